This is an optimization exercise on Yosys and OpenROAD, whose aim is small area, a short achievable clock period and few clock cycles, not a production implementation.
Function was checked by simulation only, so behaviour that the tests miss may differ from the original.
Runs are listed by start time; runs that overlapped did not see each other's results, and the first one shown may already differ from the original design.
Not every run is shown, and edits may drop behaviour that the tests do not exercise.
The clock port is modelled as an ideal driver; clocking choices that lean on that would not hold on a real chip.
Power is estimated from default activity; no workload was simulated.

===== flow/design.v =====
module adder(
    input  logic [31:0] a, b,  
    output logic [31:0] y      
);
    assign y = a + b;
endmodule
module mux2 #(parameter WIDTH = 8)
(
    input  logic [WIDTH-1:0] d0, d1,   
    input  logic             s,        
    output logic [WIDTH-1:0] y         
);
    assign y = s ? d1 : d0;   
endmodule
module signext(
    input  logic [15:0] a,   
    output logic [31:0] y    
);
    assign y = {{16{a[15]}}, a};
endmodule
module sl2(
    input  logic [31:0] a,   
    output logic [31:0] y    
);
    assign y = {a[29:0], 2'b00};
endmodule
module flopr #(parameter WIDTH = 32)
(
    input  logic             clk, reset,    
    input  logic [WIDTH-1:0] d,            
    output logic [WIDTH-1:0] q             
);
    always_ff @(posedge clk, posedge reset) begin
        if (reset) q <= 0;                 
        else q <= d;                       
    end
endmodule
module regfile(
    input  logic        clk,       
    input  logic        we3,       
    input  logic [4:0]  ra1, ra2,  
    input  logic [4:0]  wa3,       
    input  logic [31:0] wd3,       
    output logic [31:0] rd1, rd2   
);
    logic [31:0] rf[31:0];
    always_ff @(posedge clk) begin
        if (we3) begin
            if (wa3 != 0) rf[wa3] <= wd3;
        end
    end
    assign rd1 = (ra1 != 0) ? rf[ra1] : 0;
    assign rd2 = (ra2 != 0) ? rf[ra2] : 0;
endmodule
module ula(
    input  logic [31:0] a, b,          
    input  logic [2:0]  ULAcontrol,    
    output logic [31:0] result,        
    output logic        zero           
);
    always_comb begin
        case (ULAcontrol)
            3'b000:  result = a & b;                       
            3'b001:  result = a | b;                       
            3'b010:  result = a + b;                       
            3'b110:  result = a - b;                       
            3'b111:  begin
                if (a[31] != b[31])
                    result = a[31] ? 32'd1 : 32'd0;
                else
                    result = (a < b) ? 32'd1 : 32'd0;
            end
            default: begin
                if (ULAcontrol[0] == 0)
                    result = a & b;   
                else
                    result = a | b;   
            end
        endcase
    end
    assign zero = (result == 32'b0);
endmodule
module ula_control(
    input  logic [1:0] ULAop,        
    input  logic [5:0] funct,        
    output logic [2:0] ULAcontrol    
);
    always_comb begin
        case(ULAop)
            2'b00: ULAcontrol = 3'b010;   
            2'b01: ULAcontrol = 3'b110;   
            2'b10: begin
                case(funct)
                    6'b100000: ULAcontrol = 3'b010;  
                    6'b100010: ULAcontrol = 3'b110;  
                    6'b100100: ULAcontrol = 3'b000;  
                    6'b100101: ULAcontrol = 3'b001;  
                    6'b101010: ULAcontrol = 3'b111;  
                    default:   ULAcontrol = 3'b010;  
                endcase
            end
            default: ULAcontrol = 3'b010;   
        endcase
    end
endmodule
module main_control(
    input  logic [5:0] op,     
    output logic regdst,       
    output logic ULAsrc,       
    output logic memtoreg,     
    output logic regwrite,     
    output logic memread,      
    output logic memwrite,     
    output logic branch,       
    output logic [1:0] ULAop   
);
    parameter R_FORMAT = 6'b000000;   
    parameter LW       = 6'b100011;   
    parameter SW       = 6'b101011;   
    parameter BEQ      = 6'b000100;   
    parameter ADDI     = 6'b001000;   
    parameter J        = 6'b000010;   
    always_comb begin
        case(op)
            R_FORMAT: begin
                regdst   = 1'b1;   
                ULAsrc   = 1'b0;   
                memtoreg = 1'b0;   
                regwrite = 1'b1;   
                memread  = 1'b0;   
                memwrite = 1'b0;   
                branch   = 1'b0;   
                ULAop    = 2'b10;  
            end
            LW: begin
                regdst   = 1'b0;   
                ULAsrc   = 1'b1;   
                memtoreg = 1'b1;   
                regwrite = 1'b1;   
                memread  = 1'b1;   
                memwrite = 1'b0;   
                branch   = 1'b0;   
                ULAop    = 2'b00;  
            end
            SW: begin
                regdst   = 1'b0;   
                ULAsrc   = 1'b1;   
                memtoreg = 1'b0;   
                regwrite = 1'b0;   
                memread  = 1'b0;   
                memwrite = 1'b1;   
                branch   = 1'b0;   
                ULAop    = 2'b00;  
            end
            BEQ: begin
                regdst   = 1'b0;   
                ULAsrc   = 1'b0;   
                memtoreg = 1'b0;   
                regwrite = 1'b0;   
                memread  = 1'b0;   
                memwrite = 1'b0;   
                branch   = 1'b1;   
                ULAop    = 2'b01;  
            end
            ADDI: begin
                regdst   = 1'b0;   
                ULAsrc   = 1'b1;   
                memtoreg = 1'b0;   
                regwrite = 1'b1;   
                memread  = 1'b0;   
                memwrite = 1'b0;   
                branch   = 1'b0;   
                ULAop    = 2'b00;  
            end
            J: begin
                regdst   = 1'b0;   
                ULAsrc   = 1'b0;   
                memtoreg = 1'b0;   
                regwrite = 1'b0;   
                memread  = 1'b0;   
                memwrite = 1'b0;   
                branch   = 1'b0;   
                ULAop    = 2'b00;  
            end
            default: begin
                regdst   = 1'b0;   
                ULAsrc   = 1'b0;   
                memtoreg = 1'b0;   
                regwrite = 1'b0;   
                memread  = 1'b0;   
                memwrite = 1'b0;   
                branch   = 1'b0;   
                ULAop    = 2'b00;  
            end
        endcase
    end
endmodule
module controller(
    input  logic [5:0] op,      
    input  logic [5:0] funct,   
    input  logic       zero,    
    output logic       memtoreg,   
    output logic       memwrite,   
    output logic       memread,    
    output logic       pcsrc,      
    output logic       ULAsrc,     
    output logic       regdst,     
    output logic       regwrite,   
    output logic [2:0] ULAcontrol,  
    output logic       jump        
);
    logic [1:0] ULAop;    
    logic       branch;    
    main_control mc(
        .op(op),
        .memread(memread),
        .memtoreg(memtoreg),
        .memwrite(memwrite),
        .branch(branch),
        .ULAsrc(ULAsrc),
        .regdst(regdst),
        .regwrite(regwrite),
        .ULAop(ULAop)
    );
    ula_control uc(
        .funct(funct),
        .ULAop(ULAop),
        .ULAcontrol(ULAcontrol)
    );
    assign pcsrc = branch & zero;
    assign jump = (op == 6'b000010);
endmodule
module datapath(
    input  logic        clk, reset,
    input  logic        memtoreg, pcsrc,      
    input  logic        ULAsrc, regdst,       
    input  logic        regwrite, memread,
    input  logic        jump,                 
    input  logic [2:0]  ULAcontrol,           
    output logic        zero,                 
    output logic [31:0] pc,                   
    input  logic [31:0] instr,                
    output logic [31:0] ULAout, writedata,    
    input  logic [31:0] readdata              
);
    logic [4:0]  writereg;                    
    logic [31:0] pcnext, pcnextbr, pcplus4, pcbranch;   
    logic [31:0] signimm, signimmsh;          
    logic [31:0] srca, srcb;                  
    logic [31:0] result;                      
    flopr #(32) pcreg(                        
        .clk(clk),
        .reset(reset),
        .d(pcnext),     
        .q(pc)
    );
    adder pcadd1(                             
        .a(pc),
        .b(32'b100),                          
        .y(pcplus4)
    );
    sl2 immshift(                             
        .a(signimm),
        .y(signimmsh)
    );
    adder pcadd2(                             
        .a(pcplus4),
        .b(signimmsh),
        .y(pcbranch)
    );
    mux2 #(32) pcbrmux(                       
        .d0(pcplus4),
        .d1(pcbranch),
        .s(pcsrc),
        .y(pcnextbr)      
    );
    mux2 #(32) pcmux(
        .d0(pcnextbr),
        .d1({pcplus4[31:28], instr[25:0], 2'b00}),
        .s(jump),
        .y(pcnext)
    );
    regfile rf(                               
        .clk(clk),
        .we3(regwrite),                       
        .ra1(instr[25:21]),                   
        .ra2(instr[20:16]),                   
        .wa3(writereg),                       
        .wd3(result),                         
        .rd1(srca),                           
        .rd2(writedata)                       
    );
    mux2 #(5) wrmux(                          
        .d0(instr[20:16]),                    
        .d1(instr[15:11]),                    
        .s(regdst),
        .y(writereg)
    );
    mux2 #(32) resmux(                        
        .d0(ULAout),                          
        .d1(readdata),                        
        .s(memtoreg),
        .y(result)
    );
    signext se(                               
        .a(instr[15:0]),                      
        .y(signimm)                           
    );
    mux2 #(32) srcbmux(                       
        .d0(writedata),                       
        .d1(signimm),                         
        .s(ULAsrc),       
        .y(srcb)
    );
    ula mainula(                              
        .a(srca),                             
        .b(srcb),                             
        .ULAcontrol(ULAcontrol),              
        .result(ULAout),                      
        .zero(zero)                           
    );
endmodule
module mips(
    input  logic        clk, reset,
    output logic [31:0] pc,          
    input  logic [31:0] instr,       
    output logic        memwrite,    
    output logic [31:0] dataadr,     
    output logic [31:0] writedata,   
    input  logic [31:0] readdata     
);
    logic        memtoreg, memread, regdst, regwrite, pcsrc, zero, ULAsrc, jump;
    logic [2:0]  ULAcontrol;
    controller c(
        .op(instr[31:26]),
        .funct(instr[5:0]),
        .zero(zero),
        .memtoreg(memtoreg),
        .memwrite(memwrite),
        .memread(memread),
        .pcsrc(pcsrc),
        .ULAsrc(ULAsrc),
        .regdst(regdst),
        .regwrite(regwrite),
        .ULAcontrol(ULAcontrol),
        .jump(jump)
    );
    datapath dp(
        .clk(clk),
        .reset(reset),
        .memtoreg(memtoreg),
        .pcsrc(pcsrc),
        .ULAsrc(ULAsrc),
        .regdst(regdst),
        .regwrite(regwrite),
        .memread(memread),
        .jump(jump),
        .ULAcontrol(ULAcontrol),
        .zero(zero),
        .pc(pc),
        .instr(instr),
        .ULAout(dataadr),
        .writedata(writedata),
        .readdata(readdata)
    );
endmodule

===== flow/run.sh =====
#!/bin/bash
# synth_recipe.tcl (not shown) runs the flow's synth.tcl, then flattens the netlist and writes it again
# the make line also repeats each setting of config.mk as NAME=value (left out here)
make -C /OpenROAD-flow-scripts/flow DESIGN_CONFIG=/design/flow/config.mk WORK_HOME=/design/flow/orfs CLKGATE_MAP_FILE= SYNTH_SCRIPT=/design/flow/synth_recipe.tcl finish

===== flow/config.mk =====
export PLATFORM = sky130hd
export DESIGN_NAME = mips
export DESIGN_NICKNAME = mips
export VERILOG_FILES = /design/flow/design.v
export SDC_FILE = /design/flow/constraint.sdc
export NUM_CORES = 4
export LEC_CHECK = 0
export CAP_MARGIN = 20
export CORE_MARGIN = 2
export CORE_UTILIZATION = 40
export SLEW_MARGIN = 20

===== flow/constraint.sdc =====
create_clock -name core_clock -period 11.0 [get_ports {clk}]
set_input_delay 2.2000 -clock core_clock [delete_from_list [all_inputs] [get_ports {clk}]]
set_output_delay 2.2000 -clock core_clock [all_outputs]
set_load 0.01 [all_outputs]

==> results of run 1 <==
Yosys cell counts, drive strengths merged, types with 12 or more instances:
cell type,number
edfxtp,1024
mux4,640
nor2,203
nand2,181
clkbuf,144
a21oi,139
ha,135
inv,122
buf,101
o21ai,66
nand2b,55
mux2i,52
xnor2,41
nor3,38
a21o,35
nand3,35
dfrtp,30
o41ai,30
a31o,27
xor2,25
and3,23
o211ai,22
a211oi,19
o31ai,18
a31oi,16
o21bai,15
nor2b,14
nand4,13
or3,12
final cells by class:
class	instances	area (um2)
sequential	1054	31500
clock inverter	65	681.9
multi-input combinational	2080	24400
timing repair buffer	380	3608
tap	1890	2365
inverter	122	457.9
clock buffer	134	2885
fill	12210	75340
metrics by stage:
stage	std cells	util	total power, mW	setup slack (ns)
3_5_place_dp	5526	0.4412	8.065	0.2096
6_report	5725	0.4666	11.75	0.2586
2_1_floorplan	3501	-	6.818	0.6255
5_1_grt	5725	0.4666	12.19	0.006520
4_1_cts	5725	0.4665	11.78	0.1658
3_3_place_gp	5526	0.4411	8.053	0.2707
critical path: stages:
cell                              delay [ns]
sky130_fd_sc_hd__buf_8                  0.48
sky130_fd_sc_hd__buf_12                 0.30
sky130_fd_sc_hd__buf_4                  0.24
sky130_fd_sc_hd__mux4_2                 0.33
sky130_fd_sc_hd__mux4_2                 0.47
sky130_fd_sc_hd__mux2i_1                0.14
sky130_fd_sc_hd__nor2_1                 0.07
sky130_fd_sc_hd__mux2i_1                0.42
sky130_fd_sc_hd__ha_1                   0.38
sky130_fd_sc_hd__buf_4                  0.20
sky130_fd_sc_hd__nand3_1                0.14
sky130_fd_sc_hd__o311ai_1               0.14
sky130_fd_sc_hd__buf_4                  0.17
sky130_fd_sc_hd__o21a_1                 0.19
sky130_fd_sc_hd__o211ai_1               0.40
sky130_fd_sc_hd__a211oi_1               0.18
sky130_fd_sc_hd__a2111oi_0              0.48
sky130_fd_sc_hd__buf_4                  0.20
sky130_fd_sc_hd__nand2_1                0.05
sky130_fd_sc_hd__and3_1                 0.20
sky130_fd_sc_hd__a211oi_4               0.41
sky130_fd_sc_hd__clkdlybuf4s50_1        0.64
how the worst max path moves through the flow:
stage / depth (start not counted) / to / slack [ns] / start
final: 22 / dataadr[28] / 0.26 / instr[17]
after global routing: 21 / dataadr[31] / 0.007 / instr[17]
after CTS: 17 / dataadr[22] / 0.17 / instr[16]
after detailed placement: 17 / dataadr[22] / 0.21 / instr[16]
after global placement: 17 / dataadr[22] / 0.27 / instr[16]
after floorplan: 22 / dataadr[28] / 0.63 / instr[21]
kinds of logic (layout without fill, tap and decap cells):
| logic type | count (synthesis) | in the layout | synth area share |
|---|---|---|---|
| AOI/OAI and AO/OA | 511 | 511 | 0.06285 |
| xor gates and xnor gates | 66 | 66 | 0.01017 |
| adders and majority gates | 138 | 138 | 0.03078 |
| buffers and inverters | 367 | 701 | 0.02518 |
| DFF | 1054 | 1054 | 0.5542 |
| muxes | 698 | 698 | 0.2640 |
| other | 1 | 34 | 0.00006598 |
| and+or+nand+nor | 633 | 633 | 0.05275 |
report_power, final:
| part | switching [mW] | internal (mW) |
|---|---|---|
| Combinational | 1.85 | 1.10 |
| Clock | 1.63 | 2.10 |
| Sequential | 0.0509 | 5.01 |
| Total | 3.53 | 8.22 |
layer usage:
metal  up-vias  track usage  routed length, um
li1      14880            -                  -
met1     19550       0.3772              79220
met2      2005       0.4052              87570
met3       310      0.05043              18310
met4         2      0.07561               5798
met5         -            0                 12
registers in the layout, indices dropped and copies added, names as in the netlist:
register and flops:
dp.pcreg.q 30, dp.rf.rf 1024
==> impl_summary.txt, run 1 <==
----------------------------------------------------
[Outcome]
  Run status ... timing/DRC/antenna clean

[Place]
  Cell Area, Placed ... 0.06231 mm2
  IO Port Bufs ... 160
  Routability congestion estimate from global placement ... 0.9865
  Post-detail-place hpwl ... 123.5 mm

[Cells and area]
  Leading cell type in the layout, fill and taps excluded ... sky130_fd_sc_hd__edfxtp_1
  Layout Nets ... 3952
  Diodes inserted ... 0
  Share of layout cells above drive strength 1 ... 0.2931
  Area grow syn2layout ... 15.95%
  Commonest non-fill, non-tap cells in the layout ... sky130_fd_sc_hd__edfxtp_1 (1024), sky130_fd_sc_hd__mux4_2 (640), sky130_fd_sc_hd__buf_4 (197)
  Design Area, Final ... 0.06590 mm2

[Route]
  DRC errors left ... 0
  Drt initial violations ... 4886
  Remaining number of nets flagged by the antenna check after routing ... 0
  Final routed wirelength across all metal layers ... 190.9 mm
  Vias post-DR ... 36750
  Drt via density ... 6.419
  Iteration count of the initial detailed-routing pass ... 6
  Average wire per cell in the routed design ... 33.35 um

[Clocking]
  Number of gates resized after CTS ... 0
  Number of buffers added by the clock tree synthesis step ... 110
  Skew-Pair Late Insertion Delay ... 0.77 ns
  Maximum count of clock buffers along a single path ... 3
  CTS sink count ... 1054
  Root Driver ... sky130_fd_sc_hd__clkbuf_16
  Post-CTS Hold Buffers ... 0
  Level count of the clock H-tree ... 3
  Post-CTS setup buffer count ... 0
  Clock slew at reported path FFs ... 0.06 ns
  Clock tree from TritonCTS ... yes

[Die]
  DIE HEIGHT ... 380.9 um
  Die Outline Area ... 0.1451 mm2
  Initial standard-cell utilization of the core ... 0.4024
  Standard cell core area ... 0.1412 mm2
  Die W ... 380.9 um
  Boundary pin count ... 163
  Number of rows created at floorplan ... 138

[STA]
  Worst slew margin ... 0.2334
  Shortest clock period the worst path allows after layout ... 10.74 ns
  Finish-stage setup viols ... 0
  Number of pins with negative max-slew slack in the final report ... 0
  Unrepaired setup endpoints after global routing ... no
  Tcrit/Tclk final ... 0.9765
  Achievable clock frequency ... 93.10 MHz
  Max Clock Skew ... 0.06363 ns
  Slew @ Worst Pin ... 1.146 ns
  TNS Setup ... 0 ns
  Worst hold slack ... 0.6172 ns
  Final hold viol count ... 0

[Yosys]
  Top FF cell, synth ... sky130_fd_sc_hd__edfxtp_1
  Proportion of register bits with asynchronous set or reset after synthesis ... 0.02846
  Number of flops mapped to enable cells by yosys ... 1024
  Leading post-synthesis cells by cell area ... sky130_fd_sc_hd__edfxtp_1 (54%), sky130_fd_sc_hd__mux4_2 (25%), sky130_fd_sc_hd__ha_1 (3.0%), sky130_fd_sc_hd__nor2_1 (1.3%), sky130_fd_sc_hd__dfrtp_1 (1.3%)
  Area fraction of the dominant cell type after synthesis ... 0.5410
  Number of distinct library cells after synthesis ... 89
  Synthesis-stage register bit count ... 1054
  Per-instance average area after synthesis ... 16.39 um2
  Fraction of the yosys area taken by sequential cells ... 0.5542
  Top cell type by total area after synthesis ... sky130_fd_sc_hd__edfxtp_1
  Count of warnings emitted by yosys ... 5
  Synthesized cell area ... 0.05683 mm2
  Number of instances in the synthesized netlist ... 3468

[Worst setup path]
  Critical path class ... in -> out
  FF-to-FF Start ... dp.rf.rf[26][1]
  Element type at the critical path start ... primary input
  Required time at the endpoint of the critical path ... 8.80 ns
  Critical Path End Type ... primary output
  R2r worst-path depth ... 22
  Reg-to-reg slack, setup ... 3.00 ns
  Crit path DAT ... 8.54 ns
  Crit path max fanout ... 63
  Reg2Reg Capture Point ... dp.pcreg.q[30]

[GRT]
  Global route overflow ... 0
  Antenna violations before repair ... 4
  Pin count of the biggest net entering global routing ... 72
  All-layer global routing usage ... 0.2617
  Number of global-route vias before repair ... 36090
  Global-route wire length before repair ... 270.9 mm

[Hold path]
  Worst min-delay path startpoint ... dp.pcreg.q[31]
  Hold worst-path end ... dp.pcreg.q[31]
  Number of stages on the worst hold path ... 2
  Class of the most critical hold timing path ... reg -> reg

[Flow run]
  Max Cap Viol ... 0

[Power]
  Peak ir drop on the vdd network ... 178.6 uV
  LEAKAGE ... 22.03 nW
  Pwr Density ... 178.3 mW/mm2

----------------------------------------------------
Testbench counts, summed over its fixed seeds: cycles 17,920.
==> run 2, diff against run 1 <==
--- a/flow/design.v
+++ b/flow/design.v
@@ -329,38 +329,141 @@
     output logic [31:0] writedata,   
     input  logic [31:0] readdata     
 );
-    logic        memtoreg, memread, regdst, regwrite, pcsrc, zero, ULAsrc, jump;
-    logic [2:0]  ULAcontrol;
-    controller c(
-        .op(instr[31:26]),
-        .funct(instr[5:0]),
-        .zero(zero),
-        .memtoreg(memtoreg),
-        .memwrite(memwrite),
-        .memread(memread),
-        .pcsrc(pcsrc),
-        .ULAsrc(ULAsrc),
-        .regdst(regdst),
-        .regwrite(regwrite),
-        .ULAcontrol(ULAcontrol),
-        .jump(jump)
-    );
-    datapath dp(
+    localparam logic [5:0] OP_R = 6'h00, OP_J = 6'h02, OP_BEQ = 6'h04,
+                           OP_ADDI = 6'h08, OP_LW = 6'h23, OP_SW = 6'h2B;
+    logic        d_valid;
+    logic [31:0] d_instr;
+    logic [31:0] d_pc4;
+    logic        e_wr, e_load, e_store, e_beq;    
+    logic [4:0]  e_dest;
+    logic [31:0] e_a, e_b;
+    logic [15:0] e_imm;
+    logic        e_useimm, e_fwda, e_fwdb;
+    logic        e_sub, e_and, e_or, e_slt;
+    logic [31:0] e_btarget;
+    logic        m_wr, m_load;
+    logic [4:0]  m_dest;
+    logic [31:0] m_res, m_wd;
+    logic [31:0] pc4, pcnext;
+    logic        redirect_e, redirect_d, stall_d, jump_f;
+    logic [31:0] btarget_d;
+    assign pc4    = pc + 32'd4;
+    assign jump_f = (instr[31:26] == OP_J);
+    always_comb begin
+        if (redirect_e)      pcnext = e_btarget;
+        else if (redirect_d) pcnext = btarget_d;
+        else if (stall_d)    pcnext = pc;
+        else if (jump_f)     pcnext = {pc4[31:28], instr[25:0], 2'b00};
+        else                 pcnext = pc4;
+    end
+    always_ff @(posedge clk, posedge reset)
+        if (reset) pc <= 32'd0;
+        else       pc <= pcnext;
+    always_ff @(posedge clk, posedge reset)
+        if (reset) d_valid <= 1'b0;
+        else if (redirect_e | redirect_d) d_valid <= 1'b0;
+        else if (!stall_d) d_valid <= !jump_f;
+    always_ff @(posedge clk)
+        if (!stall_d) begin
+            d_instr <= instr;
+            d_pc4   <= pc4;
+        end
+    logic [5:0]  d_op, d_funct;
+    logic [4:0]  d_rs, d_rt, d_rd;
+    logic [31:0] d_simm;
+    logic        d_isr, d_isaddi, d_islw, d_issw, d_isbeq;
+    logic        d_use_rs, d_use_rt, d_wr;
+    logic [4:0]  d_dest;
+    logic [31:0] rf_a, rf_b, d_a, d_b, wb_data;
+    assign d_op    = d_instr[31:26];
+    assign d_rs    = d_instr[25:21];
+    assign d_rt    = d_instr[20:16];
+    assign d_rd    = d_instr[15:11];
+    assign d_funct = d_instr[5:0];
+    assign d_simm  = {{16{d_instr[15]}}, d_instr[15:0]};
+    assign d_isr    = (d_op == OP_R);
+    assign d_isaddi = (d_op == OP_ADDI);
+    assign d_islw   = (d_op == OP_LW);
+    assign d_issw   = (d_op == OP_SW);
+    assign d_isbeq  = (d_op == OP_BEQ);
+    assign d_dest   = d_isr ? d_rd : d_rt;
+    assign d_wr     = (d_isr | d_isaddi | d_islw) & (d_dest != 5'd0);
+    assign d_use_rs = d_isr | d_isaddi | d_islw | d_issw | (d_isbeq & (d_rs != d_rt));
+    assign d_use_rt = d_isr | d_issw | (d_isbeq & (d_rs != d_rt));
+    assign btarget_d = d_pc4 + {d_simm[29:0], 2'b00};
+    assign stall_d = d_valid & e_load &
+                     ((d_use_rs & (d_rs == e_dest)) | (d_use_rt & (d_rt == e_dest)));
+    assign redirect_d = d_valid & d_isbeq & (d_rs == d_rt) & !redirect_e;
+    assign wb_data = m_load ? readdata : m_res;
+    regfile rf(
         .clk(clk),
-        .reset(reset),
-        .memtoreg(memtoreg),
-        .pcsrc(pcsrc),
-        .ULAsrc(ULAsrc),
-        .regdst(regdst),
-        .regwrite(regwrite),
-        .memread(memread),
-        .jump(jump),
-        .ULAcontrol(ULAcontrol),
-        .zero(zero),
-        .pc(pc),
-        .instr(instr),
-        .ULAout(dataadr),
-        .writedata(writedata),
-        .readdata(readdata)
+        .we3(m_wr),
+        .ra1(d_rs),
+        .ra2(d_rt),
+        .wa3(m_dest),
+        .wd3(wb_data),
+        .rd1(rf_a),
+        .rd2(rf_b)
     );
+    assign d_a = (m_wr & (m_dest == d_rs)) ? wb_data : rf_a;
+    assign d_b = (m_wr & (m_dest == d_rt)) ? wb_data : rf_b;
+    logic d_go;
+    assign d_go = d_valid & !stall_d & !redirect_e;
+    always_ff @(posedge clk, posedge reset)
+        if (reset) begin
+            e_wr    <= 1'b0;
+            e_load  <= 1'b0;
+            e_store <= 1'b0;
+            e_beq   <= 1'b0;
+        end else begin
+            e_wr    <= d_go & d_wr;
+            e_load  <= d_go & d_islw & (d_dest != 5'd0);
+            e_store <= d_go & d_issw;
+            e_beq   <= d_go & d_isbeq & (d_rs != d_rt);
+        end
+    always_ff @(posedge clk) begin
+        e_dest    <= d_dest;
+        e_a       <= d_a;
+        e_b       <= d_b;
+        e_imm     <= d_instr[15:0];
+        e_useimm  <= !d_isr;
+        e_fwda    <= e_wr & !e_load & (e_dest == d_rs);
+        e_fwdb    <= e_wr & !e_load & (e_dest == d_rt);
+        e_sub     <= d_isr & (d_funct == 6'h22);
+        e_and     <= d_isr & (d_funct == 6'h24);
+        e_or      <= d_isr & (d_funct == 6'h25);
+        e_slt     <= d_isr & (d_funct == 6'h2A);
+        e_btarget <= btarget_d;
+    end
+    logic [31:0] a, b, srcb, sum, res;
+    logic        lt;
+    assign a    = e_fwda ? m_res : e_a;
+    assign b    = e_fwdb ? m_res : e_b;
+    assign srcb = e_useimm ? {{16{e_imm[15]}}, e_imm} : b;
+    assign sum  = a + ((e_sub | e_slt) ? ~srcb : srcb) + {31'd0, e_sub | e_slt};
+    assign lt   = (a[31] != srcb[31]) ? a[31] : sum[31];
+    always_comb begin
+        if (e_and)      res = a & srcb;
+        else if (e_or)  res = a | srcb;
+        else if (e_slt) res = {31'd0, lt};
+        else            res = sum;
+    end
+    assign redirect_e = e_beq & (a == b);
+    always_ff @(posedge clk, posedge reset)
+        if (reset) begin
+            memwrite <= 1'b0;
+            m_wr     <= 1'b0;
+            m_load   <= 1'b0;
+        end else begin
+            memwrite <= e_store;
+            m_wr     <= e_wr;
+            m_load   <= e_load;
+        end
+    always_ff @(posedge clk) begin
+        m_dest <= e_dest;
+        m_res  <= res;
+        m_wd   <= b;
+    end
+    assign dataadr   = m_res;
+    assign writedata = m_wd;
 endmodule
==> run 2 against run 1 <==
Sequential cell count is 277 higher. Count of clock-buffer cells in the layout is 40 higher. Routed wire length is 1.5% lower. Via count is 1.6% higher. Area after synthesis is 12% higher. Worst hold slack worse by 0.27 ns. Largest cell class unchanged. Largest power group unchanged.
==> impl_summary.txt, run 2 <==
----------------------------------------------------
[Outcome]
  Run status ... timing/DRC/antenna clean

[Place]
  Number of placed instances, taps included ... 5777 (+4.5%)
  IO Port Bufs ... 162 (+1.3%)
  Post-detail-place hpwl ... 110.0 mm (-11%)
  Routability congestion estimate from global placement ... 0.9374 (-5.0%)

[Worst setup path]
  Largest stage delay on the critical path ... 0.55 ns (-0.09 ns)
  Critical Path End Type ... flip-flop
  Critical path, cell by cell ... buf_4 > mux2i_1 > inv_1 > o21ai_0 > xor2_1 > ha_1 > a21o_1 > a211o_1 > o221a_1 > o21ai_1 > a31oi_2 > a31o_1 > a41oi_1 > mux2i_1 > o211ai_1
  Crit path DAT ... 5.16 ns (-3.38 ns)
  Critical path class ... reg -> reg
  Crit path max fanout ... 52 (-17%)
  Element type at the critical path start ... flip-flop
  Crit path max-delay cell type ... sky130_fd_sc_hd__buf_4
  CP most frequent cell ... sky130_fd_sc_hd__mux2i_1
  Cell class contributing the biggest share of worst-path delay ... compound AO/OA/AOI/OAI gates
  Required time at the endpoint of the critical path ... 11.65 ns (+2.85 ns)
  Crit path buffers/inverters ... 2 (-5)

[Power]
  Flop pwr share ... 0.474 (+0.043)
  Net Switching ... 3.867 mW (+9.5%)
  Pwr Density ... 191.4 mW/mm2 (+7.4%)
  LEAKAGE ... 24.01 nW (+9.0%)
  Design internal power ... 10.01 mW (+22%)
  Switching power share of the total ... 0.2787 (-0.02184)
  Portion of total power attributed to the clock network ... 0.353 (+0.035)
  Combinational group share of total power ... 0.173 (-0.078)
  Peak ir drop on the vdd network ... 111.2 uV (-38%)

[Cells and area]
  Leading cell type in the layout, fill and taps excluded ... sky130_fd_sc_hd__edfxtp_1
  Share of layout cells above drive strength 1 ... 0.2713 (-0.02176)
  Count of placed standard cells in the final layout, fillers left out ... 6035 (+5.4%)
  Layout Nets ... 3976 (+0.61%)
  Area grow syn2layout ... 14.09%
  Largest register FFs ... 1024 (unchanged)
  Number of fillers in the final layout ... 13400 (+9.7%)
  Register with the highest flop count ... rf.rf
  Commonest non-fill, non-tap cells in the layout ... sky130_fd_sc_hd__edfxtp_1 (1088), sky130_fd_sc_hd__mux4_2 (640), sky130_fd_sc_hd__dfxtp_1 (191)

[Route]
  DRC errors left ... 0 (unchanged)
  Average wire per cell in the routed design ... 31.14 um (-6.6%)
  Drt initial violations ... 4261 (-13%)
  Vias post-DR ... 37340 (+1.6%)
  Final routed wirelength across all metal layers ... 188.0 mm (-1.5%)
  Drt via density ... 6.187 (-3.6%)
  Remaining number of nets flagged by the antenna check after routing ... 0 (unchanged)
  Iteration count of the initial detailed-routing pass ... 6 (unchanged)

[Yosys]
  Synthesis-stage register bit count ... 1331 (+26%)
  Per-instance average area after synthesis ... 17.30 um2 (+5.6%)
  Top cell type by total area after synthesis ... sky130_fd_sc_hd__edfxtp_1
  Number of flops mapped to enable cells by yosys ... 1088 (+6.3%)
  Count of warnings emitted by yosys ... 2 (-3)
  Fraction of the yosys area taken by sequential cells ... 0.5941 (+0.03983)
  Area fraction of the dominant cell type after synthesis ... 0.5143 (-0.02670)
  Synthesized cell area ... 0.06352 mm2 (+12%)
  Top FF cell, synth ... sky130_fd_sc_hd__edfxtp_1
  Leading post-synthesis cells by cell area ... sky130_fd_sc_hd__edfxtp_1 (51%), sky130_fd_sc_hd__mux4_2 (23%), sky130_fd_sc_hd__dfxtp_1 (6.4%), sky130_fd_sc_hd__mux2i_1 (2.4%), sky130_fd_sc_hd__dfrtp_1 (1.6%)
  Top cells by instance count after synthesis ... sky130_fd_sc_hd__edfxtp_1 (1088), sky130_fd_sc_hd__mux4_2 (640), sky130_fd_sc_hd__dfxtp_1 (203)
  Number of instances in the synthesized netlist ... 3672 (+5.9%)
  Dominant cell by count in the synthesized netlist ... sky130_fd_sc_hd__edfxtp_1
  Number of distinct library cells after synthesis ... 98 (+10%)
  Proportion of register bits with asynchronous set or reset after synthesis ... 0.03005 (+0.001590)

[Clocking]
  Clock slew at reported path FFs ... 0.06 ns (about the same)
  CTS sink count ... 1331 (+26%)
  Number of buffers added by the clock tree synthesis step ... 139 (+26%)
  Maximum count of clock buffers along a single path ... 3 (unchanged)
  Skew-Pair Late Insertion Delay ... 0.79 ns (+0.02 ns)
  Clock tree from TritonCTS ... yes
  Number of gates resized after CTS ... 0 (unchanged)
  Level count of the clock H-tree ... 4 (+1)
  Post-CTS setup buffer count ... 0 (unchanged)
  Root Driver ... sky130_fd_sc_hd__clkbuf_16
  Post-CTS Hold Buffers ... 0 (unchanged)

[GRT]
  Global route overflow ... 0 (unchanged)
  All-layer global routing usage ... 0.2311 (-0.03065)
  Global-route wire length before repair ... 270.1 mm (-0.27%)
  Met1 usage ... 0.3196 (-0.05758)
  Met2 demand-to-capacity share in global routing ... 0.3727 (-0.03240)
  Antenna violations before repair ... 2 (-2)
  Met3 Resource Use GR ... 0.04017 (-0.01026)
  Grt peak-use layer ... met2
  Number of global-route vias before repair ... 37160 (+3.0%)
  Pin count of the biggest net entering global routing ... 122 (+69%)

[Die]
  Die W ... 402.5 um (+5.7%)
  Initial standard-cell utilization of the core ... 0.4020 (about the same)
  Die Outline Area ... 0.1620 mm2 (+12%)
  Standard cell core area ... 0.1580 mm2 (+12%)
  Boundary pin count ... 163 (unchanged)
  DIE HEIGHT ... 402.5 um (+5.7%)
  Number of rows created at floorplan ... 146 (+5.8%)

[STA]
  Finish-stage setup viols ... 0 (unchanged)
  Unrepaired setup endpoints after global routing ... no
  Number of pins with negative max-slew slack in the final report ... 0 (unchanged)
  TNS Setup ... 0 ns (unchanged)
  Max Clock Skew ... 0.02848 ns (-0.03515 ns)
  Tcrit/Tclk final ... 0.4103 (-0.5662)
  Worst hold slack ... 0.3505 ns (-0.2666 ns)
  Shortest clock period the worst path allows after layout ... 4.513 ns (-6.229 ns)
  Worst slew margin ... 0.2130 (-0.02039)
  Final hold viol count ... 0 (unchanged)
  Achievable clock frequency ... 221.6 MHz (+140%)
  Slew @ Worst Pin ... 1.148 ns (+0.001384 ns)

[Hold path]
  Class of the most critical hold timing path ... reg -> reg

[Flow run]
  Max Cap Viol ... 0 (unchanged)

----------------------------------------------------
[run 2: cell types whose count changed in the layout (fill, tap and decap cells not counted), moves of 57 or more]
| cell | before | now |
|---|---|---|
| sky130_fd_sc_hd__a21oi_1 | 136 | 72 |
| sky130_fd_sc_hd__buf_4 | 197 | 73 |
| sky130_fd_sc_hd__dfxtp_1 | 0 | 191 |
| sky130_fd_sc_hd__edfxtp_1 | 1024 | 1088 |
| sky130_fd_sc_hd__ha_1 | 135 | 62 |
| sky130_fd_sc_hd__mux2i_1 | 52 | 153 |
| sky130_fd_sc_hd__nand2_1 | 180 | 74 |
| sky130_fd_sc_hd__nor2_1 | 167 | 92 |
| sky130_fd_sc_hd__o22ai_1 | 5 | 79 |
| sky130_fd_sc_hd__xnor2_1 | 41 | 101 |
| sky130_fd_sc_hd__xor2_1 | 25 | 82 |
[run 2: cell type report]
| class | instances | area [um2] | share of cell area |
|---|---|---|---|
| Timing Repair Buffer | 240 | 2277 | 0.03142 |
| Inverter | 125 | 469.2 | 0.006474 |
| Antenna cell | 1 | 2.502 | 0.00003453 |
| Clock buffer | 174 | 3749 | 0.05172 |
| Tap cell | 2072 | 2592 | 0.03577 |
| Sequential cell | 1331 | 37780 | 0.5213 |
| Clock inverter | 83 | 962.2 | 0.01328 |
| Multi-Input combinational cell | 2009 | 24640 | 0.3400 |
[run 2: path summary, 6_finish.rpt]
kind	start	to	slack [ns]	cells after the start
worst max-delay path	e_fwdb	m_res[28]	6.49	15
worst min-delay path	e_store	memwrite	0.35	0
worst max register to register	e_fwdb	m_res[28]	6.49	15
worst min register to register	e_store	memwrite	0.35	0
max in group asynchronous	reset	m_load	8.61	3
min in group asynchronous	reset	pc[0]	1.93	3
[run 2: power by group through the flow]
stage               Clock (mW)  Combinational [mW]  Sequential [mW]
floorplan                    0                1.52             6.50
global placement             0                2.35             6.67
detailed placement           0                2.38             6.67
CTS                       4.96                2.39             6.57
global route              5.15                2.59             6.60
finish                    4.89                2.40             6.58
[run 2: metal layers]
layer / vias up / share of wire
li1: 15410 / -
met1: 19780 / 0.41
met2: 1827 / 0.48
met3: 326 / 0.081
met4: 0 / 0.030
met5: - / 0
[run 2: cell families (layout without fill, tap and decap cells)]
logic type,after synthesis,count (layout),synth area share
AO/OA/AOI/OAI,457,457,0.04765
XOR/XNOR,184,184,0.02549
adder cells (fa/ha/maj),64,64,0.01284
buffers and inverters,363,622,0.02411
flip-flops,1331,1331,0.5941
multiplexers,854,854,0.2628
other,1,33,0.00005904
AND/OR/NAND/NOR,418,418,0.03297
[run 2: per-stage QoR]
step | instance area (um2) | setup slack, ns | utilization | power, mW
2_1_floorplan | 63640 | 7.227 | - | 8.017
3_3_place_gp | 67730 | 6.421 | 0.4286 | 9.026
3_5_place_dp | 67760 | 6.403 | 0.4288 | 9.052
4_1_cts | 72470 | 6.578 | 0.4586 | 13.92
5_1_grt | 72470 | 6.285 | 0.4586 | 14.35
6_report | 72470 | 6.487 | 0.4586 | 13.87
Testbench counts for the RTL of run 2, summed over its fixed seeds: cycles 20,218.
==> run 3, diff against run 2 <==
--- a/flow/design.v
+++ b/flow/design.v
@@ -1,8 +1,29 @@
 module adder(
-    input  logic [31:0] a, b,  
-    output logic [31:0] y      
-);
-    assign y = a + b;
+    input  logic [31:0] a, b,
+    input  logic        cin,
+    output logic [31:0] y
+);
+    logic [31:0] g [0:5];
+    logic [31:0] p [0:5];
+    logic [31:0] c;
+    always_comb begin
+        g[0] = a & b;
+        p[0] = a ^ b;
+        g[0][0] = (a[0] & b[0]) | (cin & (a[0] ^ b[0]));
+        for (int l = 0; l < 5; l++) begin
+            for (int i = 0; i < 32; i++) begin
+                if ((i >> l) & 1) begin
+                    g[l+1][i] = g[l][i] | (p[l][i] & g[l][((i >> l) << l) - 1]);
+                    p[l+1][i] = p[l][i] & p[l][((i >> l) << l) - 1];
+                end else begin
+                    g[l+1][i] = g[l][i];
+                    p[l+1][i] = p[l][i];
+                end
+            end
+        end
+        c = {g[5][30:0], cin};
+        y = p[0] ^ c;
+    end
 endmodule
 module mux2 #(parameter WIDTH = 8)
 (
@@ -43,14 +64,20 @@
     input  logic [31:0] wd3,       
     output logic [31:0] rd1, rd2   
 );
-    logic [31:0] rf[31:0];
-    always_ff @(posedge clk) begin
-        if (we3) begin
-            if (wa3 != 0) rf[wa3] <= wd3;
+    logic [31:0] rf [1:31];
+    logic [31:1] sel1, sel2;
+    always_ff @(posedge clk)
+        if (we3 && wa3 != 5'd0) rf[wa3] <= wd3;
+    always_comb begin
+        rd1 = 32'd0;
+        rd2 = 32'd0;
+        for (int i = 1; i < 32; i++) begin
+            sel1[i] = (ra1 == 5'(i));
+            sel2[i] = (ra2 == 5'(i));
+            rd1 = rd1 | ({32{sel1[i]}} & rf[i]);
+            rd2 = rd2 | ({32{sel2[i]}} & rf[i]);
         end
     end
-    assign rd1 = (ra1 != 0) ? rf[ra1] : 0;
-    assign rd2 = (ra2 != 0) ? rf[ra2] : 0;
 endmodule
 module ula(
     input  logic [31:0] a, b,          
@@ -333,7 +360,6 @@
                            OP_ADDI = 6'h08, OP_LW = 6'h23, OP_SW = 6'h2B;
     logic        d_valid;
     logic [31:0] d_instr;
-    logic [31:0] d_pc4;
     logic        e_wr, e_load, e_store, e_beq;    
     logic [4:0]  e_dest;
     logic [31:0] e_a, e_b;
@@ -364,10 +390,7 @@
         else if (redirect_e | redirect_d) d_valid <= 1'b0;
         else if (!stall_d) d_valid <= !jump_f;
     always_ff @(posedge clk)
-        if (!stall_d) begin
-            d_instr <= instr;
-            d_pc4   <= pc4;
-        end
+        if (!stall_d) d_instr <= instr;
     logic [5:0]  d_op, d_funct;
     logic [4:0]  d_rs, d_rt, d_rd;
     logic [31:0] d_simm;
@@ -390,7 +413,7 @@
     assign d_wr     = (d_isr | d_isaddi | d_islw) & (d_dest != 5'd0);
     assign d_use_rs = d_isr | d_isaddi | d_islw | d_issw | (d_isbeq & (d_rs != d_rt));
     assign d_use_rt = d_isr | d_issw | (d_isbeq & (d_rs != d_rt));
-    assign btarget_d = d_pc4 + {d_simm[29:0], 2'b00};
+    assign btarget_d = pc + {d_simm[29:0], 2'b00};
     assign stall_d = d_valid & e_load &
                      ((d_use_rs & (d_rs == e_dest)) | (d_use_rt & (d_rt == e_dest)));
     assign redirect_d = d_valid & d_isbeq & (d_rs == d_rt) & !redirect_e;
@@ -440,7 +463,12 @@
     assign a    = e_fwda ? m_res : e_a;
     assign b    = e_fwdb ? m_res : e_b;
     assign srcb = e_useimm ? {{16{e_imm[15]}}, e_imm} : b;
-    assign sum  = a + ((e_sub | e_slt) ? ~srcb : srcb) + {31'd0, e_sub | e_slt};
+    adder alu_add(
+        .a(a),
+        .b((e_sub | e_slt) ? ~srcb : srcb),
+        .cin(e_sub | e_slt),
+        .y(sum)
+    );
     assign lt   = (a[31] != srcb[31]) ? a[31] : sum[31];
     always_comb begin
         if (e_and)      res = a & srcb;
==> run 3 against run 2 <==
Still clean. Final cell count increased by 1.8%. Critical path depth is the same. Global-route usage rose by 12 points. First-iteration DRC count increased to 2.8 times the previous value. Clock power fell by 9.4%. Routed wire length up 36%. Register-to-register slack got worse by 0.14 ns. Sequential share of layout area is 3.3 points higher. Synthesized cell count is 11% higher. Die area fell by 12%. Count of clock-buffer cells in the layout rose by 14. Non-clock buffer count up 62. Critical path type unchanged. Critical endpoint is now m_res[31]. Largest cell class unchanged. Largest power group unchanged.
==> impl_summary.txt, run 3 <==
----------------------------------------------------
[Outcome]
  Run status ... timing/DRC/antenna clean

[Route]
  Drt initial violations ... 11900 (+180%)
  Drt via density ... 7.494 (+21%)
  Average wire per cell in the routed design ... 41.75 um (+34%)
  Vias post-DR ... 46030 (+23%)
  Final routed wirelength across all metal layers ... 256.4 mm (+36%)
  Iteration count of the initial detailed-routing pass ... 14 (+8)
  Remaining number of nets flagged by the antenna check after routing ... 0 (unchanged)
  DRC errors left ... 0 (unchanged)

[Die]
  Standard cell core area ... 0.1377 mm2 (-13%)
  DIE HEIGHT ... 376.5 um (-6.5%)
  Number of rows created at floorplan ... 136 (-6.8%)
  Boundary pin count ... 163 (unchanged)
  Initial standard-cell utilization of the core ... 0.4032 (+0.001198)
  Die Outline Area ... 0.1418 mm2 (-12%)
  Die W ... 376.5 um (-6.5%)

[STA]
  Worst hold slack ... 0.3400 ns (-0.01049 ns)
  Tcrit/Tclk final ... 0.4227 (+0.01249)
  Slew @ Worst Pin ... 1.362 ns (+0.2143 ns)
  Max Clock Skew ... 0.04236 ns (+0.01388 ns)
  TNS Setup ... 0 ns (unchanged)
  Worst slew margin ... 0.08986 (-0.1231)
  Achievable clock frequency ... 215.0 MHz (-3.0%)
  Number of pins with negative max-slew slack in the final report ... 0 (unchanged)
  Shortest clock period the worst path allows after layout ... 4.650 ns (+0.1374 ns)
  Finish-stage setup viols ... 0 (unchanged)
  Final hold viol count ... 0 (unchanged)
  Unrepaired setup endpoints after global routing ... no

[Cells and area]
  Leading cell type in the layout, fill and taps excluded ... sky130_fd_sc_hd__edfxtp_1
  Area grow syn2layout ... 15.80%
  Sequential cell area ... 0.03562 mm2 (-5.7%)
  Share of layout cells above drive strength 1 ... 0.1149 (-0.1564)
  Register with the highest flop count ... rf.rf
  Commonest non-fill, non-tap cells in the layout ... sky130_fd_sc_hd__edfxtp_1 (1024), sky130_fd_sc_hd__a221oi_1 (453), sky130_fd_sc_hd__a22o_1 (448)
  Layout Nets ... 4369 (+9.9%)
  Post-Route Utilization ... 0.4669 (+0.008255)
  Footprint of the multi-input gates ... 0.01917 mm2 (-22%)
  Number of fillers in the final layout ... 12010 (-10%)
  Largest register FFs ... 992 (-3.1%)

[Hold path]
  Hold worst-path end ... memwrite
  Worst min-delay path startpoint ... e_store
  Number of stages on the worst hold path ... 0 (unchanged)
  Class of the most critical hold timing path ... reg -> reg

[Worst setup path]
  Critical path class ... reg -> reg
  Reg2Reg Capture Point ... m_res[31]
  R2r worst-path depth ... 15 (unchanged)
  Crit path max-delay cell type ... sky130_fd_sc_hd__a211oi_1
  Element type at the critical path start ... flip-flop
  Critical Path End Type ... flip-flop
  Crit path DAT ... 5.32 ns (+0.16 ns)
  FF-to-FF Start ... e_fwdb
  Reg-to-reg slack, setup ... 6.35 ns (-0.14 ns)
  Largest stage delay on the critical path ... 0.57 ns (+0.02 ns)
  Critical path, cell by cell ... buf_4 > mux2_2 > mux2i_1 > mux2i_1 > fa_1 > a211oi_1 > o21ai_0 > nand3_1 > a21boi_0 > buf_4 > a41o_1 > a21o_1 > a211oi_1 > or4_1 > o211ai_1
  Crit path max fanout ... 41 (-21%)
  Required time at the endpoint of the critical path ... 11.67 ns (+0.02 ns)
  Critical Path Source ... e_fwdb

[Yosys]
  Count of warnings emitted by yosys ... 5 (+3)
  Synthesis-stage register bit count ... 1257 (-5.6%)
  Top cell type by total area after synthesis ... sky130_fd_sc_hd__edfxtp_1
  Top cells by instance count after synthesis ... sky130_fd_sc_hd__edfxtp_1 (1024), sky130_fd_sc_hd__a221oi_1 (453), sky130_fd_sc_hd__a22o_1 (448)
  Number of distinct library cells after synthesis ... 78 (-20%)
  Synthesized cell area ... 0.05550 mm2 (-13%)
  Leading post-synthesis cells by cell area ... sky130_fd_sc_hd__edfxtp_1 (55%), sky130_fd_sc_hd__a221oi_1 (7.1%), sky130_fd_sc_hd__a22o_1 (7.1%), sky130_fd_sc_hd__dfxtp_1 (7.0%), sky130_fd_sc_hd__dfrtp_1 (1.8%)
  Top FF cell, synth ... sky130_fd_sc_hd__edfxtp_1
  Number of flops mapped to enable cells by yosys ... 1024 (-5.9%)
  Per-instance average area after synthesis ... 13.59 um2 (-21%)
  Fraction of the yosys area taken by sequential cells ... 0.6416 (+0.04757)
  Area fraction of the dominant cell type after synthesis ... 0.5540 (+0.03966)
  Proportion of register bits with asynchronous set or reset after synthesis ... 0.03182 (+0.001769)
  Dominant cell by count in the synthesized netlist ... sky130_fd_sc_hd__edfxtp_1
  Number of instances in the synthesized netlist ... 4085 (+11%)

[Clocking]
  Root Driver ... sky130_fd_sc_hd__clkbuf_16
  Number of buffers added by the clock tree synthesis step ... 133 (-4.3%)
  Clock tree from TritonCTS ... yes
  Maximum count of clock buffers along a single path ... 3 (unchanged)
  Post-CTS Hold Buffers ... 0 (unchanged)
  Post-CTS setup buffer count ... 0 (unchanged)
  Clock slew at reported path FFs ... 0.06 ns (about the same)
  CTS sink count ... 1257 (-5.6%)
  Skew-Pair Late Insertion Delay ... 0.80 ns (about the same)
  Number of gates resized after CTS ... 0 (unchanged)
  Level count of the clock H-tree ... 4 (unchanged)

[Flow run]
  Max Cap Viol ... 0 (unchanged)

[GRT]
  Global-route wire length before repair ... 346.2 mm (+28%)
  Antenna violations before repair ... 6 (+4)
  Number of global-route vias before repair ... 43320 (+17%)
  Pin count of the biggest net entering global routing ... 67 (-45%)
  Global route overflow ... 0 (unchanged)
  All-layer global routing usage ... 0.3519 (+0.1208)

[Place]
  IO Port Bufs ... 162 (unchanged)
  Routability congestion estimate from global placement ... 0.9448 (+0.79%)
  Post-detail-place hpwl ... 138.5 mm (+26%)

[Power]
  LEAKAGE ... 21.22 nW (-12%)
  Peak ir drop on the vdd network ... 155.0 uV (+39%)
  Pwr Density ... 197.3 mW/mm2 (+3.0%)

----------------------------------------------------
[run 3: cell families (layout without fill, tap and decap cells)]
kind of cell,count (synthesis),in the layout,synth area share
compound gates,1389,1389,0.2002
xor+xnor,173,173,0.02730
fa+ha+maj,67,67,0.01591
buf+inv,379,636,0.02673
flops,1257,1257,0.6416
mux,119,119,0.02335
other cells,0,6,0
simple gates,701,701,0.06485
[run 3: worst max-delay path by stage]
stage,endpoint,depth (start not counted)
after floorplan,m_res[23],17
after global placement,pc[21],7
after detailed placement,pc[21],7
after CTS,m_res[31],15
after global routing,m_res[31],15
final,m_res[31],15
[run 3: cell type report]
| cell class | instances | share of cell area |
|---|---|---|
| diodes | 6 | 0.0002336 |
| clock buffers | 188 | 0.05791 |
| clock inverters | 53 | 0.007300 |
| inverters | 93 | 0.005431 |
| multi-input cells | 2449 | 0.2983 |
| flip-flops and latches | 1257 | 0.5542 |
| well taps | 1794 | 0.03492 |
| repair buffers | 302 | 0.04174 |
[run 3: critical path, delay by kind of cell (launching register included)]
kind	cells	cell delay [ns]
compound gates	7	1.74
fa+ha+maj	1	0.53
buf+inv	2	0.67
flops	1	0.31
mux	3	0.91
simple gates	2	0.33
[run 3: through the flow]
step                      std cells  cell area (um2)  total power [mW]  setup WS (ns)
after floorplan                4085            55500             7.251          6.728
after global placement         5893            60000             8.222          6.083
after detailed placement       5893            60000             8.244          6.234
after CTS                      6134            64190             12.57          6.463
after global routing           6137            64260             12.99          6.053
final                          6142            64270             12.68          6.350
[run 3: routing by layer]
metal | vias to the layer above | GRT usage | wire, um
li1 | 17270 | - | -
met5 | - | 0.004117 | 100
met2 | 5058 | 0.4773 | 100100
met1 | 22340 | 0.4484 | 88480
met3 | 1358 | 0.1647 | 45970
met4 | 6 | 0.2228 | 21760
[run 3: where the power goes]
| part | switching, mW | total, mW | internal (mW) |
|---|---|---|---|
| Combinational | 1.45 | 2.17 | 0.719 |
| Clock | 1.94 | 4.43 | 2.49 |
| Sequential | 0.257 | 6.08 | 5.82 |
| Total | 3.65 | 12.7 | 9.03 |
Testbench counts for the RTL of run 3, summed over its fixed seeds: cycles 20,218.
==> run 4, diff against run 3 <==
--- a/flow/design.v
+++ b/flow/design.v
@@ -1,29 +1,8 @@
 module adder(
-    input  logic [31:0] a, b,
-    input  logic        cin,
-    output logic [31:0] y
-);
-    logic [31:0] g [0:5];
-    logic [31:0] p [0:5];
-    logic [31:0] c;
-    always_comb begin
-        g[0] = a & b;
-        p[0] = a ^ b;
-        g[0][0] = (a[0] & b[0]) | (cin & (a[0] ^ b[0]));
-        for (int l = 0; l < 5; l++) begin
-            for (int i = 0; i < 32; i++) begin
-                if ((i >> l) & 1) begin
-                    g[l+1][i] = g[l][i] | (p[l][i] & g[l][((i >> l) << l) - 1]);
-                    p[l+1][i] = p[l][i] & p[l][((i >> l) << l) - 1];
-                end else begin
-                    g[l+1][i] = g[l][i];
-                    p[l+1][i] = p[l][i];
-                end
-            end
-        end
-        c = {g[5][30:0], cin};
-        y = p[0] ^ c;
-    end
+    input  logic [31:0] a, b,  
+    output logic [31:0] y      
+);
+    assign y = a + b;
 endmodule
 module mux2 #(parameter WIDTH = 8)
 (
@@ -463,12 +442,7 @@
     assign a    = e_fwda ? m_res : e_a;
     assign b    = e_fwdb ? m_res : e_b;
     assign srcb = e_useimm ? {{16{e_imm[15]}}, e_imm} : b;
-    adder alu_add(
-        .a(a),
-        .b((e_sub | e_slt) ? ~srcb : srcb),
-        .cin(e_sub | e_slt),
-        .y(sum)
-    );
+    assign sum  = a + ((e_sub | e_slt) ? ~srcb : srcb) + {31'd0, e_sub | e_slt};
     assign lt   = (a[31] != srcb[31]) ? a[31] : sum[31];
     always_comb begin
         if (e_and)      res = a & srcb;
==> run 4 against run 3 <==
Critical path depth decreased by 2. Combinational power grew 2%. Sequential share of layout area fell by 0.45 points. Global-route usage grew 0.46 points. Routed wire length is 1.8% higher. Sequential power is 0.8% higher. Count of clock-buffer cells in the layout is 27 lower. Fmax decreased by 21%. Non-clock buffer count did not move. Die area rose by 0.47%. Worst hold slack improved by 0.021 ns. Critical path type unchanged. Critical endpoint is now m_res[30]. Highest routed layer unchanged.
==> impl_summary.txt, run 4 <==
----------------------------------------------------
[Die]
  Initial standard-cell utilization of the core ... 0.4012 (-0.002040)
  Number of rows created at floorplan ... 137 (+0.74%)
  Standard cell core area ... 0.1390 mm2 (+0.98%)
  Die Outline Area ... 0.1424 mm2 (+0.47%)
  Die W ... 377.4 um (+0.23%)
  DIE HEIGHT ... 377.4 um (+0.23%)
  Boundary pin count ... 163 (unchanged)

[Yosys]
  Number of flops mapped to enable cells by yosys ... 1024 (unchanged)
  Dominant cell by count in the synthesized netlist ... sky130_fd_sc_hd__edfxtp_1
  Top FF cell, synth ... sky130_fd_sc_hd__edfxtp_1
  Synthesized cell area ... 0.05577 mm2 (+0.47%)
  Per-instance average area after synthesis ... 13.45 um2 (-1.0%)
  Number of instances in the synthesized netlist ... 4147 (+1.5%)
  Top cells by instance count after synthesis ... sky130_fd_sc_hd__edfxtp_1 (1024), sky130_fd_sc_hd__a221oi_1 (454), sky130_fd_sc_hd__a22o_1 (453)
  Leading post-synthesis cells by cell area ... sky130_fd_sc_hd__edfxtp_1 (55%), sky130_fd_sc_hd__a221oi_1 (7.1%), sky130_fd_sc_hd__a22o_1 (7.1%), sky130_fd_sc_hd__dfxtp_1 (6.9%), sky130_fd_sc_hd__dfrtp_1 (1.8%)
  Fraction of the yosys area taken by sequential cells ... 0.6386 (-0.003023)
  Count of warnings emitted by yosys ... 2 (-3)
  Top cell type by total area after synthesis ... sky130_fd_sc_hd__edfxtp_1
  Proportion of register bits with asynchronous set or reset after synthesis ... 0.03182 (unchanged)
  Area fraction of the dominant cell type after synthesis ... 0.5514 (-0.002610)
  Synthesis-stage register bit count ... 1257 (unchanged)
  Number of distinct library cells after synthesis ... 79 (+1.3%)

[Clocking]
  Level count of the clock H-tree ... 4 (unchanged)
  Post-CTS setup buffer count ... 0 (unchanged)
  Number of buffers added by the clock tree synthesis step ... 134 (+0.75%)
  Clock slew at reported path FFs ... 0.06 ns (about the same)
  Maximum count of clock buffers along a single path ... 3 (unchanged)
  Post-CTS Hold Buffers ... 0 (unchanged)
  Number of gates resized after CTS ... 0 (unchanged)
  Root Driver ... sky130_fd_sc_hd__clkbuf_16
  Skew-Pair Late Insertion Delay ... 0.80 ns (about the same)
  Clock tree from TritonCTS ... yes
  CTS sink count ... 1257 (unchanged)

[STA]
  Max Clock Skew ... 0.03000 ns (-0.01236 ns)
  TNS Setup ... 0 ns (unchanged)
  Number of pins with negative max-slew slack in the final report ... 0 (unchanged)
  Worst slew margin ... 0.08476 (-0.005103)
  Final hold viol count ... 0 (unchanged)
  Unrepaired setup endpoints after global routing ... no
  Tcrit/Tclk final ... 0.5374 (+0.1146)
  Shortest clock period the worst path allows after layout ... 5.911 ns (+1.261 ns)
  Slew @ Worst Pin ... 1.362 ns (+0.0004037 ns)
  Finish-stage setup viols ... 0 (unchanged)
  Achievable clock frequency ... 169.2 MHz (-21%)

[Cells and area]
  Area grow syn2layout ... 16.19%
  Sequential cell area ... 0.03562 mm2 (unchanged)
  Commonest non-fill, non-tap cells in the layout ... sky130_fd_sc_hd__edfxtp_1 (1024), sky130_fd_sc_hd__a221oi_1 (454), sky130_fd_sc_hd__a22o_1 (453)
  Share of layout cells above drive strength 1 ... 0.1136 (-0.001319)
  Footprint of the multi-input gates ... 0.01941 mm2 (+1.3%)
  Post-Route Utilization ... 0.4661 (-0.0007890)
  Layout Nets ... 4430 (+1.4%)
  Register with the highest flop count ... rf.rf
  Leading cell type in the layout, fill and taps excluded ... sky130_fd_sc_hd__edfxtp_1
  Largest register FFs ... 992 (unchanged)
  Count of placed standard cells in the final layout, fillers left out ... 6291 (+2.4%)
  Number of fillers in the final layout ... 12210 (+1.6%)

[Power]
  Pwr Density ... 199.3 mW/mm2 (+1.0%)
  Design internal power ... 9.114 mW (+0.92%)
  LEAKAGE ... 21.48 nW (+1.2%)
  Portion of total power attributed to the clock network ... 0.353 (+0.004)
  Net Switching ... 3.800 mW (+4.2%)
  Flop pwr share ... 0.475 (-0.005)
  Peak ir drop on the vdd network ... 118.8 uV (-23%)
  Overall power consumption ... 12.91 mW (+1.9%)
  Switching power share of the total ... 0.2943 (+0.006598)
  Combinational group share of total power ... 0.172 (about the same)

[Flow run]
  Max Cap Viol ... 0 (unchanged)

[Route]
  Iteration count of the initial detailed-routing pass ... 10 (-4)
  Drt initial violations ... 11530 (-3.0%)
  DRC errors left ... 0 (unchanged)
  Remaining number of nets flagged by the antenna check after routing ... 0 (unchanged)
  Final routed wirelength across all metal layers ... 261.0 mm (+1.8%)
  Drt via density ... 7.439 (-0.73%)
  Average wire per cell in the routed design ... 41.50 um (-0.61%)
  Vias post-DR ... 46800 (+1.7%)

[GRT]
  Number of global-route vias before repair ... 43640 (+0.74%)
  All-layer global routing usage ... 0.3564 (+0.004563)
  Pin count of the biggest net entering global routing ... 51 (-24%)
  Global-route wire length before repair ... 351.1 mm (+1.4%)
  Global route overflow ... 0 (unchanged)
  Antenna violations before repair ... 7 (+1)

[Place]
  Post-detail-place hpwl ... 141.8 mm (+2.4%)
  Number of placed instances, taps included ... 6037 (+2.4%)
  Routability congestion estimate from global placement ... 0.9451 (about the same)
  IO Port Bufs ... 162 (unchanged)

[Worst setup path]
  Crit path DAT ... 6.56 ns (+1.24 ns)
  Critical path, cell by cell ... clkinv_1 > mux2i_1 > xor2_1 > ha_1 > and3_1 > and3_1 > a221oi_1 > a21oi_1 > a221oi_1 > o21ai_0 > a31oi_1 > mux2i_1 > o21ai_0
  Required time at the endpoint of the critical path ... 11.65 ns (-0.02 ns)
  Crit path max-delay cell type ... sky130_fd_sc_hd__clkinv_1
  Crit path max fanout ... 22 (-46%)
  Critical path class ... reg -> reg
  Largest stage delay on the critical path ... 1.00 ns (+0.43 ns)
  Critical Path End Type ... flip-flop
  Element type at the critical path start ... flip-flop

[Hold path]
  Class of the most critical hold timing path ... reg -> reg

[Outcome]
  Run status ... timing/DRC/antenna clean

----------------------------------------------------
[run 4: cell types whose count changed after synthesis, sizes merged, moves of 7 or more]
cell / before / now
o21a: 4 / 13
xor2: 84 / 110
a31oi: 12 / 19
a21o: 27 / 37
xnor2: 89 / 66
nor2: 167 / 177
inv: 93 / 102
[run 4: path summary, 6_finish.rpt]
kind / from / to / depth (start not counted) / slack, ns
worst max-delay path: e_useimm / m_res[30] / 13 / 5.09
worst min-delay path: e_store / memwrite / 0 / 0.36
worst max register to register: e_useimm / m_res[30] / 13 / 5.09
worst min register to register: e_store / memwrite / 0 / 0.36
max in group asynchronous: reset / m_load / 2 / 8.55
min in group asynchronous: reset / pc[1] / 2 / 1.88
[run 4: layer usage]
metal	track usage	vias up	routed length, um
met1	0.4576	22660	91180
li1	-	17510	-
met5	0.01132	-	241
met3	0.1641	1362	46520
met4	0.2291	16	22240
met2	0.4789	5261	100900
[run 4: power by group through the flow]
| stage | clock, mW | sequential, mW | combinational [mW] |
|---|---|---|---|
| floorplan | 0 | 6.12 | 1.19 |
| global placement | 0 | 6.22 | 2.09 |
| detailed placement | 0 | 6.22 | 2.12 |
| CTS | 4.54 | 6.12 | 2.12 |
| global route | 4.73 | 6.15 | 2.35 |
| finish | 4.56 | 6.13 | 2.22 |
[run 4: area by class of cell]
cell class,instances,area share
Sequential cell,1257,0.5497
Multi-Input combinational cell,2502,0.2996
Clock buffer,161,0.05411
Timing Repair Buffer,302,0.04130
Tap cell,1876,0.03622
Clock inverter,85,0.01288
Inverter,103,0.005986
Antenna cell,5,0.0001931
[run 4: through the flow]
step / area [um2] / hold WS (ns) / setup slack [ns]
global route: 64780 / 0.3676 / 4.869
global placement: 60390 / 0.3350 / 5.216
detailed placement: 60390 / 0.3464 / 5.243
finish: 64800 / 0.3613 / 5.089
CTS: 64730 / 0.3599 / 5.225
floorplan: 55770 / 0.3312 / 6.695
[run 4: critical path, delay by kind of cell, from the launching register on]
family | cells | cell delay (ns)
simple gates | 2 | 0.45
mux | 2 | 0.75
flops | 1 | 0.96
buf+inv | 1 | 1.00
compound gates | 6 | 2.09
fa+ha+maj | 1 | 0.40
xor+xnor | 1 | 0.12
[run 4: kinds of logic (layout without fill, tap and decap cells)]
kind of cell	count (synthesis)	in the layout	synth area share
compound gates	1421	1421	0.2035
xor+xnor	176	176	0.02764
fa+ha+maj	64	64	0.01463
buf+inv	388	651	0.02686
flops	1257	1257	0.6386
mux	125	125	0.02354
other cells	0	5	0
simple gates	716	716	0.06524
Testbench counts for the RTL of run 4, summed over its fixed seeds: cycles 20,218.
==> run 5, diff against run 4 <==
--- a/flow/design.v
+++ b/flow/design.v
@@ -1,8 +1,33 @@
-module adder(
-    input  logic [31:0] a, b,  
-    output logic [31:0] y      
-);
-    assign y = a + b;
+module adder #(parameter W = 32)
+(
+    input  logic [W-1:0] a, b,
+    input  logic         cin,
+    output logic [W-1:0] y,
+    output logic         cout
+);
+    localparam L = (W > 32) ? 6 : (W > 16) ? 5 : (W > 8) ? 4 : (W > 4) ? 3 : (W > 2) ? 2 : 1;
+    logic [W-1:0] g [0:L];
+    logic [W-1:0] p [0:L];
+    logic [W:0]   c;
+    always_comb begin
+        g[0] = a & b;
+        p[0] = a ^ b;
+        for (int l = 0; l < L; l++) begin
+            for (int i = 0; i < W; i++) begin
+                if ((i >> l) & 1) begin
+                    g[l+1][i] = g[l][i] | (p[l][i] & g[l][((i >> l) << l) - 1]);
+                    p[l+1][i] = p[l][i] & p[l][((i >> l) << l) - 1];
+                end else begin
+                    g[l+1][i] = g[l][i];
+                    p[l+1][i] = p[l][i];
+                end
+            end
+        end
+        c[0] = cin;
+        for (int i = 0; i < W; i++) c[i+1] = g[L][i] | (p[L][i] & cin);
+        y    = p[0] ^ c[W-1:0];
+        cout = c[W];
+    end
 endmodule
 module mux2 #(parameter WIDTH = 8)
 (
@@ -44,47 +69,33 @@
     output logic [31:0] rd1, rd2   
 );
     logic [31:0] rf [1:31];
-    logic [31:1] sel1, sel2;
     always_ff @(posedge clk)
         if (we3 && wa3 != 5'd0) rf[wa3] <= wd3;
-    always_comb begin
-        rd1 = 32'd0;
-        rd2 = 32'd0;
-        for (int i = 1; i < 32; i++) begin
-            sel1[i] = (ra1 == 5'(i));
-            sel2[i] = (ra2 == 5'(i));
-            rd1 = rd1 | ({32{sel1[i]}} & rf[i]);
-            rd2 = rd2 | ({32{sel2[i]}} & rf[i]);
-        end
-    end
+    assign rd1 = (ra1 != 5'd0) ? rf[ra1] : 32'd0;
+    assign rd2 = (ra2 != 5'd0) ? rf[ra2] : 32'd0;
 endmodule
 module ula(
-    input  logic [31:0] a, b,          
-    input  logic [2:0]  ULAcontrol,    
-    output logic [31:0] result,        
-    output logic        zero           
+    input  logic [31:0] a, bx,
+    input  logic        inv,
+    input  logic        op_and, op_or, op_slt,    
+    output logic [31:0] result
 );
+    logic [31:0] sum;
+    logic        lt;
+    adder add(
+        .a(a),
+        .b(bx),
+        .cin(inv),
+        .y(sum),
+        .cout()
+    );
+    assign lt = (a[31] == bx[31]) ? a[31] : sum[31];
     always_comb begin
-        case (ULAcontrol)
-            3'b000:  result = a & b;                       
-            3'b001:  result = a | b;                       
-            3'b010:  result = a + b;                       
-            3'b110:  result = a - b;                       
-            3'b111:  begin
-                if (a[31] != b[31])
-                    result = a[31] ? 32'd1 : 32'd0;
-                else
-                    result = (a < b) ? 32'd1 : 32'd0;
-            end
-            default: begin
-                if (ULAcontrol[0] == 0)
-                    result = a & b;   
-                else
-                    result = a | b;   
-            end
-        endcase
+        if (op_and)      result = a & bx;
+        else if (op_or)  result = a | bx;
+        else if (op_slt) result = {31'd0, lt};
+        else             result = sum;
     end
-    assign zero = (result == 32'b0);
 endmodule
 module ula_control(
     input  logic [1:0] ULAop,        
@@ -341,26 +352,27 @@
     logic [31:0] d_instr;
     logic        e_wr, e_load, e_store, e_beq;    
     logic [4:0]  e_dest;
-    logic [31:0] e_a, e_b;
-    logic [15:0] e_imm;
-    logic        e_useimm, e_fwda, e_fwdb;
-    logic        e_sub, e_and, e_or, e_slt;
+    logic [31:0] e_a, e_b;                        
+    logic [31:0] e_bi;                            
+    logic        e_inv;
+    logic        e_fwda, e_fwdb, e_fwdbi;         
+    logic        e_fwda_l, e_fwdb_l;              
+    logic        e_and, e_or, e_slt;
     logic [31:0] e_btarget;
     logic        m_wr, m_load;
     logic [4:0]  m_dest;
     logic [31:0] m_res, m_wd;
-    logic [31:0] pc4, pcnext;
+    logic [31:0] pc4, pcnext, btarget_d;
     logic        redirect_e, redirect_d, stall_d, jump_f;
-    logic [31:0] btarget_d;
     assign pc4    = pc + 32'd4;
     assign jump_f = (instr[31:26] == OP_J);
-    always_comb begin
-        if (redirect_e)      pcnext = e_btarget;
-        else if (redirect_d) pcnext = btarget_d;
-        else if (stall_d)    pcnext = pc;
-        else if (jump_f)     pcnext = {pc4[31:28], instr[25:0], 2'b00};
-        else                 pcnext = pc4;
-    end
+    logic [31:0] pcnext_e;
+    logic        sel_f;
+    assign pcnext_e = redirect_e ? e_btarget :
+                      redirect_d ? btarget_d :
+                      stall_d    ? pc : pc4;
+    assign sel_f    = jump_f & !redirect_e & !redirect_d & !stall_d;
+    assign pcnext   = sel_f ? {pc4[31:28], instr[25:0], 2'b00} : pcnext_e;
     always_ff @(posedge clk, posedge reset)
         if (reset) pc <= 32'd0;
         else       pc <= pcnext;
@@ -374,9 +386,9 @@
     logic [4:0]  d_rs, d_rt, d_rd;
     logic [31:0] d_simm;
     logic        d_isr, d_isaddi, d_islw, d_issw, d_isbeq;
-    logic        d_use_rs, d_use_rt, d_wr;
+    logic        d_alu_rs, d_alu_rt, d_wr, d_inv;
     logic [4:0]  d_dest;
-    logic [31:0] rf_a, rf_b, d_a, d_b, wb_data;
+    logic [31:0] rf_a, rf_b, d_a, d_b, d_bi, wb_data;
     assign d_op    = d_instr[31:26];
     assign d_rs    = d_instr[25:21];
     assign d_rt    = d_instr[20:16];
@@ -390,12 +402,18 @@
     assign d_isbeq  = (d_op == OP_BEQ);
     assign d_dest   = d_isr ? d_rd : d_rt;
     assign d_wr     = (d_isr | d_isaddi | d_islw) & (d_dest != 5'd0);
-    assign d_use_rs = d_isr | d_isaddi | d_islw | d_issw | (d_isbeq & (d_rs != d_rt));
-    assign d_use_rt = d_isr | d_issw | (d_isbeq & (d_rs != d_rt));
-    assign btarget_d = pc + {d_simm[29:0], 2'b00};
-    assign stall_d = d_valid & e_load &
-                     ((d_use_rs & (d_rs == e_dest)) | (d_use_rt & (d_rt == e_dest)));
+    assign d_alu_rs = d_isr | d_isaddi | d_islw | d_issw;
+    assign d_alu_rt = d_isr;
+    adder d_badd(
+        .a(pc),
+        .b({d_simm[29:0], 2'b00}),
+        .cin(1'b0),
+        .y(btarget_d),
+        .cout()
+    );
     assign redirect_d = d_valid & d_isbeq & (d_rs == d_rt) & !redirect_e;
+    assign stall_d = d_valid & e_load &
+                     ((d_alu_rs & (d_rs == e_dest)) | (d_alu_rt & (d_rt == e_dest)));
     assign wb_data = m_load ? readdata : m_res;
     regfile rf(
         .clk(clk),
@@ -409,6 +427,8 @@
     );
     assign d_a = (m_wr & (m_dest == d_rs)) ? wb_data : rf_a;
     assign d_b = (m_wr & (m_dest == d_rt)) ? wb_data : rf_b;
+    assign d_inv = d_isr & ((d_funct == 6'h22) | (d_funct == 6'h2A));
+    assign d_bi  = (d_isr ? d_b : d_simm) ^ {32{d_inv}};
     logic d_go;
     assign d_go = d_valid & !stall_d & !redirect_e;
     always_ff @(posedge clk, posedge reset)
@@ -427,30 +447,34 @@
         e_dest    <= d_dest;
         e_a       <= d_a;
         e_b       <= d_b;
-        e_imm     <= d_instr[15:0];
-        e_useimm  <= !d_isr;
+        e_bi      <= d_bi;
+        e_inv     <= d_inv;
         e_fwda    <= e_wr & !e_load & (e_dest == d_rs);
         e_fwdb    <= e_wr & !e_load & (e_dest == d_rt);
-        e_sub     <= d_isr & (d_funct == 6'h22);
+        e_fwdbi   <= e_wr & !e_load & (e_dest == d_rt) & d_isr;
+        e_fwda_l  <= e_load & (e_dest == d_rs);
+        e_fwdb_l  <= e_load & (e_dest == d_rt);
         e_and     <= d_isr & (d_funct == 6'h24);
         e_or      <= d_isr & (d_funct == 6'h25);
         e_slt     <= d_isr & (d_funct == 6'h2A);
         e_btarget <= btarget_d;
     end
-    logic [31:0] a, b, srcb, sum, res;
-    logic        lt;
-    assign a    = e_fwda ? m_res : e_a;
-    assign b    = e_fwdb ? m_res : e_b;
-    assign srcb = e_useimm ? {{16{e_imm[15]}}, e_imm} : b;
-    assign sum  = a + ((e_sub | e_slt) ? ~srcb : srcb) + {31'd0, e_sub | e_slt};
-    assign lt   = (a[31] != srcb[31]) ? a[31] : sum[31];
-    always_comb begin
-        if (e_and)      res = a & srcb;
-        else if (e_or)  res = a | srcb;
-        else if (e_slt) res = {31'd0, lt};
-        else            res = sum;
-    end
-    assign redirect_e = e_beq & (a == b);
+    logic [31:0] a, b, a_cmp, b_full, bx, res;
+    assign a      = e_fwda ? m_res : e_a;
+    assign b      = e_fwdb ? m_res : e_b;
+    assign a_cmp  = e_fwda_l ? readdata : a;
+    assign b_full = e_fwdb_l ? readdata : b;
+    assign bx     = e_fwdbi ? (m_res ^ {32{e_inv}}) : e_bi;
+    ula alu(
+        .a(a),
+        .bx(bx),
+        .inv(e_inv),
+        .op_and(e_and),
+        .op_or(e_or),
+        .op_slt(e_slt),
+        .result(res)
+    );
+    assign redirect_e = e_beq & (a_cmp == b_full);
     always_ff @(posedge clk, posedge reset)
         if (reset) begin
             memwrite <= 1'b0;
@@ -464,7 +488,7 @@
     always_ff @(posedge clk) begin
         m_dest <= e_dest;
         m_res  <= res;
-        m_wd   <= b;
+        m_wd   <= b_full;
     end
     assign dataadr   = m_res;
     assign writedata = m_wd;
==> flow/flow/run.sh (new file) <==
#!/bin/bash
# Standard ORFS layout with: a stronger setup repair target, plain port buffers,
# and no dummy loads in the clock tree.
set -euo pipefail
bash standard.sh \
  SETUP_SLACK_MARGIN=7.5 \
  "BUFFER_PORTS_ARGS=-buffer_cell sky130_fd_sc_hd__buf_2" \
  "CTS_ARGS=-sink_clustering_enable -repair_clock_nets -dont_use_dummy_load" \
  finish > standard.log 2>&1
==> flow/standard.sh (new file) <==
#!/bin/bash
# synth_recipe.tcl (not shown) runs the flow's synth.tcl, then flattens the netlist and writes it again
# the make line also repeats each setting of config.mk as NAME=value (left out here)
make -C /OpenROAD-flow-scripts/flow DESIGN_CONFIG=/design/flow/config.mk WORK_HOME=/design/flow/orfs CLKGATE_MAP_FILE= SYNTH_SCRIPT=/design/flow/synth_recipe.tcl "${@:-finish}"
removed: flow/run.sh
==> run 5 against run 4 <==
Final cell count fell by 0.73%. Synthesized cell count fell by 4.5%. Power fell by 3.4%. Clock skew rose by 0.016 ns. Critical path type is now in -> reg. Area after synthesis rose by 12%. Fmax rose by 58%. Final area rose by 11%. Still clean.
==> impl_summary.txt, run 5 <==
----------------------------------------------------
[STA]
  Worst slew margin ... 0.2488 (+0.1640)
  Achievable clock frequency ... 266.5 MHz (+58%)
  Unrepaired setup endpoints after global routing ... yes
  Number of pins with negative max-slew slack in the final report ... 0 (unchanged)
  Tcrit/Tclk final ... 0.3411 (-0.1962)
  Final hold viol count ... 0 (unchanged)
  Max Clock Skew ... 0.04615 ns (+0.01615 ns)
  TNS Setup ... 0 ns (unchanged)
  Shortest clock period the worst path allows after layout ... 3.752 ns (-2.159 ns)
  Slew @ Worst Pin ... 1.121 ns (-0.2416 ns)
  Finish-stage setup viols ... 0 (unchanged)

[GRT]
  Global-route wire length before repair ... 278.0 mm (-21%)
  Global route overflow ... 0 (unchanged)
  Pin count of the biggest net entering global routing ... 87 (+71%)
  Number of global-route vias before repair ... 38340 (-12%)
  All-layer global routing usage ... 0.2433 (-0.1132)
  Antenna violations before repair ... 4 (-3)

[Worst setup path]
  R2r worst-path depth ... 8 (-5)
  Required time at the endpoint of the critical path ... 11.63 ns (-0.02 ns)
  Element type at the critical path start ... primary input
  Crit path buffers/inverters ... 2 (+1)
  Critical path class ... in -> reg
  Largest stage delay on the critical path ... 0.49 ns (-0.51 ns)
  Number of cells on the critical path ... 9 (-4)
  Crit path DAT ... 4.39 ns (-2.17 ns)
  Critical Path End Type ... flip-flop
  FF-to-FF Start ... e_fwdb
  Cell class contributing the biggest share of worst-path delay ... simple AND/OR/NAND/NOR gates
  Critical path endpoint ... pc[3]
  Crit path max-delay cell type ... sky130_fd_sc_hd__nor4_4
  Reg-to-reg slack, setup ... 7.43 ns (+2.34 ns)
  Critical path, cell by cell ... buf_8 > nand2_4 > o21ai_4 > xnor2_4 > nor4_4 > nand4_1 > buf_6 > or3_4 > mux2_4
  Crit path max fanout ... 8 (-64%)
  Reg2Reg Capture Point ... pc[3]
  Critical Path Source ... readdata[9]

[Place]
  IO Port Bufs ... 162 (unchanged)
  Routability congestion estimate from global placement ... 0.8560 (-9.4%)
  Post-detail-place hpwl ... 112.7 mm (-21%)
  Cell Area, Placed ... 0.06565 mm2 (+8.7%)

[Yosys]
  Synthesized cell area ... 0.06244 mm2 (+12%)
  Leading post-synthesis cells by cell area ... sky130_fd_sc_hd__edfxtp_1 (49%), sky130_fd_sc_hd__mux4_2 (20%), sky130_fd_sc_hd__dfxtp_1 (7.1%), sky130_fd_sc_hd__mux2i_1 (4.1%), sky130_fd_sc_hd__ha_1 (1.9%)
  Top cells by instance count after synthesis ... sky130_fd_sc_hd__edfxtp_1 (1024), sky130_fd_sc_hd__mux4_2 (554), sky130_fd_sc_hd__mux2i_1 (257)
  Per-instance average area after synthesis ... 15.76 um2 (+17%)
  Proportion of register bits with asynchronous set or reset after synthesis ... 0.03113 (-0.0006934)
  Count of warnings emitted by yosys ... 6 (+4)
  Top FF cell, synth ... sky130_fd_sc_hd__edfxtp_1
  Top cell type by total area after synthesis ... sky130_fd_sc_hd__edfxtp_1
  Dominant cell by count in the synthesized netlist ... sky130_fd_sc_hd__edfxtp_1
  Area fraction of the dominant cell type after synthesis ... 0.4925 (-0.05893)
  Number of distinct library cells after synthesis ... 85 (+7.6%)
  Fraction of the yosys area taken by sequential cells ... 0.5793 (-0.05928)
  Number of flops mapped to enable cells by yosys ... 1024 (unchanged)
  Synthesis-stage register bit count ... 1285 (+2.2%)
  Number of instances in the synthesized netlist ... 3962 (-4.5%)

[Cells and area]
  Commonest non-fill, non-tap cells in the layout ... sky130_fd_sc_hd__edfxtp_1 (1024), sky130_fd_sc_hd__mux4_2 (554), sky130_fd_sc_hd__mux2i_1 (228)
  Number of fillers in the final layout ... 13140 (+7.6%)
  Area grow syn2layout ... 15.58%
  Share of layout cells above drive strength 1 ... 0.3348 (+0.2212)
  Largest register FFs ... 992 (unchanged)
  Layout Nets ... 4366 (-1.4%)
  Design Area, Final ... 0.07217 mm2 (+11%)
  Leading cell type in the layout, fill and taps excluded ... sky130_fd_sc_hd__edfxtp_1
  Register with the highest flop count ... rf.rf

[Route]
  Drt initial violations ... 4703 (-59%)
  Remaining number of nets flagged by the antenna check after routing ... 0 (unchanged)
  DRC errors left ... 0 (unchanged)
  Iteration count of the initial detailed-routing pass ... 5 (-5)
  Vias post-DR ... 39060 (-17%)
  Drt via density ... 6.254 (-16%)
  Average wire per cell in the routed design ... 31.43 um (-24%)
  Final routed wirelength across all metal layers ... 196.3 mm (-25%)

[Power]
  Peak ir drop on the vdd network ... 122.2 uV (+2.9%)
  LEAKAGE ... 24.39 nW (+14%)
  Portion of total power attributed to the clock network ... 0.319 (-0.034)
  Combinational group share of total power ... 0.199 (+0.027)
  Flop pwr share ... 0.483 (+0.008)
  Pwr Density ... 172.9 mW/mm2 (-13%)
  Design internal power ... 9.024 mW (-0.99%)
  Switching power share of the total ... 0.2769 (-0.01735)
  Net Switching ... 3.456 mW (-9.1%)

[Clocking]
  Clock tree from TritonCTS ... yes
  Clock slew at reported path FFs ... 0.05 ns (about the same)
  Level count of the clock H-tree ... 4 (unchanged)
  CTS sink count ... 1285 (+2.2%)
  Root Driver ... sky130_fd_sc_hd__clkbuf_16
  Maximum count of clock buffers along a single path ... 3 (unchanged)
  Skew-Pair Late Insertion Delay ... 0.79 ns (about the same)
  Post-CTS Hold Buffers ... 0 (unchanged)
  Number of buffers added by the clock tree synthesis step ... 139 (+3.7%)

[Die]
  Initial standard-cell utilization of the core ... 0.4039 (+0.002765)
  Die W ... 399.1 um (+5.8%)
  Boundary pin count ... 163 (unchanged)
  Standard cell core area ... 0.1546 mm2 (+11%)
  Number of rows created at floorplan ... 144 (+5.1%)
  DIE HEIGHT ... 399.1 um (+5.8%)
  Die Outline Area ... 0.1593 mm2 (+12%)

[Hold path]
  Class of the most critical hold timing path ... reg -> reg

[Outcome]
  Run status ... timing/DRC/antenna clean

[Flow run]
  Max Cap Viol ... 0 (unchanged)

----------------------------------------------------
==> run 5: cell types whose count changed in the layout (fill, tap and decap cells not counted), moves of 61 or more <==
cell and change:
sky130_fd_sc_hd__mux2i_1 +144, sky130_fd_sc_hd__xor2_1 -61, sky130_fd_sc_hd__mux4_2 +554, sky130_fd_sc_hd__clkdlybuf4s50_1 -162, sky130_fd_sc_hd__nor2_4 -71, sky130_fd_sc_hd__a221oi_1 -448, sky130_fd_sc_hd__buf_2 +108, sky130_fd_sc_hd__nor2_1 +87
sky130_fd_sc_hd__nand4_1 -130, sky130_fd_sc_hd__a222oi_1 -63, sky130_fd_sc_hd__a22o_1 -451
==> run 5: cell families after synthesis <==
kind of cell / count (synthesis) / synth area share
buffers and inverters: 419 / 0.02809
DFF: 1285 / 0.5793
muxes: 869 / 0.2525
AOI/OAI and AO/OA: 554 / 0.05679
adders and majority gates: 98 / 0.02024
and+or+nand+nor: 594 / 0.04298
xor gates and xnor gates: 143 / 0.02006
==> run 5: area by class of cell <==
type,count,area [um2],area share
well taps,2044,2557,0.03544
repair buffers,376,3458,0.04792
flip-flops and latches,1285,36390,0.5043
multi-input cells,2260,25720,0.3564
repair inverters,4,27.53,0.0003814
inverters,136,529.3,0.007334
clock buffers,139,3478,0.04820
diodes,1,2.502,0.00003468
==> run 5: through the flow <==
stage / utilization / power, mW / setup slack, ns / instances / hold WS (ns)
floorplan: - / 7.390 / 7.119 / 3962 / 0.3312
global placement: 0.4247 / 8.171 / 5.324 / 5972 / 0.3735
detailed placement: 0.4247 / 8.202 / 5.511 / 5972 / 0.3857
CTS: 0.4608 / 12.42 / 7.344 / 6206 / 0.4104
global route: 0.4668 / 12.90 / 7.285 / 6244 / 0.4055
finish: 0.4668 / 12.48 / 7.248 / 6245 / 0.4021
==> run 5: worst min-delay path by stage <==
stage                     startpoint           end  slack (ns)  cells after the start
after floorplan              e_store      memwrite        0.33                      0
after global routing       e_dest[4]     m_dest[4]        0.41                      0
final                      e_dest[4]     m_dest[4]        0.40                      0
after CTS                  e_dest[3]     m_dest[3]        0.41                      0
after global placement         pc[0]  e_btarget[0]        0.37                      0
after detailed placement       pc[0]  e_btarget[0]        0.39                      0
==> run 5: worst reg2reg max path, cell delays in order, from the launching register on <==
cell	delay, ns
sky130_fd_sc_hd__dfxtp_2	0.32
sky130_fd_sc_hd__buf_4	0.52
sky130_fd_sc_hd__mux2i_1	0.66
sky130_fd_sc_hd__o21ai_2	0.15
sky130_fd_sc_hd__xnor2_2	0.18
sky130_fd_sc_hd__nor4_4	0.51
sky130_fd_sc_hd__nand3_4	0.25
sky130_fd_sc_hd__or3_4	0.51
sky130_fd_sc_hd__mux2_4	0.35
==> run 5: per-layer routing <==
metal / GRT usage / part of all wire / vias to the layer above
met3: 0.05245 / 0.093 / 339
met1: 0.3338 / 0.40 / 20490
li1: - / - / 16250
met5: 0 / 0 / -
met2: 0.3805 / 0.47 / 1980
met4: 0.09217 / 0.038 / 0
==> run 5: power by group through the flow <==
stage | clock network (mW) | registers, mW | logic [mW]
detailed placement | 0 | 6.18 | 2.02
finish | 3.98 | 6.02 | 2.48
CTS | 4.03 | 6.02 | 2.37
floorplan | 0 | 6.08 | 1.31
global placement | 0 | 6.18 | 1.99
global route | 4.19 | 6.04 | 2.67
==> run 5: repair_timing <==
| action | CTS | global route |
|---|---|---|
| pin swaps | 25 | 35 |
| cloned | 9 | 10 |
| resized for setup | 315 | 111 |
| endpoints found under the setup margin | 253 | 306 |
| buffers inserted | 86 | 28 |
Testbench counts for the RTL of run 5, summed over its fixed seeds: cycles 20,178.
==> run 6, diff against run 5 <==
--- a/flow/design.v
+++ b/flow/design.v
@@ -356,7 +356,7 @@
     logic [31:0] e_bi;                            
     logic        e_inv;
     logic        e_fwda, e_fwdb, e_fwdbi;         
-    logic        e_fwda_l, e_fwdb_l;              
+    logic        e_fwdb_l;                        
     logic        e_and, e_or, e_slt;
     logic [31:0] e_btarget;
     logic        m_wr, m_load;
@@ -375,7 +375,7 @@
     assign pcnext   = sel_f ? {pc4[31:28], instr[25:0], 2'b00} : pcnext_e;
     always_ff @(posedge clk, posedge reset)
         if (reset) pc <= 32'd0;
-        else       pc <= pcnext;
+        else       pc <= {pcnext[31:2], 2'b00};    
     always_ff @(posedge clk, posedge reset)
         if (reset) d_valid <= 1'b0;
         else if (redirect_e | redirect_d) d_valid <= 1'b0;
@@ -402,8 +402,8 @@
     assign d_isbeq  = (d_op == OP_BEQ);
     assign d_dest   = d_isr ? d_rd : d_rt;
     assign d_wr     = (d_isr | d_isaddi | d_islw) & (d_dest != 5'd0);
-    assign d_alu_rs = d_isr | d_isaddi | d_islw | d_issw;
-    assign d_alu_rt = d_isr;
+    assign d_alu_rs = d_isr | d_isaddi | d_islw | d_issw | d_isbeq;
+    assign d_alu_rt = d_isr | d_isbeq;
     adder d_badd(
         .a(pc),
         .b({d_simm[29:0], 2'b00}),
@@ -452,17 +452,15 @@
         e_fwda    <= e_wr & !e_load & (e_dest == d_rs);
         e_fwdb    <= e_wr & !e_load & (e_dest == d_rt);
         e_fwdbi   <= e_wr & !e_load & (e_dest == d_rt) & d_isr;
-        e_fwda_l  <= e_load & (e_dest == d_rs);
         e_fwdb_l  <= e_load & (e_dest == d_rt);
         e_and     <= d_isr & (d_funct == 6'h24);
         e_or      <= d_isr & (d_funct == 6'h25);
         e_slt     <= d_isr & (d_funct == 6'h2A);
         e_btarget <= btarget_d;
     end
-    logic [31:0] a, b, a_cmp, b_full, bx, res;
+    logic [31:0] a, b, b_full, bx, res;
     assign a      = e_fwda ? m_res : e_a;
     assign b      = e_fwdb ? m_res : e_b;
-    assign a_cmp  = e_fwda_l ? readdata : a;
     assign b_full = e_fwdb_l ? readdata : b;
     assign bx     = e_fwdbi ? (m_res ^ {32{e_inv}}) : e_bi;
     ula alu(
@@ -474,7 +472,7 @@
         .op_slt(e_slt),
         .result(res)
     );
-    assign redirect_e = e_beq & (a_cmp == b_full);
+    assign redirect_e = e_beq & (a == b);
     always_ff @(posedge clk, posedge reset)
         if (reset) begin
             memwrite <= 1'b0;
==> run 6 against run 5 <==
Final cell count down 0.21%. Combinational power hardly changed. Non-clock buffer count is 11 lower. Routed wire length rose by 3.9%. First-iteration DRC count is 22% higher. Via count grew 1.3%. Area after synthesis is 0.42% lower. Sequential power rose by 1%. Clock skew rose by 0.0091 ns. Synthesized cell count rose by 0.30%. Register-to-register slack better by 0.09 ns. Critical path type is now reg -> out. Largest power group unchanged.
==> impl_summary.txt, run 6 <==
----------------------------------------------------
[Clocking]
  CTS sink count ... 1280 (-0.39%)
  Level count of the clock H-tree ... 4 (unchanged)
  Clock slew at reported path FFs ... 0.06 ns (about the same)
  Post-CTS Hold Buffers ... 0 (unchanged)
  Number of buffers added by the clock tree synthesis step ... 139 (unchanged)
  Skew-Pair Late Insertion Delay ... 0.77 ns (-0.02 ns)
  Maximum count of clock buffers along a single path ... 3 (unchanged)
  Root Driver ... sky130_fd_sc_hd__clkbuf_16
  Clock tree from TritonCTS ... yes

[Route]
  Average wire per cell in the routed design ... 32.73 um (+4.1%)
  Met1 Routed Length ... 81.40 mm (+2.8%)
  DRC errors left ... 0 (unchanged)
  Final routed wirelength across all metal layers ... 204.0 mm (+3.9%)
  Highest routed layer ... met5
  Metal2 WL ... 93.53 mm (+2.5%)
  Vias post-DR ... 39570 (+1.3%)
  Drt initial violations ... 5736 (+22%)
  Iteration count of the initial detailed-routing pass ... 7 (+2)
  Remaining number of nets flagged by the antenna check after routing ... 0 (unchanged)
  Drt via density ... 6.349 (+1.5%)
  Met3 routed WL ... 21.06 mm (+15%)

[Worst setup path]
  Crit path buffers/inverters ... 1 (-1)
  Critical path, cell by cell ... buf_6
  Crit path max-delay cell type ... sky130_fd_sc_hd__dfrtp_2
  Crit path max fanout ... 2 (-6)
  Largest stage delay on the critical path ... 0.43 ns (-0.06 ns)
  Element type at the critical path start ... flip-flop
  Critical Path End Type ... primary output
  Cell class contributing the biggest share of worst-path delay ... flip-flops
  Crit path DAT ... 1.31 ns (-3.08 ns)
  Required time at the endpoint of the critical path ... 8.80 ns (-2.83 ns)
  Critical path class ... reg -> out

[STA]
  Final hold viol count ... 0 (unchanged)
  Worst slew margin ... 0.2135 (-0.03525)
  Tcrit/Tclk final ... 0.3191 (-0.02204)
  Achievable clock frequency ... 284.9 MHz (+6.9%)
  TNS Setup ... 0 ns (unchanged)
  Number of pins with negative max-slew slack in the final report ... 0 (unchanged)
  Slew @ Worst Pin ... 1.180 ns (+0.05898 ns)
  Finish-stage setup viols ... 0 (unchanged)
  Shortest clock period the worst path allows after layout ... 3.510 ns (-0.2424 ns)
  Max Clock Skew ... 0.05522 ns (+0.009071 ns)
  Unrepaired setup endpoints after global routing ... yes

[Yosys]
  Dominant cell by count in the synthesized netlist ... sky130_fd_sc_hd__edfxtp_1
  Synthesis-stage register bit count ... 1280 (-0.39%)
  Fraction of the yosys area taken by sequential cells ... 0.5800 (+0.0006540)
  Top cells by instance count after synthesis ... sky130_fd_sc_hd__edfxtp_1 (1024), sky130_fd_sc_hd__mux4_2 (546), sky130_fd_sc_hd__mux2i_1 (236)
  Synthesized-area fraction occupied by adder cells ... 0.02032 (+0.00008471)
  Per-instance average area after synthesis ... 15.65 um2 (-0.72%)
  Leading post-synthesis cells by cell area ... sky130_fd_sc_hd__edfxtp_1 (49%), sky130_fd_sc_hd__mux4_2 (20%), sky130_fd_sc_hd__dfxtp_1 (7.0%), sky130_fd_sc_hd__mux2i_1 (3.8%), sky130_fd_sc_hd__ha_1 (1.9%)
  Area fraction of the dominant cell type after synthesis ... 0.4945 (+0.002061)
  Number of instances in the synthesized netlist ... 3974 (+0.30%)
  Compound-Gate Fraction of Synth Area ... 0.05803 (+0.001244)
  Top cell type by total area after synthesis ... sky130_fd_sc_hd__edfxtp_1
  Number of distinct library cells after synthesis ... 78 (-8.2%)
  Main combinational cell family by area after synthesis ... multiplexers
  Synth Area in XOR/XNOR ... 0.03071 (+0.01065)
  Synthesized cell area ... 0.06218 mm2 (-0.42%)
  Proportion of register bits with asynchronous set or reset after synthesis ... 0.02969 (-0.001441)
  Number of flops mapped to enable cells by yosys ... 1024 (unchanged)
  Top FF cell, synth ... sky130_fd_sc_hd__edfxtp_1
  Area fraction in and, or, nand and nor cells after synthesis ... 0.04113 (-0.001852)
  Multiplexer area fraction after synthesis ... 0.2397 (-0.01277)
  Count of warnings emitted by yosys ... 6 (unchanged)

[Die]
  Die W ... 398.3 um (-0.21%)
  Number of rows created at floorplan ... 144 (unchanged)
  Boundary pin count ... 163 (unchanged)
  Standard cell core area ... 0.1542 mm2 (-0.23%)
  Die Outline Area ... 0.1586 mm2 (-0.41%)
  DIE HEIGHT ... 398.3 um (-0.21%)
  Initial standard-cell utilization of the core ... 0.4032 (-0.0007437)

[Hold path]
  Class of the most critical hold timing path ... reg -> reg

[Power]
  Net Switching ... 3.549 mW (+2.7%)
  Peak ir drop on the vdd network ... 90.77 uV (-26%)
  Combinational group share of total power ... 0.200 (about the same)
  Flop pwr share ... 0.485 (+0.002)
  Portion of total power attributed to the clock network ... 0.316 (-0.003)
  Overall power consumption ... 12.57 mW (+0.71%)
  Pwr Density ... 176.5 mW/mm2 (+2.1%)
  Switching power share of the total ... 0.2824 (+0.005458)
  Design internal power ... 9.019 mW (about the same)
  LEAKAGE ... 24.15 nW (-0.98%)

[Flow run]
  Max Cap Viol ... 0 (unchanged)

[Place]
  IO Port Bufs ... 160 (-1.2%)
  Routability congestion estimate from global placement ... 0.9090 (+6.2%)
  Post-detail-place hpwl ... 119.6 mm (+6.1%)

[Cells and area]
  Area grow syn2layout ... 14.50%
  Leading cell type in the layout, fill and taps excluded ... sky130_fd_sc_hd__edfxtp_1
  Layout Nets ... 4352 (-0.32%)
  Share of layout cells above drive strength 1 ... 0.3060 (-0.02874)
  Commonest non-fill, non-tap cells in the layout ... sky130_fd_sc_hd__edfxtp_1 (1024), sky130_fd_sc_hd__mux4_2 (546), sky130_fd_sc_hd__mux2i_1 (211)
  Register with the highest flop count ... rf.rf
  Largest register FFs ... 992 (unchanged)

[GRT]
  Antenna violations before repair ... 10 (+6)
  Global-route wire length before repair ... 284.1 mm (+2.2%)
  Global route overflow ... 0 (unchanged)
  Number of global-route vias before repair ... 38230 (-0.29%)
  Pin count of the biggest net entering global routing ... 154 (+77%)
  All-layer global routing usage ... 0.2532 (+0.009953)

[Outcome]
  Run status ... timing/DRC/antenna clean

----------------------------------------------------
[run 6: repair_timing]
| action | 4_1_cts | 5_1_grt |
|---|---|---|
| hold endpoints to repair | 0 | 0 |
| resized for setup | 214 | 84 |
| endpoints found under the setup margin | 205 | 169 |
| setup buffers | 79 | 32 |
| pin swaps | 6 | 21 |
| gates cloned | 7 | 5 |
[run 6: power groups by stage]
stage / logic [mW] / clock network [mW] / registers (mW)
global placement: 1.99 / 0 / 6.32
finish: 2.51 / 3.97 / 6.09
detailed placement: 2.03 / 0 / 6.32
CTS: 2.40 / 4.02 / 6.08
global route: 2.69 / 4.19 / 6.11
floorplan: 1.36 / 0 / 6.11
[run 6: final timing paths]
path,from,endpoint,slack (ns),depth (start not counted)
setup / recovery,pc[4],pc[4],7.49,1
hold / removal,e_wr,m_wr,0.39,0
setup reg to reg,e_b[13],pc[17],7.52,11
hold reg to reg,e_wr,m_wr,0.39,0
max in group asynchronous,reset,pc[12],8.98,3
min in group asynchronous,reset,pc[31],1.58,3
[run 6: stage by stage]
stage | cells | util | setup WS, ns | hold slack [ns] | area (um2)
after floorplan | 3975 | - | 7.442 | 0.3312 | 62310
after global placement | 5968 | 0.4239 | 6.406 | 0.3763 | 65370
after detailed placement | 5968 | 0.4239 | 6.389 | 0.3765 | 65370
after CTS | 6193 | 0.4567 | 7.444 | 0.3901 | 70430
after global routing | 6230 | 0.4616 | 7.332 | 0.4089 | 71190
final | 6232 | 0.4616 | 7.490 | 0.3916 | 71200
[run 6: cells by family after synthesis]
family / Yosys count
AO/OA/AOI/OAI: 571
XOR/XNOR: 218
adder cells (fa/ha/maj): 98
buffers and inverters: 462
flip-flops: 1280
multiplexers: 804
other: 1
AND/OR/NAND/NOR: 540
[run 6: routing by layer]
| metal | vias to the layer above | track usage |
|---|---|---|
| li1 | 16110 | - |
| met1 | 20620 | 0.3495 |
| met2 | 2385 | 0.3918 |
| met3 | 440 | 0.05736 |
| met4 | 8 | 0.09501 |
| met5 | - | 0 |
[run 6: final cells by class]
cell class / count / area (um2)
timing repair inverter: 2 / 15.01
clock buffer: 139 / 3478
tap: 2044 / 2557
inverter: 167 / 650.6
fill: 13210 / 83030
timing repair buffer: 365 / 3162
multi-input combinational: 2233 / 25050
sequential: 1280 / 36280
antenna: 2 / 5.005
Testbench counts for the RTL of run 6, summed over its fixed seeds: cycles 20,184.
==> run 7, diff against run 6 <==
==> flow/flow/run.sh (replaced) <==
#!/bin/bash
# Standard ORFS layout with: a stronger setup repair target, plain port buffers,
# and a clock tree of larger sink clusters without dummy loads.
set -euo pipefail
bash standard.sh \
  SETUP_SLACK_MARGIN=7.5 \
  "BUFFER_PORTS_ARGS=-buffer_cell sky130_fd_sc_hd__buf_2" \
  "CTS_ARGS=-sink_clustering_enable -repair_clock_nets -dont_use_dummy_load -sink_clustering_size 24 -sink_clustering_max_diameter 100 -buf_list sky130_fd_sc_hd__clkbuf_16" \
  finish > standard.log 2>&1
--- a/flow/config.mk
+++ b/flow/config.mk
@@ -7,5 +7,5 @@
 export LEC_CHECK = 0
 export CAP_MARGIN = 20
 export CORE_MARGIN = 2
-export CORE_UTILIZATION = 40
+export CORE_UTILIZATION = 50
 export SLEW_MARGIN = 20
==> run 7 against run 6 <==
Sequential power is essentially flat. Synthesized cell count unchanged. Sequential share of layout area rose by 1.8 points. Routed wire length decreased by 3.5%. Still clean. First-iteration DRC count decreased by 8.9%. Largest cell class unchanged. Final cell count is 7.8% lower. Clock power decreased by 38%. Setup slack worse by 0.022 ns. Area after synthesis did not move.
==> impl_summary.txt, run 7 <==
----------------------------------------------------
[Cells and area]
  Leading cell type in the layout, fill and taps excluded ... sky130_fd_sc_hd__edfxtp_1
  Share of layout cells above drive strength 1 ... 0.2920 (-0.01401)
  Number of fillers in the final layout ... 9650 (-27%)
  Sequential cell area ... 0.03627 mm2 (about the same)
  Layout Nets ... 4272 (-1.8%)
  Commonest non-fill, non-tap cells in the layout ... sky130_fd_sc_hd__edfxtp_1 (1024), sky130_fd_sc_hd__mux4_2 (546), sky130_fd_sc_hd__mux2i_1 (213)
  Footprint of the multi-input gates ... 0.02506 mm2 (about the same)
  Largest register FFs ... 992 (unchanged)
  Area grow syn2layout ... 10.52%
  Register with the highest flop count ... rf.rf

[STA]
  Worst-case setup margin in the final layout ... 7.468 ns (-0.02193 ns)
  Finish-stage setup viols ... 0 (unchanged)
  Slew @ Worst Pin ... 1.052 ns (-0.1274 ns)
  Achievable clock frequency ... 283.1 MHz (-0.62%)
  Shortest clock period the worst path allows after layout ... 3.532 ns (+0.02193 ns)
  Worst slew margin ... 0.2977 (+0.08414)
  Tcrit/Tclk final ... 0.3211 (+0.001994)
  Max Clock Skew ... 0.04891 ns (-0.006307 ns)
  Worst hold slack ... 0.3985 ns (+0.006909 ns)
  Final hold viol count ... 0 (unchanged)
  Number of pins with negative max-slew slack in the final report ... 0 (unchanged)
  TNS Setup ... 0 ns (unchanged)
  Unrepaired setup endpoints after global routing ... yes

[GRT]
  Global-route wire length before repair ... 276.3 mm (-2.8%)
  Pin count of the biggest net entering global routing ... 73 (-53%)
  Global route overflow ... 0 (unchanged)
  Number of global-route vias before repair ... 37550 (-1.8%)
  Met2 demand-to-capacity share in global routing ... 0.4908 (+0.09894)
  Met1 usage ... 0.4208 (+0.07124)
  Antenna violations before repair ... 4 (-6)
  Met3 Resource Use GR ... 0.06384 (+0.006481)
  All-layer global routing usage ... 0.3068 (+0.05360)
  Grt peak-use layer ... met2

[Worst setup path]
  Required time at the endpoint of the critical path ... 11.27 ns (+2.47 ns)
  Critical path class ... in -> reg
  Critical Path Source ... readdata[22]
  Critical Path End Type ... flip-flop
  R2r worst-path depth ... 8 (-3)
  Crit path DAT ... 3.81 ns (+2.50 ns)
  Reg-to-reg slack, setup ... 7.49 ns (-0.03 ns)
  Reg2Reg Capture Point ... e_bi[25]
  Element type at the critical path start ... primary input
  Crit path max fanout ... 31 (+29)

[Power]
  Overall power consumption ... 11.04 mW (-12%)
  Combinational group share of total power ... 0.223 (+0.023)
  Pwr Density ... 160.6 mW/mm2 (-9.0%)
  Peak ir drop on the vdd network ... 209.8 uV (+130%)
  Portion of total power attributed to the clock network ... 0.225 (-0.091)
  LEAKAGE ... 23.17 nW (-4.0%)
  Flop pwr share ... 0.552 (+0.067)
  Design internal power ... 7.787 mW (-14%)
  Net Switching ... 3.249 mW (-8.4%)
  Switching power share of the total ... 0.2944 (+0.01205)

[Place]
  Post-detail-place hpwl ... 114.7 mm (-4.1%)
  Routability congestion estimate from global placement ... 0.8807 (-3.1%)
  Dpl ws ... 6.037 ns (-0.3519 ns)
  IO Port Bufs ... 160 (unchanged)

[Hold path]
  Hold worst-path end ... m_wr
  Class of the most critical hold timing path ... reg -> reg
  Number of stages on the worst hold path ... 0 (unchanged)
  Worst min-delay path startpoint ... e_wr

[Yosys]
  Top FF cell, synth ... sky130_fd_sc_hd__edfxtp_1
  Count of warnings emitted by yosys ... 6 (unchanged)
  Top cell type by total area after synthesis ... sky130_fd_sc_hd__edfxtp_1
  Leading post-synthesis cells by cell area ... sky130_fd_sc_hd__edfxtp_1 (49%), sky130_fd_sc_hd__mux4_2 (20%), sky130_fd_sc_hd__dfxtp_1 (7.0%), sky130_fd_sc_hd__mux2i_1 (3.8%), sky130_fd_sc_hd__ha_1 (1.9%)
  Number of instances in the synthesized netlist ... 3974 (unchanged)
  Number of distinct library cells after synthesis ... 78 (unchanged)
  Area fraction of the dominant cell type after synthesis ... 0.4945 (unchanged)
  Per-instance average area after synthesis ... 15.65 um2 (unchanged)
  Number of flops mapped to enable cells by yosys ... 1024 (unchanged)
  Dominant cell by count in the synthesized netlist ... sky130_fd_sc_hd__edfxtp_1
  Synthesis-stage register bit count ... 1280 (unchanged)
  Fraction of the yosys area taken by sequential cells ... 0.5800 (unchanged)
  Top cells by instance count after synthesis ... sky130_fd_sc_hd__edfxtp_1 (1024), sky130_fd_sc_hd__mux4_2 (546), sky130_fd_sc_hd__mux2i_1 (236)
  Proportion of register bits with asynchronous set or reset after synthesis ... 0.02969 (unchanged)
  Synthesized cell area ... 0.06218 mm2 (unchanged)

[Clocking]
  Skew-Pair Late Insertion Delay ... 0.73 ns (-0.04 ns)
  CTS sink count ... 1280 (unchanged)
  Root Driver ... sky130_fd_sc_hd__clkbuf_16
  Clock tree from TritonCTS ... yes
  Level count of the clock H-tree ... 2 (-2)
  Number of buffers added by the clock tree synthesis step ... 61 (-56%)
  Post-CTS Hold Buffers ... 0 (unchanged)
  Maximum count of clock buffers along a single path ... 3 (unchanged)
  Clock slew at reported path FFs ... 0.09 ns (+0.03 ns)

[Route]
  DRC errors left ... 0 (unchanged)
  Iteration count of the initial detailed-routing pass ... 6 (-1)
  Drt via density ... 6.635 (+4.5%)
  Final routed wirelength across all metal layers ... 196.8 mm (-3.5%)
  Drt initial violations ... 5223 (-8.9%)
  Average wire per cell in the routed design ... 34.26 um (+4.7%)
  Vias post-DR ... 38110 (-3.7%)
  Remaining number of nets flagged by the antenna check after routing ... 0 (unchanged)

[Die]
  Number of rows created at floorplan ... 129 (-10%)
  Standard cell core area ... 0.1235 mm2 (-20%)
  DIE HEIGHT ... 356.7 um (-10%)
  Die W ... 356.7 um (-10%)
  Die Outline Area ... 0.1272 mm2 (-20%)
  Initial standard-cell utilization of the core ... 0.5036 (+0.1004)
  Boundary pin count ... 163 (unchanged)

[Flow run]
  Max Cap Viol ... 0 (unchanged)

[Outcome]
  Run status ... timing/DRC/antenna clean

----------------------------------------------------
## run 7: worst max-delay path: stages
cell and delay (ns):
sky130_fd_sc_hd__buf_2 0.12, sky130_fd_sc_hd__mux2i_1 0.79, sky130_fd_sc_hd__inv_1 0.68
## run 7: kinds of logic (layout without fill, tap and decap cells)
family          after synthesis  count (layout)  synth area share
other cells                   1               3        0.00006031
simple gates                540             540           0.04113
fa+ha+maj                    98              98           0.02032
buf+inv                     462             593           0.03002
compound gates              571             571           0.05803
xor+xnor                    218             218           0.03071
mux                         804             804            0.2397
flops                      1280            1280            0.5800
## run 7: cell type report
cell class | instances | area share
Inverter | 167 | 0.009413
Sequential cell | 1280 | 0.5278
Antenna cell | 1 | 0.00003641
Tap cell | 1637 | 0.02980
Clock buffer | 61 | 0.02221
Multi-Input combinational cell | 2233 | 0.3646
Timing Repair Buffer | 365 | 0.04608
## run 7: per-stage QoR
stage,utilization,cells,instance area [um2]
finish,0.5566,5744,68720
global route,0.5566,5744,68720
CTS,0.5501,5706,67920
detailed placement,0.5261,5566,64960
global placement,0.5256,5564,64900
floorplan,-,3975,62310
## run 7: how the worst max path moves through the flow
stage                               end  cells after the start  slack, ns
after CTS                      e_bi[30]                      9       7.34
after floorplan                  pc[14]                      8       7.44
final                     rf.rf[15][22]                      3       7.47
after global routing           e_bi[25]                      9       7.31
after global placement         e_bi[30]                      9       6.08
after detailed placement       e_bi[30]                      9       6.04
## run 7: timing repair
action	in CTS	in global routing
pin swaps	6	24
cloned	7	4
setup endpoints to repair	207	133
setup buffers	72	32
gates resized for setup	184	95
## run 7: routing by layer
metal / vias up / routed length [um]
li1: 15930 / -
met1: 20000 / 78240
met2: 1834 / 92790
met3: 340 / 17960
met4: 2 / 7812
met5: - / 11
## run 7: power by group through the flow
stage          sequential, mW  clock, mW  combinational (mW)
6_report                 6.09       2.48                2.47
5_1_grt                  6.11       2.67                2.65
4_1_cts                  6.08       2.52                2.36
3_5_place_dp             6.30          0                2.03
3_3_place_gp             6.29          0                2.01
2_1_floorplan            6.11          0                1.36
==> run 8, diff against run 7 <==
==> flow/flow/run.sh (replaced) <==
#!/bin/bash
# Standard ORFS layout with: a stronger setup repair target (plus a second repair
# pass after CTS), plain port buffers, and a clock tree of larger sink clusters
# without dummy loads.
set -euo pipefail
bash standard.sh \
  SETUP_SLACK_MARGIN=7.5 \
  "BUFFER_PORTS_ARGS=-buffer_cell sky130_fd_sc_hd__buf_2" \
  "CTS_ARGS=-sink_clustering_enable -repair_clock_nets -dont_use_dummy_load -sink_clustering_size 24 -sink_clustering_max_diameter 100 -buf_list sky130_fd_sc_hd__clkbuf_16" \
  "POST_CTS_TCL=$PWD/flow/post_cts.tcl" \
  finish > standard.log 2>&1
==> flow/flow/post_cts.tcl (new file) <==
# Extra setup repair after clock tree synthesis: a second repair_timing pass
# that may change cell footprints, then legalise the placement again.
estimate_parasitics -placement
repair_timing -setup -setup_margin 7.5 -repair_tns 100 -verbose
detailed_placement
check_placement -verbose
estimate_parasitics -placement
report_worst_slack
==> run 8 against run 7 <==
Still clean. Setup slack worse by 0.035 ns. Core utilization about the same. First-iteration DRC count down 2.9%. Sequential cell count unchanged. Power about the same. Routed wire length about the same. Final cell count about the same. Fmax down 0.97%. Largest cell class unchanged. Highest routed layer unchanged.
==> impl_summary.txt, run 8 <==
----------------------------------------------------
[GRT]
  Number of global-route vias before repair ... 37540 (-0.027%)
  All-layer global routing usage ... 0.3076 (+0.0007962)
  Global route overflow ... 0 (unchanged)
  Antenna violations before repair ... 4 (unchanged)
  Global-route wire length before repair ... 276.9 mm (+0.21%)
  Pin count of the biggest net entering global routing ... 73 (unchanged)

[Route]
  Drt initial violations ... 5069 (-2.9%)
  Average wire per cell in the routed design ... 34.24 um (about the same)
  Iteration count of the initial detailed-routing pass ... 6 (unchanged)
  Drt via density ... 6.640 (about the same)
  Final routed wirelength across all metal layers ... 196.8 mm (about the same)
  Vias post-DR ... 38170 (+0.17%)
  Remaining number of nets flagged by the antenna check after routing ... 0 (unchanged)
  DRC errors left ... 0 (unchanged)

[Cells and area]
  Register with the highest flop count ... rf.rf
  Area grow syn2layout ... 10.44% (about the same)
  Share of layout cells above drive strength 1 ... 0.2905 (-0.001501)
  Leading cell type in the layout, fill and taps excluded ... sky130_fd_sc_hd__edfxtp_1
  Largest register FFs ... 992 (unchanged)
  Commonest non-fill, non-tap cells in the layout ... sky130_fd_sc_hd__edfxtp_1 (1024), sky130_fd_sc_hd__mux4_2 (546), sky130_fd_sc_hd__mux2i_1 (213)
  Layout Nets ... 4276 (+0.094%)

[Worst setup path]
  Crit path DAT ... 1.37 ns (-2.44 ns)
  Element type at the critical path start ... flip-flop
  Reg2Reg Capture Point ... pc[17]
  Critical path class ... reg -> out
  Required time at the endpoint of the critical path ... 8.80 ns (-2.47 ns)
  Crit path max fanout ... 2 (-94%)
  FF-to-FF Start ... e_fwda
  Critical Path End Type ... primary output
  R2r worst-path depth ... 13 (+5)
  Reg-to-reg slack, setup ... 7.46 ns (-0.03 ns)

[STA]
  Worst hold slack ... 0.4016 ns (+0.003056 ns)
  Worst-case setup margin in the final layout ... 7.434 ns (-0.03459 ns)
  Number of pins with negative max-slew slack in the final report ... 0 (unchanged)
  Final hold viol count ... 0 (unchanged)
  Achievable clock frequency ... 280.4 MHz (-0.97%)
  Shortest clock period the worst path allows after layout ... 3.566 ns (+0.03459 ns)
  Tcrit/Tclk final ... 0.3242 (+0.003145)
  Worst slew margin ... 0.3073 (+0.009628)
  Finish-stage setup viols ... 0 (unchanged)
  Max Clock Skew ... 0.05194 ns (+0.003031 ns)
  TNS Setup ... 0 ns (unchanged)
  Unrepaired setup endpoints after global routing ... yes
  Slew @ Worst Pin ... 1.038 ns (-0.01443 ns)

[Place]
  Post-detail-place hpwl ... 114.7 mm (unchanged)
  Dpl ws ... 6.037 ns (unchanged)
  Routability congestion estimate from global placement ... 0.8807 (unchanged)
  IO Port Bufs ... 160 (unchanged)

[Die]
  Standard cell core area ... 0.1235 mm2 (unchanged)
  Number of rows created at floorplan ... 129 (unchanged)
  Boundary pin count ... 163 (unchanged)
  Die Outline Area ... 0.1272 mm2 (unchanged)
  Initial standard-cell utilization of the core ... 0.5036 (unchanged)
  DIE HEIGHT ... 356.7 um (unchanged)
  Die W ... 356.7 um (unchanged)

[Flow run]
  Max Cap Viol ... 0 (unchanged)

[Clocking]
  CTS sink count ... 1280 (unchanged)
  Clock tree from TritonCTS ... yes
  Clock slew at reported path FFs ... 0.11 ns (+0.02 ns)
  Skew-Pair Late Insertion Delay ... 0.73 ns (about the same)

[Yosys]
  Number of flops mapped to enable cells by yosys ... 1024 (unchanged)
  Dominant cell by count in the synthesized netlist ... sky130_fd_sc_hd__edfxtp_1
  Fraction of the yosys area taken by sequential cells ... 0.5800 (unchanged)
  Top cells by instance count after synthesis ... sky130_fd_sc_hd__edfxtp_1 (1024), sky130_fd_sc_hd__mux4_2 (546), sky130_fd_sc_hd__mux2i_1 (236)
  Per-instance average area after synthesis ... 15.65 um2 (unchanged)
  Proportion of register bits with asynchronous set or reset after synthesis ... 0.02969 (unchanged)
  Number of instances in the synthesized netlist ... 3974 (unchanged)
  Number of distinct library cells after synthesis ... 78 (unchanged)
  Synthesis-stage register bit count ... 1280 (unchanged)
  Area fraction of the dominant cell type after synthesis ... 0.4945 (unchanged)
  Top FF cell, synth ... sky130_fd_sc_hd__edfxtp_1
  Synthesized cell area ... 0.06218 mm2 (unchanged)
  Count of warnings emitted by yosys ... 6 (unchanged)
  Top cell type by total area after synthesis ... sky130_fd_sc_hd__edfxtp_1
  Leading post-synthesis cells by cell area ... sky130_fd_sc_hd__edfxtp_1 (49%), sky130_fd_sc_hd__mux4_2 (20%), sky130_fd_sc_hd__dfxtp_1 (7.0%), sky130_fd_sc_hd__mux2i_1 (3.8%), sky130_fd_sc_hd__ha_1 (1.9%)

[Outcome]
  Run status ... timing/DRC/antenna clean

[Hold path]
  Worst min-delay path startpoint ... e_wr
  Hold worst-path end ... m_wr
  Number of stages on the worst hold path ... 0 (unchanged)
  Class of the most critical hold timing path ... reg -> reg

[Power]
  LEAKAGE ... 23.19 nW (about the same)
  Pwr Density ... 160.7 mW/mm2 (about the same)
  Peak ir drop on the vdd network ... 210.2 uV (+0.22%)

----------------------------------------------------
## run 8: cell counts after synthesis
No cell type changed its count.
## run 8: layout make-up
cell class	instances	area, um2
tap	1637	2048
timing repair buffer	369	3218
fill	9659	54800
antenna	2	5.005
inverter	167	643.1
clock buffer	61	1526
sequential	1280	36270
multi-input combinational	2233	24960
## run 8: logic make-up after synthesis
| group | after synthesis | synth area share |
|---|---|---|
| muxes | 804 | 0.2397 |
| other | 1 | 0.00006031 |
| buffers and inverters | 462 | 0.03002 |
| DFF | 1280 | 0.5800 |
| adders and majority gates | 98 | 0.02032 |
| and+or+nand+nor | 540 | 0.04113 |
| AOI/OAI and AO/OA | 571 | 0.05803 |
| xor gates and xnor gates | 218 | 0.03071 |
## run 8: how the worst max path moves through the flow
stage	start	slack, ns	to
floorplan	instr[30]	7.44	pc[14]
global placement	flip-flop	6.08	e_bi[30]
detailed placement	flip-flop	6.04	e_bi[30]
global route	flip-flop	7.31	e_bi[25]
finish	pc[2]	7.43	pc[2]
## run 8: where the power goes
part	internal [mW]	switching (mW)
clock	0.985	1.50
combinational	0.943	1.52
sequential	5.86	0.226
## run 8: routing by layer
layer  global-route usage  vias to the layer above  wire, um
li1                     -                    15940         -
met1               0.4220                    19980     78080
met2               0.4911                     1894     92470
met3              0.06435                      364     18320
met4               0.1077                        2      7942
met5                    0                        -        11
## run 8: worst max-delay path: stages (launching register included)
cell and delay, ns:
sky130_fd_sc_hd__dfrtp_2 0.42, sky130_fd_sc_hd__buf_6 0.12, sky130_fd_sc_hd__buf_6 0.11
## run 8: metrics by stage
stage / utilization / instances / total power [mW] / area (um2)
floorplan: - / 3975 / 7.472 / 62310
global route: 0.5561 / 5748 / 11.43 / 68670
global placement: 0.5256 / 5564 / 8.303 / 64900
detailed placement: 0.5261 / 5566 / 8.329 / 64960
finish: 0.5562 / 5749 / 11.04 / 68670
==> run 9, diff against run 8 <==
--- a/flow/design.v
+++ b/flow/design.v
@@ -69,10 +69,19 @@
     output logic [31:0] rd1, rd2   
 );
     logic [31:0] rf [1:31];
+    logic [31:1] sel1, sel2;
     always_ff @(posedge clk)
         if (we3 && wa3 != 5'd0) rf[wa3] <= wd3;
-    assign rd1 = (ra1 != 5'd0) ? rf[ra1] : 32'd0;
-    assign rd2 = (ra2 != 5'd0) ? rf[ra2] : 32'd0;
+    always_comb begin
+        rd1 = 32'd0;
+        rd2 = 32'd0;
+        for (int i = 1; i < 32; i++) begin
+            sel1[i] = (ra1 == 5'(i));
+            sel2[i] = (ra2 == 5'(i));
+            rd1 = rd1 | ({32{sel1[i]}} & rf[i]);
+            rd2 = rd2 | ({32{sel2[i]}} & rf[i]);
+        end
+    end
 endmodule
 module ula(
     input  logic [31:0] a, bx,
--- a/flow/config.mk
+++ b/flow/config.mk
@@ -7,5 +7,6 @@
 export LEC_CHECK = 0
 export CAP_MARGIN = 20
 export CORE_MARGIN = 2
-export CORE_UTILIZATION = 50
+export CORE_UTILIZATION = 38
+export PLACE_DENSITY = 0.42
 export SLEW_MARGIN = 20
==> run 9 against run 8 <==
Sequential share of layout area grew 2.8 points. Register-to-register slack worse by 0.07 ns. Still clean. Worst hold slack better by 0.023 ns. Critical path type is now reg -> reg. Fmax is 1.1% lower. Final area shrank 5.6%. Count of clock-buffer cells in the layout up 5.
==> impl_summary.txt, run 9 <==
----------------------------------------------------
[Yosys]
  Count of warnings emitted by yosys ... 6 (unchanged)
  Area fraction of the dominant cell type after synthesis ... 0.5422 (+0.04764)
  Number of instances in the synthesized netlist ... 4244 (+6.8%)
  Top FF cell, synth ... sky130_fd_sc_hd__edfxtp_1
  Per-instance average area after synthesis ... 13.36 um2 (-15%)
  Synthesized cell area ... 0.05672 mm2 (-8.8%)
  Synthesized-area fraction occupied by adder cells ... 0.02228 (+0.001958)
  Number of flops mapped to enable cells by yosys ... 1024 (unchanged)
  Fraction of the yosys area taken by sequential cells ... 0.6323 (+0.05235)
  Proportion of register bits with asynchronous set or reset after synthesis ... 0.02992 (+0.0002338)
  Synthesis-stage register bit count ... 1270 (-0.78%)
  Main combinational cell family by area after synthesis ... compound AO/OA/AOI/OAI gates
  Top cell type by total area after synthesis ... sky130_fd_sc_hd__edfxtp_1
  Multiplexer area fraction after synthesis ... 0.02312 (-0.2166)
  Dominant cell by count in the synthesized netlist ... sky130_fd_sc_hd__edfxtp_1
  Synth Area in XOR/XNOR ... 0.03181 (+0.001105)
  Top cells by instance count after synthesis ... sky130_fd_sc_hd__edfxtp_1 (1024), sky130_fd_sc_hd__a221oi_1 (452), sky130_fd_sc_hd__a22o_1 (449)
  Leading post-synthesis cells by cell area ... sky130_fd_sc_hd__edfxtp_1 (54%), sky130_fd_sc_hd__dfxtp_1 (7.3%), sky130_fd_sc_hd__a221oi_1 (7.0%), sky130_fd_sc_hd__a22o_1 (6.9%), sky130_fd_sc_hd__xnor2_1 (2.2%)
  Area fraction in and, or, nand and nor cells after synthesis ... 0.06186 (+0.02073)
  Compound-Gate Fraction of Synth Area ... 0.1954 (+0.1374)
  Number of distinct library cells after synthesis ... 77 (-1.3%)

[Place]
  Post-detail-place hpwl ... 168.7 mm (+47%)
  Number of placed instances, taps included ... 6205 (+11%)
  Routability congestion estimate from global placement ... 0.8909 (+1.2%)
  Cell Area, Placed ... 0.06076 mm2 (-6.5%)
  IO Port Bufs ... 160 (unchanged)

[STA]
  Final hold viol count ... 0 (unchanged)
  Slew @ Worst Pin ... 1.213 ns (+0.1750 ns)
  Tcrit/Tclk final ... 0.3279 (+0.003671)
  Achievable clock frequency ... 277.3 MHz (-1.1%)
  Worst slew margin ... 0.1914 (-0.1159)
  Number of pins with negative max-slew slack in the final report ... 0 (unchanged)
  TNS Setup ... 0 ns (unchanged)
  Shortest clock period the worst path allows after layout ... 3.607 ns (+0.04038 ns)
  Unrepaired setup endpoints after global routing ... yes
  Max Clock Skew ... 0.07547 ns (+0.02352 ns)
  Worst hold slack ... 0.4248 ns (+0.02320 ns)
  Finish-stage setup viols ... 0 (unchanged)

[Route]
  Vias post-DR ... 46180 (+21%)
  Average wire per cell in the routed design ... 47.59 um (+39%)
  Final routed wirelength across all metal layers ... 305.5 mm (+55%)
  Drt via density ... 7.193 (+8.3%)
  Drt initial violations ... 9230 (+82%)
  DRC errors left ... 0 (unchanged)
  Remaining number of nets flagged by the antenna check after routing ... 0 (unchanged)
  Iteration count of the initial detailed-routing pass ... 10 (+4)

[Power]
  Switching power share of the total ... 0.3160 (+0.02169)
  Combinational group share of total power ... 0.229 (+0.006)
  Pwr Density ... 178.2 mW/mm2 (+11%)
  Net Switching ... 3.650 mW (+12%)
  Portion of total power attributed to the clock network ... 0.233 (+0.008)
  Design internal power ... 7.900 mW (+1.5%)
  Flop pwr share ... 0.538 (-0.014)
  Peak ir drop on the vdd network ... 111.0 uV (-47%)
  LEAKAGE ... 21.66 nW (-6.6%)

[Worst setup path]
  Crit path max-delay cell type ... sky130_fd_sc_hd__buf_4
  Crit path max fanout ... 22 (+20)
  Critical path, cell by cell ... or3b_2 > nor2_4 > buf_4 > a22o_1 > a221oi_1 > nand4_1 > nor3_1 > a21oi_1
  FF-to-FF Start ... d_instr[23]
  Reg-to-reg slack, setup ... 7.39 ns (-0.07 ns)
  Element type at the critical path start ... flip-flop
  Required time at the endpoint of the critical path ... 11.57 ns (+2.77 ns)
  Critical Path End Type ... flip-flop
  Reg2Reg Capture Point ... e_a[14]
  Critical path class ... reg -> reg
  Largest stage delay on the critical path ... 0.72 ns (+0.30 ns)
  R2r worst-path depth ... 8 (-5)
  Cell class contributing the biggest share of worst-path delay ... simple AND/OR/NAND/NOR gates
  Critical Path Source ... d_instr[23]
  Crit path DAT ... 4.18 ns (+2.81 ns)
  Crit path buffers/inverters ... 1 (-1)

[Cells and area]
  Register with the highest flop count ... rf.rf
  Largest register FFs ... 992 (unchanged)
  Commonest non-fill, non-tap cells in the layout ... sky130_fd_sc_hd__edfxtp_1 (1024), sky130_fd_sc_hd__a221oi_1 (451), sky130_fd_sc_hd__a22o_1 (449)
  Diodes inserted ... 0 (-2)
  Area grow syn2layout ... 14.26%
  Count of placed standard cells in the final layout, fillers left out ... 6420 (+12%)
  Leading cell type in the layout, fill and taps excluded ... sky130_fd_sc_hd__edfxtp_1
  Post-Route Utilization ... 0.4378 (-0.1183)
  Layout Nets ... 4656 (+8.9%)
  Design Area, Final ... 0.06481 mm2 (-5.6%)
  Share of layout cells above drive strength 1 ... 0.1906 (-0.09987)

[Clocking]
  CTS sink count ... 1270 (-0.78%)
  Clock tree from TritonCTS ... yes
  Skew-Pair Late Insertion Delay ... 0.72 ns (about the same)
  Clock slew at reported path FFs ... 0.10 ns (about the same)

[GRT]
  Global-route wire length before repair ... 401.6 mm (+45%)
  Pin count of the biggest net entering global routing ... 58 (-21%)
  Antenna violations before repair ... 4 (unchanged)
  All-layer global routing usage ... 0.3907 (+0.08306)
  Number of global-route vias before repair ... 44440 (+18%)
  Global route overflow ... 0 (unchanged)

[Hold path]
  Hold worst-path end ... m_dest[2]
  Class of the most critical hold timing path ... reg -> reg
  Worst min-delay path startpoint ... e_dest[2]
  Number of stages on the worst hold path ... 0 (unchanged)

[Die]
  Die W ... 390.3 um (+9.4%)
  Number of rows created at floorplan ... 141 (+9.3%)
  Standard cell core area ... 0.1480 mm2 (+20%)
  Die Outline Area ... 0.1524 mm2 (+20%)
  Boundary pin count ... 163 (unchanged)
  Initial standard-cell utilization of the core ... 0.3832 (-0.1204)
  DIE HEIGHT ... 390.3 um (+9.4%)

[Flow run]
  Max Cap Viol ... 0 (unchanged)

[Outcome]
  Run status ... timing/DRC/antenna clean

----------------------------------------------------
## run 9: logic make-up (layout without fill, tap and decap cells)
logic type,after synthesis,after routing
compound gates,1383,1383
flops,1270,1270
simple gates,698,700
buf+inv,460,703
xor+xnor,206,206
mux,128,128
fa+ha+maj,98,98
other cells,1,2
## run 9: cell type report
class / instances / area [um2]
clock buffer: 66 / 1652
fill: 13440 / 83210
inverter: 160 / 615.6
multi-input combinational: 2517 / 20400
sequential: 1270 / 36020
tap: 1930 / 2415
timing repair buffer: 474 / 3682
timing repair inverter: 3 / 20.02
## run 9: power groups by stage
stage               registers (mW)  logic, mW  clock network (mW)
floorplan                     6.23       1.26                   0
global route                  6.24       2.81                2.85
global placement              6.37       2.25                   0
finish                        6.22       2.65                2.69
detailed placement            6.36       2.23                   0
## run 9: worst max-delay path by stage
stage / endpoint / slack [ns] / cells past startpoint
final: e_a[14] / 7.39 / 8
after detailed placement: pc[15] / 6.16 / 12
after global routing: pc[16] / 7.34 / 18
after floorplan: pc[11] / 7.40 / 7
after global placement: pc[11] / 6.21 / 12
## run 9: routing by layer
metal | up-vias | part of all wire | GRT usage
li1 | 17700 | - | -
met1 | 23580 | 0.39 | 0.5241
met2 | 3967 | 0.42 | 0.5703
met3 | 931 | 0.12 | 0.1114
met4 | 2 | 0.069 | 0.2105
met5 | - | 0.000036 | 0
## run 9: through the flow
| stage | power [mW] | setup slack, ns |
|---|---|---|
| detailed placement | 8.595 | 6.163 |
| global route | 11.90 | 7.339 |
| finish | 11.55 | 7.393 |
| floorplan | 7.496 | 7.398 |
| global placement | 8.611 | 6.206 |
Testbench counts for the RTL of run 9, summed over its fixed seeds: cycles 20,184.
==> run 10, diff against run 9 <==
--- a/flow/design.v
+++ b/flow/design.v
@@ -69,17 +69,36 @@
     output logic [31:0] rd1, rd2   
 );
     logic [31:0] rf [1:31];
-    logic [31:1] sel1, sel2;
     always_ff @(posedge clk)
         if (we3 && wa3 != 5'd0) rf[wa3] <= wd3;
+    logic [7:0]  lo1, lo2;
+    logic [3:0]  hi1, hi2;
+    logic [31:0] g1 [0:3];
+    logic [31:0] g2 [0:3];
     always_comb begin
+        for (int k = 0; k < 8; k++) begin
+            lo1[k] = (ra1[2:0] == 3'(k));
+            lo2[k] = (ra2[2:0] == 3'(k));
+        end
+        for (int k = 0; k < 4; k++) begin
+            hi1[k] = (ra1[4:3] == 2'(k));
+            hi2[k] = (ra2[4:3] == 2'(k));
+        end
+        for (int k = 0; k < 4; k++) begin
+            g1[k] = 32'd0;
+            g2[k] = 32'd0;
+            for (int j = 0; j < 8; j++) begin
+                if (8 * k + j != 0) begin
+                    g1[k] = g1[k] | ({32{lo1[j]}} & rf[8 * k + j]);
+                    g2[k] = g2[k] | ({32{lo2[j]}} & rf[8 * k + j]);
+                end
+            end
+        end
         rd1 = 32'd0;
         rd2 = 32'd0;
-        for (int i = 1; i < 32; i++) begin
-            sel1[i] = (ra1 == 5'(i));
-            sel2[i] = (ra2 == 5'(i));
-            rd1 = rd1 | ({32{sel1[i]}} & rf[i]);
-            rd2 = rd2 | ({32{sel2[i]}} & rf[i]);
+        for (int k = 0; k < 4; k++) begin
+            rd1 = rd1 | ({32{hi1[k]}} & g1[k]);
+            rd2 = rd2 | ({32{hi2[k]}} & g2[k]);
         end
     end
 endmodule
--- a/flow/config.mk
+++ b/flow/config.mk
@@ -7,6 +7,5 @@
 export LEC_CHECK = 0
 export CAP_MARGIN = 20
 export CORE_MARGIN = 2
-export CORE_UTILIZATION = 38
-export PLACE_DENSITY = 0.42
+export CORE_UTILIZATION = 45
 export SLEW_MARGIN = 20
==> run 10 against run 9 <==
Still clean. Area after synthesis is 4.0% higher. Fmax decreased by 0.61%. Synthesized cell count increased by 9.5%. Sequential cell count stayed put. Global-route usage shrank 7.2 points. Final area rose by 0.93%. Core utilization is 6.6 points higher. Register-to-register slack better by 0.13 ns. Power is 5.6% lower. Highest routed layer unchanged.
==> impl_summary.txt, run 10 <==
----------------------------------------------------
[Cells and area]
  Share of layout cells above drive strength 1 ... 0.1632 (-0.02743)
  Register with the highest flop count ... rf.rf
  Leading cell type in the layout, fill and taps excluded ... sky130_fd_sc_hd__edfxtp_1
  Count of placed standard cells in the final layout, fillers left out ... 6474 (+0.84%)
  Largest register FFs ... 992 (unchanged)
  Layout Nets ... 4896 (+5.2%)
  Number of fillers in the final layout ... 11230 (-16%)
  Area grow syn2layout ... 10.87%
  Commonest non-fill, non-tap cells in the layout ... sky130_fd_sc_hd__edfxtp_1 (1024), sky130_fd_sc_hd__a22oi_1 (607), sky130_fd_sc_hd__a21oi_1 (208)

[Worst setup path]
  Reg-to-reg slack, setup ... 7.52 ns (+0.13 ns)
  R2r worst-path depth ... 12 (+4)
  Reg2Reg Capture Point ... e_bi[4]
  Critical Path Source ... readdata[9]
  Crit path DAT ... 3.89 ns (-0.29 ns)
  Required time at the endpoint of the critical path ... 11.26 ns (-0.31 ns)
  Critical Path End Type ... flip-flop
  FF-to-FF Start ... d_instr[16]
  Element type at the critical path start ... primary input
  Critical path class ... in -> reg
  Critical path endpoint ... rf.rf[30][9]
  Crit path max fanout ... 31 (+41%)

[Die]
  Initial standard-cell utilization of the core ... 0.4545 (+0.07131)
  DIE HEIGHT ... 366.1 um (-6.2%)
  Boundary pin count ... 163 (unchanged)
  Die Outline Area ... 0.1340 mm2 (-12%)
  Number of rows created at floorplan ... 132 (-6.4%)
  Standard cell core area ... 0.1298 mm2 (-12%)
  Die W ... 366.1 um (-6.2%)

[Hold path]
  Class of the most critical hold timing path ... reg -> reg
  Worst min-delay path startpoint ... e_store

[Clocking]
  Clock slew at reported path FFs ... 0.10 ns (about the same)
  Clock tree from TritonCTS ... yes
  CTS sink count ... 1270 (unchanged)
  Skew-Pair Late Insertion Delay ... 0.75 ns (+0.03 ns)

[Place]
  Post-detail-place hpwl ... 124.8 mm (-26%)
  Number of placed instances, taps included ... 6290 (+1.4%)
  IO Port Bufs ... 160 (unchanged)
  Routability congestion estimate from global placement ... 0.9142 (+2.6%)

[Yosys]
  Proportion of register bits with asynchronous set or reset after synthesis ... 0.02992 (unchanged)
  Leading post-synthesis cells by cell area ... sky130_fd_sc_hd__edfxtp_1 (52%), sky130_fd_sc_hd__a22oi_1 (7.7%), sky130_fd_sc_hd__dfxtp_1 (7.1%), sky130_fd_sc_hd__mux2i_1 (2.4%), sky130_fd_sc_hd__a221oi_1 (2.3%)
  Dominant cell by count in the synthesized netlist ... sky130_fd_sc_hd__edfxtp_1
  Fraction of the yosys area taken by sequential cells ... 0.6079 (-0.02446)
  Per-instance average area after synthesis ... 12.70 um2 (-5.0%)
  Synthesis-stage register bit count ... 1270 (unchanged)
  Number of distinct library cells after synthesis ... 89 (+16%)
  Count of warnings emitted by yosys ... 8 (+2)
  Synthesized cell area ... 0.05900 mm2 (+4.0%)
  Area fraction of the dominant cell type after synthesis ... 0.5212 (-0.02097)
  Top FF cell, synth ... sky130_fd_sc_hd__edfxtp_1
  Top cells by instance count after synthesis ... sky130_fd_sc_hd__edfxtp_1 (1024), sky130_fd_sc_hd__a22oi_1 (607), sky130_fd_sc_hd__a21oi_1 (221)
  Number of flops mapped to enable cells by yosys ... 1024 (unchanged)
  Top cell type by total area after synthesis ... sky130_fd_sc_hd__edfxtp_1
  Number of instances in the synthesized netlist ... 4647 (+9.5%)

[Route]
  Iteration count of the initial detailed-routing pass ... 9 (-1)
  Average wire per cell in the routed design ... 34.69 um (-27%)
  Drt initial violations ... 7491 (-19%)
  DRC errors left ... 0 (unchanged)
  Drt via density ... 6.931 (-3.6%)
  Vias post-DR ... 44870 (-2.8%)
  Final routed wirelength across all metal layers ... 224.6 mm (-26%)
  Remaining number of nets flagged by the antenna check after routing ... 0 (unchanged)

[STA]
  Worst slew margin ... 0.2651 (+0.07374)
  Worst hold slack ... 0.3714 ns (-0.05336 ns)
  Max Clock Skew ... 0.05572 ns (-0.01974 ns)
  Unrepaired setup endpoints after global routing ... yes
  Achievable clock frequency ... 275.6 MHz (-0.61%)
  Finish-stage setup viols ... 0 (unchanged)
  Number of pins with negative max-slew slack in the final report ... 0 (unchanged)
  TNS Setup ... 0 ns (unchanged)
  Shortest clock period the worst path allows after layout ... 3.629 ns (+0.02232 ns)
  Tcrit/Tclk final ... 0.3299 (+0.002029)
  Final hold viol count ... 0 (unchanged)
  Slew @ Worst Pin ... 1.072 ns (-0.1413 ns)

[Power]
  Pwr Density ... 166.7 mW/mm2 (-6.5%)
  LEAKAGE ... 21.67 nW (about the same)
  Overall power consumption ... 10.90 mW (-5.6%)
  Peak ir drop on the vdd network ... 142.2 uV (+28%)

[GRT]
  Number of global-route vias before repair ... 42840 (-3.6%)
  Global-route wire length before repair ... 311.8 mm (-22%)
  Global route overflow ... 0 (unchanged)
  Antenna violations before repair ... 7 (+3)
  Pin count of the biggest net entering global routing ... 97 (+67%)
  All-layer global routing usage ... 0.3186 (-0.07212)

[Flow run]
  Max Cap Viol ... 0 (unchanged)

[Outcome]
  Run status ... timing/DRC/antenna clean

----------------------------------------------------
## run 10: cell types whose count changed in the layout (fill, tap and decap cells not counted), sizes merged, moves of 33 or more
cell	previous run	this run
a211oi	9	46
buf	469	363
nand3	41	74
a311oi	0	35
a221oi	452	155
a22o	449	140
mux2	15	72
nor3	91	45
o21ai	85	140
a22oi	6	607
a222oi	65	3
## run 10: cell families after synthesis
group / count (synthesis) / share of synthesized area
compound gates: 1520 / 0.1869
fa+ha+maj: 98 / 0.02142
flops: 1270 / 0.6079
mux: 244 / 0.04929
other cells: 1 / 0.00006356
buf+inv: 543 / 0.03805
simple gates: 758 / 0.06481
xor+xnor: 213 / 0.03162
## run 10: how the worst min path moves through the flow
stage	end	cells after the start
after floorplan	memwrite	0
after global placement	memwrite	0
after detailed placement	memwrite	0
after global routing	memwrite	0
final	memwrite	0
## run 10: per-stage QoR
| stage | setup WS (ns) | area (um2) | utilization |
|---|---|---|---|
| 2_1_floorplan | 7.128 | 59090 | - |
| 5_1_grt | 7.435 | 65410 | 0.5039 |
| 3_3_place_gp | 6.370 | 61640 | 0.4748 |
| 3_5_place_dp | 6.353 | 61640 | 0.4749 |
| 6_report | 7.371 | 65410 | 0.5039 |
## run 10: layer usage
metal  track usage  share of wire  up-vias
met5             0        0.00018        -
met4        0.1497          0.052        6
met3       0.07783           0.12      667
met2        0.4984           0.45     3499
met1        0.4175           0.37    22180
li1              -              -    18520
## run 10: area by class of cell
type	count	area (um2)	area share
Tap cell	1742	2180	0.03332
Timing Repair inverter	4	25.02	0.0003826
Timing Repair Buffer	376	3216	0.04916
Inverter	173	664.4	0.01016
Clock buffer	59	1476	0.02257
Sequential cell	1270	36040	0.5509
Antenna cell	2	5.005	0.00007651
Multi-Input combinational cell	2848	21810	0.3334
## run 10: critical path, stage by stage
cell and delay (ns):
sky130_fd_sc_hd__buf_2 0.10, sky130_fd_sc_hd__mux2i_1 0.82, sky130_fd_sc_hd__inv_1 0.74
## run 10: power by group
group,switching (mW),internal [mW]
clock network,1.48,0.954
registers,0.161,5.81
logic,1.66,0.834
Testbench counts for the RTL of run 10, summed over its fixed seeds: cycles 20,184.
==> run 11, diff against run 10 <==
--- a/flow/design.v
+++ b/flow/design.v
@@ -69,36 +69,17 @@
     output logic [31:0] rd1, rd2   
 );
     logic [31:0] rf [1:31];
+    logic [31:1] sel1, sel2;
     always_ff @(posedge clk)
         if (we3 && wa3 != 5'd0) rf[wa3] <= wd3;
-    logic [7:0]  lo1, lo2;
-    logic [3:0]  hi1, hi2;
-    logic [31:0] g1 [0:3];
-    logic [31:0] g2 [0:3];
     always_comb begin
-        for (int k = 0; k < 8; k++) begin
-            lo1[k] = (ra1[2:0] == 3'(k));
-            lo2[k] = (ra2[2:0] == 3'(k));
-        end
-        for (int k = 0; k < 4; k++) begin
-            hi1[k] = (ra1[4:3] == 2'(k));
-            hi2[k] = (ra2[4:3] == 2'(k));
-        end
-        for (int k = 0; k < 4; k++) begin
-            g1[k] = 32'd0;
-            g2[k] = 32'd0;
-            for (int j = 0; j < 8; j++) begin
-                if (8 * k + j != 0) begin
-                    g1[k] = g1[k] | ({32{lo1[j]}} & rf[8 * k + j]);
-                    g2[k] = g2[k] | ({32{lo2[j]}} & rf[8 * k + j]);
-                end
-            end
-        end
         rd1 = 32'd0;
         rd2 = 32'd0;
-        for (int k = 0; k < 4; k++) begin
-            rd1 = rd1 | ({32{hi1[k]}} & g1[k]);
-            rd2 = rd2 | ({32{hi2[k]}} & g2[k]);
+        for (int i = 1; i < 32; i++) begin
+            sel1[i] = (ra1 == 5'(i));
+            sel2[i] = (ra2 == 5'(i));
+            rd1 = rd1 | ({32{sel1[i]}} & rf[i]);
+            rd2 = rd2 | ({32{sel2[i]}} & rf[i]);
         end
     end
 endmodule
@@ -453,8 +434,11 @@
         .rd1(rf_a),
         .rd2(rf_b)
     );
-    assign d_a = (m_wr & (m_dest == d_rs)) ? wb_data : rf_a;
-    assign d_b = (m_wr & (m_dest == d_rt)) ? wb_data : rf_b;
+    logic fwd_ma, fwd_mb;
+    assign fwd_ma = m_wr & (m_dest == d_rs);
+    assign fwd_mb = m_wr & (m_dest == d_rt);
+    assign d_a = (fwd_ma & m_load) ? readdata : (fwd_ma ? m_res : rf_a);
+    assign d_b = (fwd_mb & m_load) ? readdata : (fwd_mb ? m_res : rf_b);
     assign d_inv = d_isr & ((d_funct == 6'h22) | (d_funct == 6'h2A));
     assign d_bi  = (d_isr ? d_b : d_simm) ^ {32{d_inv}};
     logic d_go;
--- a/flow/config.mk
+++ b/flow/config.mk
@@ -7,5 +7,6 @@
 export LEC_CHECK = 0
 export CAP_MARGIN = 20
 export CORE_MARGIN = 2
-export CORE_UTILIZATION = 45
+export CORE_UTILIZATION = 38
+export PLACE_DENSITY = 0.42
 export SLEW_MARGIN = 20
==> run 11 against run 10 <==
Still clean. Via count up 4.7%. Area after synthesis down 2.8%. Power up 5.0%. Die area up 15%. Count of clock-buffer cells in the layout up 7. Global-route usage up 6.9 points. First-iteration DRC count up 27%. Fmax about the same. Highest routed layer unchanged.
==> impl_summary.txt, run 11 <==
----------------------------------------------------
[Route]
  Final routed wirelength across all metal layers ... 306.8 mm (+37%)
  Remaining number of nets flagged by the antenna check after routing ... 0 (unchanged)
  Vias post-DR ... 46970 (+4.7%)
  Drt via density ... 7.028 (+1.4%)
  Average wire per cell in the routed design ... 45.90 um (+32%)
  Iteration count of the initial detailed-routing pass ... 9 (unchanged)
  DRC errors left ... 0 (unchanged)
  Drt initial violations ... 9487 (+27%)

[Yosys]
  Per-instance average area after synthesis ... 12.84 um2 (+1.1%)
  Top cell type by total area after synthesis ... sky130_fd_sc_hd__edfxtp_1
  Proportion of register bits with asynchronous set or reset after synthesis ... 0.02992 (unchanged)
  Count of warnings emitted by yosys ... 6 (-2)
  Top FF cell, synth ... sky130_fd_sc_hd__edfxtp_1
  Dominant cell by count in the synthesized netlist ... sky130_fd_sc_hd__edfxtp_1
  Synthesized cell area ... 0.05734 mm2 (-2.8%)
  Area fraction of the dominant cell type after synthesis ... 0.5362 (+0.01506)
  Fraction of the yosys area taken by sequential cells ... 0.6254 (+0.01756)
  Number of instances in the synthesized netlist ... 4467 (-3.9%)
  Number of flops mapped to enable cells by yosys ... 1024 (unchanged)
  Number of distinct library cells after synthesis ... 85 (-4.5%)
  Top cells by instance count after synthesis ... sky130_fd_sc_hd__edfxtp_1 (1024), sky130_fd_sc_hd__a22oi_1 (449), sky130_fd_sc_hd__a221oi_1 (238)
  Leading post-synthesis cells by cell area ... sky130_fd_sc_hd__edfxtp_1 (54%), sky130_fd_sc_hd__dfxtp_1 (7.3%), sky130_fd_sc_hd__a22oi_1 (5.9%), sky130_fd_sc_hd__a221oi_1 (3.6%), sky130_fd_sc_hd__a22o_1 (3.4%)
  Synthesis-stage register bit count ... 1270 (unchanged)

[Cells and area]
  Design Area, Final ... 0.06524 mm2 (-0.26%)
  Largest register FFs ... 992 (unchanged)
  Number of fillers in the final layout ... 13780 (+23%)
  Register with the highest flop count ... rf.rf
  Leading cell type in the layout, fill and taps excluded ... sky130_fd_sc_hd__edfxtp_1
  Commonest non-fill, non-tap cells in the layout ... sky130_fd_sc_hd__edfxtp_1 (1024), sky130_fd_sc_hd__a22oi_1 (449), sky130_fd_sc_hd__a221oi_1 (237)
  Layout Nets ... 4823 (-1.5%)
  Area grow syn2layout ... 13.78%
  Share of layout cells above drive strength 1 ... 0.1814 (+0.01823)

[Place]
  Routability congestion estimate from global placement ... 0.8703 (-4.8%)
  Post-detail-place hpwl ... 165.6 mm (+33%)
  IO Port Bufs ... 160 (unchanged)
  Cell Area, Placed ... 0.06125 mm2 (-0.64%)
  Dpl ws ... 6.365 ns (+0.01231 ns)

[STA]
  TNS Setup ... 0 ns (unchanged)
  Max Clock Skew ... 0.06723 ns (+0.01151 ns)
  Number of pins with negative max-slew slack in the final report ... 0 (unchanged)
  Unrepaired setup endpoints after global routing ... yes
  Achievable clock frequency ... 275.8 MHz (about the same)
  Worst-case setup margin in the final layout ... 7.374 ns (+0.002820 ns)
  Worst hold slack ... 0.3953 ns (+0.02385 ns)
  Worst slew margin ... 0.1912 (-0.07390)
  Tcrit/Tclk final ... 0.3297 (about the same)
  Slew @ Worst Pin ... 1.213 ns (+0.1415 ns)
  Finish-stage setup viols ... 0 (unchanged)
  Shortest clock period the worst path allows after layout ... 3.626 ns (-0.002820 ns)
  Final hold viol count ... 0 (unchanged)

[Power]
  Portion of total power attributed to the clock network ... 0.235 (+0.012)
  Pwr Density ... 175.5 mW/mm2 (+5.3%)
  Overall power consumption ... 11.45 mW (+5.0%)
  LEAKAGE ... 21.78 nW (+0.51%)
  Design internal power ... 7.842 mW (+3.2%)
  Combinational group share of total power ... 0.223 (-0.006)
  Switching power share of the total ... 0.3151 (+0.01219)
  Net Switching ... 3.608 mW (+9.2%)
  Flop pwr share ... 0.542 (-0.006)
  Peak ir drop on the vdd network ... 109.3 uV (-23%)

[Worst setup path]
  Critical path endpoint ... e_bi[5]
  Critical Path End Type ... flip-flop
  Critical path class ... reg -> reg
  Reg2Reg Capture Point ... e_bi[5]
  Required time at the endpoint of the critical path ... 11.54 ns (+0.28 ns)
  Crit path max fanout ... 27 (-13%)
  FF-to-FF Start ... d_instr[18]
  Largest stage delay on the critical path ... 0.57 ns (-0.25 ns)
  Number of cells on the critical path ... 10 (+7)
  Critical path, cell by cell ... or2_2 > nor2_4 > buf_6 > a222oi_1 > nand3_1 > nor3_1 > and3_1 > a21oi_1 > xnor2_1 > o21ai_1
  Cell class contributing the biggest share of worst-path delay ... simple AND/OR/NAND/NOR gates
  Crit path DAT ... 4.17 ns (+0.28 ns)
  Crit path buffers/inverters ... 1 (-1)
  Critical Path Source ... d_instr[18]
  Crit path max-delay cell type ... sky130_fd_sc_hd__edfxtp_1
  R2r worst-path depth ... 10 (-2)
  Reg-to-reg slack, setup ... 7.37 ns (-0.15 ns)
  Element type at the critical path start ... flip-flop

[Flow run]
  Max Cap Viol ... 0 (unchanged)

[GRT]
  Antenna violations before repair ... 3 (-4)
  Global route overflow ... 0 (unchanged)
  Pin count of the biggest net entering global routing ... 65 (-33%)
  All-layer global routing usage ... 0.3874 (+0.06888)
  Global-route wire length before repair ... 401.3 mm (+29%)
  Number of global-route vias before repair ... 44230 (+3.2%)

[Die]
  Initial standard-cell utilization of the core ... 0.3829 (-0.07163)
  Die Outline Area ... 0.1540 mm2 (+15%)
  Number of rows created at floorplan ... 142 (+7.6%)
  Boundary pin count ... 163 (unchanged)
  Standard cell core area ... 0.1498 mm2 (+15%)
  Die W ... 392.5 um (+7.2%)
  DIE HEIGHT ... 392.5 um (+7.2%)

[Clocking]
  CTS sink count ... 1270 (unchanged)
  Skew-Pair Late Insertion Delay ... 0.70 ns (-0.05 ns)
  Clock slew at reported path FFs ... 0.11 ns (about the same)
  Clock tree from TritonCTS ... yes

[Outcome]
  Run status ... timing/DRC/antenna clean

[Hold path]
  Class of the most critical hold timing path ... reg -> reg

----------------------------------------------------
## run 11: cell types whose count changed after synthesis, moves of 64 or more
cell                       delta
sky130_fd_sc_hd__a222oi_1    +64
sky130_fd_sc_hd__a22o_1      +85
sky130_fd_sc_hd__a22oi_1    -158
sky130_fd_sc_hd__nand2_1     +77
sky130_fd_sc_hd__a221oi_1    +84
sky130_fd_sc_hd__nor3_1      +66
## run 11: routing by layer
metal	vias to the layer above	wire length, um	global-route usage
li1	18120	-	-
met1	24110	121400	0.5338
met2	3935	129800	0.5678
met3	804	37920	0.09899
met4	4	17620	0.1860
met5	-	15	0
## run 11: cell families (layout without fill, tap and decap cells)
| group | Yosys count | in the layout | share of synthesized area |
|---|---|---|---|
| AOI/OAI and AO/OA | 1396 | 1396 | 0.1875 |
| xor gates and xnor gates | 210 | 210 | 0.03207 |
| adders and majority gates | 98 | 98 | 0.02204 |
| muxes | 120 | 120 | 0.02173 |
| and+or+nand+nor | 893 | 894 | 0.07670 |
| DFF | 1270 | 1270 | 0.6254 |
| buffers and inverters | 479 | 667 | 0.03445 |
| other | 1 | 12 | 0.00006540 |
## run 11: worst register-to-register path, cell delays in order (launching register included)
cell and delay (ns):
sky130_fd_sc_hd__edfxtp_1 0.57, sky130_fd_sc_hd__or2_2 0.53, sky130_fd_sc_hd__nor2_4 0.39, sky130_fd_sc_hd__buf_6 0.56, sky130_fd_sc_hd__a222oi_1 0.31, sky130_fd_sc_hd__nand3_1 0.13
sky130_fd_sc_hd__nor3_1 0.07, sky130_fd_sc_hd__and3_1 0.40, sky130_fd_sc_hd__a21oi_1 0.30, sky130_fd_sc_hd__xnor2_1 0.16, sky130_fd_sc_hd__o21ai_1 0.08
## run 11: cell type report
cell class,instances,area (um2),share of cell area
Sequential cell,1270,36020,0.5521
Multi-Input combinational cell,2720,20960,0.3213
Timing Repair Buffer,435,3420,0.05241
Tap cell,2016,2522,0.03866
Clock buffer,66,1652,0.02531
Inverter,164,623.1,0.009550
Antenna cell,10,25.02,0.0003836
Timing Repair inverter,2,15.01,0.0002301
## run 11: worst min path at each step
stage                   from        end  slack, ns  depth (start not counted)
2_1_floorplan        e_store   memwrite       0.33                          0
5_1_grt            e_dest[3]  m_dest[3]       0.41                          0
3_3_place_gp            e_wr       m_wr       0.38                          0
3_5_place_dp            e_wr       m_wr       0.37                          0
6_report       e_btarget[13]     pc[13]       0.40                          1
## run 11: power groups by stage
stage                     Sequential (mW)  Combinational, mW  Clock (mW)
after floorplan                      6.20               1.27           0
after global placement               6.36               2.18           0
after detailed placement             6.35               2.18           0
after global routing                 6.23               2.70        2.85
final                                6.20               2.56        2.69
## run 11: per-stage QoR
stage,util,std cells
2_1_floorplan,-,4468
3_3_place_gp,0.4088,6469
3_5_place_dp,0.4089,6469
6_report,0.4356,6683
5_1_grt,0.4355,6675
Testbench counts for the RTL of run 11, summed over its fixed seeds: cycles 20,184.
==> run 12, diff against run 11 <==
--- a/flow/config.mk
+++ b/flow/config.mk
@@ -7,6 +7,6 @@
 export LEC_CHECK = 0
 export CAP_MARGIN = 20
 export CORE_MARGIN = 2
-export CORE_UTILIZATION = 38
-export PLACE_DENSITY = 0.42
+export CORE_UTILIZATION = 44
+export PLACE_DENSITY = 0.5
 export SLEW_MARGIN = 20
==> run 12 against run 11 <==
Still clean on timing, DRC and antenna. Global-route usage is 2.6 points higher. Setup slack worse by 0.00072 ns. Core utilization is 6.3 points higher. Clock skew is 0.040 ns higher. Largest cell class unchanged.
==> impl_summary.txt, run 12 <==
----------------------------------------------------
[Route]
  Remaining number of nets flagged by the antenna check after routing ... 0 (unchanged)
  Iteration count of the initial detailed-routing pass ... 9 (unchanged)
  DRC errors left ... 0 (unchanged)
  Drt initial violations ... 10530 (+11%)
  Average wire per cell in the routed design ... 44.18 um (-3.8%)
  Vias post-DR ... 47010 (+0.096%)
  Final routed wirelength across all metal layers ... 282.5 mm (-7.9%)
  Drt via density ... 7.351 (+4.6%)

[Yosys]
  Per-instance average area after synthesis ... 12.84 um2 (unchanged)
  Count of warnings emitted by yosys ... 6 (unchanged)
  Top cell type by total area after synthesis ... sky130_fd_sc_hd__edfxtp_1
  Compound-Gate Fraction of Synth Area ... 0.1875 (unchanged)
  Leading post-synthesis cells by cell area ... sky130_fd_sc_hd__edfxtp_1 (54%), sky130_fd_sc_hd__dfxtp_1 (7.3%), sky130_fd_sc_hd__a22oi_1 (5.9%), sky130_fd_sc_hd__a221oi_1 (3.6%), sky130_fd_sc_hd__a22o_1 (3.4%)
  Area fraction in and, or, nand and nor cells after synthesis ... 0.07670 (unchanged)
  Number of instances in the synthesized netlist ... 4467 (unchanged)
  Synth Area in XOR/XNOR ... 0.03208 (unchanged)
  Synthesized cell area ... 0.05734 mm2 (unchanged)
  Proportion of register bits with asynchronous set or reset after synthesis ... 0.02992 (unchanged)
  Top cells by instance count after synthesis ... sky130_fd_sc_hd__edfxtp_1 (1024), sky130_fd_sc_hd__a22oi_1 (449), sky130_fd_sc_hd__a221oi_1 (238)
  Area fraction of the dominant cell type after synthesis ... 0.5362 (unchanged)
  Top FF cell, synth ... sky130_fd_sc_hd__edfxtp_1
  Number of distinct library cells after synthesis ... 85 (unchanged)
  Main combinational cell family by area after synthesis ... compound AO/OA/AOI/OAI gates
  Number of flops mapped to enable cells by yosys ... 1024 (unchanged)
  Multiplexer area fraction after synthesis ... 0.02173 (unchanged)
  Dominant cell by count in the synthesized netlist ... sky130_fd_sc_hd__edfxtp_1
  Fraction of the yosys area taken by sequential cells ... 0.6254 (unchanged)
  Synthesized-area fraction occupied by adder cells ... 0.02204 (unchanged)
  Synthesis-stage register bit count ... 1270 (unchanged)

[Die]
  Die Outline Area ... 0.1332 mm2 (-14%)
  Boundary pin count ... 163 (unchanged)
  Number of rows created at floorplan ... 132 (-7.0%)
  DIE HEIGHT ... 365.0 um (-7.0%)
  Die W ... 365.0 um (-7.0%)
  Standard cell core area ... 0.1295 mm2 (-14%)
  Initial standard-cell utilization of the core ... 0.4429 (+0.06000)

[Clocking]
  Skew-Pair Late Insertion Delay ... 0.77 ns (+0.07 ns)
  Clock slew at reported path FFs ... 0.11 ns (about the same)
  Clock tree from TritonCTS ... yes
  CTS sink count ... 1270 (unchanged)

[Place]
  Cell Area, Placed ... 0.06086 mm2 (-0.63%)
  Post-detail-place hpwl ... 148.9 mm (-10%)
  Dpl ws ... 6.446 ns (+0.08012 ns)
  Routability congestion estimate from global placement ... 0.9101 (+4.6%)
  IO Port Bufs ... 160 (unchanged)

[Cells and area]
  Layout Nets ... 4812 (-0.23%)
  Share of layout cells above drive strength 1 ... 0.1724 (-0.009041)
  Area grow syn2layout ... 12.57%
  Leading cell type in the layout, fill and taps excluded ... sky130_fd_sc_hd__edfxtp_1
  Design Area, Final ... 0.06455 mm2 (-1.1%)
  Commonest non-fill, non-tap cells in the layout ... sky130_fd_sc_hd__edfxtp_1 (1024), sky130_fd_sc_hd__a22oi_1 (449), sky130_fd_sc_hd__a221oi_1 (238)
  Largest register FFs ... 992 (unchanged)
  Register with the highest flop count ... rf.rf
  Number of fillers in the final layout ... 11350 (-18%)

[Worst setup path]
  Crit path max fanout ... 25 (-7.4%)
  Crit path DAT ... 4.16 ns (about the same)
  Reg-to-reg slack, setup ... 7.37 ns (about the same)
  Required time at the endpoint of the critical path ... 11.53 ns (about the same)
  Cell class contributing the biggest share of worst-path delay ... simple AND/OR/NAND/NOR gates
  Largest stage delay on the critical path ... 0.72 ns (+0.15 ns)
  Crit path max-delay cell type ... sky130_fd_sc_hd__nor2_4
  Element type at the critical path start ... flip-flop
  Crit path buffers/inverters ... 1 (unchanged)
  Critical path, cell by cell ... nand3b_1 > nor2_4 > buf_4 > a22o_1 > a221oi_1 > nand4_1 > nor3_1 > a21oi_1
  Critical Path End Type ... flip-flop
  Critical path class ... reg -> reg

[STA]
  Final hold viol count ... 0 (unchanged)
  Max Clock Skew ... 0.1072 ns (+0.03999 ns)
  Worst slew margin ... 0.2013 (+0.01012)
  Unrepaired setup endpoints after global routing ... yes
  Achievable clock frequency ... 275.7 MHz (about the same)
  Number of pins with negative max-slew slack in the final report ... 0 (unchanged)
  Finish-stage setup viols ... 0 (unchanged)
  TNS Setup ... 0 ns (unchanged)
  Worst-case setup margin in the final layout ... 7.373 ns (-0.0007200 ns)
  Tcrit/Tclk final ... 0.3297 (about the same)
  Slew @ Worst Pin ... 1.198 ns (-0.01517 ns)
  Shortest clock period the worst path allows after layout ... 3.627 ns (+0.0007200 ns)

[GRT]
  All-layer global routing usage ... 0.4130 (+0.02551)
  Number of global-route vias before repair ... 43830 (-0.91%)
  Antenna violations before repair ... 9 (+6)
  Pin count of the biggest net entering global routing ... 66 (+1.5%)
  Global route overflow ... 0 (unchanged)
  Global-route wire length before repair ... 374.5 mm (-6.7%)

[Power]
  LEAKAGE ... 21.65 nW (-0.56%)
  Overall power consumption ... 11.30 mW (-1.3%)
  Pwr Density ... 175.0 mW/mm2 (-0.26%)
  Peak ir drop on the vdd network ... 109.2 uV (about the same)

[Outcome]
  Run status ... timing/DRC/antenna clean

[Hold path]
  Class of the most critical hold timing path ... reg -> reg

[Flow run]
  Max Cap Viol ... 0 (unchanged)

----------------------------------------------------
-- run 12: cell count changes in the layout (fill, tap and decap cells not counted), moves of 4 or more --
cell / before / now
sky130_fd_sc_hd__clkbuf_16: 72 / 65
sky130_fd_sc_hd__buf_2: 147 / 140
sky130_fd_sc_hd__buf_6: 39 / 52
sky130_fd_sc_hd__buf_8: 5 / 0
sky130_fd_sc_hd__nor3_1: 91 / 98
sky130_fd_sc_hd__nor3_2: 17 / 12
sky130_fd_sc_hd__mux2i_4: 8 / 3
sky130_fd_sc_hd__mux2i_1: 78 / 84
sky130_fd_sc_hd__buf_12: 15 / 11
-- run 12: power by group --
part | internal [mW] | switching [mW] | total, mW
combinational | 0.864 | 1.73 | 2.60
clock | 0.986 | 1.56 | 2.54
sequential | 5.93 | 0.232 | 6.16
-- run 12: worst min-delay path: cells and delay by family (launching register included) --
kind	cells	cell delay (ns)
DFF	1	0.30
and+or+nand+nor	2	0.09
-- run 12: path summary, 6_finish.rpt --
check                              start     end  cells after the start
max                          d_instr[23]  e_a[3]                      8
min                        e_btarget[29]  pc[29]                      2
max reg2reg                  d_instr[23]  e_a[3]                      8
min reg2reg                e_btarget[29]  pc[29]                      2
max in group asynchronous          reset  pc[19]                      2
min in group asynchronous          reset  pc[30]                      2
-- run 12: cell type report --
type,instances,area (um2),share of cell area
inverters,164,619.3,0.009595
flip-flops and latches,1270,36030,0.5581
diodes,7,17.52,0.0002714
repair inverters,1,5.005,0.00007753
repair buffers,430,3396,0.05261
well taps,1742,2180,0.03377
clock buffers,61,1526,0.02365
multi-input cells,2720,20780,0.3219
-- run 12: through the flow --
| step | hold slack [ns] | utilization | cells |
|---|---|---|---|
| 2_1_floorplan | 0.3312 | - | 4468 |
| 6_report | 0.3913 | 0.4985 | 6395 |
| 5_1_grt | 0.4128 | 0.4984 | 6390 |
| 3_5_place_dp | 0.3711 | 0.4701 | 6191 |
| 3_3_place_gp | 0.3707 | 0.4700 | 6190 |
-- run 12: per-layer routing --
layer  part of all wire  wire length [um]  track usage
met1               0.37            105900       0.5625
met2               0.40            114400       0.5776
met3               0.15             41790       0.1362
met4              0.072             20390       0.2309
met5           0.000081                23     0.001816
-- run 12: cell families after synthesis --
logic type,count (synthesis)
DFF,1270
adders and majority gates,98
AOI/OAI and AO/OA,1396
buffers and inverters,479
other,1
muxes,120
and+or+nand+nor,893
xor gates and xnor gates,210
==> run 13, diff against run 12 <==
--- a/flow/design.v
+++ b/flow/design.v
@@ -367,6 +367,7 @@
     logic        e_fwda, e_fwdb, e_fwdbi;         
     logic        e_fwdb_l;                        
     logic        e_and, e_or, e_slt;
+    logic        e_addi;                          
     logic [31:0] e_btarget;
     logic        m_wr, m_load;
     logic [4:0]  m_dest;
@@ -420,7 +421,11 @@
         .y(btarget_d),
         .cout()
     );
-    assign redirect_d = d_valid & d_isbeq & (d_rs == d_rt) & !redirect_e;
+    logic d_zbeq, e_zero;
+    assign d_zbeq = d_isbeq & e_addi &
+                    (((d_rt == 5'd0) & (d_rs == e_dest)) | ((d_rs == 5'd0) & (d_rt == e_dest)));
+    assign e_zero = ((e_a ^ e_bi) == {(e_a[30:0] | e_bi[30:0]), 1'b0});
+    assign redirect_d = d_valid & d_isbeq & ((d_rs == d_rt) | (d_zbeq & e_zero)) & !redirect_e;
     assign stall_d = d_valid & e_load &
                      ((d_alu_rs & (d_rs == e_dest)) | (d_alu_rt & (d_rt == e_dest)));
     assign wb_data = m_load ? readdata : m_res;
@@ -453,7 +458,7 @@
             e_wr    <= d_go & d_wr;
             e_load  <= d_go & d_islw & (d_dest != 5'd0);
             e_store <= d_go & d_issw;
-            e_beq   <= d_go & d_isbeq & (d_rs != d_rt);
+            e_beq   <= d_go & d_isbeq & !redirect_d;
         end
     always_ff @(posedge clk) begin
         e_dest    <= d_dest;
@@ -468,6 +473,7 @@
         e_and     <= d_isr & (d_funct == 6'h24);
         e_or      <= d_isr & (d_funct == 6'h25);
         e_slt     <= d_isr & (d_funct == 6'h2A);
+        e_addi    <= d_go & d_isaddi & (d_dest != 5'd0) & !(e_wr & !e_load & (e_dest == d_rs));
         e_btarget <= btarget_d;
     end
     logic [31:0] a, b, b_full, bx, res;
--- a/flow/config.mk
+++ b/flow/config.mk
@@ -7,6 +7,6 @@
 export LEC_CHECK = 0
 export CAP_MARGIN = 20
 export CORE_MARGIN = 2
-export CORE_UTILIZATION = 44
-export PLACE_DENSITY = 0.5
+export CORE_UTILIZATION = 38
+export PLACE_DENSITY = 0.42
 export SLEW_MARGIN = 20
==> run 13 against run 12 <==
Still clean on timing, DRC and antenna. Register-to-register slack better by 0.06 ns. Sequential power up 1%. Routed wire length up 10%. First-iteration DRC count down 17%. Synthesized cell count up 0.51%. Global-route usage down 2.5 points. Critical path depth down 5. Core utilization down 5.9 points. Count of clock-buffer cells in the layout up 6. Setup slack better by 0.037 ns. Critical endpoint is now rf.rf[26][13]. Largest power group unchanged.
==> impl_summary.txt, run 13 <==
----------------------------------------------------
[STA]
  Slew @ Worst Pin ... 1.279 ns (+0.08142 ns)
  Achievable clock frequency ... 278.6 MHz (+1.0%)
  Tcrit/Tclk final ... 0.3263 (-0.003395)
  Worst slew margin ... 0.1470 (-0.05428)
  TNS Setup ... 0 ns (unchanged)
  Number of pins with negative max-slew slack in the final report ... 0 (unchanged)
  Unrepaired setup endpoints after global routing ... yes
  Max Clock Skew ... 0.09161 ns (-0.01561 ns)
  Final hold viol count ... 0 (unchanged)
  Shortest clock period the worst path allows after layout ... 3.590 ns (-0.03734 ns)
  Finish-stage setup viols ... 0 (unchanged)

[Cells and area]
  Largest register FFs ... 992 (unchanged)
  Leading cell type in the layout, fill and taps excluded ... sky130_fd_sc_hd__edfxtp_1
  Count of placed standard cells in the final layout, fillers left out ... 6767 (+5.8%)
  Post-Route Utilization ... 0.4400 (-0.05852)
  Commonest non-fill, non-tap cells in the layout ... sky130_fd_sc_hd__edfxtp_1 (1024), sky130_fd_sc_hd__a221oi_1 (463), sky130_fd_sc_hd__a22o_1 (451)
  Register with the highest flop count ... rf.rf
  Area grow syn2layout ... 15.19%
  Layout Nets ... 4928 (+2.4%)
  Share of layout cells above drive strength 1 ... 0.1873 (+0.01487)

[Yosys]
  Top cell type by total area after synthesis ... sky130_fd_sc_hd__edfxtp_1
  Synthesized cell area ... 0.05796 mm2 (+1.1%)
  Count of warnings emitted by yosys ... 6 (unchanged)
  Number of distinct library cells after synthesis ... 84 (-1.2%)
  Area fraction of the dominant cell type after synthesis ... 0.5306 (-0.005684)
  Number of flops mapped to enable cells by yosys ... 1024 (unchanged)
  Top FF cell, synth ... sky130_fd_sc_hd__edfxtp_1
  Fraction of the yosys area taken by sequential cells ... 0.6192 (-0.006284)
  Proportion of register bits with asynchronous set or reset after synthesis ... 0.02990 (about the same)
  Leading post-synthesis cells by cell area ... sky130_fd_sc_hd__edfxtp_1 (53%), sky130_fd_sc_hd__dfxtp_1 (7.2%), sky130_fd_sc_hd__a221oi_1 (7.1%), sky130_fd_sc_hd__a22o_1 (6.8%), sky130_fd_sc_hd__ha_1 (2.7%)
  Per-instance average area after synthesis ... 12.91 um2 (+0.55%)
  Top cells by instance count after synthesis ... sky130_fd_sc_hd__edfxtp_1 (1024), sky130_fd_sc_hd__a221oi_1 (468), sky130_fd_sc_hd__a22o_1 (451)
  Dominant cell by count in the synthesized netlist ... sky130_fd_sc_hd__edfxtp_1
  Number of instances in the synthesized netlist ... 4490 (+0.51%)
  Synthesis-stage register bit count ... 1271 (+0.079%)

[Route]
  Average wire per cell in the routed design ... 46.02 um (+4.2%)
  Final routed wirelength across all metal layers ... 311.4 mm (+10%)
  DRC errors left ... 0 (unchanged)
  Drt via density ... 7.085 (-3.6%)
  Remaining number of nets flagged by the antenna check after routing ... 0 (unchanged)
  Vias post-DR ... 47940 (+2.0%)
  Drt initial violations ... 8753 (-17%)
  Iteration count of the initial detailed-routing pass ... 9 (unchanged)

[Power]
  Peak ir drop on the vdd network ... 118.0 uV (+8.1%)
  Portion of total power attributed to the clock network ... 0.236 (+0.011)
  Design internal power ... 7.853 mW (+1.0%)
  Switching power share of the total ... 0.3198 (+0.008009)
  Flop pwr share ... 0.539 (-0.006)
  Pwr Density ... 173.0 mW/mm2 (-1.2%)
  Net Switching ... 3.693 mW (+4.8%)
  LEAKAGE ... 22.66 nW (+4.7%)
  Combinational group share of total power ... 0.225 (-0.005)
  Overall power consumption ... 11.55 mW (+2.2%)

[Worst setup path]
  Critical path class ... in -> reg
  Reg-to-reg slack, setup ... 7.43 ns (+0.06 ns)
  Crit path max fanout ... 31 (+24%)
  Critical Path End Type ... flip-flop
  Required time at the endpoint of the critical path ... 11.28 ns (-0.25 ns)
  Element type at the critical path start ... primary input
  Largest stage delay on the critical path ... 0.83 ns (+0.11 ns)
  Crit path DAT ... 3.87 ns (-0.29 ns)
  Critical path, cell by cell ... buf_2 > mux2i_2 > inv_1
  Crit path buffers/inverters ... 2 (+1)
  Cell class contributing the biggest share of worst-path delay ... multiplexers
  Crit path max-delay cell type ... sky130_fd_sc_hd__mux2i_2

[Clocking]
  Skew-Pair Late Insertion Delay ... 0.72 ns (-0.05 ns)
  CTS sink count ... 1271 (+0.079%)
  Clock slew at reported path FFs ... 0.09 ns (-0.02 ns)
  Clock tree from TritonCTS ... yes

[Die]
  Standard cell core area ... 0.1517 mm2 (+17%)
  Die W ... 394.5 um (+8.1%)
  Initial standard-cell utilization of the core ... 0.3820 (-0.06087)
  Number of rows created at floorplan ... 143 (+8.3%)
  DIE HEIGHT ... 394.5 um (+8.1%)
  Boundary pin count ... 163 (unchanged)
  Die Outline Area ... 0.1557 mm2 (+17%)

[Outcome]
  Run status ... timing/DRC/antenna clean

[GRT]
  Global route overflow ... 0 (unchanged)
  Antenna violations before repair ... 16 (+7)
  Number of global-route vias before repair ... 45670 (+4.2%)
  Pin count of the biggest net entering global routing ... 65 (-1.5%)
  Global-route wire length before repair ... 410.8 mm (+9.7%)
  All-layer global routing usage ... 0.3876 (-0.02538)

[Place]
  Routability congestion estimate from global placement ... 0.8879 (-2.4%)
  Post-detail-place hpwl ... 174.5 mm (+17%)
  Number of placed instances, taps included ... 6536 (+5.6%)
  IO Port Bufs ... 160 (unchanged)

[Flow run]
  Max Cap Viol ... 0 (unchanged)

[Hold path]
  Class of the most critical hold timing path ... reg -> reg

----------------------------------------------------
run 13: cell types whose count changed after synthesis, moves of 18 or more:
cell                       delta
sky130_fd_sc_hd__a21boi_0    +22
sky130_fd_sc_hd__a21oi_1     +47
sky130_fd_sc_hd__a21oi_2     -20
sky130_fd_sc_hd__a221oi_1   +230
sky130_fd_sc_hd__a22o_1     +226
sky130_fd_sc_hd__a22oi_1    -444
sky130_fd_sc_hd__and3_1      -30
sky130_fd_sc_hd__buf_2       -48
sky130_fd_sc_hd__clkbuf_1    +50
sky130_fd_sc_hd__ha_1        +31
sky130_fd_sc_hd__inv_1       +78
sky130_fd_sc_hd__nand2_1     -67
sky130_fd_sc_hd__nand3_1     -38
sky130_fd_sc_hd__nand4_1     +18
run 13: final timing paths:
kind                                    from       endpoint  cells past startpoint
worst min register to register          e_wr           m_wr                      0
worst min-delay path                    e_wr           m_wr                      0
min in group asynchronous              reset         pc[30]                      2
worst max register to register   d_instr[21]        e_a[16]                      8
max in group asynchronous              reset         pc[12]                      2
worst max-delay path            readdata[13]  rf.rf[26][13]                      3
run 13: area by class of cell:
cell class | instances | area, um2
Inverter | 241 | 923.4
Multi-Input combinational cell | 2672 | 21700
Timing Repair Buffer | 476 | 3845
Timing Repair inverter | 4 | 27.53
Fill cell | 14040 | 84970
Clock buffer | 67 | 1677
Tap cell | 2030 | 2540
Antenna cell | 6 | 15.01
Sequential cell | 1271 | 36030
run 13: per-layer routing:
metal,global-route usage,up-vias,part of all wire
li1,-,18440,-
met1,0.5240,24570,0.39
met2,0.5710,4051,0.43
met3,0.1051,872,0.12
met4,0.1949,14,0.058
met5,0,-,0.00030
run 13: through the flow:
stage / hold slack, ns / setup slack, ns / cell area (um2)
2_1_floorplan: 0.3312 / 6.921 / 58040
3_3_place_gp: 0.3710 / 5.587 / 62080
3_5_place_dp: 0.3777 / 5.536 / 62150
5_1_grt: 0.4066 / 7.278 / 66750
6_report: 0.3851 / 7.410 / 66760
run 13: power by group through the flow:
| stage | Combinational, mW | Clock, mW | Sequential, mW |
|---|---|---|---|
| 6_report | 2.60 | 2.72 | 6.23 |
| 5_1_grt | 2.75 | 2.88 | 6.25 |
| 3_5_place_dp | 2.22 | 0 | 6.36 |
| 3_3_place_gp | 2.23 | 0 | 6.36 |
| 2_1_floorplan | 1.27 | 0 | 6.21 |
run 13: cell families after synthesis:
kind of cell,share of synthesized area
buffers and inverters,0.03726
AOI/OAI and AO/OA,0.1970
adders and majority gates,0.02850
and+or+nand+nor,0.06656
muxes,0.01591
xor gates and xnor gates,0.03551
DFF,0.6192
other,0.00006470
Testbench counts for the RTL of run 13, summed over its fixed seeds: cycles 19,766.
==> run 14, diff against run 13 <==
--- a/flow/config.mk
+++ b/flow/config.mk
@@ -7,6 +7,6 @@
 export LEC_CHECK = 0
 export CAP_MARGIN = 20
 export CORE_MARGIN = 2
-export CORE_UTILIZATION = 38
-export PLACE_DENSITY = 0.42
+export CORE_UTILIZATION = 44
+export PLACE_DENSITY = 0.5
 export SLEW_MARGIN = 20
==> run 14 against run 13 <==
Critical path depth stayed put. Highest routed layer unchanged. Global-route usage up 2.7 points. Setup slack worse by 0.0093 ns. Clock skew is 0.0077 ns lower.
==> impl_summary.txt, run 14 <==
----------------------------------------------------
[Outcome]
  Run status ... timing/DRC/antenna clean

[GRT]
  Number of global-route vias before repair ... 45020 (-1.4%)
  Met1 usage ... 0.5514 (+0.02740)
  Antenna violations before repair ... 9 (-7)
  Grt peak-use layer ... met2
  Met2 demand-to-capacity share in global routing ... 0.5870 (+0.01603)
  Pin count of the biggest net entering global routing ... 62 (-4.6%)
  All-layer global routing usage ... 0.4143 (+0.02675)
  Global-route wire length before repair ... 384.0 mm (-6.5%)
  Global route overflow ... 0 (unchanged)
  Met3 Resource Use GR ... 0.1521 (+0.04700)

[Yosys]
  Area fraction of the dominant cell type after synthesis ... 0.5306 (unchanged)
  Number of flops mapped to enable cells by yosys ... 1024 (unchanged)
  Number of instances in the synthesized netlist ... 4490 (unchanged)
  Per-instance average area after synthesis ... 12.91 um2 (unchanged)
  Synthesized cell area ... 0.05796 mm2 (unchanged)
  Synthesis-stage register bit count ... 1271 (unchanged)
  Top cell type by total area after synthesis ... sky130_fd_sc_hd__edfxtp_1
  Dominant cell by count in the synthesized netlist ... sky130_fd_sc_hd__edfxtp_1
  Leading post-synthesis cells by cell area ... sky130_fd_sc_hd__edfxtp_1 (53%), sky130_fd_sc_hd__dfxtp_1 (7.2%), sky130_fd_sc_hd__a221oi_1 (7.1%), sky130_fd_sc_hd__a22o_1 (6.8%), sky130_fd_sc_hd__ha_1 (2.7%)
  Number of distinct library cells after synthesis ... 84 (unchanged)
  Top FF cell, synth ... sky130_fd_sc_hd__edfxtp_1
  Proportion of register bits with asynchronous set or reset after synthesis ... 0.02990 (unchanged)
  Fraction of the yosys area taken by sequential cells ... 0.6192 (unchanged)
  Count of warnings emitted by yosys ... 6 (unchanged)
  Top cells by instance count after synthesis ... sky130_fd_sc_hd__edfxtp_1 (1024), sky130_fd_sc_hd__a221oi_1 (468), sky130_fd_sc_hd__a22o_1 (451)

[Die]
  Boundary pin count ... 163 (unchanged)
  Number of rows created at floorplan ... 133 (-7.0%)
  Standard cell core area ... 0.1311 mm2 (-14%)
  DIE HEIGHT ... 366.9 um (-7.0%)
  Die W ... 366.9 um (-7.0%)
  Initial standard-cell utilization of the core ... 0.4420 (+0.05999)
  Die Outline Area ... 0.1346 mm2 (-14%)

[Route]
  Drt via density ... 7.370 (+4.0%)
  Remaining number of nets flagged by the antenna check after routing ... 0 (unchanged)
  Average wire per cell in the routed design ... 44.39 um (-3.5%)
  Iteration count of the initial detailed-routing pass ... 10 (+1)
  Drt initial violations ... 10610 (+21%)
  DRC errors left ... 0 (unchanged)
  Vias post-DR ... 48050 (+0.23%)
  Final routed wirelength across all metal layers ... 289.4 mm (-7.1%)

[Place]
  Post-detail-place hpwl ... 157.8 mm (-9.6%)
  IO Port Bufs ... 160 (unchanged)
  Dpl ws ... 5.576 ns (+0.04022 ns)
  Routability congestion estimate from global placement ... 0.9234 (+4.0%)

[Hold path]
  Class of the most critical hold timing path ... reg -> reg

[Clocking]
  Clock tree from TritonCTS ... yes
  Skew-Pair Late Insertion Delay ... 0.78 ns (+0.06 ns)
  Clock slew at reported path FFs ... 0.10 ns (about the same)
  CTS sink count ... 1271 (unchanged)

[Cells and area]
  Area grow syn2layout ... 14.88%
  Footprint of the multi-input gates ... 0.02163 mm2 (-0.34%)
  Leading cell type in the layout, fill and taps excluded ... sky130_fd_sc_hd__edfxtp_1
  Commonest non-fill, non-tap cells in the layout ... sky130_fd_sc_hd__edfxtp_1 (1024), sky130_fd_sc_hd__a221oi_1 (463), sky130_fd_sc_hd__a22o_1 (451)
  Largest register FFs ... 992 (unchanged)
  Sequential cell area ... 0.03606 mm2 (about the same)
  Layout Nets ... 4958 (+0.61%)
  Register with the highest flop count ... rf.rf
  Share of layout cells above drive strength 1 ... 0.1918 (+0.004491)
  Number of fillers in the final layout ... 11490 (-18%)

[Worst setup path]
  Crit path max-delay cell type ... sky130_fd_sc_hd__mux2i_1
  Element type at the critical path start ... primary input
  Reg-to-reg slack, setup ... 7.42 ns (about the same)
  Crit path DAT ... 3.91 ns (+0.04 ns)
  Critical path, cell by cell ... buf_2 > mux2i_1 > inv_1
  Critical path class ... in -> reg
  Required time at the endpoint of the critical path ... 11.31 ns (+0.03 ns)
  Largest stage delay on the critical path ... 0.84 ns (about the same)
  Crit path max fanout ... 31 (unchanged)
  Cell class contributing the biggest share of worst-path delay ... buffers and inverters
  Critical Path End Type ... flip-flop
  Crit path buffers/inverters ... 2 (unchanged)

[STA]
  TNS Setup ... 0 ns (unchanged)
  Worst slew margin ... 0.2074 (+0.06033)
  Number of pins with negative max-slew slack in the final report ... 0 (unchanged)
  Worst-case setup margin in the final layout ... 7.401 ns (-0.009300 ns)
  Worst hold slack ... 0.3891 ns (+0.004002 ns)
  Unrepaired setup endpoints after global routing ... yes
  Finish-stage setup viols ... 0 (unchanged)
  Max Clock Skew ... 0.08395 ns (-0.007663 ns)
  Final hold viol count ... 0 (unchanged)
  Tcrit/Tclk final ... 0.3272 (+0.0008455)
  Shortest clock period the worst path allows after layout ... 3.599 ns (+0.009300 ns)
  Achievable clock frequency ... 277.9 MHz (-0.26%)
  Slew @ Worst Pin ... 1.189 ns (-0.09049 ns)

[Power]
  Peak ir drop on the vdd network ... 148.0 uV (+25%)
  LEAKAGE ... 22.83 nW (+0.72%)
  Pwr Density ... 170.6 mW/mm2 (-1.3%)
  Overall power consumption ... 11.36 mW (-1.6%)

[Flow run]
  Max Cap Viol ... 0 (unchanged)

----------------------------------------------------
==> run 14: cell counts after synthesis <==
Identical to the previous run, type by type.
==> run 14: area by class of cell <==
cell class | count | share of cell area
sequential | 1271 | 0.5415
multi-input combinational | 2671 | 0.3248
timing repair buffer | 518 | 0.06429
clock buffer | 60 | 0.02255
inverter | 241 | 0.01364
tap | 1755 | 0.03298
antenna | 4 | 0.0001503
==> run 14: logic make-up after synthesis <==
family          after synthesis  share of synthesized area
simple gates                779                    0.06656
fa+ha+maj                   129                    0.02850
buf+inv                     550                    0.03726
mux                          90                    0.01591
flops                      1271                     0.6192
xor+xnor                    235                    0.03551
other cells                   1                 0.00006470
compound gates             1435                     0.1970
==> run 14: worst paths after layout <==
check                               end    startpoint  cells past startpoint
max in group asynchronous         pc[4]         reset                      3
setup / recovery           rf.rf[8][31]  readdata[31]                      3
min in group asynchronous        pc[31]         reset                      3
setup reg to reg                  pc[2]       e_a[16]                     15
hold / removal                     m_wr          e_wr                      0
hold reg to reg                    m_wr          e_wr                      0
==> run 14: worst register-to-register path, stage by stage, from the launching register on <==
cell	delay [ns]
sky130_fd_sc_hd__dfxtp_1	0.59
sky130_fd_sc_hd__inv_1	0.09
sky130_fd_sc_hd__ha_1	0.31
sky130_fd_sc_hd__xnor2_1	0.12
sky130_fd_sc_hd__nor3_1	0.37
sky130_fd_sc_hd__and3_1	0.44
sky130_fd_sc_hd__o2111a_1	0.29
sky130_fd_sc_hd__o21ai_4	0.06
sky130_fd_sc_hd__buf_8	0.21
sky130_fd_sc_hd__clkinvlp_4	0.20
sky130_fd_sc_hd__nor3_4	0.06
sky130_fd_sc_hd__buf_6	0.15
sky130_fd_sc_hd__buf_12	0.13
sky130_fd_sc_hd__a311oi_1	0.29
sky130_fd_sc_hd__a21oi_1	0.07
sky130_fd_sc_hd__o21ai_1	0.11
==> run 14: per-stage QoR <==
step                  util  instance area, um2  instances
global route        0.5077               66570       6516
global placement    0.4701               61640       6247
floorplan                -               58040       4491
finish              0.5077               66580       6520
detailed placement  0.4709               61750       6251
==> run 14: where the power goes <==
group          switching, mW  leakage (nW)  internal [mW]
logic                   1.78          10.6          0.875
registers              0.245          11.5           5.94
clock network           1.56         0.739          0.970
total                   3.58          22.8           7.78
==> run 14: layer usage <==
layer / vias to the layer above / part of all wire
met5: - / 0.00032
met4: 12 / 0.070
met3: 1072 / 0.15
met2: 4479 / 0.41
met1: 24010 / 0.37
li1: 18480 / -
==> run 15, diff against run 14 <==
--- a/flow/design.v
+++ b/flow/design.v
@@ -87,6 +87,8 @@
     input  logic [31:0] a, bx,
     input  logic        inv,
     input  logic        op_and, op_or, op_slt,    
+    input  logic        op_mov,                   
+    input  logic [31:0] movd,
     output logic [31:0] result
 );
     logic [31:0] sum;
@@ -100,7 +102,8 @@
     );
     assign lt = (a[31] == bx[31]) ? a[31] : sum[31];
     always_comb begin
-        if (op_and)      result = a & bx;
+        if (op_mov)      result = movd;
+        else if (op_and) result = a & bx;
         else if (op_or)  result = a | bx;
         else if (op_slt) result = {31'd0, lt};
         else             result = sum;
@@ -368,30 +371,49 @@
     logic        e_fwdb_l;                        
     logic        e_and, e_or, e_slt;
     logic        e_addi;                          
+    logic        e_mov;                           
     logic [31:0] e_btarget;
     logic        m_wr, m_load;
     logic [4:0]  m_dest;
     logic [31:0] m_res, m_wd;
     logic [31:0] pc4, pcnext, btarget_d;
-    logic        redirect_e, redirect_d, stall_d, jump_f;
+    logic        redirect_e, redirect_d, stall_d, jump_f, ubeq_f, take_f;
+    logic [7:0]  lo_f;
+    logic        lo_c;
     assign pc4    = pc + 32'd4;
     assign jump_f = (instr[31:26] == OP_J);
+    adder #(8) f_badd(
+        .a(pc4[9:2]),
+        .b(instr[7:0]),
+        .cin(1'b0),
+        .y(lo_f),
+        .cout(lo_c)
+    );
+    assign ubeq_f = (instr[31:26] == OP_BEQ) & (instr[25:21] == instr[20:16]) &
+                    (instr[15:8] == {8{instr[7]}}) & (lo_c == instr[7]);
+    assign take_f = jump_f | ubeq_f;
     logic [31:0] pcnext_e;
     logic        sel_f;
     assign pcnext_e = redirect_e ? e_btarget :
                       redirect_d ? btarget_d :
                       stall_d    ? pc : pc4;
-    assign sel_f    = jump_f & !redirect_e & !redirect_d & !stall_d;
-    assign pcnext   = sel_f ? {pc4[31:28], instr[25:0], 2'b00} : pcnext_e;
+    assign sel_f    = take_f & !redirect_e & !redirect_d & !stall_d;
+    assign pcnext   = sel_f ? (jump_f ? {pc4[31:28], instr[25:0], 2'b00}
+                                      : {pc4[31:10], lo_f, 2'b00})
+                            : pcnext_e;
     always_ff @(posedge clk, posedge reset)
         if (reset) pc <= 32'd0;
         else       pc <= {pcnext[31:2], 2'b00};    
     always_ff @(posedge clk, posedge reset)
         if (reset) d_valid <= 1'b0;
         else if (redirect_e | redirect_d) d_valid <= 1'b0;
-        else if (!stall_d) d_valid <= !jump_f;
+        else if (!stall_d) d_valid <= !take_f;
+    logic        d_stlf, f_stlf;                  
     always_ff @(posedge clk)
-        if (!stall_d) d_instr <= instr;
+        if (!stall_d) begin
+            d_instr <= instr;
+            d_stlf  <= f_stlf;
+        end
     logic [5:0]  d_op, d_funct;
     logic [4:0]  d_rs, d_rt, d_rd;
     logic [31:0] d_simm;
@@ -405,6 +427,8 @@
     assign d_rd    = d_instr[15:11];
     assign d_funct = d_instr[5:0];
     assign d_simm  = {{16{d_instr[15]}}, d_instr[15:0]};
+    assign f_stlf = d_valid & (d_op == OP_SW) & (instr[31:26] == OP_LW) &
+                    (instr[25:21] == d_rs) & (instr[15:0] == d_instr[15:0]);
     assign d_isr    = (d_op == OP_R);
     assign d_isaddi = (d_op == OP_ADDI);
     assign d_islw   = (d_op == OP_LW);
@@ -446,6 +470,8 @@
     assign d_b = (fwd_mb & m_load) ? readdata : (fwd_mb ? m_res : rf_b);
     assign d_inv = d_isr & ((d_funct == 6'h22) | (d_funct == 6'h2A));
     assign d_bi  = (d_isr ? d_b : d_simm) ^ {32{d_inv}};
+    logic d_copy;
+    assign d_copy = d_islw & d_stlf & e_store;
     logic d_go;
     assign d_go = d_valid & !stall_d & !redirect_e;
     always_ff @(posedge clk, posedge reset)
@@ -456,7 +482,7 @@
             e_beq   <= 1'b0;
         end else begin
             e_wr    <= d_go & d_wr;
-            e_load  <= d_go & d_islw & (d_dest != 5'd0);
+            e_load  <= d_go & d_islw & !d_copy & (d_dest != 5'd0);
             e_store <= d_go & d_issw;
             e_beq   <= d_go & d_isbeq & !redirect_d;
         end
@@ -473,6 +499,7 @@
         e_and     <= d_isr & (d_funct == 6'h24);
         e_or      <= d_isr & (d_funct == 6'h25);
         e_slt     <= d_isr & (d_funct == 6'h2A);
+        e_mov     <= d_copy;
         e_addi    <= d_go & d_isaddi & (d_dest != 5'd0) & !(e_wr & !e_load & (e_dest == d_rs));
         e_btarget <= btarget_d;
     end
@@ -488,6 +515,8 @@
         .op_and(e_and),
         .op_or(e_or),
         .op_slt(e_slt),
+        .op_mov(e_mov),
+        .movd(m_wd),
         .result(res)
     );
     assign redirect_e = e_beq & (a == b);
==> run 15 against run 14 <==
Clock power grew 6%. Sequential cell count grew 2. Via count grew 3.8%. Count of clock-buffer cells in the layout grew 6. Final area grew 1.9%.
==> impl_summary.txt, run 15 <==
----------------------------------------------------
[Outcome]
  Run status ... timing/DRC/antenna clean

[Route]
  Remaining number of nets flagged by the antenna check after routing ... 0 (unchanged)
  DRC errors left ... 0 (unchanged)
  Iteration count of the initial detailed-routing pass ... 9 (-1)
  Drt via density ... 7.467 (+1.3%)
  Final routed wirelength across all metal layers ... 300.7 mm (+3.9%)
  Average wire per cell in the routed design ... 45.02 um (+1.4%)
  Drt initial violations ... 10580 (-0.33%)
  Vias post-DR ... 49860 (+3.8%)

[Die]
  Die W ... 371.7 um (+1.3%)
  Boundary pin count ... 163 (unchanged)
  Die Outline Area ... 0.1382 mm2 (+2.6%)
  Standard cell core area ... 0.1338 mm2 (+2.0%)
  DIE HEIGHT ... 371.7 um (+1.3%)
  Number of rows created at floorplan ... 134 (+0.75%)
  Initial standard-cell utilization of the core ... 0.4447 (+0.002726)

[Cells and area]
  Leading cell type in the layout, fill and taps excluded ... sky130_fd_sc_hd__edfxtp_1
  Number of fillers in the final layout ... 11650 (+1.4%)
  Count of placed standard cells in the final layout, fillers left out ... 6678 (+2.4%)
  Share of layout cells above drive strength 1 ... 0.1892 (-0.002572)
  Post-Route Utilization ... 0.5071 (-0.0006410)
  Design Area, Final ... 0.06785 mm2 (+1.9%)
  Commonest non-fill, non-tap cells in the layout ... sky130_fd_sc_hd__edfxtp_1 (1025), sky130_fd_sc_hd__a221oi_1 (451), sky130_fd_sc_hd__a22o_1 (451)
  Layout Nets ... 5112 (+3.1%)
  Area grow syn2layout ... 14.03%
  Largest register FFs ... 992 (unchanged)
  Register with the highest flop count ... rf.rf

[STA]
  Finish-stage setup viols ... 0 (unchanged)
  Achievable clock frequency ... 241.9 MHz (-13%)
  Max Clock Skew ... 0.08398 ns (+0.00003320 ns)
  Worst hold slack ... 0.3844 ns (-0.004719 ns)
  Number of pins with negative max-slew slack in the final report ... 0 (unchanged)
  TNS Setup ... 0 ns (unchanged)
  Tcrit/Tclk final ... 0.3758 (+0.04859)
  Slew @ Worst Pin ... 1.249 ns (+0.05955 ns)
  Worst-case setup margin in the final layout ... 6.867 ns (-0.5345 ns)
  Worst slew margin ... 0.1677 (-0.03970)
  Unrepaired setup endpoints after global routing ... yes
  Shortest clock period the worst path allows after layout ... 4.133 ns (+0.5345 ns)
  Final hold viol count ... 0 (unchanged)

[Worst setup path]
  Crit path max fanout ... 5 (-84%)
  Required time at the endpoint of the critical path ... 11.58 ns (+0.27 ns)
  Element type at the critical path start ... primary input
  Critical Path End Type ... flip-flop
  Critical path class ... in -> reg
  Crit path DAT ... 4.71 ns (+0.80 ns)

[Yosys]
  Number of distinct library cells after synthesis ... 91 (+8.3%)
  Top FF cell, synth ... sky130_fd_sc_hd__edfxtp_1
  Top cell type by total area after synthesis ... sky130_fd_sc_hd__edfxtp_1
  Fraction of the yosys area taken by sequential cells ... 0.6040 (-0.01520)
  Synthesized cell area ... 0.05950 mm2 (+2.7%)
  Number of flops mapped to enable cells by yosys ... 1025 (+0.098%)
  Area fraction of the dominant cell type after synthesis ... 0.5173 (-0.01324)
  Leading post-synthesis cells by cell area ... sky130_fd_sc_hd__edfxtp_1 (52%), sky130_fd_sc_hd__dfxtp_1 (7.1%), sky130_fd_sc_hd__a221oi_1 (6.7%), sky130_fd_sc_hd__a22o_1 (6.6%), sky130_fd_sc_hd__ha_1 (2.8%)
  Proportion of register bits with asynchronous set or reset after synthesis ... 0.02985 (-0.00004697)
  Dominant cell by count in the synthesized netlist ... sky130_fd_sc_hd__edfxtp_1
  Count of warnings emitted by yosys ... 9 (+3)
  Synthesis-stage register bit count ... 1273 (+0.16%)
  Number of instances in the synthesized netlist ... 4676 (+4.1%)
  Per-instance average area after synthesis ... 12.72 um2 (-1.4%)
  Top cells by instance count after synthesis ... sky130_fd_sc_hd__edfxtp_1 (1025), sky130_fd_sc_hd__a221oi_1 (454), sky130_fd_sc_hd__a22o_1 (451)

[GRT]
  Pin count of the biggest net entering global routing ... 68 (+9.7%)
  Global-route wire length before repair ... 396.9 mm (+3.3%)
  Global route overflow ... 0 (unchanged)
  Number of global-route vias before repair ... 46010 (+2.2%)
  Antenna violations before repair ... 13 (+4)
  All-layer global routing usage ... 0.4214 (+0.007077)

[Power]
  LEAKAGE ... 23.07 nW (+1.1%)
  Pwr Density ... 174.4 mW/mm2 (+2.2%)
  Overall power consumption ... 11.83 mW (+4.1%)
  Peak ir drop on the vdd network ... 112.6 uV (-24%)

[Place]
  Routability congestion estimate from global placement ... 0.9372 (+1.5%)
  Post-detail-place hpwl ... 167.4 mm (+6.1%)
  IO Port Bufs ... 160 (unchanged)
  Dpl ws ... 5.512 ns (-0.06369 ns)
  Number of placed instances, taps included ... 6445 (+3.1%)
  Cell Area, Placed ... 0.06326 mm2 (+2.4%)

[Clocking]
  Clock tree from TritonCTS ... yes
  CTS sink count ... 1273 (+0.16%)
  Clock slew at reported path FFs ... 0.10 ns (about the same)
  Skew-Pair Late Insertion Delay ... 0.73 ns (-0.05 ns)

[Flow run]
  Max Cap Viol ... 0 (unchanged)

[Hold path]
  Class of the most critical hold timing path ... reg -> reg

----------------------------------------------------
==> run 15: layout make-up <==
| class | instances | area (um2) | share of cell area |
|---|---|---|---|
| Timing Repair Buffer | 479 | 3871 | 0.05706 |
| Sequential cell | 1273 | 36100 | 0.5321 |
| Clock buffer | 66 | 1652 | 0.02434 |
| Antenna cell | 5 | 12.51 | 0.0001844 |
| Inverter | 228 | 867.1 | 0.01278 |
| Timing Repair inverter | 2 | 12.51 | 0.0001844 |
| Tap cell | 1768 | 2212 | 0.03260 |
| Multi-Input combinational cell | 2857 | 23120 | 0.3407 |
==> run 15: per-layer routing <==
layer | global-route usage | share of wire
met5 | 0.005944 | 0.00084
met4 | 0.2230 | 0.072
met3 | 0.1456 | 0.14
met2 | 0.6226 | 0.42
met1 | 0.5444 | 0.36
==> run 15: logic make-up (layout without fill, tap and decap cells) <==
| group | count (synthesis) | in the layout | synth area share |
|---|---|---|---|
| adders and majority gates | 139 | 139 | 0.03024 |
| and+or+nand+nor | 845 | 848 | 0.07055 |
| AOI/OAI and AO/OA | 1467 | 1467 | 0.1964 |
| DFF | 1273 | 1273 | 0.6040 |
| xor gates and xnor gates | 282 | 282 | 0.04151 |
| muxes | 119 | 119 | 0.02059 |
| buffers and inverters | 550 | 775 | 0.03672 |
| other | 1 | 7 | 0.00006303 |
==> run 15: critical path, stage by stage <==
cell                       delay (ns)
sky130_fd_sc_hd__buf_8           0.10
sky130_fd_sc_hd__ha_4            0.15
sky130_fd_sc_hd__fa_2            0.36
sky130_fd_sc_hd__a21oi_2         0.16
sky130_fd_sc_hd__o211ai_1        0.17
sky130_fd_sc_hd__o41ai_2         0.29
sky130_fd_sc_hd__mux2i_1         0.14
sky130_fd_sc_hd__o21ai_2         0.18
sky130_fd_sc_hd__nor2_2          0.08
sky130_fd_sc_hd__and2_4          0.20
sky130_fd_sc_hd__buf_4           0.14
sky130_fd_sc_hd__buf_6           0.13
sky130_fd_sc_hd__a221o_1         0.31
sky130_fd_sc_hd__a21oi_2         0.11
==> run 15: report_power, final <==
group,internal [mW],leakage (nW),switching (mW)
registers,5.93,11.5,0.315
clock network,1.08,0.813,1.59
logic,0.972,10.8,1.94
total,7.98,23.1,3.85
==> run 15: worst paths after layout <==
check	startpoint	to	slack (ns)	cells after the start
worst min-delay path	e_store	memwrite	0.38	0
max in group asynchronous	reset	pc[18]	8.78	2
min in group asynchronous	reset	pc[29]	1.63	2
worst max-delay path	instr[0]	pc[18]	6.87	14
worst min register to register	e_store	memwrite	0.38	0
worst max register to register	e_a[27]	pc[18]	7.02	14
Testbench counts for the RTL of run 15, summed over its fixed seeds: cycles 18,757.
==> run 16, diff against run 15 <==
--- a/flow/design.v
+++ b/flow/design.v
@@ -370,37 +370,23 @@
     logic        e_fwda, e_fwdb, e_fwdbi;         
     logic        e_fwdb_l;                        
     logic        e_and, e_or, e_slt;
-    logic        e_addi;                          
     logic        e_mov;                           
     logic [31:0] e_btarget;
     logic        m_wr, m_load;
     logic [4:0]  m_dest;
     logic [31:0] m_res, m_wd;
     logic [31:0] pc4, pcnext, btarget_d;
-    logic        redirect_e, redirect_d, stall_d, jump_f, ubeq_f, take_f;
-    logic [7:0]  lo_f;
-    logic        lo_c;
+    logic        redirect_e, redirect_d, stall_d, jump_f, take_f;
     assign pc4    = pc + 32'd4;
     assign jump_f = (instr[31:26] == OP_J);
-    adder #(8) f_badd(
-        .a(pc4[9:2]),
-        .b(instr[7:0]),
-        .cin(1'b0),
-        .y(lo_f),
-        .cout(lo_c)
-    );
-    assign ubeq_f = (instr[31:26] == OP_BEQ) & (instr[25:21] == instr[20:16]) &
-                    (instr[15:8] == {8{instr[7]}}) & (lo_c == instr[7]);
-    assign take_f = jump_f | ubeq_f;
+    assign take_f = jump_f;
     logic [31:0] pcnext_e;
     logic        sel_f;
     assign pcnext_e = redirect_e ? e_btarget :
                       redirect_d ? btarget_d :
                       stall_d    ? pc : pc4;
     assign sel_f    = take_f & !redirect_e & !redirect_d & !stall_d;
-    assign pcnext   = sel_f ? (jump_f ? {pc4[31:28], instr[25:0], 2'b00}
-                                      : {pc4[31:10], lo_f, 2'b00})
-                            : pcnext_e;
+    assign pcnext   = sel_f ? {pc4[31:28], instr[25:0], 2'b00} : pcnext_e;
     always_ff @(posedge clk, posedge reset)
         if (reset) pc <= 32'd0;
         else       pc <= {pcnext[31:2], 2'b00};    
@@ -445,11 +431,7 @@
         .y(btarget_d),
         .cout()
     );
-    logic d_zbeq, e_zero;
-    assign d_zbeq = d_isbeq & e_addi &
-                    (((d_rt == 5'd0) & (d_rs == e_dest)) | ((d_rs == 5'd0) & (d_rt == e_dest)));
-    assign e_zero = ((e_a ^ e_bi) == {(e_a[30:0] | e_bi[30:0]), 1'b0});
-    assign redirect_d = d_valid & d_isbeq & ((d_rs == d_rt) | (d_zbeq & e_zero)) & !redirect_e;
+    assign redirect_d = d_valid & d_isbeq & (d_rs == d_rt) & !redirect_e;
     assign stall_d = d_valid & e_load &
                      ((d_alu_rs & (d_rs == e_dest)) | (d_alu_rt & (d_rt == e_dest)));
     assign wb_data = m_load ? readdata : m_res;
@@ -484,7 +466,7 @@
             e_wr    <= d_go & d_wr;
             e_load  <= d_go & d_islw & !d_copy & (d_dest != 5'd0);
             e_store <= d_go & d_issw;
-            e_beq   <= d_go & d_isbeq & !redirect_d;
+            e_beq   <= d_go & d_isbeq & (d_rs != d_rt);
         end
     always_ff @(posedge clk) begin
         e_dest    <= d_dest;
@@ -500,7 +482,6 @@
         e_or      <= d_isr & (d_funct == 6'h25);
         e_slt     <= d_isr & (d_funct == 6'h2A);
         e_mov     <= d_copy;
-        e_addi    <= d_go & d_isaddi & (d_dest != 5'd0) & !(e_wr & !e_load & (e_dest == d_rs));
         e_btarget <= btarget_d;
     end
     logic [31:0] a, b, b_full, bx, res;
==> run 16 against run 15 <==
Routed wire length fell by 5.3%. Core utilization decreased by 0.67 points. Clock power decreased by 4%. Global-route usage down 1.1 points. Area after synthesis decreased by 2.9%. Worst hold slack better by 0.013 ns. Non-clock buffer count shrank 63. Setup slack gained 0.55 ns. Fmax rose by 15%. Critical path type is now reg -> reg.
==> impl_summary.txt, run 16 <==
----------------------------------------------------
[STA]
  Shortest clock period the worst path allows after layout ... 3.588 ns (-0.5455 ns)
  Final hold viol count ... 0 (unchanged)
  Worst slew margin ... 0.1806 (+0.01292)
  Slew @ Worst Pin ... 1.223 ns (-0.02509 ns)
  TNS Setup ... 0 ns (unchanged)
  Number of pins with negative max-slew slack in the final report ... 0 (unchanged)
  Worst-case setup margin in the final layout ... 7.412 ns (+0.5455 ns)
  Achievable clock frequency ... 278.7 MHz (+15%)
  Finish-stage setup viols ... 0 (unchanged)
  Unrepaired setup endpoints after global routing ... yes
  Tcrit/Tclk final ... 0.3262 (-0.04959)
  Max Clock Skew ... 0.08213 ns (-0.001850 ns)
  Worst hold slack ... 0.3975 ns (+0.01307 ns)

[Yosys]
  Top cells by instance count after synthesis ... sky130_fd_sc_hd__edfxtp_1 (1025), sky130_fd_sc_hd__a22oi_1 (452), sky130_fd_sc_hd__clkbuf_1 (270)
  Proportion of register bits with asynchronous set or reset after synthesis ... 0.02987 (about the same)
  Fraction of the yosys area taken by sequential cells ... 0.6216 (+0.01768)
  Area fraction of the dominant cell type after synthesis ... 0.5328 (+0.01544)
  Synthesized cell area ... 0.05777 mm2 (-2.9%)
  Dominant cell by count in the synthesized netlist ... sky130_fd_sc_hd__edfxtp_1
  Number of distinct library cells after synthesis ... 86 (-5.5%)
  Synthesis-stage register bit count ... 1272 (-0.079%)
  Leading post-synthesis cells by cell area ... sky130_fd_sc_hd__edfxtp_1 (53%), sky130_fd_sc_hd__dfxtp_1 (7.2%), sky130_fd_sc_hd__a22oi_1 (5.9%), sky130_fd_sc_hd__a22o_1 (3.5%), sky130_fd_sc_hd__a221oi_1 (3.4%)
  Top cell type by total area after synthesis ... sky130_fd_sc_hd__edfxtp_1
  Number of instances in the synthesized netlist ... 4543 (-2.8%)
  Number of flops mapped to enable cells by yosys ... 1025 (unchanged)
  Per-instance average area after synthesis ... 12.72 um2 (about the same)
  Top FF cell, synth ... sky130_fd_sc_hd__edfxtp_1
  Count of warnings emitted by yosys ... 6 (-3)

[Route]
  Drt initial violations ... 9939 (-6.0%)
  Drt via density ... 7.326 (-1.9%)
  Vias post-DR ... 47280 (-5.2%)
  DRC errors left ... 0 (unchanged)
  Average wire per cell in the routed design ... 44.14 um (-2.0%)
  Final routed wirelength across all metal layers ... 284.9 mm (-5.3%)
  Met1 Routed Length ... 103.3 mm (-5.3%)
  Met3 routed WL ... 40.34 mm (-6.7%)
  Iteration count of the initial detailed-routing pass ... 10 (+1)
  Metal2 WL ... 120.5 mm (-4.6%)
  Remaining number of nets flagged by the antenna check after routing ... 0 (unchanged)
  Highest routed layer ... met5

[Place]
  Cell Area, Placed ... 0.06133 mm2 (-3.0%)
  Dpl ws ... 6.007 ns (+0.4947 ns)
  IO Port Bufs ... 160 (unchanged)
  Routability congestion estimate from global placement ... 0.9108 (-2.8%)
  Post-detail-place hpwl ... 153.9 mm (-8.1%)

[Worst setup path]
  Critical path, cell by cell ... buf_4 > nand2_2 > nor2_4 > clkbuf_8 > a222oi_1 > nand4_1 > nor4_1 > mux2i_1 > a21oi_1 > xnor2_1
  Crit path max fanout ... 32 (+27)
  Largest stage delay on the critical path ... 0.65 ns (+0.29 ns)
  Crit path buffers/inverters ... 2 (-1)
  Required time at the endpoint of the critical path ... 11.65 ns (+0.07 ns)
  Critical Path End Type ... flip-flop
  Crit path DAT ... 4.24 ns (-0.47 ns)
  Critical path class ... reg -> reg
  Cell class contributing the biggest share of worst-path delay ... simple AND/OR/NAND/NOR gates
  Element type at the critical path start ... flip-flop
  Crit path max-delay cell type ... sky130_fd_sc_hd__nor4_1

[Cells and area]
  Leading cell type in the layout, fill and taps excluded ... sky130_fd_sc_hd__edfxtp_1
  Area grow syn2layout ... 12.58%
  Design Area, Final ... 0.06504 mm2 (-4.1%)
  Commonest non-fill, non-tap cells in the layout ... sky130_fd_sc_hd__edfxtp_1 (1025), sky130_fd_sc_hd__a22oi_1 (452), sky130_fd_sc_hd__a22o_1 (229)
  Register with the highest flop count ... rf.rf
  Diodes inserted ... 0 (-5)
  Share of layout cells above drive strength 1 ... 0.1636 (-0.02557)
  Layout Nets ... 4878 (-4.6%)
  Largest register FFs ... 992 (unchanged)
  Post-Route Utilization ... 0.5004 (-0.006703)

[Die]
  Standard cell core area ... 0.1300 mm2 (-2.8%)
  Die W ... 366.4 um (-1.4%)
  DIE HEIGHT ... 366.4 um (-1.4%)
  Number of rows created at floorplan ... 132 (-1.5%)
  Initial standard-cell utilization of the core ... 0.4445 (about the same)
  Boundary pin count ... 163 (unchanged)
  Die Outline Area ... 0.1342 mm2 (-2.9%)

[Clocking]
  Clock tree from TritonCTS ... yes
  Skew-Pair Late Insertion Delay ... 0.79 ns (+0.06 ns)
  CTS sink count ... 1272 (-0.079%)
  Clock slew at reported path FFs ... 0.10 ns (about the same)

[Flow run]
  Max Cap Viol ... 0 (unchanged)

[GRT]
  Number of global-route vias before repair ... 44750 (-2.7%)
  All-layer global routing usage ... 0.4107 (-0.01065)
  Pin count of the biggest net entering global routing ... 65 (-4.4%)
  Global route overflow ... 0 (unchanged)
  Global-route wire length before repair ... 381.8 mm (-3.8%)
  Antenna violations before repair ... 10 (-3)

[Power]
  LEAKAGE ... 22.06 nW (-4.4%)
  Peak ir drop on the vdd network ... 141.3 uV (+25%)
  Pwr Density ... 172.9 mW/mm2 (-0.86%)

[Outcome]
  Run status ... timing/DRC/antenna clean

[Hold path]
  Class of the most critical hold timing path ... reg -> reg

----------------------------------------------------
-- run 16: cell types whose count changed in the layout (fill, tap and decap cells not counted), sizes merged, moves of 32 or more --
| cell | previous run | this run |
|---|---|---|
| a22oi | 2 | 452 |
| a221oi | 455 | 227 |
| a22o | 451 | 229 |
| inv | 224 | 145 |
| nand2 | 146 | 212 |
| buf | 474 | 409 |
| nand4 | 179 | 131 |
| ha | 131 | 93 |
| and3 | 13 | 49 |
| mux2i | 101 | 136 |
| nand3 | 39 | 71 |
-- run 16: report_power, final --
part | internal, mW | leakage, nW | switching [mW]
registers | 5.92 | 11.5 | 0.204
clock network | 0.985 | 0.752 | 1.57
logic | 0.830 | 9.85 | 1.73
total | 7.73 | 22.1 | 3.51
-- run 16: cells by family (layout without fill, tap and decap cells) --
kind of cell,count (synthesis),in the layout,synth area share
AOI/OAI and AO/OA,1426,1426,0.1873
DFF,1272,1272,0.6216
and+or+nand+nor,904,906,0.07584
buffers and inverters,461,627,0.03136
xor gates and xnor gates,231,231,0.03502
muxes,150,150,0.02688
adders and majority gates,98,98,0.02187
other,1,2,0.00006491
-- run 16: area by class of cell --
class                      count  area, um2
clock buffer                  61       1526
multi-input combinational   2813      21320
timing repair buffer         416       3358
timing repair inverter         2      15.01
inverter                     148      563.0
fill                       11390      64940
tap                         1742       2180
sequential                  1272      36080
-- run 16: final timing paths --
kind,slack (ns),from,to,cells past startpoint
worst min register to register,0.40,e_dest[2],m_dest[2],0
min in group asynchronous,1.52,reset,pc[23],2
worst max register to register,7.41,d_instr[19],e_bi[19],10
worst min-delay path,0.40,e_dest[2],m_dest[2],0
worst max-delay path,7.41,d_instr[19],e_bi[19],10
max in group asynchronous,8.91,reset,pc[15],3
-- run 16: stage by stage --
stage                     power, mW  std cells
after detailed placement      8.433       6267
after global routing          11.57       6454
after floorplan               7.439       4544
final                         11.24       6454
after global placement        8.412       6262
-- run 16: per-layer routing --
layer,vias to the layer above,track usage
met3,1133,0.1371
met5,-,0
li1,18370,-
met1,23470,0.5291
met4,16,0.2374
met2,4299,0.6047
Testbench counts for the RTL of run 16, summed over its fixed seeds: cycles 19,752.
==> run 17, diff against run 16 <==
--- a/flow/design.v
+++ b/flow/design.v
@@ -376,29 +376,46 @@
     logic [4:0]  m_dest;
     logic [31:0] m_res, m_wd;
     logic [31:0] pc4, pcnext, btarget_d;
-    logic        redirect_e, redirect_d, stall_d, jump_f, take_f;
+    logic        redirect_e, redirect_d, stall_d, jump_f, fbeq_f, take_f;
+    logic [7:0]  lo_f;
+    logic        lo_c, fix_f;
     assign pc4    = pc + 32'd4;
     assign jump_f = (instr[31:26] == OP_J);
-    assign take_f = jump_f;
+    assign fbeq_f = (instr[31:26] == OP_BEQ) & (instr[25:21] == instr[20:16]) &
+                    (instr[15:8] == {8{instr[7]}});
+    assign take_f = jump_f | fbeq_f;
+    adder #(8) f_badd(
+        .a(pc4[9:2]),
+        .b(instr[7:0]),
+        .cin(1'b0),
+        .y(lo_f),
+        .cout(lo_c)
+    );
+    assign fix_f = (lo_c != instr[7]);
     logic [31:0] pcnext_e;
     logic        sel_f;
     assign pcnext_e = redirect_e ? e_btarget :
                       redirect_d ? btarget_d :
                       stall_d    ? pc : pc4;
     assign sel_f    = take_f & !redirect_e & !redirect_d & !stall_d;
-    assign pcnext   = sel_f ? {pc4[31:28], instr[25:0], 2'b00} : pcnext_e;
+    assign pcnext   = sel_f ? (jump_f ? {pc4[31:28], instr[25:0], 2'b00}
+                                      : {pc4[31:10], lo_f, 2'b00})
+                            : pcnext_e;
     always_ff @(posedge clk, posedge reset)
         if (reset) pc <= 32'd0;
         else       pc <= {pcnext[31:2], 2'b00};    
     always_ff @(posedge clk, posedge reset)
         if (reset) d_valid <= 1'b0;
         else if (redirect_e | redirect_d) d_valid <= 1'b0;
-        else if (!stall_d) d_valid <= !take_f;
+        else if (!stall_d) d_valid <= !jump_f;
     logic        d_stlf, f_stlf;                  
+    logic        d_fast, d_fix;                   
     always_ff @(posedge clk)
         if (!stall_d) begin
             d_instr <= instr;
             d_stlf  <= f_stlf;
+            d_fast  <= fbeq_f;
+            d_fix   <= fix_f;
         end
     logic [5:0]  d_op, d_funct;
     logic [4:0]  d_rs, d_rt, d_rd;
@@ -426,12 +443,12 @@
     assign d_alu_rt = d_isr | d_isbeq;
     adder d_badd(
         .a(pc),
-        .b({d_simm[29:0], 2'b00}),
+        .b(d_fast ? (d_instr[7] ? 32'hFFFFFC00 : 32'h00000400) : {d_simm[29:0], 2'b00}),
         .cin(1'b0),
         .y(btarget_d),
         .cout()
     );
-    assign redirect_d = d_valid & d_isbeq & (d_rs == d_rt) & !redirect_e;
+    assign redirect_d = d_valid & d_isbeq & (d_rs == d_rt) & (!d_fast | d_fix) & !redirect_e;
     assign stall_d = d_valid & e_load &
                      ((d_alu_rs & (d_rs == e_dest)) | (d_alu_rt & (d_rt == e_dest)));
     assign wb_data = m_load ? readdata : m_res;
==> run 17 against run 16 <==
Synthesized cell count shrank 0.22%. Area after synthesis grew 1.2%. Die area grew 1.1%. Worst hold slack is essentially flat. Routed wire length grew 2.7%. Sequential power grew 2%. Final cell count grew 1.4%. First-iteration DRC count shrank 5.6%. Via count grew 2.9%. Clock skew grew 0.0080 ns. Non-clock buffer count grew 83. Combinational power grew 17%. Critical path type unchanged.
==> impl_summary.txt, run 17 <==
----------------------------------------------------
[STA]
  Worst slew margin ... 0.1311 (-0.04943)
  Finish-stage setup viols ... 0 (unchanged)
  Final hold viol count ... 0 (unchanged)
  Slew @ Worst Pin ... 1.302 ns (+0.07846 ns)
  Unrepaired setup endpoints after global routing ... yes
  Worst-case setup margin in the final layout ... 7.365 ns (-0.04721 ns)
  Number of pins with negative max-slew slack in the final report ... 0 (unchanged)
  Achievable clock frequency ... 275.1 MHz (-1.3%)
  Shortest clock period the worst path allows after layout ... 3.635 ns (+0.04721 ns)
  Max Clock Skew ... 0.09011 ns (+0.007977 ns)
  Tcrit/Tclk final ... 0.3305 (+0.004292)
  TNS Setup ... 0 ns (unchanged)

[Worst setup path]
  Reg-to-reg slack, setup ... 7.36 ns (-0.05 ns)
  Element type at the critical path start ... flip-flop
  Critical path, cell by cell ... buf_4 > buf_4 > xor2_1 > nor4_4 > and3_2 > nor3_2 > a21oi_1 > xnor2_1 > a21oi_1
  Crit path max fanout ... 12 (-63%)
  Critical path class ... reg -> reg
  Crit path max-delay cell type ... sky130_fd_sc_hd__and3_2
  Largest stage delay on the critical path ... 1.07 ns (+0.42 ns)
  Crit path DAT ... 4.15 ns (-0.09 ns)
  Critical Path End Type ... flip-flop
  Required time at the endpoint of the critical path ... 11.51 ns (-0.14 ns)

[Power]
  Pwr Density ... 176.4 mW/mm2 (+2.0%)
  Flop pwr share ... 0.524 (-0.020)
  LEAKAGE ... 22.80 nW (+3.4%)
  Net Switching ... 3.808 mW (+8.5%)
  Design internal power ... 8.051 mW (+4.1%)
  Switching power share of the total ... 0.3211 (+0.008895)
  Portion of total power attributed to the clock network ... 0.224 (-0.003)
  Peak ir drop on the vdd network ... 120.7 uV (-15%)
  Combinational group share of total power ... 0.252 (+0.024)

[Clocking]
  Clock tree from TritonCTS ... yes
  Skew-Pair Late Insertion Delay ... 0.73 ns (-0.06 ns)
  CTS sink count ... 1274 (+0.16%)
  Clock slew at reported path FFs ... 0.08 ns (-0.02 ns)

[Cells and area]
  Design Area, Final ... 0.06723 mm2 (+3.4%)
  Footprint of the multi-input gates ... 0.02256 mm2 (+5.8%)
  Count of placed standard cells in the final layout, fillers left out ... 6543 (+1.4%)
  Post-Route Utilization ... 0.5107 (+0.01034)
  Largest register FFs ... 992 (unchanged)
  Area grow syn2layout ... 15.03%
  Layout Nets ... 4962 (+1.7%)
  Number of fillers in the final layout ... 11420 (+0.19%)
  Leading cell type in the layout, fill and taps excluded ... sky130_fd_sc_hd__edfxtp_1
  Commonest non-fill, non-tap cells in the layout ... sky130_fd_sc_hd__edfxtp_1 (1027), sky130_fd_sc_hd__a221oi_1 (451), sky130_fd_sc_hd__a22o_1 (449)
  Sequential cell area ... 0.03615 mm2 (+0.18%)
  Share of layout cells above drive strength 1 ... 0.2020 (+0.03842)
  Register with the highest flop count ... rf.rf

[Route]
  Met1 Routed Length ... 105.7 mm (+2.2%)
  Average wire per cell in the routed design ... 44.70 um (+1.3%)
  Iteration count of the initial detailed-routing pass ... 15 (+5)
  Drt via density ... 7.437 (+1.5%)
  Drt initial violations ... 9382 (-5.6%)
  Highest routed layer ... met5
  Final routed wirelength across all metal layers ... 292.5 mm (+2.7%)
  Met3 routed WL ... 41.89 mm (+3.8%)
  DRC errors left ... 0 (unchanged)
  Vias post-DR ... 48660 (+2.9%)
  Metal2 WL ... 123.7 mm (+2.7%)
  Remaining number of nets flagged by the antenna check after routing ... 0 (unchanged)

[Yosys]
  Fraction of the yosys area taken by sequential cells ... 0.6155 (-0.006119)
  Proportion of register bits with asynchronous set or reset after synthesis ... 0.02983 (-0.00004690)
  Synthesized cell area ... 0.05845 mm2 (+1.2%)
  Leading post-synthesis cells by cell area ... sky130_fd_sc_hd__edfxtp_1 (53%), sky130_fd_sc_hd__dfxtp_1 (7.2%), sky130_fd_sc_hd__a221oi_1 (6.8%), sky130_fd_sc_hd__a22o_1 (6.7%), sky130_fd_sc_hd__xnor2_1 (2.4%)
  Per-instance average area after synthesis ... 12.89 um2 (+1.4%)
  Number of instances in the synthesized netlist ... 4533 (-0.22%)
  Area fraction of the dominant cell type after synthesis ... 0.5277 (-0.005097)
  Top cell type by total area after synthesis ... sky130_fd_sc_hd__edfxtp_1
  Synthesis-stage register bit count ... 1274 (+0.16%)
  Top cells by instance count after synthesis ... sky130_fd_sc_hd__edfxtp_1 (1027), sky130_fd_sc_hd__a221oi_1 (453), sky130_fd_sc_hd__a22o_1 (449)
  Dominant cell by count in the synthesized netlist ... sky130_fd_sc_hd__edfxtp_1
  Number of flops mapped to enable cells by yosys ... 1027 (+0.20%)
  Number of distinct library cells after synthesis ... 86 (unchanged)
  Top FF cell, synth ... sky130_fd_sc_hd__edfxtp_1
  Count of warnings emitted by yosys ... 9 (+3)

[GRT]
  Antenna violations before repair ... 14 (+4)
  Number of global-route vias before repair ... 45540 (+1.8%)
  Global-route wire length before repair ... 387.5 mm (+1.5%)
  Pin count of the biggest net entering global routing ... 63 (-3.1%)
  All-layer global routing usage ... 0.4148 (+0.004045)
  Global route overflow ... 0 (unchanged)

[Die]
  DIE HEIGHT ... 368.5 um (+0.57%)
  Boundary pin count ... 163 (unchanged)
  Initial standard-cell utilization of the core ... 0.4440 (-0.0004684)
  Die W ... 368.5 um (+0.57%)
  Standard cell core area ... 0.1316 mm2 (+1.3%)
  Die Outline Area ... 0.1358 mm2 (+1.1%)
  Number of rows created at floorplan ... 133 (+0.76%)

[Hold path]
  Class of the most critical hold timing path ... reg -> reg

[Place]
  Cell Area, Placed ... 0.06216 mm2 (+1.4%)
  IO Port Bufs ... 160 (unchanged)
  Dpl ws ... 6.154 ns (+0.1469 ns)
  Post-detail-place hpwl ... 162.7 mm (+5.7%)
  Routability congestion estimate from global placement ... 0.9238 (+1.4%)
  Number of placed instances, taps included ... 6283 (+0.26%)

[Outcome]
  Run status ... timing/DRC/antenna clean

[Flow run]
  Max Cap Viol ... 0 (unchanged)

----------------------------------------------------
-- run 17: cell count changes in the layout (fill, tap and decap cells not counted), moves of 13 or more --
cell                       before  now
sky130_fd_sc_hd__a22oi_1      452    1
sky130_fd_sc_hd__inv_1        144  167
sky130_fd_sc_hd__nor3_1        88   62
sky130_fd_sc_hd__nand4_1      131  145
sky130_fd_sc_hd__nor2_1       139  160
sky130_fd_sc_hd__and3_1        43    9
sky130_fd_sc_hd__a21oi_2        6   22
sky130_fd_sc_hd__mux2i_1      116  103
sky130_fd_sc_hd__buf_4        198  275
sky130_fd_sc_hd__o21ai_1       14   27
sky130_fd_sc_hd__a22o_1       229  449
sky130_fd_sc_hd__a221oi_1     227  451
sky130_fd_sc_hd__nand3_1       68   31
sky130_fd_sc_hd__nand2_1      206  117
-- run 17: final timing paths --
check                            startpoint        end  cells past startpoint
worst max-delay path            d_instr[17]    e_bi[5]                      9
worst min-delay path              e_dest[4]  m_dest[4]                      0
worst max register to register  d_instr[17]    e_bi[5]                      9
worst min register to register    e_dest[4]  m_dest[4]                      0
max in group asynchronous             reset     pc[13]                      2
min in group asynchronous             reset      pc[7]                      2
-- run 17: layer usage --
layer | global-route usage | vias up
met5 | 0 | -
met4 | 0.2243 | 22
met3 | 0.1460 | 1285
met2 | 0.6180 | 4481
met1 | 0.5287 | 24160
li1 | - | 18710
-- run 17: power by group through the flow --
stage	combinational (mW)	sequential [mW]	clock (mW)
2_1_floorplan	1.45	6.24	0
3_5_place_dp	2.42	6.39	0
6_report	2.99	6.22	2.66
5_1_grt	3.17	6.24	2.79
3_3_place_gp	2.40	6.39	0
-- run 17: worst max-delay path: cells and delay by family, from the launching register on --
| family | cells | cell delay (ns) |
|---|---|---|
| AOI/OAI and AO/OA | 2 | 0.45 |
| xor gates and xnor gates | 2 | 0.36 |
| buffers and inverters | 2 | 0.36 |
| DFF | 1 | 0.36 |
| and+or+nand+nor | 3 | 1.92 |
-- run 17: per-stage QoR --
stage	power, mW	hold WS [ns]
detailed placement	8.805	0.3885
finish	11.86	0.3971
global placement	8.793	0.3944
global route	12.20	0.4162
floorplan	7.689	0.3540
-- run 17: layout make-up --
type | count | share of cell area
Sequential cell | 1274 | 0.5377
Antenna cell | 2 | 0.00007444
Timing Repair Buffer | 499 | 0.05963
Inverter | 176 | 0.009827
Multi-Input combinational cell | 2771 | 0.3356
Tap cell | 1755 | 0.03266
Clock buffer | 66 | 0.02457
-- run 17: kinds of logic after synthesis --
group | share of synthesized area
compound gates | 0.1976
flops | 0.6155
simple gates | 0.06677
buf+inv | 0.03318
xor+xnor | 0.03686
mux | 0.02582
fa+ha+maj | 0.02415
other cells | 0.00006416
Testbench counts for the RTL of run 17, summed over its fixed seeds: cycles 19,175.
==> run 18, diff against run 17 <==
==> flow/design.v: back to that of run 16 <==
--- a/flow/flow/run.sh
+++ b/flow/flow/run.sh
@@ -4,7 +4,7 @@
 # without dummy loads.
 set -euo pipefail
 bash standard.sh \
-  SETUP_SLACK_MARGIN=7.5 \
+  SETUP_SLACK_MARGIN=7.3 \
   "BUFFER_PORTS_ARGS=-buffer_cell sky130_fd_sc_hd__buf_2" \
   "CTS_ARGS=-sink_clustering_enable -repair_clock_nets -dont_use_dummy_load -sink_clustering_size 24 -sink_clustering_max_diameter 100 -buf_list sky130_fd_sc_hd__clkbuf_16" \
   "POST_CTS_TCL=$PWD/flow/post_cts.tcl" \
==> flow/flow/post_cts.tcl (replaced) <==
# Extra setup repair after clock tree synthesis: a second repair_timing pass
# that may change cell footprints, then legalise the placement again.
estimate_parasitics -placement
repair_timing -setup -setup_margin 7.3 -repair_tns 100 -verbose
detailed_placement
check_placement -verbose
estimate_parasitics -placement
report_worst_slack
==> run 18 against run 17 <==
Sequential share of layout area increased by 2.7 points. Critical path depth fell by 6. Routed wire length fell by 4.3%. Final area decreased by 5.4%. Sequential cell count fell by 2. Setup slack worse by 0.14 ns. Global-route usage shrank 1.1 points. Core utilization shrank 2.1 points. Area after synthesis shrank 1.1%. Sequential power about the same. Fmax is 3.6% lower. Critical endpoint is now rf.rf[15][22]. Highest routed layer unchanged.
==> impl_summary.txt, run 18 <==
----------------------------------------------------
[Cells and area]
  Share of layout cells above drive strength 1 ... 0.1344 (-0.06765)
  Layout Nets ... 4794 (-3.4%)
  Count of placed standard cells in the final layout, fillers left out ... 6372 (-2.6%)
  Number of fillers in the final layout ... 11530 (+0.97%)
  Footprint of the multi-input gates ... 0.02112 mm2 (-6.4%)
  Commonest non-fill, non-tap cells in the layout ... sky130_fd_sc_hd__edfxtp_1 (1025), sky130_fd_sc_hd__a22oi_1 (452), sky130_fd_sc_hd__a22o_1 (229)
  Largest register FFs ... 992 (unchanged)
  Design Area, Final ... 0.06363 mm2 (-5.4%)
  Register with the highest flop count ... rf.rf
  Area grow syn2layout ... 10.14%
  Sequential cell area ... 0.03595 mm2 (-0.56%)
  Leading cell type in the layout, fill and taps excluded ... sky130_fd_sc_hd__edfxtp_1

[Power]
  Peak ir drop on the vdd network ... 143.2 uV (+19%)
  Pwr Density ... 172.6 mW/mm2 (-2.2%)
  LEAKAGE ... 21.46 nW (-5.9%)

[Die]
  Die Outline Area ... 0.1342 mm2 (-1.1%)
  Initial standard-cell utilization of the core ... 0.4445 (+0.0004684)
  Die W ... 366.4 um (-0.57%)
  Number of rows created at floorplan ... 132 (-0.75%)
  DIE HEIGHT ... 366.4 um (-0.57%)
  Boundary pin count ... 163 (unchanged)
  Standard cell core area ... 0.1300 mm2 (-1.3%)

[Yosys]
  Top cells by instance count after synthesis ... sky130_fd_sc_hd__edfxtp_1 (1025), sky130_fd_sc_hd__a22oi_1 (452), sky130_fd_sc_hd__clkbuf_1 (270)
  Fraction of the yosys area taken by sequential cells ... 0.6216 (+0.006119)
  Number of distinct library cells after synthesis ... 86 (unchanged)
  Top FF cell, synth ... sky130_fd_sc_hd__edfxtp_1
  Area fraction of the dominant cell type after synthesis ... 0.5328 (+0.005097)
  Leading post-synthesis cells by cell area ... sky130_fd_sc_hd__edfxtp_1 (53%), sky130_fd_sc_hd__dfxtp_1 (7.2%), sky130_fd_sc_hd__a22oi_1 (5.9%), sky130_fd_sc_hd__a22o_1 (3.5%), sky130_fd_sc_hd__a221oi_1 (3.4%)
  Proportion of register bits with asynchronous set or reset after synthesis ... 0.02987 (+0.00004690)
  Number of instances in the synthesized netlist ... 4543 (+0.22%)
  Dominant cell by count in the synthesized netlist ... sky130_fd_sc_hd__edfxtp_1
  Number of flops mapped to enable cells by yosys ... 1025 (-0.19%)
  Synthesis-stage register bit count ... 1272 (-0.16%)
  Top cell type by total area after synthesis ... sky130_fd_sc_hd__edfxtp_1
  Count of warnings emitted by yosys ... 6 (-3)
  Synthesized cell area ... 0.05777 mm2 (-1.1%)
  Per-instance average area after synthesis ... 12.72 um2 (-1.4%)

[STA]
  Achievable clock frequency ... 265.1 MHz (-3.6%)
  Slew @ Worst Pin ... 1.223 ns (-0.07923 ns)
  Worst slew margin ... 0.1616 (+0.03043)
  Tcrit/Tclk final ... 0.3430 (+0.01248)
  Worst-case setup margin in the final layout ... 7.228 ns (-0.1373 ns)
  Shortest clock period the worst path allows after layout ... 3.772 ns (+0.1373 ns)
  Number of pins with negative max-slew slack in the final report ... 0 (unchanged)
  Finish-stage setup viols ... 0 (unchanged)
  Final hold viol count ... 0 (unchanged)
  Worst hold slack ... 0.3918 ns (-0.005268 ns)
  Max Clock Skew ... 0.07963 ns (-0.01048 ns)
  TNS Setup ... 0 ns (unchanged)
  Unrepaired setup endpoints after global routing ... yes

[Clocking]
  Clock slew at reported path FFs ... 0.09 ns (about the same)
  Clock tree from TritonCTS ... yes
  CTS sink count ... 1272 (-0.16%)
  Skew-Pair Late Insertion Delay ... 0.78 ns (+0.05 ns)

[Outcome]
  Run status ... timing/DRC/antenna clean

[Place]
  Cell Area, Placed ... 0.06132 mm2 (-1.4%)
  Routability congestion estimate from global placement ... 0.9051 (-2.0%)
  Dpl ws ... 5.931 ns (-0.2230 ns)
  Post-detail-place hpwl ... 150.7 mm (-7.4%)
  Number of placed instances, taps included ... 6266 (-0.27%)
  IO Port Bufs ... 160 (unchanged)

[GRT]
  All-layer global routing usage ... 0.4038 (-0.01103)
  Pin count of the biggest net entering global routing ... 65 (+3.2%)
  Global-route wire length before repair ... 374.9 mm (-3.2%)
  Number of global-route vias before repair ... 43900 (-3.6%)
  Antenna violations before repair ... 14 (unchanged)
  Global route overflow ... 0 (unchanged)

[Route]
  DRC errors left ... 0 (unchanged)
  Final routed wirelength across all metal layers ... 280.0 mm (-4.3%)
  Drt initial violations ... 10650 (+13%)
  Average wire per cell in the routed design ... 43.94 um (-1.7%)
  Drt via density ... 7.348 (-1.2%)
  Vias post-DR ... 46820 (-3.8%)
  Iteration count of the initial detailed-routing pass ... 13 (-2)
  Remaining number of nets flagged by the antenna check after routing ... 0 (unchanged)

[Worst setup path]
  Element type at the critical path start ... primary input
  Critical Path End Type ... flip-flop
  Crit path DAT ... 4.09 ns (-0.06 ns)
  Crit path max fanout ... 31 (+19)
  Critical path class ... in -> reg
  Required time at the endpoint of the critical path ... 11.32 ns (-0.19 ns)

[Hold path]
  Class of the most critical hold timing path ... reg -> reg

[Flow run]
  Max Cap Viol ... 0 (unchanged)

----------------------------------------------------
[run 18: changes by cell type in the layout (fill, tap and decap cells not counted), sizes merged, moves of 26 or more]
cell / previous run / this run
inv: 175 / 147
nand3: 37 / 71
nand2: 130 / 211
and3: 14 / 49
a221oi: 453 / 227
buf: 493 / 332
a21oi: 215 / 189
nor2: 266 / 232
a22o: 449 / 229
a22oi: 1 / 452
[run 18: per-layer routing]
| layer | wire (um) | track usage | part of all wire | vias up |
|---|---|---|---|---|
| li1 | - | - | - | 18180 |
| met1 | 102200 | 0.5247 | 0.37 | 23010 |
| met2 | 116700 | 0.5901 | 0.42 | 4417 |
| met3 | 40480 | 0.1391 | 0.14 | 1195 |
| met4 | 20400 | 0.2234 | 0.073 | 20 |
| met5 | 225 | 0.003205 | 0.00080 | - |
[run 18: area by class of cell]
type / count / area share
tap: 1742 / 0.03425
multi-input combinational: 2812 / 0.3319
clock buffer: 61 / 0.02399
timing repair buffer: 335 / 0.03610
inverter: 148 / 0.008731
antenna: 2 / 0.00007865
sequential: 1272 / 0.5649
[run 18: per-stage QoR]
stage,utilization,power [mW]
floorplan,-,7.439
global placement,0.4717,8.394
detailed placement,0.4717,8.410
global route,0.4895,11.31
finish,0.4895,10.98
[run 18: cells by family after synthesis]
group                    Yosys count  share of synthesized area
multiplexers                     150                    0.02688
buffers and inverters            461                    0.03136
other                              1                 0.00006491
AND/OR/NAND/NOR                  904                    0.07584
AO/OA/AOI/OAI                   1426                     0.1873
flip-flops                      1272                     0.6216
adder cells (fa/ha/maj)           98                    0.02187
XOR/XNOR                         231                    0.03502
[run 18: report_power, final]
group,internal [mW],switching [mW]
logic,0.689,1.53
clock network,0.985,1.57
registers,5.89,0.322
total,7.56,3.42
[run 18: worst paths after layout]
path / from / endpoint / slack [ns] / depth (start not counted)
max reg2reg: d_instr[23] / e_a[31] / 7.24 / 8
min in group asynchronous: reset / pc[11] / 1.43 / 2
max: readdata[22] / rf.rf[15][22] / 7.23 / 3
min reg2reg: e_btarget[31] / pc[31] / 0.39 / 2
max in group asynchronous: reset / pc[16] / 9.07 / 3
min: e_btarget[31] / pc[31] / 0.39 / 2
[run 18: critical path, cell delays in order]
cell and delay, ns:
sky130_fd_sc_hd__buf_2 0.16, sky130_fd_sc_hd__mux2i_1 0.95, sky130_fd_sc_hd__inv_1 0.77
Testbench counts for the RTL of run 18, summed over its fixed seeds: cycles 19,752.
==> run 19, diff against run 18 <==
--- a/flow/flow/run.sh
+++ b/flow/flow/run.sh
@@ -4,7 +4,7 @@
 # without dummy loads.
 set -euo pipefail
 bash standard.sh \
-  SETUP_SLACK_MARGIN=7.3 \
+  SETUP_SLACK_MARGIN=7.5 \
   "BUFFER_PORTS_ARGS=-buffer_cell sky130_fd_sc_hd__buf_2" \
   "CTS_ARGS=-sink_clustering_enable -repair_clock_nets -dont_use_dummy_load -sink_clustering_size 24 -sink_clustering_max_diameter 100 -buf_list sky130_fd_sc_hd__clkbuf_16" \
   "POST_CTS_TCL=$PWD/flow/post_cts.tcl" \
==> flow/flow/post_cts.tcl (replaced) <==
# Extra setup repair after clock tree synthesis: a second repair_timing pass
# that may change cell footprints, then legalise the placement again.
estimate_parasitics -placement
repair_timing -setup -setup_margin 7.5 -repair_tns 100 -verbose
detailed_placement
check_placement -verbose
estimate_parasitics -placement
report_worst_slack
--- a/flow/config.mk
+++ b/flow/config.mk
@@ -7,6 +7,6 @@
 export LEC_CHECK = 0
 export CAP_MARGIN = 20
 export CORE_MARGIN = 2
-export CORE_UTILIZATION = 44
-export PLACE_DENSITY = 0.5
+export CORE_UTILIZATION = 48
+export PLACE_DENSITY = 0.56
 export SLEW_MARGIN = 20
==> run 19 against run 18 <==
Power increased by 1.2%. Via count increased by 1.4%. Fmax increased by 3.7%. Global-route usage increased by 2.4 points. Clock power about the same.
==> impl_summary.txt, run 19 <==
----------------------------------------------------
[Flow run]
  Max Cap Viol ... 0 (unchanged)

[Worst setup path]
  Crit path buffers/inverters ... 2 (unchanged)
  Required time at the endpoint of the critical path ... 11.65 ns (+0.33 ns)
  Critical path class ... reg -> reg
  Number of cells on the critical path ... 11 (+8)
  Crit path max-delay cell type ... sky130_fd_sc_hd__edfxtp_1
  Critical path, cell by cell ... nand2b_2 > nor2_4 > clkbuf_8 > buf_6 > a22oi_1 > and4_1 > nand4_1 > nor4_2 > mux2i_1 > a21oi_1 > xnor2_1
  Cell class contributing the biggest share of worst-path delay ... simple AND/OR/NAND/NOR gates
  Largest stage delay on the critical path ... 0.62 ns (-0.33 ns)
  Crit path max fanout ... 19 (-39%)
  Crit path DAT ... 4.29 ns (+0.20 ns)
  Element type at the critical path start ... flip-flop
  R2r worst-path depth ... 11 (+3)
  Critical Path End Type ... flip-flop

[Cells and area]
  Commonest non-fill, non-tap cells in the layout ... sky130_fd_sc_hd__edfxtp_1 (1025), sky130_fd_sc_hd__a22oi_1 (452), sky130_fd_sc_hd__a22o_1 (229)
  Largest register FFs ... 992 (unchanged)
  Leading cell type in the layout, fill and taps excluded ... sky130_fd_sc_hd__edfxtp_1
  Share of layout cells above drive strength 1 ... 0.1638 (+0.02940)
  Post-Route Utilization ... 0.5411 (+0.05160)
  Area grow syn2layout ... 12.07%
  Register with the highest flop count ... rf.rf
  Layout Nets ... 4873 (+1.6%)

[Place]
  Post-detail-place hpwl ... 146.1 mm (-3.1%)
  IO Port Bufs ... 160 (unchanged)
  Routability congestion estimate from global placement ... 0.9349 (+3.3%)

[Die]
  DIE HEIGHT ... 350.9 um (-4.2%)
  Die W ... 350.9 um (-4.2%)
  Number of rows created at floorplan ... 127 (-3.8%)
  Standard cell core area ... 0.1197 mm2 (-7.9%)
  Initial standard-cell utilization of the core ... 0.4828 (+0.03836)
  Die Outline Area ... 0.1232 mm2 (-8.2%)
  Boundary pin count ... 163 (unchanged)

[Yosys]
  Dominant cell by count in the synthesized netlist ... sky130_fd_sc_hd__edfxtp_1
  Per-instance average area after synthesis ... 12.72 um2 (unchanged)
  Top FF cell, synth ... sky130_fd_sc_hd__edfxtp_1
  Top cells by instance count after synthesis ... sky130_fd_sc_hd__edfxtp_1 (1025), sky130_fd_sc_hd__a22oi_1 (452), sky130_fd_sc_hd__clkbuf_1 (270)
  Leading post-synthesis cells by cell area ... sky130_fd_sc_hd__edfxtp_1 (53%), sky130_fd_sc_hd__dfxtp_1 (7.2%), sky130_fd_sc_hd__a22oi_1 (5.9%), sky130_fd_sc_hd__a22o_1 (3.5%), sky130_fd_sc_hd__a221oi_1 (3.4%)
  Top cell type by total area after synthesis ... sky130_fd_sc_hd__edfxtp_1
  Proportion of register bits with asynchronous set or reset after synthesis ... 0.02987 (unchanged)
  Number of flops mapped to enable cells by yosys ... 1025 (unchanged)
  Number of instances in the synthesized netlist ... 4543 (unchanged)
  Area fraction of the dominant cell type after synthesis ... 0.5328 (unchanged)
  Synthesis-stage register bit count ... 1272 (unchanged)
  Count of warnings emitted by yosys ... 6 (unchanged)
  Fraction of the yosys area taken by sequential cells ... 0.6216 (unchanged)
  Number of distinct library cells after synthesis ... 86 (unchanged)
  Synthesized cell area ... 0.05777 mm2 (unchanged)

[STA]
  Worst slew margin ... 0.2173 (+0.05572)
  Worst hold slack ... 0.4021 ns (+0.01031 ns)
  Shortest clock period the worst path allows after layout ... 3.639 ns (-0.1339 ns)
  Max Clock Skew ... 0.1329 ns (+0.05328 ns)
  Finish-stage setup viols ... 0 (unchanged)
  Tcrit/Tclk final ... 0.3308 (-0.01218)
  Slew @ Worst Pin ... 1.174 ns (-0.04860 ns)
  Achievable clock frequency ... 274.8 MHz (+3.7%)
  Number of pins with negative max-slew slack in the final report ... 0 (unchanged)
  TNS Setup ... 0 ns (unchanged)
  Unrepaired setup endpoints after global routing ... yes
  Final hold viol count ... 0 (unchanged)

[Clocking]
  CTS sink count ... 1272 (unchanged)
  Clock slew at reported path FFs ... 0.10 ns (about the same)
  Clock tree from TritonCTS ... yes
  Skew-Pair Late Insertion Delay ... 0.79 ns (about the same)

[Power]
  Overall power consumption ... 11.11 mW (+1.2%)
  LEAKAGE ... 21.98 nW (+2.4%)
  Pwr Density ... 171.6 mW/mm2 (-0.53%)
  Peak ir drop on the vdd network ... 166.2 uV (+16%)

[Route]
  Remaining number of nets flagged by the antenna check after routing ... 0 (unchanged)
  Vias post-DR ... 47470 (+1.4%)
  Iteration count of the initial detailed-routing pass ... 10 (-3)
  Drt initial violations ... 10380 (-2.5%)
  DRC errors left ... 0 (unchanged)
  Average wire per cell in the routed design ... 42.74 um (-2.7%)
  Final routed wirelength across all metal layers ... 270.6 mm (-3.4%)
  Drt via density ... 7.499 (+2.1%)

[GRT]
  Antenna violations before repair ... 15 (+1)
  Number of global-route vias before repair ... 43940 (+0.093%)
  All-layer global routing usage ... 0.4281 (+0.02432)
  Pin count of the biggest net entering global routing ... 65 (unchanged)
  Global route overflow ... 0 (unchanged)
  Global-route wire length before repair ... 362.2 mm (-3.4%)

[Outcome]
  Run status ... timing/DRC/antenna clean

[Hold path]
  Number of stages on the worst hold path ... 0 (-2)
  Class of the most critical hold timing path ... reg -> reg

----------------------------------------------------
==> run 19: cell counts after synthesis <==
No cell type changed its count.
==> run 19: metrics by stage <==
step	setup WS (ns)	instance area [um2]	cells
after global routing	7.322	64720	6320
final	7.361	64750	6330
after global placement	6.047	61180	6141
after detailed placement	5.952	61180	6142
after floorplan	7.021	57860	4544
==> run 19: per-layer routing <==
layer  global-route usage  vias up  part of all wire
met5                    0        -           0.00052
met4               0.2442       16             0.072
met3               0.1859     1203              0.17
met2               0.6079     4834              0.41
met1               0.5446    23060              0.35
li1                     -    18360                 -
==> run 19: path summary, 6_finish.rpt <==
check / start / to / slack [ns]
max in group asynchronous: reset / pc[23] / 8.91
setup / recovery: d_instr[18] / e_bi[19] / 7.36
hold reg to reg: e_dest[2] / m_dest[2] / 0.40
hold / removal: e_dest[2] / m_dest[2] / 0.40
min in group asynchronous: reset / pc[2] / 1.55
setup reg to reg: d_instr[18] / e_bi[19] / 7.36
==> run 19: cells by family (layout without fill, tap and decap cells) <==
family,count (synthesis),in the layout,synth area share
xor+xnor,231,231,0.03502
buf+inv,461,621,0.03136
flops,1272,1272,0.6216
simple gates,904,907,0.07584
fa+ha+maj,98,98,0.02187
other cells,1,13,0.00006491
compound gates,1426,1426,0.1873
mux,150,150,0.02688
==> run 19: area by class of cell <==
cell class | count | area (um2)
antenna | 11 | 27.53
timing repair buffer | 410 | 3161
multi-input combinational | 2814 | 21360
fill | 10150 | 54910
sequential | 1272 | 36080
tap | 1612 | 2017
clock buffer | 61 | 1526
timing repair inverter | 2 | 15.01
inverter | 148 | 563.0
==> run 19: power breakdown <==
group	total (mW)	switching (mW)	leakage, nW	internal (mW)
clock	2.53	1.54	0.752	0.985
combinational	2.44	1.65	9.77	0.793
sequential	6.15	0.230	11.5	5.92
total	11.1	3.42	22.0	7.70
==> run 20, diff against run 19 <==
--- a/flow/flow/run.sh
+++ b/flow/flow/run.sh
@@ -4,7 +4,7 @@
 # without dummy loads.
 set -euo pipefail
 bash standard.sh \
-  SETUP_SLACK_MARGIN=7.5 \
+  SETUP_SLACK_MARGIN=7.7 \
   "BUFFER_PORTS_ARGS=-buffer_cell sky130_fd_sc_hd__buf_2" \
   "CTS_ARGS=-sink_clustering_enable -repair_clock_nets -dont_use_dummy_load -sink_clustering_size 24 -sink_clustering_max_diameter 100 -buf_list sky130_fd_sc_hd__clkbuf_16" \
   "POST_CTS_TCL=$PWD/flow/post_cts.tcl" \
==> flow/flow/post_cts.tcl (replaced) <==
# Extra setup repair after clock tree synthesis: a second repair_timing pass
# that may change cell footprints, then legalise the placement again.
estimate_parasitics -placement
repair_timing -setup -setup_margin 7.7 -repair_tns 100 -verbose
detailed_placement
check_placement -verbose
estimate_parasitics -placement
report_worst_slack
--- a/flow/config.mk
+++ b/flow/config.mk
@@ -7,6 +7,6 @@
 export LEC_CHECK = 0
 export CAP_MARGIN = 20
 export CORE_MARGIN = 2
-export CORE_UTILIZATION = 48
-export PLACE_DENSITY = 0.56
+export CORE_UTILIZATION = 44
+export PLACE_DENSITY = 0.5
 export SLEW_MARGIN = 20
==> run 20 against run 19 <==
Routed wire length grew 5.3%. Register-to-register slack gained 0.11 ns. Global-route usage shrank 2.1 points. Clock power is essentially flat. Sequential share of layout area shrank 2.0 points. Final cell count grew 3.7%. Fmax grew 2.0%. Sequential cell count is the same. Critical path depth is the same. Sequential power shrank 1%. Synthesized cell count is the same. Combinational power grew 18%. Critical path type is now in -> reg.
==> impl_summary.txt, run 20 <==
----------------------------------------------------
[Cells and area]
  Number of fillers in the final layout ... 11200 (+10%)
  Area grow syn2layout ... 16.30%
  Share of layout cells above drive strength 1 ... 0.2044 (+0.04056)
  Leading cell type in the layout, fill and taps excluded ... sky130_fd_sc_hd__edfxtp_1
  Commonest non-fill, non-tap cells in the layout ... sky130_fd_sc_hd__edfxtp_1 (1025), sky130_fd_sc_hd__a22oi_1 (452), sky130_fd_sc_hd__buf_4 (270)
  Register with the highest flop count ... rf.rf
  Largest register FFs ... 992 (unchanged)
  Layout Nets ... 4981 (+2.2%)

[Flow run]
  Max Cap Viol ... 0 (unchanged)

[Place]
  Post-detail-place hpwl ... 153.5 mm (+5.1%)
  Routability congestion estimate from global placement ... 0.9028 (-3.4%)
  IO Port Bufs ... 160 (unchanged)

[Outcome]
  Run status ... timing/DRC/antenna clean

[GRT]
  Number of global-route vias before repair ... 44550 (+1.4%)
  Antenna violations before repair ... 14 (-1)
  Global route overflow ... 0 (unchanged)
  All-layer global routing usage ... 0.4075 (-0.02060)
  Global-route wire length before repair ... 379.5 mm (+4.8%)
  Pin count of the biggest net entering global routing ... 65 (unchanged)

[Clocking]
  Clock tree from TritonCTS ... yes
  CTS sink count ... 1272 (unchanged)
  Skew-Pair Late Insertion Delay ... 0.78 ns (about the same)
  Clock slew at reported path FFs ... 0.10 ns (about the same)

[Power]
  Switching power share of the total ... 0.3120 (+0.004582)
  LEAKAGE ... 22.80 nW (+3.7%)
  Portion of total power attributed to the clock network ... 0.221 (-0.006)
  Design internal power ... 7.924 mW (+3.0%)
  Peak ir drop on the vdd network ... 148.2 uV (-11%)
  Pwr Density ... 171.4 mW/mm2 (-0.13%)
  Overall power consumption ... 11.52 mW (+3.6%)
  Combinational group share of total power ... 0.250 (+0.031)
  Flop pwr share ... 0.529 (-0.024)
  Net Switching ... 3.594 mW (+5.2%)

[Die]
  Initial standard-cell utilization of the core ... 0.4445 (-0.03836)
  Standard cell core area ... 0.1300 mm2 (+8.6%)
  Die Outline Area ... 0.1342 mm2 (+9.0%)
  DIE HEIGHT ... 366.4 um (+4.4%)
  Number of rows created at floorplan ... 132 (+3.9%)
  Boundary pin count ... 163 (unchanged)
  Die W ... 366.4 um (+4.4%)

[Yosys]
  Top cells by instance count after synthesis ... sky130_fd_sc_hd__edfxtp_1 (1025), sky130_fd_sc_hd__a22oi_1 (452), sky130_fd_sc_hd__clkbuf_1 (270)
  Number of flops mapped to enable cells by yosys ... 1025 (unchanged)
  Number of distinct library cells after synthesis ... 86 (unchanged)
  Leading post-synthesis cells by cell area ... sky130_fd_sc_hd__edfxtp_1 (53%), sky130_fd_sc_hd__dfxtp_1 (7.2%), sky130_fd_sc_hd__a22oi_1 (5.9%), sky130_fd_sc_hd__a22o_1 (3.5%), sky130_fd_sc_hd__a221oi_1 (3.4%)
  Fraction of the yosys area taken by sequential cells ... 0.6216 (unchanged)
  Synthesized cell area ... 0.05777 mm2 (unchanged)
  Number of instances in the synthesized netlist ... 4543 (unchanged)
  Synthesis-stage register bit count ... 1272 (unchanged)
  Top cell type by total area after synthesis ... sky130_fd_sc_hd__edfxtp_1
  Dominant cell by count in the synthesized netlist ... sky130_fd_sc_hd__edfxtp_1
  Area fraction of the dominant cell type after synthesis ... 0.5328 (unchanged)
  Count of warnings emitted by yosys ... 6 (unchanged)
  Proportion of register bits with asynchronous set or reset after synthesis ... 0.02987 (unchanged)
  Per-instance average area after synthesis ... 12.72 um2 (unchanged)
  Top FF cell, synth ... sky130_fd_sc_hd__edfxtp_1

[Route]
  Iteration count of the initial detailed-routing pass ... 10 (unchanged)
  Remaining number of nets flagged by the antenna check after routing ... 0 (unchanged)
  Average wire per cell in the routed design ... 43.43 um (+1.6%)
  Drt initial violations ... 9987 (-3.8%)
  Drt via density ... 7.309 (-2.5%)
  Final routed wirelength across all metal layers ... 285.0 mm (+5.3%)
  DRC errors left ... 0 (unchanged)
  Vias post-DR ... 47970 (+1.1%)

[Worst setup path]
  Required time at the endpoint of the critical path ... 11.64 ns (about the same)
  Critical path endpoint ... pc[9]
  Crit path DAT ... 4.20 ns (-0.09 ns)
  Reg-to-reg slack, setup ... 7.47 ns (+0.11 ns)
  Critical Path Source ... instr[30]
  R2r worst-path depth ... 13 (+2)
  Element type at the critical path start ... primary input
  FF-to-FF Start ... e_fwda
  Critical path class ... in -> reg
  Crit path max fanout ... 6 (-13)
  Reg2Reg Capture Point ... pc[26]
  Critical Path End Type ... flip-flop

[STA]
  Tcrit/Tclk final ... 0.3243 (-0.006462)
  Slew @ Worst Pin ... 1.174 ns (-0.0003411 ns)
  Unrepaired setup endpoints after global routing ... yes
  Worst slew margin ... 0.2175 (+0.0002270)
  Finish-stage setup viols ... 0 (unchanged)
  Max Clock Skew ... 0.08109 ns (-0.05182 ns)
  Achievable clock frequency ... 280.3 MHz (+2.0%)
  Final hold viol count ... 0 (unchanged)
  Number of pins with negative max-slew slack in the final report ... 0 (unchanged)
  Shortest clock period the worst path allows after layout ... 3.567 ns (-0.07108 ns)
  TNS Setup ... 0 ns (unchanged)

[Hold path]
  Class of the most critical hold timing path ... reg -> reg
  Worst min-delay path startpoint ... e_dest[4]

----------------------------------------------------
-- run 20: through the flow --
stage	setup WS, ns	cells	cell area, um2	utilization	hold WS, ns
after floorplan	7.021	4544	57900	-	0.3540
after global placement	6.111	6271	61370	0.4722	0.3932
after detailed placement	6.074	6272	61380	0.4722	0.3935
after global routing	7.327	6557	67180	0.5168	0.4205
final	7.433	6563	67190	0.5170	0.4076
-- run 20: final cells by class --
cell class / instances / area (um2) / area share
tap: 1742 / 2180 / 0.03244
antenna: 6 / 15.01 / 0.0002235
clock buffer: 61 / 1526 / 0.02272
timing repair buffer: 512 / 4711 / 0.07011
timing repair inverter: 7 / 47.55 / 0.0007076
sequential: 1272 / 36130 / 0.5377
multi-input combinational: 2815 / 22000 / 0.3274
inverter: 148 / 583.1 / 0.008677
-- run 20: how the worst min path moves through the flow --
stage | end | slack (ns) | depth (start not counted)
after floorplan | m_wr | 0.35 | 0
after global placement | m_dest[4] | 0.39 | 0
after detailed placement | m_dest[1] | 0.39 | 0
after global routing | m_dest[0] | 0.42 | 0
final | m_dest[4] | 0.41 | 0
-- run 20: cell families after synthesis --
group,synth area share
mux,0.02688
buf+inv,0.03136
xor+xnor,0.03502
simple gates,0.07584
fa+ha+maj,0.02187
compound gates,0.1873
other cells,0.00006491
flops,0.6216
-- run 20: layer usage --
metal / routed length (um) / global-route usage
met1: 103300 / 0.5227
met2: 120300 / 0.6025
met3: 40990 / 0.1381
met4: 20380 / 0.2316
met5: 91 / 0
-- run 20: critical path: stages --
cell	delay, ns
sky130_fd_sc_hd__buf_6	0.09
sky130_fd_sc_hd__or4b_4	0.55
sky130_fd_sc_hd__nor3_4	0.14
sky130_fd_sc_hd__o31ai_1	0.09
sky130_fd_sc_hd__a41o_1	0.23
sky130_fd_sc_hd__buf_8	0.15
sky130_fd_sc_hd__nor2_4	0.19
sky130_fd_sc_hd__nand2_8	0.10
sky130_fd_sc_hd__buf_12	0.16
sky130_fd_sc_hd__o211ai_1	0.16
sky130_fd_sc_hd__o21a_1	0.13
-- run 20: power by group through the flow --
| stage | logic [mW] | registers (mW) | clock network, mW |
|---|---|---|---|
| 2_1_floorplan | 1.24 | 6.20 | 0 |
| 3_3_place_gp | 2.11 | 6.30 | 0 |
| 3_5_place_dp | 2.12 | 6.30 | 0 |
| 5_1_grt | 3.02 | 6.12 | 2.71 |
| 6_report | 2.88 | 6.09 | 2.55 |

## separate check: timing with driven ports
Ports are ideal in the flow. The routed layouts listed here were re-timed in OpenROAD. Step 1: set_driving_cell puts a clkbuf_16 on clk and a buf_2 on each other input, an assumption about the parent block. Step 2 moves the port delays by t, midway between the first and last clock arrival at a register: inputs arrive t later, outputs are due t later. That takes back most of the time a late clock gives input paths. Slacks: no drivers / after step 1 / after step 2; pairs: no drivers / after step 1.
run | shift t [ns] | setup slack, ns | worst setup path at the end | latest minus earliest clock arrival (ns) | slew at the worst register clock pin (ns)
run 1 | 0.822 | 0.259 / 0.197 / 0.197 | input to output | 0.064 / 0.064 | 0.07 / 0.07
run 2 | 0.856 | 6.487 / 6.487 / 6.241 | input to register | 0.033 / 0.032 | 0.07 / 0.07
run 3 | 0.860 | 6.350 / 6.350 / 6.221 | input to register | 0.048 / 0.048 | 0.07 / 0.07
run 4 | 0.859 | 5.089 / 5.089 / 5.089 | register to register | 0.036 / 0.035 | 0.07 / 0.07
run 5 | 0.835 | 7.248 / 7.263 / 6.428 | input to register | 0.066 / 0.066 | 0.06 / 0.06
run 6 | 0.823 | 7.490 / 7.407 / 6.738 | input to register | 0.059 / 0.058 | 0.06 / 0.06
run 7 | 0.784 | 7.468 / 7.411 / 6.743 | input to register | 0.059 / 0.059 | 0.11 / 0.11
run 8 | 0.785 | 7.434 / 7.353 / 6.811 | input to register | 0.061 / 0.061 | 0.11 / 0.11
run 9 | 0.767 | 7.393 / 7.369 / 6.761 | input to register | 0.076 / 0.076 | 0.11 / 0.11
run 10 | 0.799 | 7.371 / 7.426 / 6.627 | input to register | 0.065 / 0.065 | 0.11 / 0.11
run 11 | 0.756 | 7.374 / 7.374 / 6.786 | input to register | 0.091 / 0.091 | 0.11 / 0.11
run 12 | 0.795 | 7.373 / 7.373 / 6.640 | input to register | 0.108 / 0.107 | 0.11 / 0.11
run 13 | 0.766 | 7.410 / 7.435 / 6.715 | input to register | 0.093 / 0.093 | 0.11 / 0.11
run 14 | 0.820 | 7.401 / 7.416 / 6.649 | input to register | 0.093 / 0.093 | 0.11 / 0.11
run 15 | 0.761 | 6.867 / 6.901 / 6.140 | input to register | 0.086 / 0.086 | 0.10 / 0.10
run 16 | 0.810 | 7.412 / 7.412 / 6.646 | input to register | 0.104 / 0.103 | 0.11 / 0.11
run 17 | 0.761 | 7.365 / 7.365 / 6.661 | input to register | 0.091 / 0.090 | 0.11 / 0.11
run 18 | 0.822 | 7.228 / 7.243 / 6.473 | input to register | 0.103 / 0.103 | 0.11 / 0.11
run 19 | 0.802 | 7.361 / 7.361 / 6.632 | input to register | 0.133 / 0.133 | 0.10 / 0.10
run 20 | 0.795 | 7.433 / 7.438 / 6.673 | input to register | 0.119 / 0.119 | 0.11 / 0.11
After both steps setup and hold are still met in every run listed. For run 5, which loses most, drivers alone change the setup slack by +0.015 ns; drivers and shift together by -0.820 ns.
